Background: an optimization exercise with open tools, aiming at small area. Do not read the settings as production practice. RTL that was checked went through simulation tests only; none was proved equivalent to the original. Runs are listed by start time; runs that overlapped did not see each other's results, and the first one shown may already differ from the original design. The series may have gaps, and a smaller design here may also do less where the tests do not look. Function not checked in runs 7 to 9: the RTL went through the layout flow alone. No driver is modelled on the clock port, so clocking that relies on it looks cheaper here than on a real chip. Power figures rest on the tool's default switching activity, not on a simulated workload.

$ cat flow/design.v
module axi_shifter
#(
	parameter DATA_WIDTH = 16,
	parameter SHIFTER = 0,
	parameter SHIFT_VALUE_LEN = 4
)
(
	input logic [DATA_WIDTH*8 -1 : 0] data_in,
        input logic [SHIFT_VALUE_LEN-1:0] shift_value,
	output logic [DATA_WIDTH*8 -1 : 0] data_out
);
always_comb data_out = (SHIFTER ==0) ?  data_in >> (8 * shift_value* 16 ) : data_in >> (8 * shift_value ) ; 
endmodule
module axi_keep_shifter
#(
	parameter DATA_WIDTH = 16,
	parameter SHIFTER = 0,
	parameter SHIFT_VALUE_LEN = 4
)
(
	input logic [DATA_WIDTH*8 -1 : 0] data_in,
        input logic [SHIFT_VALUE_LEN-1:0] shift_value,
	output logic [DATA_WIDTH*8 -1 : 0] data_out
);
always_comb data_out = (SHIFTER ==0) ?  data_in >> ( shift_value* 16 ) : data_in >> ( shift_value ) ; 
endmodule
module axi_trim
#(
	parameter DATA_WIDTH = 8,
	parameter TRIM_LEN = 7
)
(
	input logic         clk,
	input logic         rst_n,
	input logic [DATA_WIDTH*8-1:0] trim_in_tdata,
	input logic [DATA_WIDTH-1:0]   trim_in_tkeep,
	input logic                    trim_in_tlast,
	input logic                    trim_in_tvalid,
	output logic                   trim_in_tready,
	output logic [DATA_WIDTH*8-1:0] trim_out_tdata,
	output logic [DATA_WIDTH-1:0]   trim_out_tkeep,
	output logic                    trim_out_tlast,
	output logic                    trim_out_tvalid,
	input logic                   trim_out_tready,
	input logic [TRIM_LEN-1:0]     trim_len
);
logic [DATA_WIDTH*8*2-1:0] trim_in_tdata_d1;
logic [DATA_WIDTH*8*2-1:0] trim_in_tdata_d1_masked;
logic [DATA_WIDTH*8*2-1:0] trim_in_tdata_d2_in;
logic [DATA_WIDTH*8*2-1:0] trim_in_tdata_d2;
logic [DATA_WIDTH*8*2-1:0] trim_in_tdata_d3_in;
logic [DATA_WIDTH*8*2-1:0] trim_in_tdata_d3;
logic [1:0] d1_valid;
logic d2_valid;
logic d3_valid;
logic d1_out_valid;
logic [1:0] d1_last;
logic d2_last;
logic d3_last;
logic d1_out_last;
logic [7:0] trim_len_d1_in;
logic [7:0] trim_len_d1_0;
logic [7:0] trim_len_d1_1;
logic [7:0] trim_len_d2;
logic [DATA_WIDTH-1:0] keep_in_d1_in;
logic [DATA_WIDTH-1:0] keep_in_d1_0;
logic [DATA_WIDTH-1:0] keep_in_d1_1;
logic [DATA_WIDTH*2-1:0] keep_in_d1_masked;
logic [DATA_WIDTH*2-1:0] keep_in_d2_in;
logic [DATA_WIDTH*2-1:0] keep_in_d2;
logic [DATA_WIDTH*2-1:0] keep_in_d3_in;
logic [DATA_WIDTH*2-1:0] keep_in_d3;
logic d1_push;
always_comb d1_push = (trim_in_tvalid | |d1_last ) & trim_out_tready;
always_ff @(posedge clk or negedge rst_n) begin 
  if (!rst_n)
    trim_in_tdata_d1 <= 'b0;
  else
    if (d1_push)
    begin
	trim_in_tdata_d1[DATA_WIDTH*8-1:0] <= trim_in_tdata_d1[DATA_WIDTH*8+:8*DATA_WIDTH];
	trim_in_tdata_d1[DATA_WIDTH*8+:8*DATA_WIDTH] <= trim_in_tdata;
    end
end
always_ff @(posedge clk or negedge rst_n) begin 
  if (!rst_n)
    d1_valid <= 'b0;
  else
    if (d1_push)
    begin
	d1_valid <= {d1_valid[0],trim_in_tvalid} ;
    end
end
always_ff @(posedge clk or negedge rst_n) begin 
  if (!rst_n)
    d1_last <= 'b0;
  else
    if (d1_push)
    begin
	d1_last <= {d1_last[0],trim_in_tlast} ;
    end
end
always_comb trim_len_d1_in = 8'b0+ trim_len;
always_ff @(posedge clk or negedge rst_n) begin 
  if (!rst_n)
  begin
    trim_len_d1_0 <= 'b0;
    trim_len_d1_1 <= 'b0;
    end
  else
    if (d1_push)
    begin
	trim_len_d1_0 <= trim_len_d1_in ;
	trim_len_d1_1 <= trim_len_d1_0;
    end
end
always_ff @(posedge clk or negedge rst_n) begin 
  if (!rst_n)
  begin
    keep_in_d1_0 <= 'b0;
    keep_in_d1_1 <= 'b0;
    end
  else
    if (d1_push)
    begin
	keep_in_d1_0 <= trim_in_tkeep ;
	keep_in_d1_1 <= keep_in_d1_0;
    end
end
always_comb trim_in_tdata_d1_masked = ( d1_last[1] ) ?  trim_in_tdata_d1 & {DATA_WIDTH*8{1'b1}} : trim_in_tdata_d1 ;
always_comb keep_in_d1_masked = ( d1_last[1] ) ?  {keep_in_d1_0,keep_in_d1_1} & {DATA_WIDTH{1'b1}} : {keep_in_d1_0,keep_in_d1_1} ;
axi_shifter
#( .DATA_WIDTH (8* DATA_WIDTH*2),
  .SHIFTER (0)
  ) u_axi_shifter_0
(
	.data_in ( trim_in_tdata_d1_masked ),
	.data_out ( trim_in_tdata_d2_in ),
	.shift_value (trim_len_d1_1[7:4])
);
axi_keep_shifter
#( .DATA_WIDTH (DATA_WIDTH*2),
   .SHIFTER (0)
  ) u_axi_shifter_keep_0
(
	.data_in ( keep_in_d1_masked),
	.data_out ( keep_in_d2_in ),
	.shift_value (trim_len_d1_1[7:4])
);
always_comb d1_out_valid = d1_valid[1] ;
always_ff @(posedge clk or negedge rst_n) begin 
  if (!rst_n)
    trim_in_tdata_d2 <= 'b0;
  else
    if ( trim_out_tready)
    begin
	trim_in_tdata_d2 <=  d1_out_valid ? trim_in_tdata_d2_in : '0 ;
    end
end
always_ff @(posedge clk or negedge rst_n) begin 
  if (!rst_n)
    keep_in_d2 <= 'b0;
  else
    if ( trim_out_tready)
    begin
	keep_in_d2 <=  d1_out_valid ? keep_in_d2_in : '0 ;
    end
end
always_ff @(posedge clk or negedge rst_n) begin 
  if (!rst_n)
    d2_valid <= 'b0;
  else
    if ( trim_out_tready)
    begin
	d2_valid <= d1_out_valid;
    end
end
always_ff @(posedge clk or negedge rst_n) begin 
  if (!rst_n)
    d2_last <= 'b0;
  else
    if ( trim_out_tready)
    begin
	d2_last <= d1_last[1];
    end
end
always_ff @(posedge clk or negedge rst_n) begin 
  if (!rst_n)
    trim_len_d2 <= 'b0;
  else
    if ( trim_out_tready)
    begin
	trim_len_d2 <= trim_len_d1_1 ;
    end
end
axi_shifter
#( .DATA_WIDTH (8*DATA_WIDTH*2),
  .SHIFTER (1)
  ) u_axi_shifter_1
(
	.data_in ( trim_in_tdata_d2 ),
	.data_out ( trim_in_tdata_d3_in ),
	.shift_value (trim_len_d2[3:0])
);
axi_keep_shifter
#( .DATA_WIDTH (DATA_WIDTH*2),
  .SHIFTER (1)
  ) u_axi_shifter_keep_1
(
	.data_in ( keep_in_d2 ),
	.data_out ( keep_in_d3_in ),
	.shift_value (trim_len_d2[3:0])
);
always_ff @(posedge clk or negedge rst_n) begin 
  if (!rst_n)
    trim_in_tdata_d3 <= 'b1;
  else
    if ( trim_out_tready)
    begin
	trim_in_tdata_d3 <= trim_in_tdata_d3_in;
    end
end
always_ff @(posedge clk or negedge rst_n) begin 
  if (!rst_n)
    keep_in_d3 <= 'b1;
  else
    if ( trim_out_tready)
    begin
	keep_in_d3 <= keep_in_d3_in;
    end
end
always_ff @(posedge clk or negedge rst_n) begin 
  if (!rst_n)
    d3_valid <= 'b0;
  else
    if (trim_out_tready)
    begin
	d3_valid <= d2_valid ;
    end
end
always_ff @(posedge clk or negedge rst_n) begin 
  if (!rst_n)
    d3_last <= 'b0;
  else
    if (trim_out_tready)
    begin
	d3_last <= d2_last ;
    end
end
always_comb trim_out_tdata = trim_in_tdata_d3[DATA_WIDTH*8-1:0];
always_comb trim_out_tkeep = keep_in_d3[DATA_WIDTH-1:0];
always_comb trim_out_tvalid = d3_valid & |(keep_in_d3[DATA_WIDTH-1:0]) ;
always_comb trim_out_tlast = trim_out_tvalid & ((d2_valid & ( |(keep_in_d3_in[DATA_WIDTH-1:0]) == 0)) ? d2_last : d3_last );
always_comb trim_in_tready = trim_out_tready; 
endmodule
$ cat flow/run.sh
#!/bin/bash
# synth_recipe.tcl (not shown) runs the flow's synth.tcl, then flattens the netlist and writes it again
# the make line also repeats each setting of config.mk as NAME=value (left out here)
make -C /OpenROAD-flow-scripts/flow DESIGN_CONFIG=/design/flow/config.mk WORK_HOME=/design/flow/orfs CLKGATE_MAP_FILE= SYNTH_SCRIPT=/design/flow/synth_recipe.tcl finish
$ cat flow/config.mk
export PLATFORM = sky130hd
export DESIGN_NAME = axi_trim
export DESIGN_NICKNAME = axi_trim
export VERILOG_FILES = /design/flow/design.v
export SDC_FILE = /design/flow/constraint.sdc
export NUM_CORES = 4
export LEC_CHECK = 0
export CAP_MARGIN = 20
export CORE_MARGIN = 2
export CORE_UTILIZATION = 40
export SLEW_MARGIN = 20
$ cat flow/constraint.sdc
create_clock -name core_clock -period 4.0 [get_ports {clk}]
set_input_delay 0.8000 -clock core_clock [delete_from_list [all_inputs] [get_ports {clk}]]
set_output_delay 0.8000 -clock core_clock [all_outputs]
set_load 0.01 [all_outputs]
==> reports/metrics.yaml, run 1 <==
run_status:
  outcome: "no timing/DRC/antenna violations"
synth:
  netlist_area_sq_mm: 0.0188
  seq_area_frac_synth_pct: 51.3
  ys_ff_latch: 386
  ys_types: 42
  postSynth.asyncResetShare_pct: 100
  yosys_warnings: 13
  syn-num-nets: 1772
  syn_avg_cell_area_sq_um: 11.2
  dominantRegCellSynth: "dfrtp_1"
  synth_edf_count: 0
  syn_inst: 1688
critical_path:
  critPathMaxFanout: 12
  startpoint_type: "register"
  required_ps: 3200
  criticalPathCategory: "register to primary output"
  r2r_slack_ps: 920
  arrival_ps: 2790
  cp-end-kind: "primary output"
timing:
  rsz0062_at_grt: "no"
  hold_viol: 0
  period_needed_ps: 3590
  worst_pin_slew_ps: 1070
  slew_headroom_pct: 28.7
  setup_viol: 0
  fin_crit_sh_pct: 89.8
  fmax_ghz: 0.278
  slew_violations: 0
  fin_setup_tns_ps: 0
  fin_skew_ps: 13.9
detailed_routing:
  drc: 0
  drt_wl_total_mm: 53.0
  antenna_left: 0
  top_layer_used: "met4"
  wl_met3_mm: 4.43
  wl_per_cell_microns: 21.8
  drt_pass1_iterations: 5
  wl_met1_mm: 24.7
  routed-via-count: 13500
  dr_wl_met2_mm: 22.3
  drtIter0Drc: 1423
  viasPerCell: 5.56
power:
  clockPowerShare_pct: 32.8
  p_leak_nw: 9.10
  powerDensity_mw_per_mm2: 504
  p_int_mw: 7.90
  combinationalPowerShare_pct: 23.0
  ir_drop_mv: 0.351
  sw_frac_of_total_pct: 29.9
  report.power.total_mw: 11.3
  seqPwrFrac_pct: 44.3
  switching_power_mw: 3.36
cts:
  cts_max_level: 2
  cts_tree: "done"
  cts_made_buffers: 41
  clkTransAtPathRegs_ps: 60
  clock_tree.root_cell: "clkbuf_16"
  cts.sinks: 386
  insertion_delay_ps: 560
  clock_path_buffers: 3
floorplan:
  core_area_sq_mm: 0.0466
  die_w_microns: 221
  die_area_sq_mm: 0.0489
  rows: 79
  pin_count: 159
  initial_utilization_pct: 40.5
  fp.dieH_microns: 221
placed_design:
  dp_hpwl_mm: 37.0
  place_inst: 2357
  gp_congestion: 0.883
  port_buffers: 158
grt:
  antenna_found_initial: 1
  grt_usage_pct: 21.6
  grt_pass1_wl_mm: 81.8
  grt_max_degree: 142
  overflow: 0
  grt_pass1_vias: 13100
cells_and_area:
  area_delta_synth_final_pct: 18.6
  drive_gt1_share_pct: 22.5
  nNetsFinal: 1881
  fill_cells: 4278
  final-instance-count-excl-fill: 2433
  num_antenna_cells: 0
job:
  cap_violations: 0
worst_hold_path:
  hold_path_class: "input port to async pin"
[through the flow]
step | util [%] | setup WS (ps) | area [sq um] | hold WS (ps)
after global placement | 45.1 | 332 | 21000 | 453
after floorplan | - | 1160 | 18800 | 442
after global routing | 48.0 | 215 | 22400 | 351
final | 48.0 | 409 | 22400 | 276
after detailed placement | 45.1 | 361 | 21000 | 461
after CTS | 48.0 | 1.51 | 22400 | 313
[final timing paths]
path / to / start / depth (start not counted)
worst min-delay path: trim_in_tdata_d1[88] / rst_n / 1
worst max register to register: trim_in_tdata_d3[33] / trim_len_d2[0] / 8
max in group asynchronous: trim_in_tdata_d1[64] / rst_n / 2
worst max-delay path: trim_out_tlast / trim_len_d2[0] / 9
worst min register to register: trim_in_tdata_d2[17] / trim_in_tdata_d1[17] / 2
min in group core_clock: trim_in_tdata_d2[17] / trim_in_tdata_d1[17] / 2
[critical path, cell delays in order (launching register included)]
cell and delay [ps]:
dfrtp_4 450, buf_4 160, buf_6 180, mux2_2 340, a221oi_1 300, a21oi_2 100
nor4_2 210, nand3b_1 150, mux2i_1 170, dlymetal6s2s_1 170
[timing repair]
item / CTS / global route
setup buffers: 4 / 0
gates resized for setup: 2 / 1
pin swaps: 0 / 0
hold buffers: 0 / 0
setup endpoints to repair: 1 / 1
[cell usage after synthesis, types with 3 or more instances]
cell type | number | area (sq um)
buf_2 | 36 | 180
o211a_1 | 8 | 80.1
nand2_1 | 209 | 785
and2_1 | 3 | 18.8
buf_4 | 6 | 45.0
mux2_2 | 206 | 2320
buf_1 | 11 | 41.3
a21oi_1 | 106 | 531
nor2_1 | 94 | 353
nand3_1 | 4 | 20.0
and3_1 | 17 | 106
nor3_1 | 4 | 20.0
mux4_2 | 88 | 1980
a22oi_1 | 16 | 120
a31oi_1 | 3 | 18.8
nor4_1 | 3 | 18.8
nor2b_1 | 5 | 31.3
clkbuf_1 | 68 | 255
dfrtp_1 | 384 | 9610
mux2i_1 | 43 | 430
a211oi_1 | 9 | 67.6
o21ai_0 | 176 | 881
or3_1 | 7 | 43.8
a211o_1 | 7 | 61.3
o211ai_1 | 3 | 22.5
inv_1 | 150 | 563
[cells by family after synthesis]
logic type	share of synthesized area [%]
muxes	25.2
AOI/OAI and AO/OA	9.86
DFF	51.3
buffers and inverters	6.01
and+or+nand+nor	7.68
[sequential cells by signal, summed over array words and instances, names as in the netlist]
register and cells:
d1_last 2, d1_valid 2, d2_last 1, d2_valid 1, d3_last 1, d3_valid 1
keep_in_d1_0 8, keep_in_d1_1 8, keep_in_d2 16, keep_in_d3 8, trim_in_tdata_d1 128, trim_in_tdata_d2 128
trim_in_tdata_d3 64, trim_len_d1_0 7, trim_len_d1_1 7, trim_len_d2 4
[metal layers]
metal	up-vias	GRT usage [%]
li1	6080	-
met1	6858	33.5
met2	510	30.2
met3	73	4.90
met4	0	6.19
met5	-	0
[placed cells by master (no fill, tap or decap), drive strengths merged, types with 2 or more instances in the layout]
cell type / synthesis / final
o211ai: 3 / 3
and2: 3 / 3
dfrtp: 384 / 384
o21ai: 176 / 176
mux2i: 44 / 44
a31oi: 3 / 3
and3: 17 / 17
nor2: 94 / 94
o31ai: 2 / 2
dfstp: 2 / 2
nor4: 5 / 5
inv: 152 / 152
a211o: 7 / 7
nor2b: 5 / 5
a221oi: 2 / 2
clkinvlp: 0 / 2
nor3: 4 / 4
clkdlybuf4s50: 0 / 155
o211a: 8 / 8
mux4: 88 / 88
a22oi: 16 / 16
or3: 7 / 7
clkinv: 0 / 7
buf: 56 / 34
a211oi: 9 / 9
nand2: 209 / 209
clkbuf: 68 / 63
nand3: 4 / 4
mux2: 206 / 206
a21oi: 106 / 106
[final cells by class]
type,instances,area (sq um),area share [%]
sequential,386,9670,43.3
multi-input combinational,1026,8100,36.2
clock buffer,63,1240,5.54
timing repair buffer,190,1960,8.76
inverter,152,571,2.55
tap,607,759,3.40
clock inverter,9,61.3,0.274
[power groups by stage]
| stage | registers (mW) | logic (mW) | clock network, mW |
|---|---|---|---|
| CTS | 4.98 | 2.59 | 3.77 |
| global route | 5.05 | 2.80 | 3.93 |
| detailed placement | 5.07 | 2.53 | 0 |
| floorplan | 4.85 | 1.68 | 0 |
| global placement | 5.05 | 2.49 | 0 |
| finish | 4.98 | 2.58 | 3.69 |
==> inputs of run 2 (changes only) <==
==> flow/design.v (replaced) <==
module axi_trim
#(
	parameter DATA_WIDTH = 8,
	parameter TRIM_LEN = 7
)
(
	input logic         clk,
	input logic         rst_n,
	input logic [DATA_WIDTH*8-1:0] trim_in_tdata,
	input logic [DATA_WIDTH-1:0]   trim_in_tkeep,
	input logic                    trim_in_tlast,
	input logic                    trim_in_tvalid,
	output logic                   trim_in_tready,
	output logic [DATA_WIDTH*8-1:0] trim_out_tdata,
	output logic [DATA_WIDTH-1:0]   trim_out_tkeep,
	output logic                    trim_out_tlast,
	output logic                    trim_out_tvalid,
	input logic                   trim_out_tready,
	input logic [TRIM_LEN-1:0]     trim_len
);
logic [63:0] prev_data;    
logic [7:0]  prev_keep;    
logic [3:0]  t_q;          
logic        in_pkt;       
logic        flush;        
logic [7:0]  sel_prev;     
logic [2:0]  rot;
logic [63:0] merged;
logic [7:0]  merged_keep;
logic        tail;
always_comb begin
	rot = t_q[2:0] & {3{~t_q[3]}};
	for (int i = 0; i < 8; i++)
		sel_prev[i] = (i >= t_q);
	for (int i = 0; i < 8; i++) begin
		merged[8*i +: 8] = sel_prev[i] ? prev_data[8*i +: 8] : trim_in_tdata[8*i +: 8];
		merged_keep[i]   = sel_prev[i] ? prev_keep[i] : (trim_in_tkeep[i] & ~flush);
	end
	trim_out_tdata = 64'({merged, merged} >> (8*rot));
	trim_out_tkeep = 8'({merged_keep, merged_keep} >> rot);
	tail = (trim_len[3] == 1'b0) && trim_in_tkeep[trim_len[2:0]];
end
always_comb trim_out_tvalid = flush | (trim_in_tvalid & in_pkt);
always_comb trim_out_tlast  = flush | (trim_in_tlast & ~tail);
always_comb trim_in_tready  = trim_out_tready;
always_ff @(posedge clk) begin
	if (trim_out_tready) begin
		prev_data <= trim_in_tdata;
		prev_keep <= trim_in_tkeep;
		t_q       <= trim_len[3:0];
	end
end
always_ff @(posedge clk or negedge rst_n) begin
	if (!rst_n) begin
		in_pkt <= 1'b0;
		flush  <= 1'b0;
	end else if (trim_out_tready) begin
		flush <= trim_in_tvalid & trim_in_tlast & tail;
		if (trim_in_tvalid)
			in_pkt <= ~trim_in_tlast;
	end
end
endmodule
==> run 2 against run 1 <==
Net effect:
- routed wire length decreased by 53%
- clock-buffer cell count decreased by 54
- register-to-register slack improved by 2200 ps
- critical path depth decreased by 1
- non-clock buffer count increased by 5
- hold slack improved by 220 ps
- largest cell class is now multi-input gates
- utilization increased by 5.8 points
- highest routed layer unchanged
==> reports/metrics.yaml, run 2 <==
detailed_routing:
  drt_pass1_iterations: 7  # +2
  routed-via-count: 6820  # -50%
  drt_wl_total_mm: 24.8  # -53%
  drc: 0  # unchanged
  wl_per_cell_microns: 22.8  # +4.6%
  viasPerCell: 6.26  # +13%
  antenna_left: 0  # unchanged
  drtIter0Drc: 877  # -38%
job:
  cap_violations: 0  # unchanged
timing:
  worst_pin_slew_ps: 901  # -169 ps
  slew_violations: 0  # unchanged
  fin_setup_tns_ps: 0  # unchanged
  fin_crit_sh_pct: 96.9  # +7.2 points
  slew_headroom_pct: 39.7  # +11 points
  period_needed_ps: 3880  # +286 ps
  hold_ws_ps: 494  # +218 ps
  fin_ws_ps: 123  # -286 ps
  rsz0062_at_grt: "no"
  hold_viol: 0  # unchanged
  fin_skew_ps: 0  # -13.9 ps
  fmax_ghz: 0.258  # -7.4%
  setup_viol: 0  # unchanged
floorplan:
  core_area_sq_mm: 0.0165  # -65%
  initial_utilization_pct: 40.6  # +0.077 points
  die_w_microns: 133  # -40%
  die_area_sq_mm: 0.0177  # -64%
  pin_count: 159  # unchanged
  rows: 47  # -41%
  fp.dieH_microns: 133  # -40%
cts:
  clock_tree.root_cell: "clkbuf_16"
  clock_path_buffers: 2  # -1
  cts_tree: "done"
  clkTransAtPathRegs_ps: 60  # about the same
  cts_max_level: 3  # +1
  insertion_delay_ps: 350  # -210 ps
  cts_made_buffers: 9  # -78%
  cts.sinks: 78  # -80%
synth:
  synth_area_leader_cell: "edfxtp_1"
  ys_ff_latch: 78  # -80%
  synth_top_area_share_pct: 34.2  # -17 points
  syn_avg_cell_area_sq_um: 9.19  # -18%
  synthMuxAreaShare_pct: 21.8  # -3.4 points
  ys_types: 60  # +43%
  netlist_area_sq_mm: 0.00668  # -65%
  yosys-top-cells-count: "mux2i_1 (106), edfxtp_1 (76), nand2_1 (70)"
  syn-num-nets: 811  # -54%
  synth_compound_area_share_pct: 24.0  # +14 points
  yosys-top-cells-area: "edfxtp_1 (34%), mux2i_1 (16%), a21oi_1 (4.6%)"
  yosys.area_share.simple_pct: 12.6  # +5.0 points
  synth_xor_xnor_area_share_pct: 0  # unchanged
  dominantRegCellSynth: "edfxtp_1"
  postSynth.asyncResetShare_pct: 2.56  # -97 points
  synth_adder_area_share_pct: 0  # unchanged
  synth_edf_count: 76  # +76
  syn_inst: 727  # -57%
  yosys_warnings: 1  # -12
  synth_top_family_by_area: "compound AO/OA/AOI/OAI gates"
  seq_area_frac_synth_pct: 34.9  # -16 points
  yosys.cell_count.top_type: "mux2i_1"
cells_and_area:
  final_cell_mix: "clkdlybuf4s50_1 (153), mux2i_1 (106), edfxtp_1 (76)"
  top_register: "prev_data"
  fill_cells: 1501  # -65%
  area_delta_synth_final_pct: 32.6
  num_antenna_cells: 0  # unchanged
  reg_top3: "prev_data (64), prev_keep (8), t_q (4)"
  largest_reg_flops: 64
  nNetsFinal: 948  # -50%
  final_common_cell: "clkdlybuf4s50_1"
  drive_gt1_share_pct: 11.6  # -11 points
critical_path:
  reg2reg_from: "flush"
  critPathTopFamily: "buffers and inverters"
  path_cells: "buf_4 > or2_4 > buf_12 > mux2_2 > o21ai_0 > o21a_1 > o2bb2ai_1 > clkdlybuf4s50_1"
  cp-end-kind: "primary output"
  critPathMaxStageDelay_ps: 490  # +40 ps
  arrival_ps: 3080  # +290 ps
  crit_path_start: "t_q[2]"
  critPathMaxFanout: 24  # +12
  path_buf_inv: 3  # unchanged
  required_ps: 3200  # about the same
  crit_slowest_cell: "clkdlybuf4s50_1"
  criticalPathCategory: "register to primary output"
  startpoint_type: "register"
worst_hold_path:
  hold_path_class: "register to register"
  min_from: "in_pkt"
placed_design:
  dp_slack_ps: 154  # -207 ps
  gp_congestion: 0.931  # +5.5%
  dp_hpwl_mm: 17.0  # -54%
  port_buffers: 155  # -1.9%
grt:
  overflow: 0  # unchanged
  grt_pass1_wl_mm: 38.8  # -53%
  antenna_found_initial: 0  # -1
  grt_max_degree: 80  # -44%
  grt_pass1_vias: 6847  # -48%
  grt_usage_pct: 27.8  # +6.2 points
power:
  ir_drop_mv: 0.244  # -31%
  p_leak_nw: 3.41  # -63%
  powerDensity_mw_per_mm2: 361  # -28%
run_status:
  outcome: "no timing/DRC/antenna violations"
## run 2: changes by cell type after synthesis, sizes merged, moves of 16 or more
cell / delta
dfrtp: -382
mux2: -191
nand2: -139
inv: -134
o21ai: -126
mux4: -78
edfxtp: +76
mux2i: +62
clkbuf: -47
a21oi: -43
nor2: -37
o22ai: +35
a221oi: +16
and3: -16
## run 2: worst reg2reg max path, stage by stage, from the launching register on
cell	delay (ps)
dfrtp_1	510
inv_1	160
o22ai_1	190
## run 2: power breakdown
| part | switching [mW] | leakage (nW) | internal (mW) |
|---|---|---|---|
| clock | 0.362 | 0.149 | 0.543 |
| combinational | 0.667 | 2.49 | 0.607 |
| sequential | 0.0451 | 0.770 | 0.971 |
## run 2: final cells by class
cell class / count / area (sq um) / share of cell area (%)
timing repair buffer: 195 / 1910 / 21.6
clock buffer: 9 / 225 / 2.54
clock inverter: 7 / 88.8 / 1.00
inverter: 18 / 71.3 / 0.805
sequential: 78 / 2330 / 26.3
tap: 220 / 275 / 3.11
multi-input combinational: 562 / 3950 / 44.6
## run 2: per-stage QoR
step                area (sq um)  std cells  util (%)  power (mW)
detailed placement          8420       1066      51.2        2.27
CTS                         8770       1086      53.2        3.18
global route                8860       1089      53.8        3.33
global placement            8420       1066      51.2        2.26
floorplan                   6680        727         -        1.69
finish                      8860       1089      53.8        3.20
## run 2: routing by layer
layer	routed length [microns]	track usage, %	part of all wire, %
met5	0	0	0
met3	2070	4.87	8.3
met1	10400	37.1	42
met4	418	9.34	1.7
met2	11900	46.0	48
## run 2: final timing paths
kind	cells after the start	end	slack (ps)
max	8	trim_out_tdata[29]	120
min	2	in_pkt	490
max reg2reg	2	flush	3070
min reg2reg	2	in_pkt	490
max in group asynchronous	1	in_pkt	3280
min in group asynchronous	1	flush	610
## run 2: cell families (layout without fill, tap and decap cells)
| kind of cell | Yosys count | after routing |
|---|---|---|
| multiplexers | 131 | 131 |
| buffers and inverters | 87 | 229 |
| flip-flops | 78 | 78 |
| AND/OR/NAND/NOR | 186 | 186 |
| AO/OA/AOI/OAI | 245 | 245 |
## run 2: timing repair
action / 4_1_cts / 5_1_grt
buffers inserted: 4 / 2
hold buffers: 0 / 0
cloned: 0 / 0
pin swaps: 0 / 1
resized for setup: 0 / 10
hold endpoints to repair: 0 / 0
setup endpoints to repair: 2 / 9
==> inputs of run 3 (changes only) <==
--- a/flow/design.v
+++ b/flow/design.v
@@ -28,4 +28,6 @@
 logic [63:0] merged;
 logic [7:0]  merged_keep;
+logic [63:0] r1, r2;
+logic [7:0]  k1, k2;
 logic        tail;
 always_comb begin
@@ -37,6 +39,10 @@
 		merged_keep[i]   = sel_prev[i] ? prev_keep[i] : (trim_in_tkeep[i] & ~flush);
 	end
-	trim_out_tdata = 64'({merged, merged} >> (8*rot));
-	trim_out_tkeep = 8'({merged_keep, merged_keep} >> rot);
+	r1 = rot[2] ? {merged[31:0], merged[63:32]} : merged;
+	r2 = rot[1] ? {r1[15:0], r1[63:16]} : r1;
+	trim_out_tdata = rot[0] ? {r2[7:0], r2[63:8]} : r2;
+	k1 = rot[2] ? {merged_keep[3:0], merged_keep[7:4]} : merged_keep;
+	k2 = rot[1] ? {k1[1:0], k1[7:2]} : k1;
+	trim_out_tkeep = rot[0] ? {k2[0], k2[7:1]} : k2;
 	tail = (trim_len[3] == 1'b0) && trim_in_tkeep[trim_len[2:0]];
 end
==> run 3 against run 2 <==
Net effect:
- fmax rose by 1.5%
- total power fell by 4.8%
- sequential cell count did not move
- die area fell by 9.5%
- worst setup slack improved by 59 ps
- utilization rose by 2.0 points
- synthesized cell count fell by 15%
- non-clock buffer count fell by 7
- sequential share of layout area rose by 2.2 points
- via count fell by 15%
- highest routed layer unchanged
==> reports/metrics.yaml, run 3 <==
run_status:
  outcome: "no timing/DRC/antenna violations"
cts:
  clock_tree.root_cell: "clkbuf_16"
  clock_path_buffers: 2  # unchanged
  cts_tree: "done"
  cts.sinks: 78  # unchanged
  clkTransAtPathRegs_ps: 60  # about the same
  cts_made_buffers: 9  # unchanged
  cts_max_level: 3  # unchanged
  insertion_delay_ps: 350  # about the same
floorplan:
  pin_count: 159  # unchanged
  rows: 44  # -6.4%
  fp.dieH_microns: 127  # -4.9%
  die_area_sq_mm: 0.0161  # -9.5%
  initial_utilization_pct: 41.1  # +0.58 points
  core_area_sq_mm: 0.0146  # -11%
  die_w_microns: 127  # -4.9%
critical_path:
  startpoint_type: "register"
  critPathMostFrequentCell: "mux2i_1"
  crit_slowest_cell: "clkdlybuf4s50_1"
  r2r_slack_ps: 3050  # -20 ps
  ff2ff_path_depth: 2  # unchanged
  reg2reg_from: "flush"
  critPathMaxFanout: 15  # -38%
  criticalPathCategory: "register to primary output"
  arrival_ps: 3020  # -60 ps
  critPathMaxStageDelay_ps: 600  # +110 ps
  cp-end-kind: "primary output"
  rr_endpoint: "flush"
  crit_path_start: "t_q[3]"
  path_cells: "buf_4 > a211oi_1 > mux2i_1 > mux2i_1 > mux2i_1 > a22oi_1 > clkdlybuf4s50_1"
  required_ps: 3200  # about the same
placed_design:
  dp_slack_ps: 243  # +88.9 ps
  gp_congestion: 0.881  # -5.4%
  port_buffers: 155  # unchanged
  dp_hpwl_mm: 15.0  # -12%
synth:
  seq_area_frac_synth_pct: 38.7  # +3.8 points
  yosys-top-cells-area: "edfxtp_1 (38%), mux2i_1 (15%), mux2_2 (7.5%)"
  synth_area_leader_cell: "edfxtp_1"
  netlist_area_sq_mm: 0.00602  # -9.8%
  postSynth.asyncResetShare_pct: 2.56  # unchanged
  ys_types: 45  # -25%
  syn_inst: 620  # -15%
  yosys_warnings: 1  # unchanged
  dominantRegCellSynth: "edfxtp_1"
  syn-num-nets: 704  # -13%
  syn_avg_cell_area_sq_um: 9.72  # +5.8%
  yosys-top-cells-count: "mux2i_1 (92), edfxtp_1 (76), nand2_1 (67)"
  ys_ff_latch: 78  # unchanged
  synth_edf_count: 76  # unchanged
  synth_top_area_share_pct: 37.9  # +3.7 points
  yosys.cell_count.top_type: "mux2i_1"
worst_hold_path:
  hold_path_class: "register to register"
  min_path_cells: 2  # unchanged
  min_from: "in_pkt"
  holdPathEnd: "in_pkt"
cells_and_area:
  drive_gt1_share_pct: 14.3  # +2.7 points
  final_common_cell: "clkdlybuf4s50_1"
  nNetsFinal: 849  # -10%
  top_register: "prev_data"
  largest_reg_flops: 64  # unchanged
  area_delta_synth_final_pct: 35.7
  fin_util_pct: 55.8  # +2.0 points
  num_antenna_cells: 0  # unchanged
  reg_top3: "prev_data (64), prev_keep (8), t_q (4)"
  final_cell_mix: "clkdlybuf4s50_1 (154), mux2i_1 (92), edfxtp_1 (76)"
grt:
  overflow: 0  # unchanged
  grt_usage_pct: 26.0  # -1.9 points
  grt_max_degree: 80  # unchanged
  antenna_found_initial: 0  # unchanged
  grt_pass1_wl_mm: 32.2  # -17%
  grt_pass1_vias: 5770  # -16%
timing:
  hold_viol: 0  # unchanged
  slew_headroom_pct: 28.1  # -12 points
  fin_crit_sh_pct: 95.4  # -1.5 points
  setup_viol: 0  # unchanged
  fin_skew_ps: 0  # unchanged
  rsz0062_at_grt: "no"
  worst_pin_slew_ps: 1080  # +178 ps
  fin_setup_tns_ps: 0  # unchanged
  fmax_ghz: 0.262  # +1.5%
  fin_ws_ps: 182  # +58.8 ps
  period_needed_ps: 3820  # -58.8 ps
  hold_ws_ps: 491  # -3.82 ps
  slew_violations: 0  # unchanged
power:
  ir_drop_mv: 0.212  # -13%
  powerDensity_mw_per_mm2: 372  # +3.2%
  p_leak_nw: 3.12  # -8.5%
detailed_routing:
  wl_per_cell_microns: 21.8  # -4.3%
  drc: 0  # unchanged
  drtIter0Drc: 626  # -29%
  drt_pass1_iterations: 5  # -2
  routed-via-count: 5774  # -15%
  viasPerCell: 6.05  # -3.4%
  drt_wl_total_mm: 20.8  # -16%
  antenna_left: 0  # unchanged
job:
  cap_violations: 0  # unchanged
[run 3: cell count changes after synthesis, sizes merged, moves of 6 or more]
cell,delta
a221o,+8
mux2i,-14
nand2b,-11
buf,-17
nor2,-9
a221oi,-17
mux2,+27
inv,-12
o22ai,-31
a21oi,-7
o21ai,-18
mux4,-6
[run 3: stage by stage]
stage | cell area [sq um] | cells | power (mW)
5_1_grt | 8170 | 954 | 3.18
3_3_place_gp | 7870 | 938 | 2.19
2_1_floorplan | 6020 | 620 | 1.62
6_report | 8170 | 954 | 3.04
3_5_place_dp | 7870 | 938 | 2.20
4_1_cts | 8170 | 954 | 3.05
[run 3: how the worst max path moves through the flow]
stage	endpoint	depth (start not counted)	slack (ps)
after floorplan	trim_out_tdata[53]	7	1320
after global placement	trim_out_tdata[12]	7	250
after detailed placement	trim_out_tdata[24]	6	240
after CTS	trim_out_tdata[7]	7	90
after global routing	trim_out_tkeep[0]	7	20
final	trim_out_tkeep[0]	7	180
[run 3: cell families (layout without fill, tap and decap cells)]
group,after synthesis,count (layout),synth area share [%]
AO/OA/AOI/OAI,177,177,19.8
buffers and inverters,61,211,4.53
flip-flops,78,78,38.7
multiplexers,138,138,24.7
AND/OR/NAND/NOR,166,166,12.3
[run 3: layout make-up]
cell class	instances	area [sq um]
Fill cell	1318	6470
Multi-Input combinational cell	481	3440
Sequential cell	78	2330
Timing Repair Buffer	188	1850
Clock buffer	11	243
Tap cell	184	230
Clock inverter	5	58.8
Inverter	7	26.3
[run 3: power breakdown]
| group | switching (mW) | internal, mW | total, mW | leakage [nW] |
|---|---|---|---|---|
| Clock | 0.348 | 0.502 | 0.849 | 0.142 |
| Sequential | 0.0296 | 0.971 | 1.00 | 0.770 |
| Combinational | 0.603 | 0.590 | 1.19 | 2.20 |
[run 3: worst max-delay path, delay by kind of cell, from the launching register on]
kind / cells / cell delay, ps
buffers and inverters: 2 / 850
AO/OA/AOI/OAI: 2 / 710
multiplexers: 3 / 600
flip-flops: 1 / 510
[run 3: layer usage]
layer  vias to the layer above  track usage (%)  routed length, microns
met1                      2793             31.1                    8310
li1                       2666                -                       -
met5                         -                0                       0
met4                         0             12.9                     793
met3                        45             4.05                    1260
met2                       270             45.4                   10400
[run 3: timing repair]
action / 4_1_cts / 5_1_grt
endpoints found under the setup margin: 0 / 8
setup buffers: 0 / 0
endpoints found under the hold margin: 0 / 0
resized for setup: 0 / 2
hold buffers: 0 / 0
==> inputs of run 4 (changes only) <==
--- a/flow/config.mk
+++ b/flow/config.mk
@@ -8,4 +8,5 @@
 export CAP_MARGIN = 20
 export CORE_MARGIN = 2
-export CORE_UTILIZATION = 40
+export CORE_UTILIZATION = 70
+export CTS_BUF_LIST = sky130_fd_sc_hd__clkbuf_2 sky130_fd_sc_hd__clkbuf_4
 export SLEW_MARGIN = 20
==> run 4 against run 3 <==
Net effect:
- the flow now stops in 5_1_grt
- area after synthesis unchanged
- synthesized cell count stayed put
==> reports/metrics.yaml, run 4 <==
floorplan:
  fp.dieH_microns: 96.8  # -24%
  rows: 33  # -25%
  die_w_microns: 96.8  # -24%
  initial_utilization_pct: 72.6  # +31 points
  pin_count: 159  # unchanged
synth:
  yosys.cell_count.top_type: "mux2i_1"
  postSynth.asyncResetShare_pct: 2.56  # unchanged
  yosys-top-cells-count: "mux2i_1 (92), edfxtp_1 (76), nand2_1 (67)"
  yosys_warnings: 1  # unchanged
  seq_area_frac_synth_pct: 38.7  # unchanged
  dominantRegCellSynth: "edfxtp_1"
  syn_inst: 620  # unchanged
  netlist_area_sq_mm: 0.00602  # unchanged
  synth_top_area_share_pct: 37.9  # unchanged
  ys_ff_latch: 78  # unchanged
  syn_avg_cell_area_sq_um: 9.72  # unchanged
  synth_area_leader_cell: "edfxtp_1"
  synth_edf_count: 76  # unchanged
  syn-num-nets: 704  # unchanged
  ys_types: 45  # unchanged
  yosys-top-cells-area: "edfxtp_1 (38%), mux2i_1 (15%), mux2_2 (7.5%)"
grt:
  grt_usage_pct: 94.7
  grt_max_degree: 80
  overflow: 533
cts:
  cts_max_level: 3  # unchanged
  cts.sinks: 78  # unchanged
  clock_path_buffers: 2  # unchanged
  hold_buffers: 0  # unchanged
  clock_tree.root_cell: "clkbuf_4"
  cts_made_buffers: 9  # unchanged
run_status:
  outcome: "did not finish"
  haltStage: "5_1_grt"
  first-error: "[ERROR GRT-0232] Routing congestion too high. Check the congestion heatmap in the GUI."
placed_design:
  dp_hpwl_mm: 15.3  # +2.0%
  port_buffers: 155  # unchanged
  gp_congestion: 1.01  # +14%
timing:
  endpoint_type: "primary output"
  postGrtWorstEndpoint: "trim_out_tdata[6]"
==> run 4: cell counts after synthesis <==
No cell type changed its count.
==> run 4: what timing repair did <==
| action | in CTS |
|---|---|
| setup buffers | 4 |
| hold endpoints to repair | 0 |
| endpoints found under the setup margin | 31 |
| pin swaps | 1 |
| resized for setup | 9 |
==> run 4: power by group through the flow <==
| stage | clock (mW) | sequential [mW] | combinational (mW) |
|---|---|---|---|
| after CTS | 0.528 | 1.01 | 1.22 |
| after detailed placement | 0 | 1.02 | 1.16 |
| after global placement | 0 | 1.02 | 1.12 |
| after floorplan | 0 | 1.01 | 0.613 |
==> run 4: stage by stage <==
step                instances  setup WS, ps  instance area (sq um)
global placement          854           298                   7720
detailed placement        854           148                   7720
floorplan                 620          1320                   6020
CTS                       874          31.7                   7930
==> run 4: cell families after synthesis <==
kind of cell,after synthesis,share of synthesized area (%)
buffers and inverters,61,4.53
muxes,138,24.7
DFF,78,38.7
AOI/OAI and AO/OA,177,19.8
and+or+nand+nor,166,12.3
==> run 4: layer usage <==
layer,overflow,global-route usage [%]
met2,350,116
met1,3,89.3
met5,1,26.9
met3,9,75.3
met4,170,107
==> run 4: how the worst max path moves through the flow <==
stage / slack [ps] / endpoint / cells after the start / from
4_1_cts: 30 / trim_out_tdata[0] / 8 / t_q[2]
3_3_place_gp: 300 / trim_out_tdata[12] / 7 / trim_in_tdata[20]
2_1_floorplan: 1320 / trim_out_tdata[53] / 7 / t_q[1]
3_5_place_dp: 150 / trim_out_tdata[12] / 7 / trim_in_tdata[20]
==> inputs of run 5 (changes only) <==
==> flow/flow/run.sh (new file) <==
#!/bin/bash
# Standard ORFS layout with three changes: an area-oriented ABC mapping script
# (abc_area.script here), the smallest buffer on the ports, and clock tree
# synthesis without dummy loads. Each tool's output goes to a log of its own.
set -euo pipefail
here=$(pwd)
rm -rf "$here/scripts"
cp -r "$FLOW_HOME/scripts" "$here/scripts"
cp "$here/flow/abc_area.script" "$here/scripts/abc_area.script"
export SCRIPTS_DIR="$here/scripts"
export BUFFER_PORTS_ARGS="-buffer_cell sky130_fd_sc_hd__buf_1"
export CTS_ARGS="-sink_clustering_enable -repair_clock_nets -dont_use_dummy_load"
bash standard.sh > "$here/standard_flow.log" 2>&1
==> flow/flow/abc_area.script (new file) <==
strash
dch
amap
topo
==> flow/standard.sh (new file) <==
#!/bin/bash
# synth_recipe.tcl (not shown) runs the flow's synth.tcl, then flattens the netlist and writes it again
# the make line also repeats each setting of config.mk as NAME=value (left out here)
make -C /OpenROAD-flow-scripts/flow DESIGN_CONFIG=/design/flow/config.mk WORK_HOME=/design/flow/orfs CLKGATE_MAP_FILE= SYNTH_SCRIPT=/design/flow/synth_recipe.tcl "${@:-finish}"
--- a/flow/config.mk
+++ b/flow/config.mk
@@ -6,7 +6,7 @@
 export NUM_CORES = 4
 export LEC_CHECK = 0
+export ABC_AREA = 1
 export CAP_MARGIN = 20
 export CORE_MARGIN = 2
-export CORE_UTILIZATION = 70
-export CTS_BUF_LIST = sky130_fd_sc_hd__clkbuf_2 sky130_fd_sc_hd__clkbuf_4
+export CORE_UTILIZATION = 40
 export SLEW_MARGIN = 20
removed: flow/run.sh
==> run 5 against run 4 <==
Net effect:
- the run now finishes clean
- synthesized cell count down 33%
- area after synthesis down 22%
==> reports/metrics.yaml, run 5 <==
detailed_routing:
  drt_wl_total_mm: 16.5
  antenna_left: 0
  drt_pass1_iterations: 5
  routed-via-count: 4921
  drc: 0
  drtIter0Drc: 347
  wl_per_cell_microns: 22.2
  viasPerCell: 6.64
cells_and_area:
  top_register: "prev_data"
  area_delta_synth_final_pct: 25.7
  fill_cells: 1116
  final_cell_mix: "buf_1 (154), o22ai_1 (131), o22a_1 (120)"
  final_common_cell: "buf_1"
  nNetsFinal: 683
  reg_top3: "prev_data (64), prev_keep (8), t_q (4)"
  drive_gt1_share_pct: 7.54
  fin_util_pct: 51.5
  largest_reg_flops: 64
critical_path:
  cp_num_cells: 10
  critPathMaxStageDelay_ps: 540
  required_ps: 3200
  crit_slowest_cell: "edfxtp_1"
  r2r_slack_ps: 3100
  arrival_ps: 3030
  ff2ff_path_depth: 2
  path_cells: "nor2_2 > clkinvlp_4 > nor2_1 > buf_4 > clkinvlp_4 > a32oi_1 > o22a_1 > o22a_1 > o22ai_1 > buf_1"
  startpoint_type: "register"
  cp-end-kind: "primary output"
  path_buf_inv: 4
  critPathTopFamily: "buffers and inverters"
  criticalPathCategory: "register to primary output"
  critPathMaxFanout: 11
synth:
  yosys.cell_count.top_type: "o22ai_1"
  syn_avg_cell_area_sq_um: 11.3  # +16%
  syn_inst: 415  # -33%
  synth_edf_count: 76  # unchanged
  netlist_area_sq_mm: 0.00468  # -22%
  ys_types: 19  # -58%
  yosys-top-cells-area: "edfxtp_1 (49%), o22a_1 (22%), o22ai_1 (18%)"
  synth_area_leader_cell: "edfxtp_1"
  seq_area_frac_synth_pct: 49.8  # +11 points
  yosys_warnings: 1  # unchanged
  syn-num-nets: 499  # -29%
  dominantRegCellSynth: "edfxtp_1"
  synth_top_area_share_pct: 48.8  # +11 points
  ys_ff_latch: 78  # unchanged
  postSynth.asyncResetShare_pct: 2.56  # unchanged
  yosys-top-cells-count: "o22ai_1 (131), o22a_1 (120), edfxtp_1 (76)"
cts:
  insertion_delay_ps: 330
  cts_made_buffers: 9  # unchanged
  clock_path_buffers: 2  # unchanged
  cts_max_level: 3  # unchanged
  hold_buffers: 0  # unchanged
  clkTransAtPathRegs_ps: 60
  clock_tree.root_cell: "clkbuf_16"
  cts.sinks: 78  # unchanged
  cts_tree: "done"
floorplan:
  initial_utilization_pct: 41.0  # -32 points
  die_w_microns: 112  # +16%
  core_area_sq_mm: 0.0114
  die_area_sq_mm: 0.0126
  pin_count: 159  # unchanged
  rows: 39  # +18%
  fp.dieH_microns: 112  # +16%
power:
  ir_drop_mv: 0.184
  switching_power_uw: 884
  seqPwrFrac_pct: 38.2
  p_int_mw: 1.72
  sw_frac_of_total_pct: 34.0
  combinationalPowerShare_pct: 35.3
  clockPowerShare_pct: 26.4
  powerDensity_mw_per_mm2: 442
  p_leak_nw: 1.82
job:
  cap_violations: 0
grt:
  grt_usage_pct: 24.7
  grt_pass1_wl_mm: 24.2
  grt_pass1_vias: 4401
  grt_max_degree: 73
  overflow: 0
  antenna_found_initial: 0
timing:
  slew_violations: 0
  period_needed_ps: 3830
  slew_headroom_pct: 41.1
  worst_pin_slew_ps: 882
  fmax_ghz: 0.261
  fin_crit_sh_pct: 95.7
  setup_viol: 0
  hold_viol: 0
  fin_skew_ps: 0
  fin_ws_ps: 173
placed_design:
  dp_hpwl_mm: 11.2  # -27%
  dp_slack_ps: 361  # +213 ps
  port_buffers: 155  # unchanged
  gp_congestion: 0.842  # -16%
run_status:
  outcome: "no timing/DRC/antenna violations"
worst_hold_path:
  hold_path_class: "input port to async pin"
## run 5: changes by cell type after synthesis, moves of 22 or more
cell,delta
o22a_1,+120
mux2_2,-40
a211oi_1,-24
o21ai_0,-22
clkbuf_1,-23
mux2i_1,-92
nand2_1,-54
o22ai_1,+127
a21oi_1,-52
nor2_1,-34
## run 5: final timing paths
path | startpoint | endpoint
worst max-delay path | t_q[3] | trim_out_tkeep[7]
worst min-delay path | rst_n | in_pkt
worst max register to register | flush | flush
worst min register to register | in_pkt | in_pkt
max in group asynchronous | rst_n | flush
min in group core_clock | in_pkt | in_pkt
## run 5: power by group through the flow
stage                     logic (mW)  registers (mW)  clock network, mW
after floorplan                0.586            1.00                  0
after global placement         0.883            1.01                  0
after detailed placement       0.899            1.01                  0
after CTS                      0.904           0.995              0.692
after global routing           0.993            1.00              0.725
final                          0.919           0.996              0.688
## run 5: layer usage
| metal | GRT usage [%] | routed length, microns | up-vias |
|---|---|---|---|
| li1 | - | - | 2289 |
| met5 | 0 | 0 | - |
| met3 | 5.13 | 1130 | 23 |
| met2 | 39.5 | 7630 | 203 |
| met1 | 34.1 | 7420 | 2406 |
| met4 | 7.15 | 299 | 0 |
## run 5: cell families after synthesis
family	count (synthesis)	synth area share (%)
compound gates	292	46.5
buf+inv	18	1.52
flops	78	49.8
simple gates	27	2.17
## run 5: metrics by stage
step                cell area [sq um]  total power [mW]  std cells  hold slack [ps]  TNS, ps
floorplan                        4720              1.59        415              450        0
global placement                 5600              1.89        728              474        0
detailed placement               5600              1.91        728              487        0
CTS                              5830              2.59        737              236        0
global route                     5880              2.72        740              235    -11.7
finish                           5880              2.60        741              240        0
## run 5: final cells by class
type	count	area [sq um]	share of cell area, %
inverters	17	90.1	1.53
repair buffers	174	741	12.6
multi-input cells	319	2310	39.3
well taps	143	179	3.04
diodes	1	2.50	0.0425
clock buffers	9	225	3.83
flip-flops and latches	78	2330	39.6
## run 5: what timing repair did
action,in CTS,in global routing
gates resized for setup,0,6
setup buffers,0,3
endpoints found under the setup margin,0,72
## run 5: worst reg2reg max path, delay by kind of cell, from the launching register on
kind            cells  cell delay (ps)
compound gates      1              200
buf+inv             1              280
flops               1              320
==> inputs of run 6 (changes only) <==
--- a/flow/design.v
+++ b/flow/design.v
@@ -19,30 +19,27 @@
 	input logic [TRIM_LEN-1:0]     trim_len
 );
-logic [63:0] prev_data;    
+logic [63:0] prev_data_n;  
 logic [7:0]  prev_keep;    
-logic [3:0]  t_q;          
 logic        in_pkt;       
 logic        flush;        
-logic [7:0]  sel_prev;     
-logic [2:0]  rot;
-logic [63:0] merged;
-logic [7:0]  merged_keep;
-logic [63:0] r1, r2;
-logic [7:0]  k1, k2;
+logic [2:0]  rot;          
+logic [7:0]  low;          
+logic [63:0] d1, d2, in_rot;
+logic [7:0]  k1, k2, keep_rot;
 logic        tail;
 always_comb begin
-	rot = t_q[2:0] & {3{~t_q[3]}};
-	for (int i = 0; i < 8; i++)
-		sel_prev[i] = (i >= t_q);
-	for (int i = 0; i < 8; i++) begin
-		merged[8*i +: 8] = sel_prev[i] ? prev_data[8*i +: 8] : trim_in_tdata[8*i +: 8];
-		merged_keep[i]   = sel_prev[i] ? prev_keep[i] : (trim_in_tkeep[i] & ~flush);
+	rot = trim_len[2:0];
+	for (int j = 0; j < 8; j++)
+		low[j] = (j + trim_len[3:0] < 8);
+	d1 = rot[2] ? {trim_in_tdata[31:0], trim_in_tdata[63:32]} : trim_in_tdata;
+	d2 = rot[1] ? {d1[15:0], d1[63:16]} : d1;
+	in_rot = rot[0] ? {d2[7:0], d2[63:8]} : d2;
+	k1 = rot[2] ? {trim_in_tkeep[3:0], trim_in_tkeep[7:4]} : trim_in_tkeep;
+	k2 = rot[1] ? {k1[1:0], k1[7:2]} : k1;
+	keep_rot = rot[0] ? {k2[0], k2[7:1]} : k2;
+	for (int j = 0; j < 8; j++) begin
+		trim_out_tdata[8*j +: 8] = (flush | low[j]) ? ~prev_data_n[8*j +: 8] : in_rot[8*j +: 8];
+		trim_out_tkeep[j]        = (flush | low[j]) ? prev_keep[j] : keep_rot[j];
 	end
-	r1 = rot[2] ? {merged[31:0], merged[63:32]} : merged;
-	r2 = rot[1] ? {r1[15:0], r1[63:16]} : r1;
-	trim_out_tdata = rot[0] ? {r2[7:0], r2[63:8]} : r2;
-	k1 = rot[2] ? {merged_keep[3:0], merged_keep[7:4]} : merged_keep;
-	k2 = rot[1] ? {k1[1:0], k1[7:2]} : k1;
-	trim_out_tkeep = rot[0] ? {k2[0], k2[7:1]} : k2;
 	tail = (trim_len[3] == 1'b0) && trim_in_tkeep[trim_len[2:0]];
 end
@@ -52,7 +49,6 @@
 always_ff @(posedge clk) begin
 	if (trim_out_tready) begin
-		prev_data <= trim_in_tdata;
-		prev_keep <= trim_in_tkeep;
-		t_q       <= trim_len[3:0];
+		prev_data_n <= ~in_rot;
+		prev_keep <= keep_rot & low;
 	end
 end
==> flow/flow/run.sh (replaced) <==
#!/bin/bash
# Standard ORFS layout with these changes: an area-oriented ABC mapping
# (abc_area.script here) that maps 2:1 muxes to inverting o22ai cells (the
# non-inverting mux-like cells are withheld from ABC only), the smallest
# buffer on the ports, and clock tree synthesis with small clock buffers and
# without dummy loads. Each tool's output goes to a log of its own under
# orfs/logs; standard_flow.log has the make output.
set -euo pipefail
here=$(pwd)
rm -rf "$here/scripts"
cp -r "$FLOW_HOME/scripts" "$here/scripts"
cp "$here/flow/abc_area.script" "$here/scripts/abc_area.script"
du=""
for c in o22a_1 o22a_2 o22a_4 a22o_1 a22o_2 a22o_4 mux2_1 mux2_2 mux2_4 mux2_8; do
  du="$du -dont_use sky130_fd_sc_hd__$c"
done
sed -i "s|log_cmd abc {\*}\$abc_args|log_cmd abc {*}\$abc_args$du|" "$here/scripts/synth.tcl"
grep -q "sky130_fd_sc_hd__mux2_8" "$here/scripts/synth.tcl"
export SCRIPTS_DIR="$here/scripts"
export BUFFER_PORTS_ARGS="-buffer_cell sky130_fd_sc_hd__buf_1"
export CTS_ARGS="-sink_clustering_enable -repair_clock_nets -dont_use_dummy_load -buf_list {sky130_fd_sc_hd__clkbuf_2 sky130_fd_sc_hd__clkbuf_4}"
bash standard.sh > "$here/standard_flow.log" 2>&1
==> flow/flow/abc_area.script (replaced) <==
strash
dch
amap -m -F 4 -A 20
topo
==> run 6 against run 5 <==
Net effect:
- largest cell class unchanged
- clock skew unchanged
- total power down 23%
- critical path type is now input port to primary output
- still clean
- die area decreased by 9.2%
==> reports/metrics.yaml, run 6 <==
job:
  cap_violations: 0  # unchanged
cells_and_area:
  fill_cells: 1013  # -9.2%
  seqCellArea_sq_mm: 0.00221  # -5.2%
  nNetsFinal: 685  # +0.29%
  area_delta_synth_final_pct: 23.1
  final-instance-count-excl-fill: 735  # -0.81%
  finish.instance_area_sq_mm: 0.00521  # -11%
  drive_gt1_share_pct: 5.84  # -1.7 points
  num_antenna_cells: 0  # -1
  final_cell_mix: "o22ai_1 (279), buf_1 (151), edfxtp_1 (72)"
  fin_util_pct: 50.5  # -1.0 points
  largest_reg_flops: 64  # unchanged
  multi_input_area_sq_mm: 0.00195  # -16%
  reg_top3: "prev_data_n (64), prev_keep (8)"
  final_common_cell: "o22ai_1"
  top_register: "prev_data_n"
synth:
  synthMuxAreaShare_pct: 0  # unchanged
  synth_edf_count: 72  # -5.3%
  syn-num-nets: 502  # +0.60%
  yosys-top-cells-area: "edfxtp_1 (51%), o22ai_1 (41%), o21ai_0 (1.7%)"
  yosys_warnings: 1  # unchanged
  synth_compound_area_share_pct: 43.4  # -3.1 points
  yosys.cell_count.top_type: "o22ai_1"
  ys_ff_latch: 74  # -5.1%
  ys_types: 12  # -7
  synth_xor_xnor_area_share_pct: 0  # unchanged
  synth_top_area_share_pct: 51.0  # +2.3 points
  postSynth.asyncResetShare_pct: 2.70  # +0.14 points
  syn_inst: 418  # +0.72%
  syn_avg_cell_area_sq_um: 10.1  # -10%
  yosys.area_share.simple_pct: 2.60  # +0.43 points
  seq_area_frac_synth_pct: 52.2  # +2.4 points
  synth_adder_area_share_pct: 0  # unchanged
  dominantRegCellSynth: "edfxtp_1"
  yosys-top-cells-count: "o22ai_1 (279), edfxtp_1 (72), clkinv_1 (18)"
  synth_area_leader_cell: "edfxtp_1"
  synth_top_family_by_area: "compound AO/OA/AOI/OAI gates"
  netlist_area_sq_mm: 0.00424  # -9.5%
timing:
  period_needed_ps: 3710  # -120 ps
  setup_viol: 0  # unchanged
  fin_crit_sh_pct: 92.7  # -3.0 points
  rsz0062_at_grt: "no"
  fin_skew_ps: 0  # unchanged
  hold_ws_ps: 131  # -109 ps
  fmax_ghz: 0.270  # +3.2%
  hold_viol: 0  # unchanged
  slew_violations: 0  # unchanged
  fin_setup_tns_ps: 0  # unchanged
  worst_pin_slew_ps: 985  # +103 ps
  slew_headroom_pct: 34.3  # -6.8 points
cts:
  hold_buffers: 0  # unchanged
  clkTransAtPathRegs_ps: 110  # +50 ps
  post_cts_buffers: 0  # unchanged
  cts.sinks: 74  # -5.1%
  cts_max_level: 3  # unchanged
  clock_path_buffers: 2  # unchanged
  cts_tree: "done"
  insertion_delay_ps: 420  # +90 ps
  clock_tree.root_cell: "clkbuf_4"
  cts_resized: 0  # unchanged
  cts_made_buffers: 9  # unchanged
placed_design:
  placed_cell_area_sq_mm: 0.00515  # -8.1%
  dp_hpwl_mm: 11.1  # -0.96%
  place_inst: 726  # -0.27%
  port_buffers: 155  # unchanged
  gp_congestion: 0.928  # +10%
detailed_routing:
  drtIter0Drc: 418  # +20%
  drc: 0  # unchanged
  antenna_left: 0  # unchanged
  drt_pass1_iterations: 5  # unchanged
  routed-via-count: 4876  # -0.91%
  drt_wl_total_mm: 15.5  # -5.9%
  viasPerCell: 6.63  # -0.11%
  wl_per_cell_microns: 21.1  # -5.2%
critical_path:
  criticalPathCategory: "input port to primary output"
  critPathMaxStageDelay_ps: 460  # -80 ps
  required_ps: 3200  # about the same
  critPathMaxFanout: 53  # +42
  r2r_slack_ps: 3010  # -90 ps
  path_cells: "clkbuf_2 > clkinv_4 > buf_4 > o21ai_0 > nand2_1 > clkinv_1 > o22ai_1 > buf_1"
  cp-end-kind: "primary output"
  startpoint_type: "input port"
  crit_slowest_cell: "buf_4"
  arrival_ps: 2910  # -120 ps
floorplan:
  fp.dieH_microns: 107  # -4.7%
  die_w_microns: 107  # -4.7%
  die_area_sq_mm: 0.0114  # -9.2%
  initial_utilization_pct: 41.0  # +0.045 points
  rows: 37  # -5.1%
  core_area_sq_mm: 0.0103  # -9.6%
  pin_count: 159  # unchanged
power:
  combinationalPowerShare_pct: 33.5  # -1.8 points
  ir_drop_mv: 0.196  # +6.6%
  p_int_mw: 1.28  # -25%
  powerDensity_mw_per_mm2: 382  # -14%
  p_leak_nw: 1.53  # -16%
  seqPwrFrac_pct: 48.9  # +11 points
  clockPowerShare_pct: 17.5  # -8.9 points
  switching_power_uw: 708  # -20%
  sw_frac_of_total_pct: 35.5  # +1.5 points
grt:
  grt_pass1_wl_mm: 23.9  # -1.6%
  grt_usage_pct: 27.3  # +2.6 points
  grt_pass1_vias: 4457  # +1.3%
  overflow: 0  # unchanged
  grt_max_degree: 75  # +2.7%
  antenna_found_initial: 0  # unchanged
run_status:
  outcome: "no timing/DRC/antenna violations"
worst_hold_path:
  hold_path_class: "input port to async pin"
run 6: cell types whose count changed after synthesis, moves of 4 or more:
| cell | previous run | this run |
|---|---|---|
| a21oi_1 | 4 | 0 |
| o22ai_1 | 131 | 279 |
| a222oi_1 | 6 | 0 |
| o21bai_1 | 6 | 0 |
| a32oi_1 | 6 | 0 |
| a22oi_1 | 5 | 1 |
| edfxtp_1 | 76 | 72 |
| o22a_1 | 120 | 0 |
| o21ai_0 | 9 | 14 |
run 6: metrics by stage:
stage               setup WS [ps]  total power [mW]
finish                        292              1.99
global route                 51.8              2.10
CTS                           321              2.00
detailed placement            331              1.65
global placement              420              1.64
floorplan                     119              1.36
run 6: path summary, 6_finish.rpt:
path,from,endpoint,cells after the start
hold / removal,rst_n,flush,1
setup / recovery,trim_len[2],trim_out_tdata[24],8
min in group core_clock,in_pkt,in_pkt,2
max in group asynchronous,rst_n,in_pkt,1
hold reg to reg,in_pkt,in_pkt,2
setup reg to reg,flush,flush,2
run 6: cells by family (layout without fill, tap and decap cells):
family | count (synthesis) | count (layout)
AO/OA/AOI/OAI | 296 | 296
flip-flops | 74 | 74
AND/OR/NAND/NOR | 29 | 29
buffers and inverters | 19 | 200
run 6: power groups by stage:
stage,clock (mW),combinational [mW],sequential (mW)
after floorplan,0,0.371,0.984
after global placement,0,0.651,0.990
after detailed placement,0,0.659,0.991
after CTS,0.359,0.662,0.975
after global routing,0.386,0.734,0.983
final,0.349,0.668,0.975
run 6: critical path, delay by kind of cell:
kind	cells	cell delay, ps
buffers and inverters	5	1290
AOI/OAI and AO/OA	2	450
and+or+nand+nor	1	350
run 6: final cells by class:
type | instances | area share (%)
Clock buffer | 9 | 1.30
Inverter | 18 | 1.49
Multi-Input combinational cell | 325 | 37.4
Sequential cell | 74 | 42.4
Tap cell | 136 | 3.26
Timing Repair Buffer | 173 | 14.1
run 6: per-layer routing:
layer / global-route usage, % / up-vias / part of all wire, %
met2: 41.1 / 259 / 44
met3: 6.02 / 46 / 7.9
li1: - / 2289 / -
met1: 36.8 / 2282 / 43
met4: 14.4 / 0 / 4.7
met5: 0 / - / 0
==> inputs of run 7 (changes only) <==
--- a/flow/design.v
+++ b/flow/design.v
@@ -20,5 +20,5 @@
 );
 logic [63:0] prev_data_n;  
-logic [7:0]  prev_keep;    
+logic [7:1]  tail_keep;    
 logic        in_pkt;       
 logic        flush;        
@@ -40,6 +40,6 @@
 	for (int j = 0; j < 8; j++) begin
 		trim_out_tdata[8*j +: 8] = (flush | low[j]) ? ~prev_data_n[8*j +: 8] : in_rot[8*j +: 8];
-		trim_out_tkeep[j]        = (flush | low[j]) ? prev_keep[j] : keep_rot[j];
 	end
+	trim_out_tkeep = flush ? {tail_keep, 1'b1} : (low | keep_rot);
 	tail = (trim_len[3] == 1'b0) && trim_in_tkeep[trim_len[2:0]];
 end
@@ -50,5 +50,5 @@
 	if (trim_out_tready) begin
 		prev_data_n <= ~in_rot;
-		prev_keep <= keep_rot & low;
+		tail_keep <= keep_rot[7:1] & low[7:1];
 	end
 end
--- a/flow/flow/run.sh
+++ b/flow/flow/run.sh
@@ -19,4 +19,4 @@
 export SCRIPTS_DIR="$here/scripts"
 export BUFFER_PORTS_ARGS="-buffer_cell sky130_fd_sc_hd__buf_1"
-export CTS_ARGS="-sink_clustering_enable -repair_clock_nets -dont_use_dummy_load -buf_list {sky130_fd_sc_hd__clkbuf_2 sky130_fd_sc_hd__clkbuf_4}"
+export CTS_ARGS="-sink_clustering_enable -repair_clock_nets -dont_use_dummy_load -buf_list {sky130_fd_sc_hd__clkbuf_8 sky130_fd_sc_hd__clkbuf_16} -sink_clustering_size 40 -sink_clustering_max_diameter 300"
 bash standard.sh > "$here/standard_flow.log" 2>&1
==> run 7 against run 6 <==
Net effect:
- first-iteration DRC count rose by 3.6%
- utilization up 0.45 points
- total power up 3.8%
- fmax down 1.3%
- critical path depth rose by 2
- critical endpoint is now trim_out_tdata[12]
==> reports/metrics.yaml, run 7 <==
detailed_routing:
  drc: 0  # unchanged
  antenna_left: 0  # unchanged
  wl_per_cell_microns: 20.5  # -2.7%
  routed-via-count: 4882  # +0.12%
  drt_pass1_iterations: 5  # unchanged
  viasPerCell: 6.63  # about the same
  drtIter0Drc: 433  # +3.6%
  drt_wl_total_mm: 15.1  # -2.5%
timing:
  rsz0062_at_grt: "no"
  slew_headroom_pct: 36.0  # +1.7 points
  fin_setup_tns_ps: 0  # unchanged
  fin_skew_ps: 0  # unchanged
  hold_viol: 0  # unchanged
  fmax_ghz: 0.266  # -1.3%
  fin_crit_sh_pct: 93.9  # +1.2 points
  fin_ws_ps: 244  # -48.1 ps
  slew_violations: 0  # unchanged
  period_needed_ps: 3760  # +48.1 ps
  worst_pin_slew_ps: 960  # -25.4 ps
  setup_viol: 0  # unchanged
critical_path:
  critPathMaxStageDelay_ps: 310  # -150 ps
  arrival_ps: 2960  # +50 ps
  critPathTopFamily: "buffers and inverters"
  criticalPathCategory: "input port to primary output"
  path_cells: "clkbuf_2 > clkinv_4 > o21ai_0 > clkinv_1 > nor2_1 > clkinv_1 > nor2_1 > clkinv_1 > o22ai_1 > buf_1"
  critPathMostFrequentCell: "clkinv_1"
  required_ps: 3200  # about the same
  cp-end-kind: "primary output"
  path_buf_inv: 6  # +1
  startpoint_type: "input port"
  critPathMaxFanout: 35  # -34%
  crit_slowest_cell: "o21ai_0"
job:
  cap_violations: 0  # unchanged
cells_and_area:
  num_antenna_cells: 0  # unchanged
  top_register: "prev_data_n"
  fill_cells: 993  # -2.0%
  final-instance-count-excl-fill: 736  # +0.14%
  drive_gt1_share_pct: 5.50  # -0.34 points
  final_common_cell: "o22ai_1"
  nNetsFinal: 686  # +0.15%
  final_cell_mix: "o22ai_1 (279), buf_1 (151), edfxtp_1 (71)"
  reg_top3: "prev_data_n (64), tail_keep (7)"
  seqCellArea_sq_mm: 0.00218  # -1.4%
  multi_input_area_sq_mm: 0.00195  # -0.19%
  largest_reg_flops: 64  # unchanged
  fin_util_pct: 50.9  # +0.45 points
  area_delta_synth_final_pct: 24.3
synth:
  yosys-top-cells-count: "o22ai_1 (279), edfxtp_1 (71), nor2_1 (25)"
  ys_ff_latch: 73  # -1.4%
  syn_avg_cell_area_sq_um: 10.0  # -1.0%
  postSynth.asyncResetShare_pct: 2.74  # +0.037 points
  syn_inst: 420  # +0.48%
  ys_types: 12  # unchanged
  netlist_area_sq_mm: 0.00421  # -0.56%
  yosys-top-cells-area: "edfxtp_1 (51%), o22ai_1 (41%), nor2_1 (2.2%)"
  synth_edf_count: 71  # -1.4%
  yosys.cell_count.top_type: "o22ai_1"
  seq_area_frac_synth_pct: 51.8  # -0.42 points
  dominantRegCellSynth: "edfxtp_1"
  synth_area_leader_cell: "edfxtp_1"
  syn-num-nets: 504  # +0.40%
  synth_top_area_share_pct: 50.6  # -0.42 points
  yosys_warnings: 1  # unchanged
cts:
  cts_made_buffers: 9  # unchanged
  cts_max_level: 3  # unchanged
  clock_tree.root_cell: "clkbuf_8"
  hold_buffers: 0  # unchanged
  clock_path_buffers: 2  # unchanged
  insertion_delay_ps: 360  # -60 ps
  cts_resized: 0  # unchanged
  cts_tree: "done"
  clkTransAtPathRegs_ps: 80  # -30 ps
  cts.sinks: 73  # -1.4%
  post_cts_buffers: 0  # unchanged
run_status:
  outcome: "no timing/DRC/antenna violations"
floorplan:
  fp.dieH_microns: 107  # -0.27%
  initial_utilization_pct: 41.0  # -0.046 points
  die_area_sq_mm: 0.0114  # -0.54%
  die_w_microns: 107  # -0.27%
  pin_count: 159  # unchanged
  rows: 37  # unchanged
  core_area_sq_mm: 0.0103  # -0.45%
placed_design:
  port_buffers: 155  # unchanged
  gp_congestion: 0.924  # -0.43%
  place_inst: 727  # +0.14%
  dp_slack_ps: 286  # -44.9 ps
  dp_hpwl_mm: 11.1  # -0.14%
grt:
  grt_pass1_wl_mm: 22.6  # -5.2%
  grt_pass1_vias: 4320  # -3.1%
  antenna_found_initial: 0  # unchanged
  overflow: 0  # unchanged
  grt_usage_pct: 26.0  # -1.3 points
  grt_max_degree: 74  # -1.3%
power:
  powerDensity_mw_per_mm2: 395  # +3.4%
  ir_drop_mv: 0.213  # +8.7%
  p_leak_nw: 1.54  # +1.1%
worst_hold_path:
  hold_path_class: "input port to async pin"
run 7: cell families after synthesis:
logic type / after synthesis / synth area share [%]
flip-flops: 73 / 51.8
AND/OR/NAND/NOR: 33 / 3.00
buffers and inverters: 21 / 1.96
AO/OA/AOI/OAI: 293 / 43.2
run 7: per-layer routing:
metal	wire length [microns]	vias to the layer above	share of wire (%)	GRT usage [%]
met3	1280	40	8.5	4.92
met5	0	-	0	0
met1	6400	2286	42	35.1
met2	6830	273	45	40.4
met4	597	0	4.0	12.3
li1	-	2283	-	-
run 7: worst paths after layout:
check | from | endpoint | slack, ps | cells past startpoint
setup / recovery | trim_len[1] | trim_out_tdata[12] | 240 | 10
max in group asynchronous | rst_n | flush | 3650 | 1
min in group core_clock | in_pkt | in_pkt | 490 | 2
hold / removal | rst_n | in_pkt | 220 | 1
setup reg to reg | flush | flush | 2800 | 2
hold reg to reg | in_pkt | in_pkt | 490 | 2
run 7: worst register-to-register path, cell delays in order, from the launching register on:
cell and delay [ps]:
dfrtp_1 500, clkinv_1 380, o32ai_1 230
run 7: area by class of cell:
type / count / area share (%)
Clock buffer: 9 / 2.37
Sequential cell: 73 / 41.7
Tap cell: 136 / 3.25
Multi-Input combinational cell: 326 / 37.2
Timing Repair Buffer: 172 / 13.9
Inverter: 20 / 1.62
run 7: metrics by stage:
| step | total power [mW] | area (sq um) | hold WS (ps) |
|---|---|---|---|
| 2_1_floorplan | 1.34 | 4220 | 450 |
| 3_3_place_gp | 1.61 | 5110 | 463 |
| 3_5_place_dp | 1.62 | 5110 | 483 |
| 4_1_cts | 2.07 | 5240 | 199 |
| 5_1_grt | 2.17 | 5240 | 201 |
| 6_report | 2.07 | 5240 | 216 |
run 7: report_power, final:
group | total (mW) | switching [mW] | internal, mW
registers | 0.963 | 0.0229 | 0.940
clock network | 0.452 | 0.251 | 0.201
logic | 0.654 | 0.430 | 0.225
==> inputs of run 8 (changes only) <==
--- a/flow/flow/run.sh
+++ b/flow/flow/run.sh
@@ -19,4 +19,4 @@
 export SCRIPTS_DIR="$here/scripts"
 export BUFFER_PORTS_ARGS="-buffer_cell sky130_fd_sc_hd__buf_1"
-export CTS_ARGS="-sink_clustering_enable -repair_clock_nets -dont_use_dummy_load -buf_list {sky130_fd_sc_hd__clkbuf_8 sky130_fd_sc_hd__clkbuf_16} -sink_clustering_size 40 -sink_clustering_max_diameter 300"
+export CTS_ARGS="-sink_clustering_enable -repair_clock_nets -dont_use_dummy_load -buf_list {sky130_fd_sc_hd__clkbuf_4 sky130_fd_sc_hd__clkbuf_8}"
 bash standard.sh > "$here/standard_flow.log" 2>&1
--- a/flow/config.mk
+++ b/flow/config.mk
@@ -7,6 +7,6 @@
 export LEC_CHECK = 0
 export ABC_AREA = 1
-export CAP_MARGIN = 20
+export CAP_MARGIN = 0
 export CORE_MARGIN = 2
 export CORE_UTILIZATION = 40
-export SLEW_MARGIN = 20
+export SLEW_MARGIN = 0
==> run 8 against run 7 <==
Net effect:
- still clean on timing, DRC and antenna
- clock power about the same
- die area unchanged
- sequential cell count unchanged
- worst setup slack unchanged
- via count did not move
- register-to-register slack hardly changed
- final area unchanged
==> reports/metrics.yaml, run 8 <==
run_status:
  outcome: "no timing/DRC/antenna violations"
power:
  combinationalPowerShare_pct: 31.6  # about the same
  sw_frac_of_total_pct: 34.0  # unchanged
  p_int_mw: 1.37  # unchanged
  report.power.total_mw: 2.07  # unchanged
  p_leak_nw: 1.54  # unchanged
  seqPwrFrac_pct: 46.5  # about the same
  powerDensity_mw_per_mm2: 395  # unchanged
  switching_power_uw: 704  # unchanged
  ir_drop_mv: 0.213  # unchanged
  clockPowerShare_pct: 21.8  # about the same
floorplan:
  core_area_sq_mm: 0.0103  # unchanged
  rows: 37  # unchanged
  die_area_sq_mm: 0.0114  # unchanged
  pin_count: 159  # unchanged
  die_w_microns: 107  # unchanged
  initial_utilization_pct: 41.0  # unchanged
  fp.dieH_microns: 107  # unchanged
synth:
  syn_inst: 420  # unchanged
  postSynth.asyncResetShare_pct: 2.74  # unchanged
  synth_edf_count: 71  # unchanged
  dominantRegCellSynth: "edfxtp_1"
  syn-num-nets: 504  # unchanged
  synth_area_leader_cell: "edfxtp_1"
  yosys-top-cells-area: "edfxtp_1 (51%), o22ai_1 (41%), nor2_1 (2.2%)"
  netlist_area_sq_mm: 0.00421  # unchanged
  yosys_warnings: 1  # unchanged
  ys_ff_latch: 73  # unchanged
  yosys.cell_count.top_type: "o22ai_1"
  ys_types: 12  # unchanged
  syn_avg_cell_area_sq_um: 10.0  # unchanged
  seq_area_frac_synth_pct: 51.8  # unchanged
  yosys-top-cells-count: "o22ai_1 (279), edfxtp_1 (71), nor2_1 (25)"
  synth_top_area_share_pct: 50.6  # unchanged
cts:
  cts.sinks: 73  # unchanged
  clock_path_buffers: 2  # unchanged
  clock_tree.root_cell: "clkbuf_8"
  cts_max_level: 3  # unchanged
  cts_tree: "done"
  clkTransAtPathRegs_ps: 80  # about the same
  cts_made_buffers: 9  # unchanged
  post_cts_buffers: 0  # unchanged
  cts_resized: 0  # unchanged
  insertion_delay_ps: 360  # about the same
  hold_buffers: 0  # unchanged
cells_and_area:
  top_register: "prev_data_n"
  num_antenna_cells: 0  # unchanged
  drive_gt1_share_pct: 5.50  # unchanged
  final-instance-count-excl-fill: 736  # unchanged
  largest_reg_flops: 64  # unchanged
  final_cell_mix: "o22ai_1 (279), buf_1 (151), edfxtp_1 (71)"
  fill_cells: 993  # unchanged
  fin_util_pct: 50.9  # unchanged
  nNetsFinal: 686  # unchanged
  final_common_cell: "o22ai_1"
  reg_top3: "prev_data_n (64), tail_keep (7)"
  area_delta_synth_final_pct: 24.3  # unchanged
critical_path:
  arrival_ps: 2960  # about the same
  r2r_slack_ps: 2800  # about the same
  required_ps: 3200  # about the same
  critPathMaxFanout: 35  # unchanged
  rr_endpoint: "flush"
  startpoint_type: "input port"
  criticalPathCategory: "input port to primary output"
  ff2ff_path_depth: 2  # unchanged
  cp-end-kind: "primary output"
  reg2reg_from: "flush"
timing:
  slew_violations: 0  # unchanged
  rsz0062_at_grt: "no"
  fin_setup_tns_ps: 0  # unchanged
  worst_pin_slew_ps: 960  # unchanged
  fin_ws_ps: 244  # unchanged
  setup_viol: 0  # unchanged
  fin_crit_sh_pct: 93.9  # unchanged
  hold_viol: 0  # unchanged
  slew_headroom_pct: 36.0  # unchanged
  fin_skew_ps: 0  # unchanged
  fmax_ghz: 0.266  # unchanged
  period_needed_ps: 3760  # unchanged
placed_design:
  dp_hpwl_mm: 11.1  # unchanged
  port_buffers: 155  # unchanged
  dp_slack_ps: 286  # unchanged
  place_inst: 727  # unchanged
  gp_congestion: 0.924  # unchanged
grt:
  overflow: 0  # unchanged
  grt_usage_pct: 26.0  # unchanged
  grtUsageMet3_pct: 4.92  # unchanged
  grt_pass1_vias: 4320  # unchanged
  busiest_layer: "met2"
  grt_max_degree: 74  # unchanged
  antenna_found_initial: 0  # unchanged
  grtUsageMet1_pct: 35.1  # unchanged
  grt_pass1_wl_mm: 22.6  # unchanged
  grtUsageMet2_pct: 40.4  # unchanged
worst_hold_path:
  hold_path_class: "input port to async pin"
detailed_routing:
  viasPerCell: 6.63  # unchanged
  wl_per_cell_microns: 20.5  # unchanged
  drc: 0  # unchanged
  drt_wl_total_mm: 15.1  # unchanged
  routed-via-count: 4882  # unchanged
  drtIter0Drc: 433  # unchanged
  drt_pass1_iterations: 5  # unchanged
  antenna_left: 0  # unchanged
job:
  cap_violations: 0  # unchanged
-- run 8: cell counts after synthesis --
Identical to the previous run, type by type.
-- run 8: critical path: stages --
cell and delay (ps):
clkbuf_2 160, clkinv_4 230, o21ai_0 310, clkinv_1 130
nor2_1 150, clkinv_1 270, nor2_1 230, clkinv_1 250
o22ai_1 240, buf_1 170
-- run 8: power groups by stage --
stage	combinational [mW]	clock [mW]	sequential (mW)
final	0.654	0.452	0.963
after global routing	0.710	0.491	0.970
after CTS	0.648	0.460	0.963
after detailed placement	0.645	0	0.977
after global placement	0.637	0	0.977
after floorplan	0.365	0	0.971
-- run 8: routing by layer --
metal  part of all wire [%]  wire (microns)  up-vias
met1                     42            6400     2286
li1                       -               -     2283
met3                    8.5            1280       40
met4                    4.0             597        0
met5                      0               0        -
met2                     45            6830      273
-- run 8: per-stage QoR --
step | area (sq um) | hold slack (ps)
floorplan | 4220 | 450
global placement | 5110 | 463
detailed placement | 5110 | 483
CTS | 5240 | 199
global route | 5240 | 201
finish | 5240 | 216
-- run 8: how the worst max path moves through the flow --
stage	start	endpoint	slack (ps)	cells past startpoint
5_1_grt	trim_len[1]	trim_out_tdata[12]	20	10
2_1_floorplan	trim_len[1]	trim_out_tdata[10]	50	8
3_5_place_dp	trim_len[1]	trim_out_tdata[14]	290	10
6_report	trim_len[1]	trim_out_tdata[12]	240	10
4_1_cts	trim_len[1]	trim_out_tdata[14]	290	10
3_3_place_gp	trim_len[1]	trim_out_tdata[12]	390	10
-- run 8: layout make-up --
cell class                      instances  area, sq um  share of cell area (%)
Clock buffer                            9          124                    2.37
Inverter                               20         85.1                    1.62
Tap cell                              136          170                    3.25
Timing Repair Buffer                  172          727                    13.9
Sequential cell                        73         2180                    41.7
Multi-Input combinational cell        326         1950                    37.2
-- run 8: cells by family after synthesis --
| logic type | after synthesis | synth area share (%) |
|---|---|---|
| compound gates | 293 | 43.2 |
| flops | 73 | 51.8 |
| simple gates | 33 | 3.00 |
| buf+inv | 21 | 1.96 |
==> inputs of run 9 (changes only) <==
--- a/flow/config.mk
+++ b/flow/config.mk
@@ -7,6 +7,7 @@
 export LEC_CHECK = 0
 export ABC_AREA = 1
-export CAP_MARGIN = 0
+export CAP_MARGIN = 20
 export CORE_MARGIN = 2
 export CORE_UTILIZATION = 40
-export SLEW_MARGIN = 0
+export GPL_TIMING_DRIVEN = 0
+export SLEW_MARGIN = 20
==> run 9 against run 8 <==
Net effect:
- still clean
- global-route usage down 0.27 points
- sequential power about the same
- area after synthesis stayed put
- largest cell class unchanged
==> reports/metrics.yaml, run 9 <==
run_status:
  outcome: "no timing/DRC/antenna violations"
critical_path:
  reg2reg_from: "flush"
  path_cells: "buf_6 > buf_16 > inv_12 > o21ai_1 > clkinv_1 > nor2_4 > clkinv_2 > nor2_4 > clkinv_2 > o22ai_1 > buf_1"
  cp-end-kind: "primary output"
  required_ps: 3200  # about the same
  crit_slowest_cell: "buf_6"
  critPathMaxStageDelay_ps: 260  # -50 ps
  critPathMaxFanout: 74  # +110%
  arrival_ps: 3010  # +50 ps
  crit_path_start: "trim_len[1]"
  criticalPathCategory: "input port to primary output"
  path_buf_inv: 7  # +1
  startpoint_type: "input port"
  critPathTopFamily: "buffers and inverters"
cts:
  insertion_delay_ps: 340  # -20 ps
  cts_made_buffers: 9  # unchanged
  cts_tree: "done"
  cts_max_level: 3  # unchanged
  clkTransAtPathRegs_ps: 70  # about the same
  clock_path_buffers: 2  # unchanged
  cts.sinks: 73  # unchanged
  clock_tree.root_cell: "clkbuf_8"
synth:
  seq_area_frac_synth_pct: 51.8  # unchanged
  yosys.area_share.simple_pct: 3.00  # unchanged
  netlist_area_sq_mm: 0.00421  # unchanged
  synth_compound_area_share_pct: 43.2  # unchanged
  ys_ff_latch: 73  # unchanged
  postSynth.asyncResetShare_pct: 2.74  # unchanged
  synth_xor_xnor_area_share_pct: 0  # unchanged
  synth_top_area_share_pct: 50.6  # unchanged
  yosys_warnings: 1  # unchanged
  ys_types: 12  # unchanged
  synth_area_leader_cell: "edfxtp_1"
  yosys.cell_count.top_type: "o22ai_1"
  synth_edf_count: 71  # unchanged
  yosys-top-cells-area: "edfxtp_1 (51%), o22ai_1 (41%), nor2_1 (2.2%)"
  yosys-top-cells-count: "o22ai_1 (279), edfxtp_1 (71), nor2_1 (25)"
  syn-num-nets: 504  # unchanged
  synthMuxAreaShare_pct: 0  # unchanged
  dominantRegCellSynth: "edfxtp_1"
  syn_inst: 420  # unchanged
  synth_adder_area_share_pct: 0  # unchanged
  synth_top_family_by_area: "compound AO/OA/AOI/OAI gates"
  syn_avg_cell_area_sq_um: 10.0  # unchanged
timing:
  fin_crit_sh_pct: 95.2  # +1.3 points
  worst_pin_slew_ps: 758  # -202 ps
  slew_violations: 0  # unchanged
  hold_viol: 0  # unchanged
  rsz0062_at_grt: "no"
  fin_skew_ps: 0  # unchanged
  period_needed_ps: 3810  # +53.8 ps
  slew_headroom_pct: 49.3  # +13 points
  fin_ws_ps: 190  # -53.8 ps
  setup_viol: 0  # unchanged
  fin_setup_tns_ps: 0  # unchanged
  fmax_ghz: 0.263  # -1.4%
grt:
  grt_pass1_wl_mm: 22.4  # -0.95%
  grt_usage_pct: 25.7  # -0.27 points
  overflow: 0  # unchanged
  antenna_found_initial: 0  # unchanged
  grt_max_degree: 75  # +1.4%
  grt_pass1_vias: 4327  # +0.16%
detailed_routing:
  dr_wl_met2_mm: 7.15  # +4.7%
  top_layer_used: "met4"
  drtIter0Drc: 302  # -30%
  routed-via-count: 4865  # -0.35%
  drt_pass1_iterations: 5  # unchanged
  viasPerCell: 6.66  # +0.47%
  antenna_left: 0  # unchanged
  wl_met1_mm: 6.42  # +0.25%
  drt_wl_total_mm: 15.1  # about the same
  wl_met3_mm: 1.24  # -2.8%
  drc: 0  # unchanged
  wl_per_cell_microns: 20.7  # +0.87%
cells_and_area:
  reg_top3: "prev_data_n (64), tail_keep (7)"
  fill_cells: 1008  # +1.5%
  top_register: "prev_data_n"
  final_common_cell: "o22ai_1"
  drive_gt1_share_pct: 6.23  # +0.73 points
  final_cell_mix: "o22ai_1 (279), buf_1 (151), edfxtp_1 (71)"
  nNetsFinal: 680  # -0.87%
  area_delta_synth_final_pct: 26.9
  largest_reg_flops: 64  # unchanged
  num_antenna_cells: 0  # unchanged
  fin_util_pct: 52.0  # +1.1 points
  finish.instance_area_sq_mm: 0.00535  # +2.1%
placed_design:
  port_buffers: 155  # unchanged
  placed_cell_area_sq_mm: 0.00511  # about the same
  dp_hpwl_mm: 11.1  # about the same
  gp_congestion: 0.890  # -3.7%
  dp_slack_ps: -1870  # -2150 ps
floorplan:
  core_area_sq_mm: 0.0103  # unchanged
  fp.dieH_microns: 107  # unchanged
  initial_utilization_pct: 41.0  # unchanged
  die_area_sq_mm: 0.0114  # unchanged
  rows: 37  # unchanged
  pin_count: 159  # unchanged
  die_w_microns: 107  # unchanged
power:
  powerDensity_mw_per_mm2: 390  # -1.2%
  ir_drop_mv: 0.192  # -10%
  p_leak_nw: 1.56  # +1.3%
  report.power.total_mw: 2.09  # +0.91%
job:
  cap_violations: 0  # unchanged
worst_hold_path:
  hold_path_class: "input port to async pin"
-- run 9: per-layer routing --
| layer | track usage [%] | vias to the layer above |
|---|---|---|
| met5 | 0 | - |
| met2 | 41.9 | 256 |
| met1 | 34.7 | 2300 |
| met3 | 4.80 | 30 |
| met4 | 8.53 | 0 |
| li1 | - | 2279 |
-- run 9: where the power goes --
group          switching, mW  leakage (nW)  internal [mW]
clock                  0.258        0.0647          0.201
sequential            0.0237         0.718          0.939
combinational          0.433         0.782          0.233
total                  0.714          1.56           1.37
-- run 9: worst paths after layout --
path                                           end  slack (ps)  cells past startpoint
worst min register to register              in_pkt         520                      2
worst max-delay path            trim_out_tdata[12]         190                     11
worst min-delay path                         flush         230                      1
max in group asynchronous                   in_pkt        3640                      1
min in group core_clock                     in_pkt         520                      2
worst max register to register               flush        2630                      2
-- run 9: logic make-up (layout without fill, tap and decap cells) --
group                  Yosys count  after routing
AND/OR/NAND/NOR                 33             33
AO/OA/AOI/OAI                  293            293
buffers and inverters           21            195
flip-flops                      73             73
-- run 9: layout make-up --
class	count	area [sq um]	share of cell area (%)
Timing Repair Buffer	165	759	14.2
Buffer	1	7.51	0.140
Sequential cell	73	2180	40.8
Inverter	20	113	2.11
Clock buffer	9	124	2.32
Multi-Input combinational cell	326	1990	37.2
Tap cell	136	170	3.18
-- run 9: stage by stage --
| stage | std cells | hold WS (ps) |
|---|---|---|
| after global placement | 711 | 471 |
| after CTS | 727 | 216 |
| after global routing | 730 | 222 |
| after floorplan | 420 | 450 |
| final | 730 | 231 |
| after detailed placement | 717 | 497 |
-- run 9: what timing repair did --
action / 4_1_cts / 5_1_grt
pin swaps: 1 / 1
hold buffers: 0 / 0
gates resized for setup: 18 / 8
hold endpoints to repair: 0 / 0
setup endpoints to repair: 44 / 26
setup buffers: 1 / 3
==> inputs of run 10 (changes only) <==
--- a/flow/design.v
+++ b/flow/design.v
@@ -20,5 +20,5 @@
 );
 logic [63:0] prev_data_n;  
-logic [7:1]  tail_keep;    
+logic [2:0]  tail_cnt;     
 logic        in_pkt;       
 logic        flush;        
@@ -28,4 +28,6 @@
 logic [7:0]  k1, k2, keep_rot;
 logic        tail;
+logic [7:0]  tk;           
+logic [7:0]  tail_keep;
 always_comb begin
 	rot = trim_len[2:0];
@@ -41,5 +43,8 @@
 		trim_out_tdata[8*j +: 8] = (flush | low[j]) ? ~prev_data_n[8*j +: 8] : in_rot[8*j +: 8];
 	end
-	trim_out_tkeep = flush ? {tail_keep, 1'b1} : (low | keep_rot);
+	for (int j = 0; j < 8; j++)
+		tail_keep[j] = (tail_cnt >= j);
+	trim_out_tkeep = flush ? tail_keep : (low | keep_rot);
+	tk = keep_rot & low;
 	tail = (trim_len[3] == 1'b0) && trim_in_tkeep[trim_len[2:0]];
 end
@@ -50,5 +55,6 @@
 	if (trim_out_tready) begin
 		prev_data_n <= ~in_rot;
-		tail_keep <= keep_rot[7:1] & low[7:1];
+		tail_cnt  <= {tk[4], tk[6] | (tk[2] & ~tk[4]),
+		              tk[7] | (tk[5] & ~tk[6]) | (tk[3] & ~tk[4]) | (tk[1] & ~tk[2])};
 	end
 end
--- a/flow/flow/run.sh
+++ b/flow/flow/run.sh
@@ -19,4 +19,4 @@
 export SCRIPTS_DIR="$here/scripts"
 export BUFFER_PORTS_ARGS="-buffer_cell sky130_fd_sc_hd__buf_1"
-export CTS_ARGS="-sink_clustering_enable -repair_clock_nets -dont_use_dummy_load -buf_list {sky130_fd_sc_hd__clkbuf_4 sky130_fd_sc_hd__clkbuf_8}"
+export CTS_ARGS="-sink_clustering_enable -repair_clock_nets -dont_use_dummy_load -buf_list {sky130_fd_sc_hd__clkbuf_8}"
 bash standard.sh > "$here/standard_flow.log" 2>&1
--- a/flow/config.mk
+++ b/flow/config.mk
@@ -10,4 +10,3 @@
 export CORE_MARGIN = 2
 export CORE_UTILIZATION = 40
-export GPL_TIMING_DRIVEN = 0
 export SLEW_MARGIN = 20
==> run 10 against run 9 <==
Net effect:
- die area decreased by 1.9%
- sequential share of layout area decreased by 0.76 points
- worst setup slack improved by 220 ps
- final cell count up 0.68%
- total power shrank 3.3%
- area after synthesis fell by 2.0%
- critical path depth down 2
- non-clock buffer count increased by 8
- largest cell class unchanged
- largest power group unchanged
==> reports/metrics.yaml, run 10 <==
run_status:
  outcome: "no timing/DRC/antenna violations"
cts:
  clock_path_buffers: 2  # unchanged
  hold_buffers: 0  # unchanged
  cts_resized: 0  # -18
  cts_made_buffers: 9  # unchanged
  insertion_delay_ps: 330  # about the same
  clock_tree.root_cell: "clkbuf_8"
  post_cts_buffers: 0  # -1
  cts_tree: "done"
  clkTransAtPathRegs_ps: 70  # about the same
  cts.sinks: 69  # -5.5%
  cts_max_level: 3  # unchanged
critical_path:
  startpoint_type: "input port"
  r2r_slack_ps: 2830  # +200 ps
  critPathMaxStageDelay_ps: 510  # +250 ps
  path_buf_inv: 4  # -3
  required_ps: 3200  # about the same
  criticalPathCategory: "input port to primary output"
  critPathMaxFanout: 12  # -84%
  cp-end-kind: "primary output"
  critPathTopFamily: "buffers and inverters"
  arrival_ps: 2790  # -220 ps
  path_cells: "clkbuf_2 > nor2_1 > clkinv_1 > nor3_1 > nor2_1 > clkinv_1 > a221oi_1 > a21oi_1 > buf_1"
  crit_slowest_cell: "nor2_1"
grt:
  grtUsageMet2_pct: 39.8  # -2.1 points
  grtUsageMet3_pct: 4.33  # -0.47 points
  overflow: 0  # unchanged
  antenna_found_initial: 0  # unchanged
  grt_usage_pct: 26.7  # +0.93 points
  grt_pass1_vias: 4391  # +1.5%
  grt_max_degree: 69  # -8.0%
  grtUsageMet1_pct: 37.9  # +3.2 points
  grt_pass1_wl_mm: 23.0  # +2.7%
  busiest_layer: "met2"
job:
  cap_violations: 0  # unchanged
synth:
  seq_area_frac_synth_pct: 49.9  # -1.9 points
  ys_ff_latch: 69  # -5.5%
  syn_inst: 417  # -0.71%
  yosys.cell_count.top_type: "o22ai_1"
  yosys-top-cells-count: "o22ai_1 (277), edfxtp_1 (67), clkinv_1 (18)"
  dominantRegCellSynth: "edfxtp_1"
  synth_area_leader_cell: "edfxtp_1"
  syn_avg_cell_area_sq_um: 9.90  # -1.3%
  postSynth.asyncResetShare_pct: 2.90  # +0.16 points
  syn-num-nets: 501  # -0.60%
  yosys-top-cells-area: "edfxtp_1 (49%), o22ai_1 (42%), clkinv_1 (1.6%)"
  synth_top_area_share_pct: 48.7  # -1.9 points
  yosys_warnings: 1  # unchanged
  ys_types: 20  # +8
  netlist_area_sq_mm: 0.00413  # -2.0%
  synth_edf_count: 67  # -5.6%
power:
  powerDensity_mw_per_mm2: 392  # +0.46%
  ir_drop_mv: 0.182  # -5.2%
  p_leak_nw: 1.52  # -2.7%
detailed_routing:
  routed-via-count: 4940  # +1.5%
  drt_wl_total_mm: 15.4  # +1.6%
  drc: 0  # unchanged
  drtIter0Drc: 446  # +48%
  antenna_left: 0  # unchanged
  viasPerCell: 6.72  # +0.85%
  drt_pass1_iterations: 5  # unchanged
  wl_per_cell_microns: 20.9  # +0.86%
timing:
  fin_setup_tns_ps: 0  # unchanged
  hold_viol: 0  # unchanged
  worst_pin_slew_ps: 885  # +127 ps
  fmax_ghz: 0.279  # +6.2%
  rsz0062_at_grt: "no"
  slew_headroom_pct: 41.0  # -8.3 points
  setup_viol: 0  # unchanged
  fin_skew_ps: 0  # unchanged
  period_needed_ps: 3590  # -223 ps
  fin_crit_sh_pct: 89.7  # -5.6 points
  slew_violations: 0  # unchanged
placed_design:
  port_buffers: 155  # unchanged
  dp_hpwl_mm: 10.9  # -1.8%
  gp_congestion: 0.932  # +4.7%
  placed_cell_area_sq_mm: 0.00502  # -1.6%
floorplan:
  initial_utilization_pct: 40.6  # -0.44 points
  pin_count: 159  # unchanged
  die_w_microns: 106  # -0.95%
  die_area_sq_mm: 0.0112  # -1.9%
  core_area_sq_mm: 0.0102  # -0.90%
  rows: 37  # unchanged
  fp.dieH_microns: 106  # -0.95%
cells_and_area:
  num_antenna_cells: 0  # unchanged
  fill_cells: 997  # -1.1%
  finish.instance_area_sq_mm: 0.00515  # -3.7%
  nNetsFinal: 685  # +0.74%
  drive_gt1_share_pct: 5.84  # -0.39 points
  final_cell_mix: "o22ai_1 (277), buf_1 (151), edfxtp_1 (67)"
  area_delta_synth_final_pct: 24.7
  largest_reg_flops: 64  # unchanged
  final_common_cell: "o22ai_1"
  reg_top3: "prev_data_n (64), tail_cnt (3)"
  top_register: "prev_data_n"
worst_hold_path:
  hold_path_class: "input port to async pin"
## run 10: changes by cell type in the layout (fill, tap and decap cells not counted), moves of 3 or more
cell / before / now
buf_4: 6 / 19
nand2_1: 5 / 12
nor2_1: 21 / 14
buf_12: 5 / 0
a21oi_1: 7 / 3
edfxtp_1: 71 / 67
nor2_4: 4 / 0
o21ai_0: 3 / 7
clkbuf_2: 0 / 3
## run 10: worst paths after layout
| check | to | start | depth (start not counted) |
|---|---|---|---|
| max | trim_out_tkeep[7] | trim_len[2] | 9 |
| min | in_pkt | rst_n | 1 |
| max reg2reg | flush | flush | 2 |
| min reg2reg | in_pkt | in_pkt | 2 |
| max in group asynchronous | flush | rst_n | 1 |
| min in group core_clock | in_pkt | in_pkt | 2 |
## run 10: area by class of cell
class | instances | area [sq um] | share of cell area (%)
flip-flops and latches | 69 | 2060 | 40.0
multi-input cells | 329 | 1990 | 38.7
repair buffers | 174 | 729 | 14.2
well taps | 136 | 170 | 3.30
clock buffers | 9 | 124 | 2.41
inverters | 18 | 70.1 | 1.36
## run 10: per-layer routing
layer | wire length (microns) | vias to the layer above
met5 | 0 | -
met4 | 547 | 0
met3 | 1570 | 41
met2 | 6680 | 327
met1 | 6550 | 2288
li1 | - | 2284
## run 10: cell families after synthesis
family	share of synthesized area, %
compound gates	45.1
simple gates	3.18
flops	49.9
buf+inv	1.82
## run 10: per-stage QoR
step                setup slack, ps  util (%)  power, mW  cells  hold slack [ps]
CTS                             467      50.6       2.01    735              237
floorplan                       337         -       1.29    417              450
global route                    180      50.6       2.11    735              246
detailed placement              468      49.3       1.58    726              493
finish                          414      50.6       2.02    735              237
global placement                504      49.3       1.57    726              464
## run 10: power by group
group / switching, mW / internal, mW / total, mW
combinational: 0.437 / 0.226 / 0.663
sequential: 0.0235 / 0.891 / 0.914
clock: 0.241 / 0.201 / 0.442
==> inputs of run 11 (changes only) <==
--- a/flow/flow/run.sh
+++ b/flow/flow/run.sh
@@ -4,5 +4,6 @@
 # non-inverting mux-like cells are withheld from ABC only), the smallest
 # buffer on the ports, and clock tree synthesis with small clock buffers and
-# without dummy loads. Each tool's output goes to a log of its own under
+# without dummy loads, then smaller clock buffers where the clock slew allows
+# (post_cts.tcl). Each tool's output goes to a log of its own under
 # orfs/logs; standard_flow.log has the make output.
 set -euo pipefail
@@ -19,4 +20,5 @@
 export SCRIPTS_DIR="$here/scripts"
 export BUFFER_PORTS_ARGS="-buffer_cell sky130_fd_sc_hd__buf_1"
+export POST_CTS_TCL="$here/flow/post_cts.tcl"
 export CTS_ARGS="-sink_clustering_enable -repair_clock_nets -dont_use_dummy_load -buf_list {sky130_fd_sc_hd__clkbuf_8}"
 bash standard.sh > "$here/standard_flow.log" 2>&1
==> flow/flow/post_cts.tcl (new file) <==
# After clock tree synthesis: swap each clock buffer for the smaller
# clkbuf_4 where every flip-flop clock pin keeps a slew of at most 100 ps.
proc worst_clk_slew {} {
  set w 0
  foreach p [get_pins -hier */CLK] {
    set s [get_property $p slew_max]
    if {$s > $w} { set w $s }
  }
  return $w
}
estimate_parasitics -placement
puts "post_cts: worst flip-flop clock slew before [worst_clk_slew]"
foreach inst [get_cells clkbuf_*_clk] {
  set old [get_property $inst ref_name]
  if {$old ne "sky130_fd_sc_hd__clkbuf_8"} { continue }
  replace_cell $inst sky130_fd_sc_hd__clkbuf_4
  estimate_parasitics -placement
  set w [worst_clk_slew]
  if {$w > 0.100} {
    replace_cell $inst $old
    estimate_parasitics -placement
    puts "post_cts: kept [get_full_name $inst] as $old ($w)"
  } else {
    puts "post_cts: [get_full_name $inst] now clkbuf_4 ($w)"
  }
}
puts "post_cts: worst flip-flop clock slew after [worst_clk_slew]"
--- a/flow/config.mk
+++ b/flow/config.mk
@@ -9,4 +9,4 @@
 export CAP_MARGIN = 20
 export CORE_MARGIN = 2
-export CORE_UTILIZATION = 40
+export CORE_UTILIZATION = 55
 export SLEW_MARGIN = 20
==> run 11 against run 10 <==
Net effect:
- final area fell by 1.5%
- worst setup slack got worse by 110 ps
- die area fell by 26%
- sequential share of layout area rose by 0.62 points
- final cell count fell by 5.2%
- global-route usage rose by 8.3 points
- largest power group unchanged
- sequential power barely moved
- sequential cell count did not move
- first-iteration DRC count rose by 55%
- clock skew did not move
- hold slack got worse by 66 ps
==> reports/metrics.yaml, run 11 <==
synth:
  yosys.cell_count.top_type: "o22ai_1"
  syn-num-nets: 501  # unchanged
  syn_avg_cell_area_sq_um: 9.90  # unchanged
  yosys_warnings: 1  # unchanged
  synth_top_area_share_pct: 48.7  # unchanged
  yosys-top-cells-count: "o22ai_1 (277), edfxtp_1 (67), clkinv_1 (18)"
  dominantRegCellSynth: "edfxtp_1"
  netlist_area_sq_mm: 0.00413  # unchanged
  synth_edf_count: 67  # unchanged
  ys_ff_latch: 69  # unchanged
  postSynth.asyncResetShare_pct: 2.90  # unchanged
  synth_area_leader_cell: "edfxtp_1"
  syn_inst: 417  # unchanged
  yosys-top-cells-area: "edfxtp_1 (49%), o22ai_1 (42%), clkinv_1 (1.6%)"
  seq_area_frac_synth_pct: 49.9  # unchanged
  ys_types: 20  # unchanged
power:
  ir_drop_mv: 0.223  # +23%
  report.power.total_mw: 1.94  # -4.1%
  combinationalPowerShare_pct: 34.0  # +1.2 points
  sw_frac_of_total_pct: 35.3  # +0.54 points
  clockPowerShare_pct: 18.7  # -3.2 points
  powerDensity_mw_per_mm2: 382  # -2.6%
  seqPwrFrac_pct: 47.2  # +1.9 points
  switching_power_uw: 683  # -2.6%
  p_int_mw: 1.25  # -4.9%
  p_leak_nw: 1.51  # -1.1%
floorplan:
  rows: 31  # -16%
  core_area_sq_mm: 0.00725  # -29%
  die_area_sq_mm: 0.00822  # -26%
  initial_utilization_pct: 56.9  # +16 points
  fp.dieH_microns: 90.7  # -14%
  die_w_microns: 90.7  # -14%
  pin_count: 159  # unchanged
placed_design:
  dp_hpwl_mm: 9.89  # -9.1%
  port_buffers: 155  # unchanged
  gp_congestion: 0.942  # +1.0%
  place_inst: 688  # -5.2%
worst_hold_path:
  hold_path_class: "input port to async pin"
cells_and_area:
  final_common_cell: "o22ai_1"
  final-instance-count-excl-fill: 697  # -5.2%
  fin_util_pct: 69.9  # +19 points
  drive_gt1_share_pct: 5.69  # -0.16 points
  top_register: "prev_data_n"
  reg_top3: "prev_data_n (64), tail_cnt (3)"
  largest_reg_flops: 64  # unchanged
  num_antenna_cells: 0  # unchanged
  final_cell_mix: "o22ai_1 (277), buf_1 (151), edfxtp_1 (67)"
  nNetsFinal: 684  # -0.15%
  fill_cells: 625  # -37%
  area_delta_synth_final_pct: 22.8
detailed_routing:
  viasPerCell: 7.25  # +7.8%
  antenna_left: 0  # unchanged
  drt_wl_total_mm: 14.7  # -4.1%
  routed-via-count: 5052  # +2.3%
  drt_pass1_iterations: 5  # unchanged
  drc: 0  # unchanged
  drtIter0Drc: 692  # +55%
  wl_per_cell_microns: 21.1  # +1.2%
grt:
  grt_pass1_wl_mm: 22.5  # -2.3%
  overflow: 0  # unchanged
  antenna_found_initial: 0  # unchanged
  grt_pass1_vias: 4444  # +1.2%
  grt_usage_pct: 35.0  # +8.3 points
  grt_max_degree: 76  # +10%
timing:
  slew_headroom_pct: 46.7  # +5.7 points
  fin_setup_tns_ps: 0  # unchanged
  worst_pin_slew_ps: 799  # -85.7 ps
  slew_violations: 0  # unchanged
  fmax_ghz: 0.270  # -3.1%
  fin_skew_ps: 0  # unchanged
  period_needed_ps: 3700  # +113 ps
  fin_crit_sh_pct: 92.5  # +2.8 points
  rsz0062_at_grt: "no"
  hold_viol: 0  # unchanged
  setup_viol: 0  # unchanged
critical_path:
  cp-end-kind: "primary output"
  reg2reg_from: "flush"
  ff2ff_path_depth: 2  # unchanged
  required_ps: 3200  # about the same
  crit_path_start: "trim_len[2]"
  rr_endpoint: "flush"
  critPathMaxFanout: 12  # unchanged
  r2r_slack_ps: 2820  # about the same
  arrival_ps: 2900  # +110 ps
  startpoint_type: "input port"
  criticalPathCategory: "input port to primary output"
job:
  cap_violations: 0  # unchanged
cts:
  clkTransAtPathRegs_ps: 80  # about the same
  cts.sinks: 69  # unchanged
  insertion_delay_ps: 390  # +60 ps
  cts_tree: "done"
run_status:
  outcome: "no timing/DRC/antenna violations"
==> run 11: worst max-delay path by stage <==
stage                                    end  slack (ps)  cells past startpoint
after floorplan            trim_out_tkeep[5]         340                      5
after global placement    trim_out_tdata[13]         400                      9
after detailed placement   trim_out_tdata[8]         340                      9
after global routing       trim_out_tdata[8]         150                      9
final                      trim_out_tdata[8]         300                      9
==> run 11: area by class of cell <==
cell class	instances	area, sq um	area share, %
clock buffer	9	86.3	1.70
inverter	18	70.1	1.38
multi-input combinational	329	1990	39.3
sequential	69	2060	40.7
tap	99	124	2.44
timing repair buffer	173	734	14.5
==> run 11: power groups by stage <==
stage | clock network (mW) | registers (mW) | logic (mW)
floorplan | 0 | 0.922 | 0.367
global placement | 0 | 0.927 | 0.631
detailed placement | 0 | 0.928 | 0.643
global route | 0.387 | 0.922 | 0.710
finish | 0.363 | 0.915 | 0.659
==> run 11: logic make-up (layout without fill, tap and decap cells) <==
family | count (synthesis) | after routing | share of synthesized area [%]
flip-flops | 69 | 69 | 49.9
buffers and inverters | 19 | 200 | 1.82
AND/OR/NAND/NOR | 32 | 32 | 3.18
AO/OA/AOI/OAI | 297 | 297 | 45.1
==> run 11: metal layers <==
layer  wire (microns)  global-route usage [%]
met1             5590                    47.9
met2             6610                    54.4
met3             2020                    7.43
met4              516                    14.5
met5                0                       0
==> run 11: per-stage QoR <==
stage	setup slack [ps]	hold WS (ps)	area, sq um
final	300	172	5070
after global routing	151	159	5070
after detailed placement	342	499	4980
after global placement	403	464	4980
after floorplan	337	450	4130
==> run 11: critical path, cell delays in order <==
cell and delay (ps):
clkbuf_2 290, clkinv_2 260, nor2_1 210, a21oi_1 120, nor2_1 100, buf_4 210
clkinv_1 370, o22ai_1 320, buf_1 210
==> inputs of run 12 (changes only) <==
--- a/flow/config.mk
+++ b/flow/config.mk
@@ -9,4 +9,4 @@
 export CAP_MARGIN = 20
 export CORE_MARGIN = 2
-export CORE_UTILIZATION = 55
+export CORE_UTILIZATION = 40
 export SLEW_MARGIN = 20
==> run 12 against run 11 <==
Net effect:
- non-clock buffer count grew 1
- still clean
- final cell count grew 5.5%
- hold slack lost 24 ps
- critical endpoint is now trim_out_tkeep[7]
- clock skew is the same
- critical path type unchanged
- final area grew 0.81%
- critical path depth is the same
- die area grew 36%
- combinational power is essentially flat
- area after synthesis is the same
==> reports/metrics.yaml, run 12 <==
power:
  p_leak_nw: 1.51  # about the same
  ir_drop_mv: 0.158  # -29%
  report.power.total_mw: 1.94  # +0.27%
  powerDensity_mw_per_mm2: 380  # -0.54%
placed_design:
  dp_slack_ps: 468  # +126 ps
  dp_hpwl_mm: 10.9  # +10%
  placed_cell_area_sq_mm: 0.00502  # +0.83%
  port_buffers: 155  # unchanged
  gp_congestion: 0.932  # -1.0%
  place_inst: 726  # +5.5%
floorplan:
  initial_utilization_pct: 40.6  # -16 points
  die_area_sq_mm: 0.0112  # +36%
  die_w_microns: 106  # +17%
  core_area_sq_mm: 0.0102  # +40%
  pin_count: 159  # unchanged
  rows: 37  # +19%
  fp.dieH_microns: 106  # +17%
detailed_routing:
  routed-via-count: 4898  # -3.0%
  drc: 0  # unchanged
  drtIter0Drc: 432  # -38%
  antenna_left: 0  # unchanged
  drt_pass1_iterations: 5  # unchanged
  drt_wl_total_mm: 15.3  # +3.9%
  wl_per_cell_microns: 20.8  # -1.5%
  viasPerCell: 6.66  # -8.1%
cells_and_area:
  top_register: "prev_data_n"
  drive_gt1_share_pct: 5.84  # +0.16 points
  final_cell_mix: "o22ai_1 (277), buf_1 (151), edfxtp_1 (67)"
  fill_cells: 1004  # +61%
  fin_util_pct: 50.2  # -20 points
  num_antenna_cells: 0  # unchanged
  reg_top3: "prev_data_n (64), tail_cnt (3)"
  area_delta_synth_final_pct: 23.8
  finish.instance_area_sq_mm: 0.00511  # +0.81%
  final_common_cell: "o22ai_1"
  seqCellArea_sq_mm: 0.00206  # unchanged
  final-instance-count-excl-fill: 735  # +5.5%
  multi_input_area_sq_mm: 0.00199  # unchanged
  nNetsFinal: 685  # +0.15%
  largest_reg_flops: 64  # unchanged
critical_path:
  critPathMaxFanout: 12  # unchanged
  required_ps: 3200  # about the same
  r2r_slack_ps: 2820  # about the same
  crit_slowest_cell: "nor2_1"
  ff2ff_path_depth: 2  # unchanged
  critPathMaxStageDelay_ps: 510  # +140 ps
  criticalPathCategory: "input port to primary output"
  path_cells: "clkbuf_2 > nor2_1 > clkinv_1 > nor3_1 > nor2_1 > clkinv_1 > a221oi_1 > a21oi_1 > buf_1"
  arrival_ps: 2790  # -110 ps
  rr_endpoint: "flush"
  reg2reg_from: "flush"
  startpoint_type: "input port"
  cp-end-kind: "primary output"
synth:
  seq_area_frac_synth_pct: 49.9  # unchanged
  ys_types: 20  # unchanged
  yosys-top-cells-area: "edfxtp_1 (49%), o22ai_1 (42%), clkinv_1 (1.6%)"
  dominantRegCellSynth: "edfxtp_1"
  yosys-top-cells-count: "o22ai_1 (277), edfxtp_1 (67), clkinv_1 (18)"
  ys_ff_latch: 69  # unchanged
  synth_edf_count: 67  # unchanged
  netlist_area_sq_mm: 0.00413  # unchanged
  synth_area_leader_cell: "edfxtp_1"
  syn-num-nets: 501  # unchanged
  yosys.cell_count.top_type: "o22ai_1"
  syn_avg_cell_area_sq_um: 9.90  # unchanged
  yosys_warnings: 1  # unchanged
  syn_inst: 417  # unchanged
  postSynth.asyncResetShare_pct: 2.90  # unchanged
  synth_top_area_share_pct: 48.7  # unchanged
grt:
  grtUsageMet2_pct: 39.8  # -15 points
  grt_usage_pct: 26.7  # -8.3 points
  grtUsageMet1_pct: 37.9  # -10 points
  grt_pass1_vias: 4389  # -1.2%
  busiest_layer: "met2"
  grt_pass1_wl_mm: 23.0  # +2.4%
  antenna_found_initial: 0  # unchanged
  overflow: 0  # unchanged
  grtUsageMet3_pct: 4.33  # -3.1 points
  grt_max_degree: 69  # -9.2%
timing:
  fin_crit_sh_pct: 89.8  # -2.7 points
  hold_viol: 0  # unchanged
  fin_setup_tns_ps: 0  # unchanged
  fmax_ghz: 0.278  # +3.0%
  rsz0062_at_grt: "no"
  period_needed_ps: 3590  # -108 ps
  hold_ws_ps: 148  # -23.9 ps
  slew_violations: 0  # unchanged
  slew_headroom_pct: 40.6  # -6.1 points
  fin_skew_ps: 0  # unchanged
  fin_ws_ps: 409  # +108 ps
  worst_pin_slew_ps: 890  # +91.5 ps
  setup_viol: 0  # unchanged
worst_hold_path:
  hold_path_class: "input port to async pin"
cts:
  clkTransAtPathRegs_ps: 100  # +20 ps
  cts.sinks: 69  # unchanged
  insertion_delay_ps: 410  # +20 ps
  cts_tree: "done"
job:
  cap_violations: 0  # unchanged
run_status:
  outcome: "no timing/DRC/antenna violations"
run 12: power by group:
group / internal (mW) / total (mW) / switching [mW]
Combinational: 0.226 / 0.661 / 0.435
Clock: 0.136 / 0.367 / 0.230
Sequential: 0.890 / 0.913 / 0.0234
run 12: cell families (layout without fill, tap and decap cells):
logic type / Yosys count / in the layout / synth area share (%)
flip-flops: 69 / 69 / 49.9
AND/OR/NAND/NOR: 32 / 32 / 3.18
buffers and inverters: 19 / 201 / 1.82
AO/OA/AOI/OAI: 297 / 297 / 45.1
run 12: final cells by class:
cell class                 count  area share (%)
tap                          136            3.33
inverter                      18            1.37
sequential                    69            40.3
multi-input combinational    329            39.0
timing repair buffer         174            14.3
clock buffer                   9            1.69
run 12: critical path: cells and delay by family:
kind | cells | cell delay [ps]
AND/OR/NAND/NOR | 3 | 700
buffers and inverters | 4 | 910
AO/OA/AOI/OAI | 2 | 360
run 12: worst max path at each step:
stage	start	endpoint	slack, ps	depth (start not counted)
after floorplan	trim_len[0]	trim_out_tkeep[5]	340	5
after global placement	trim_len[2]	trim_out_tkeep[7]	500	9
after detailed placement	trim_len[2]	trim_out_tkeep[7]	470	9
after global routing	trim_len[2]	trim_out_tkeep[7]	180	9
final	trim_len[2]	trim_out_tkeep[7]	410	9
run 12: routing by layer:
layer  wire, microns  share of wire (%)
met5               0                  0
met4             540                3.5
met3            1510                9.9
met2            6630                 43
met1            6620                 43
==> inputs of run 13 (changes only) <==
==> flow/run.sh (new file) <==
#!/bin/bash
# synth_recipe.tcl (not shown) runs the flow's synth.tcl, then flattens the netlist and writes it again
# the make line also repeats each setting of config.mk as NAME=value (left out here)
make -C /OpenROAD-flow-scripts/flow DESIGN_CONFIG=/design/flow/config.mk WORK_HOME=/design/flow/orfs CLKGATE_MAP_FILE= SYNTH_SCRIPT=/design/flow/synth_recipe.tcl finish
--- a/flow/config.mk
+++ b/flow/config.mk
@@ -10,3 +10,4 @@
 export CORE_MARGIN = 2
 export CORE_UTILIZATION = 40
+export CTS_BUF_LIST = sky130_fd_sc_hd__clkbuf_8
 export SLEW_MARGIN = 20
removed: flow/flow/run.sh
removed: flow/flow/abc_area.script
removed: flow/flow/post_cts.tcl
removed: flow/standard.sh
==> run 13 against run 12 <==
Net effect:
- still clean
- clock skew unchanged
- area after synthesis increased by 41%
- clock power increased by 44%
- utilization increased by 2.5 points
- die area increased by 40%
- hold slack improved by 350 ps
- global-route usage decreased by 1.5 points
- highest routed layer unchanged
==> reports/metrics.yaml, run 13 <==
run_status:
  outcome: "no timing/DRC/antenna violations"
floorplan:
  core_area_sq_mm: 0.0144  # +42%
  die_area_sq_mm: 0.0156  # +40%
  pin_count: 159  # unchanged
  initial_utilization_pct: 40.5  # -0.069 points
  die_w_microns: 125  # +18%
  fp.dieH_microns: 125  # +18%
  rows: 44  # +19%
detailed_routing:
  wl_per_cell_microns: 17.2  # -18%
  drc: 0  # unchanged
  drt_pass1_iterations: 6  # +1
  drt_wl_total_mm: 19.8  # +29%
  viasPerCell: 5.20  # -22%
  routed-via-count: 5990  # +22%
  drtIter0Drc: 533  # +23%
  antenna_left: 0  # unchanged
synth:
  synth_edf_count: 67  # unchanged
  yosys_warnings: 1  # unchanged
  dominantRegCellSynth: "edfxtp_1"
  ys_ff_latch: 69  # unchanged
  yosys.cell_count.top_type: "nand2_1"
  synth_area_leader_cell: "edfxtp_1"
  synth_top_area_share_pct: 34.5  # -14 points
  yosys-top-cells-area: "edfxtp_1 (34%), nand2_1 (20%), mux2i_1 (9.1%)"
  ys_types: 26  # +30%
  yosys-top-cells-count: "nand2_1 (307), o21ai_0 (94), nand3_1 (92)"
  seq_area_frac_synth_pct: 35.3  # -15 points
  netlist_area_sq_mm: 0.00584  # +41%
  syn_inst: 834  # +100%
  syn_avg_cell_area_sq_um: 7.00  # -29%
  postSynth.asyncResetShare_pct: 2.90  # unchanged
  syn-num-nets: 918  # +83%
critical_path:
  critPathMaxStageDelay_ps: 650  # +140 ps
  path_buf_inv: 2  # -2
  criticalPathCategory: "input port to primary output"
  crit_slowest_cell: "clkdlybuf4s50_1"
  critPathTopFamily: "buffers and inverters"
  critPathMaxFanout: 17  # +5
  path_cells: "clkdlybuf4s50_1 > nor2_4 > nand2_2 > nand2_2 > o21ai_2 > nand3_1 > o21ai_1 > clkdlybuf4s50_1"
  arrival_ps: 2960  # +170 ps
  startpoint_type: "input port"
  required_ps: 3200  # about the same
  r2r_slack_ps: 2850  # +30 ps
  cp-end-kind: "primary output"
timing:
  fmax_ghz: 0.266  # -4.6%
  rsz0062_at_grt: "no"
  hold_viol: 0  # unchanged
  slew_headroom_pct: 41.6  # +0.91 points
  fin_setup_tns_ps: 0  # unchanged
  hold_ws_ps: 497  # +349 ps
  fin_ws_ps: 235  # -174 ps
  fin_skew_ps: 0  # unchanged
  slew_violations: 0  # unchanged
  worst_pin_slew_ps: 877  # -13.6 ps
  period_needed_ps: 3760  # +174 ps
  setup_viol: 0  # unchanged
  fin_crit_sh_pct: 94.1  # +4.3 points
cts:
  cts_tree: "done"
  clock_path_buffers: 2
  cts_max_level: 3
  clock_tree.root_cell: "clkbuf_8"
  cts.sinks: 69  # unchanged
  clkTransAtPathRegs_ps: 70  # -30 ps
  cts_resized: 0
  insertion_delay_ps: 360  # -50 ps
  post_cts_buffers: 0
  hold_buffers: 0
  cts_made_buffers: 9
worst_hold_path:
  hold_path_class: "register to register"
placed_design:
  dp_hpwl_mm: 15.0  # +38%
  gp_congestion: 0.881  # -5.5%
  port_buffers: 155  # unchanged
  dp_slack_ps: 253  # -215 ps
grt:
  antenna_found_initial: 0  # unchanged
  overflow: 0  # unchanged
  grt_max_degree: 72  # +4.3%
  grt_usage_pct: 25.2  # -1.5 points
  grt_pass1_vias: 5528  # +26%
  grt_pass1_wl_mm: 30.4  # +32%
cells_and_area:
  final_common_cell: "nand2_1"
  area_delta_synth_final_pct: 30.1
  fin_util_pct: 52.7  # +2.5 points
  fill_cells: 1444  # +44%
  seqCellArea_sq_mm: 0.00206  # unchanged
  largest_reg_flops: 64  # unchanged
  nNetsFinal: 1047  # +53%
  num_antenna_cells: 0  # unchanged
  final_cell_mix: "nand2_1 (307), clkdlybuf4s50_1 (151), o21ai_0 (94)"
  top_register: "prev_data_n"
  multi_input_area_sq_mm: 0.00315  # +58%
  drive_gt1_share_pct: 5.89  # +0.045 points
  reg_top3: "prev_data_n (64), tail_cnt (3)"
power:
  powerDensity_mw_per_mm2: 316  # -17%
  report.power.total_mw: 2.40  # +24%
  p_leak_nw: 3.54  # +140%
  ir_drop_mv: 0.138  # -13%
job:
  cap_violations: 0  # unchanged
run 13: area by class of cell:
cell class / instances / share of cell area (%)
Multi-Input combinational cell: 636 / 41.4
Tap cell: 184 / 3.03
Clock inverter: 7 / 0.560
Timing Repair Buffer: 169 / 22.4
Clock buffer: 9 / 1.63
Inverter: 78 / 3.85
Sequential cell: 69 / 27.1
run 13: through the flow:
stage | area [sq um] | cells
final | 7600 | 1152
after global routing | 7600 | 1152
after CTS | 7600 | 1152
after detailed placement | 7430 | 1136
after global placement | 7430 | 1136
after floorplan | 5840 | 834
run 13: metal layers:
layer	vias to the layer above	GRT usage, %	wire length [microns]
met5	-	0	0
met4	0	7.65	371
met3	20	4.68	1550
met2	252	37.0	8470
met1	2682	37.6	9400
li1	3036	-	-
run 13: tightest hold or removal path, stage by stage (launching register included):
cell	delay (ps)
dfrtp_1	340
nand2_1	50
o21ai_0	70
run 13: cells by family (layout without fill, tap and decap cells):
group                  after synthesis  in the layout  synth area share [%]
AO/OA/AOI/OAI                      161            161                  14.7
buffers and inverters              129            263                  10.8
flip-flops                          69             69                  35.3
multiplexers                        53             53                  9.09
AND/OR/NAND/NOR                    422            422                  30.0
run 13: worst paths after layout:
| check | startpoint | end | cells after the start |
|---|---|---|---|
| setup / recovery | trim_len[3] | trim_out_tdata[63] | 8 |
| hold / removal | in_pkt | in_pkt | 2 |
| setup reg to reg | flush | flush | 2 |
| hold reg to reg | in_pkt | in_pkt | 2 |
| max in group asynchronous | rst_n | flush | 1 |
| min in group asynchronous | rst_n | in_pkt | 1 |
run 13: where the power goes:
part	switching (mW)	internal (mW)
Sequential	0.0228	0.891
Combinational	0.530	0.429
Clock	0.308	0.222
==> inputs of run 14 (changes only) <==
==> flow/flow/run.sh (new file) <==
#!/bin/bash
# Standard ORFS layout with these changes: an area-oriented ABC mapping
# (abc_area.script here) that maps 2:1 muxes to inverting o22ai cells (the
# non-inverting mux-like cells are withheld from ABC only), the smallest
# buffer on the ports, and clock tree synthesis with small clock buffers and
# without dummy loads, then smaller clock buffers where the clock slew allows
# (post_cts.tcl). Each tool's output goes to a log of its own under
# orfs/logs; standard_flow.log has the make output.
set -euo pipefail
here=$(pwd)
rm -rf "$here/scripts"
cp -r "$FLOW_HOME/scripts" "$here/scripts"
cp "$here/flow/abc_area.script" "$here/scripts/abc_area.script"
du=""
for c in o22a_1 o22a_2 o22a_4 a22o_1 a22o_2 a22o_4 mux2_1 mux2_2 mux2_4 mux2_8; do
  du="$du -dont_use sky130_fd_sc_hd__$c"
done
sed -i "s|log_cmd abc {\*}\$abc_args|log_cmd abc {*}\$abc_args$du|" "$here/scripts/synth.tcl"
grep -q "sky130_fd_sc_hd__mux2_8" "$here/scripts/synth.tcl"
export SCRIPTS_DIR="$here/scripts"
export BUFFER_PORTS_ARGS="-buffer_cell sky130_fd_sc_hd__buf_1"
export POST_CTS_TCL="$here/flow/post_cts.tcl"
export CTS_ARGS="-sink_clustering_enable -repair_clock_nets -dont_use_dummy_load -buf_list {sky130_fd_sc_hd__clkbuf_8}"
bash standard.sh > "$here/standard_flow.log" 2>&1
==> flow/flow/abc_area.script (new file) <==
strash
dch
amap
topo
==> flow/flow/post_cts.tcl (new file) <==
# After clock tree synthesis: swap each clock buffer for the smaller
# clkbuf_4 where every flip-flop clock pin keeps a slew of at most 100 ps.
proc worst_clk_slew {} {
  set w 0
  foreach p [get_pins -hier */CLK] {
    set s [get_property $p slew_max]
    if {$s > $w} { set w $s }
  }
  return $w
}
estimate_parasitics -placement
puts "post_cts: worst flip-flop clock slew before [worst_clk_slew]"
foreach inst [get_cells clkbuf_*_clk] {
  set old [get_property $inst ref_name]
  if {$old ne "sky130_fd_sc_hd__clkbuf_8"} { continue }
  replace_cell $inst sky130_fd_sc_hd__clkbuf_4
  estimate_parasitics -placement
  set w [worst_clk_slew]
  if {$w > 0.100} {
    replace_cell $inst $old
    estimate_parasitics -placement
    puts "post_cts: kept [get_full_name $inst] as $old ($w)"
  } else {
    puts "post_cts: [get_full_name $inst] now clkbuf_4 ($w)"
  }
}
puts "post_cts: worst flip-flop clock slew after [worst_clk_slew]"
==> flow/standard.sh (new file) <==
#!/bin/bash
# synth_recipe.tcl (not shown) runs the flow's synth.tcl, then flattens the netlist and writes it again
# the make line also repeats each setting of config.mk as NAME=value (left out here)
make -C /OpenROAD-flow-scripts/flow DESIGN_CONFIG=/design/flow/config.mk WORK_HOME=/design/flow/orfs CLKGATE_MAP_FILE= SYNTH_SCRIPT=/design/flow/synth_recipe.tcl "${@:-finish}"
--- a/flow/config.mk
+++ b/flow/config.mk
@@ -10,4 +10,3 @@
 export CORE_MARGIN = 2
 export CORE_UTILIZATION = 40
-export CTS_BUF_LIST = sky130_fd_sc_hd__clkbuf_8
 export SLEW_MARGIN = 20
removed: flow/run.sh
==> run 14 against run 13 <==
Net effect:
- still clean
- global-route usage grew 1.5 points
- hold slack lost 340 ps
- synthesized cell count shrank 50%
- largest power group is now sequential cells
==> reports/metrics.yaml, run 14 <==
run_status:
  outcome: "no timing/DRC/antenna violations"
timing:
  fin_setup_tns_ps: 0  # unchanged
  fin_skew_ps: 0  # unchanged
  setup_viol: 0  # unchanged
  slew_violations: 0  # unchanged
  fin_crit_sh_pct: 89.5  # -4.6 points
  fin_ws_ps: 421  # +185 ps
  period_needed_ps: 3580  # -185 ps
  fmax_ghz: 0.279  # +5.2%
  slew_headroom_pct: 36.7  # -4.9 points
  worst_pin_slew_ps: 949  # +72.8 ps
  rsz0062_at_grt: "no"
  hold_viol: 0  # unchanged
cells_and_area:
  final_cell_mix: "o22ai_1 (279), buf_1 (151), edfxtp_1 (67)"
  top_register: "prev_data_n"
  final-instance-count-excl-fill: 729  # -37%
  finish.instance_area_sq_mm: 0.00509  # -33%
  drive_gt1_share_pct: 5.73  # -0.15 points
  area_delta_synth_final_pct: 23.7
  reg_top3: "prev_data_n (64), tail_cnt (3)"
  final_common_cell: "o22ai_1"
  num_antenna_cells: 0  # unchanged
  fill_cells: 999  # -31%
  largest_reg_flops: 64  # unchanged
  nNetsFinal: 679  # -35%
floorplan:
  die_w_microns: 105  # -16%
  core_area_sq_mm: 0.0101  # -30%
  initial_utilization_pct: 40.6  # +0.13 points
  die_area_sq_mm: 0.0111  # -29%
  fp.dieH_microns: 105  # -16%
  pin_count: 159  # unchanged
  rows: 37  # -16%
power:
  p_leak_nw: 1.49  # -58%
  report.power.total_mw: 1.96  # -19%
  powerDensity_mw_per_mm2: 384  # +21%
  ir_drop_mv: 0.177  # +28%
synth:
  ys_types: 18  # -31%
  postSynth.asyncResetShare_pct: 2.90  # unchanged
  syn_inst: 413  # -50%
  yosys-top-cells-count: "o22ai_1 (279), edfxtp_1 (67), clkinv_1 (17)"
  seq_area_frac_synth_pct: 50.1  # +15 points
  yosys_warnings: 1  # unchanged
  synth_area_leader_cell: "edfxtp_1"
  syn_avg_cell_area_sq_um: 9.97  # +42%
  dominantRegCellSynth: "edfxtp_1"
  yosys-top-cells-area: "edfxtp_1 (49%), o22ai_1 (42%), clkinv_1 (1.5%)"
  ys_ff_latch: 69  # unchanged
  syn-num-nets: 497  # -46%
  netlist_area_sq_mm: 0.00412  # -29%
  synth_top_area_share_pct: 48.9  # +14 points
  synth_edf_count: 67  # unchanged
  yosys.cell_count.top_type: "o22ai_1"
detailed_routing:
  drtIter0Drc: 429  # -20%
  routed-via-count: 4864  # -19%
  wl_per_cell_microns: 21.2  # +23%
  drt_wl_total_mm: 15.4  # -22%
  viasPerCell: 6.67  # +28%
  drc: 0  # unchanged
  antenna_left: 0  # unchanged
  drt_pass1_iterations: 5  # -1
grt:
  grt_usage_pct: 26.7  # +1.5 points
  grt_pass1_wl_mm: 23.1  # -24%
  grt_pass1_vias: 4495  # -19%
  grt_max_degree: 74  # +2.8%
  overflow: 0  # unchanged
  antenna_found_initial: 0  # unchanged
critical_path:
  criticalPathCategory: "register to primary output"
  reg2reg_from: "flush"
  critPathMostFrequentCell: "clkinv_1"
  critPathMaxFanout: 11  # -6
  cp-end-kind: "primary output"
  arrival_ps: 2780  # -180 ps
  required_ps: 3200  # about the same
  path_cells: "clkinv_1 > nand2_1 > clkinv_1 > a22oi_1 > buf_1"
  cp_num_cells: 5  # -3
  path_buf_inv: 3  # +1
  critPathMaxStageDelay_ps: 620  # -30 ps
  ff2ff_path_depth: 2  # unchanged
  startpoint_type: "register"
  crit_path_start: "flush"
  crit_path_end: "trim_out_tkeep[5]"
  crit_slowest_cell: "dfrtp_1"
  rr_endpoint: "flush"
  r2r_slack_ps: 2710  # -140 ps
  critPathTopFamily: "buffers and inverters"
worst_hold_path:
  hold_path_class: "input port to async pin"
placed_design:
  port_buffers: 155  # unchanged
  placed_cell_area_sq_mm: 0.00500  # -33%
  dp_slack_ps: 282  # +28.5 ps
  place_inst: 720  # -37%
  dp_hpwl_mm: 11.0  # -27%
  gp_congestion: 0.992  # +13%
job:
  cap_violations: 0  # unchanged
cts:
  cts.sinks: 69  # unchanged
  insertion_delay_ps: 410  # +50 ps
  clkTransAtPathRegs_ps: 70  # about the same
  cts_tree: "done"
## run 14: changes by cell type in the layout (fill, tap and decap cells not counted), sizes merged, moves of 4 or more
| cell | change |
|---|---|
| a22oi | +4 |
| mux2i | -53 |
| nand3 | -91 |
| o21ai | -145 |
| buf | +151 |
| clkdlybuf4s50 | -151 |
| inv | -80 |
| or2 | -9 |
| o22ai | +279 |
| clkinv | +14 |
| nand2 | -301 |
## run 14: worst min path at each step
stage               endpoint  slack, ps  depth (start not counted)
floorplan             in_pkt        460                          1
global placement      in_pkt        470                          1
detailed placement    in_pkt        480                          1
global route           flush        130                          1
finish                in_pkt        160                          1
## run 14: cell families (layout without fill, tap and decap cells)
kind of cell	count (synthesis)	after routing	share of synthesized area (%)
simple gates	27	27	2.67
flops	69	69	50.1
buf+inv	18	198	1.73
compound gates	299	299	45.5
## run 14: routing by layer
layer	wire length (microns)	vias to the layer above	global-route usage, %
met3	1260	26	5.94
met4	342	0	9.43
li1	-	2264	-
met2	7310	281	43.9
met5	0	-	0
met1	6520	2293	34.7
## run 14: area by class of cell
cell class              instances  area, sq um  share of cell area [%]
clock buffers                   9         92.6                    1.82
flip-flops and latches         69         2060                    40.5
well taps                     136          170                    3.34
multi-input cells             326         1990                    39.0
inverters                      17         67.6                    1.33
repair buffers                172          714                    14.0
## run 14: power breakdown
part           leakage, nW  internal, mW  total [mW]  switching (mW)
sequential           0.678         0.891       0.917          0.0269
clock               0.0518         0.147       0.386           0.240
combinational        0.760         0.224       0.653           0.429
total                 1.49          1.26        1.96           0.696
## run 14: per-stage QoR
step	utilization (%)	hold WS, ps
2_1_floorplan	-	464
3_3_place_gp	49.3	475
5_1_grt	50.2	131
6_report	50.2	156
3_5_place_dp	49.3	481
==> inputs of run 15 (changes only) <==
--- a/flow/flow/run.sh
+++ b/flow/flow/run.sh
@@ -5,5 +5,5 @@
 # buffer on the ports, and clock tree synthesis with small clock buffers and
 # without dummy loads, then smaller clock buffers where the clock slew allows
-# (post_cts.tcl). Each tool's output goes to a log of its own under
+# and other buffers smaller where timing and slew allow (post_cts.tcl). Each tool's output goes to a log of its own under
 # orfs/logs; standard_flow.log has the make output.
 set -euo pipefail
--- a/flow/flow/post_cts.tcl
+++ b/flow/flow/post_cts.tcl
@@ -26,2 +26,35 @@
 }
 puts "post_cts: worst flip-flop clock slew after [worst_clk_slew]"
+
+# Then swap each buffer outside the clock tree for the smallest buffer that
+# keeps setup slack of at least 150 ps, hold slack of at least 50 ps and no
+# slew or capacitance violation.
+proc shrink_ok {} {
+  estimate_parasitics -placement
+  if {[sta::worst_slack_cmd max] < 0.15e-9} { return 0 }
+  if {[sta::worst_slack_cmd min] < 0.05e-9} { return 0 }
+  if {[sta::max_slew_violation_count] > 0} { return 0 }
+  if {[sta::max_capacitance_violation_count] > 0} { return 0 }
+  return 1
+}
+set saved 0
+foreach inst [get_cells *] {
+  set m [get_property $inst ref_name]
+  if {![regexp {^sky130_fd_sc_hd__(buf|clkbuf)_(2|4|6|8|12|16)$} $m]} { continue }
+  set n [get_full_name $inst]
+  if {[string match clkbuf_*_clk $n]} { continue }
+  set a0 [get_property [get_lib_cells */$m] area]
+  foreach c {sky130_fd_sc_hd__buf_1 sky130_fd_sc_hd__buf_2 sky130_fd_sc_hd__buf_4} {
+    set a1 [get_property [get_lib_cells */$c] area]
+    if {$a1 >= $a0} { break }
+    replace_cell $inst $c
+    if {[shrink_ok]} {
+      set saved [expr {$saved + $a0 - $a1}]
+      puts "post_cts: $n $m -> $c"
+      break
+    }
+    replace_cell $inst $m
+  }
+}
+estimate_parasitics -placement
+puts "post_cts: buffers shrunk by $saved um2, setup slack [sta::worst_slack_cmd max], hold slack [sta::worst_slack_cmd min]"
==> run 15 against run 14 <==
Net effect:
- still clean
- global-route usage unchanged
- area after synthesis is the same
- utilization fell by 0.47 points
- sequential power about the same
- total power is 0.43% lower
- critical endpoint is now trim_out_tdata[27]
- largest cell class unchanged
==> reports/metrics.yaml, run 15 <==
timing:
  slew_headroom_pct: 35.2  # -1.5 points
  rsz0062_at_grt: "no"
  fmax_ghz: 0.270  # -3.3%
  fin_skew_ps: 0  # unchanged
  fin_crit_sh_pct: 92.6  # +3.1 points
  slew_violations: 0  # unchanged
  fin_setup_tns_ps: 0  # unchanged
  worst_pin_slew_ps: 972  # +22.7 ps
  period_needed_ps: 3700  # +123 ps
  setup_viol: 0  # unchanged
  hold_viol: 0  # unchanged
detailed_routing:
  antenna_left: 0  # unchanged
  routed-via-count: 4878  # +0.29%
  drc: 0  # unchanged
  drt_pass1_iterations: 5  # unchanged
  drt_wl_total_mm: 15.3  # -0.76%
  viasPerCell: 6.69  # +0.29%
  wl_per_cell_microns: 21.0  # -0.76%
  drtIter0Drc: 468  # +9.1%
cts:
  cts.sinks: 69  # unchanged
  cts_tree: "done"
  clkTransAtPathRegs_ps: 70  # about the same
  insertion_delay_ps: 400  # about the same
run_status:
  outcome: "no timing/DRC/antenna violations"
cells_and_area:
  area_delta_synth_final_pct: 22.5
  drive_gt1_share_pct: 3.71  # -2.0 points
  num_antenna_cells: 0  # unchanged
  final_common_cell: "o22ai_1"
  nNetsFinal: 679  # unchanged
  final_cell_mix: "o22ai_1 (279), buf_1 (163), edfxtp_1 (67)"
  reg_top3: "prev_data_n (64), tail_cnt (3)"
  largest_reg_flops: 64  # unchanged
  top_register: "prev_data_n"
critical_path:
  path_cells: "buf_1 > clkinv_2 > buf_2 > o21ai_0 > nand2_1 > clkinv_1 > o22ai_1 > buf_1"
  critPathMaxStageDelay_ps: 550  # -70 ps
  crit_slowest_cell: "buf_2"
  cp-end-kind: "primary output"
  criticalPathCategory: "input port to primary output"
  critPathMostFrequentCell: "buf_1"
  arrival_ps: 2900  # +120 ps
  startpoint_type: "input port"
  critPathMaxFanout: 41  # +30
  required_ps: 3200  # about the same
synth:
  synth_compound_area_share_pct: 45.5  # unchanged
  synth_top_area_share_pct: 48.9  # unchanged
  yosys.area_share.simple_pct: 2.67  # unchanged
  synth_xor_xnor_area_share_pct: 0  # unchanged
  yosys_warnings: 1  # unchanged
  synth_top_family_by_area: "compound AO/OA/AOI/OAI gates"
  dominantRegCellSynth: "edfxtp_1"
  netlist_area_sq_mm: 0.00412  # unchanged
  yosys-top-cells-count: "o22ai_1 (279), edfxtp_1 (67), clkinv_1 (17)"
  postSynth.asyncResetShare_pct: 2.90  # unchanged
  synth_area_leader_cell: "edfxtp_1"
  yosys-top-cells-area: "edfxtp_1 (49%), o22ai_1 (42%), clkinv_1 (1.5%)"
  syn_avg_cell_area_sq_um: 9.97  # unchanged
  syn_inst: 413  # unchanged
  syn-num-nets: 497  # unchanged
  synthMuxAreaShare_pct: 0  # unchanged
  synth_edf_count: 67  # unchanged
  yosys.cell_count.top_type: "o22ai_1"
  ys_types: 18  # unchanged
  seq_area_frac_synth_pct: 50.1  # unchanged
  ys_ff_latch: 69  # unchanged
  synth_adder_area_share_pct: 0  # unchanged
floorplan:
  fp.dieH_microns: 105  # unchanged
  initial_utilization_pct: 40.6  # unchanged
  core_area_sq_mm: 0.0101  # unchanged
  rows: 37  # unchanged
  pin_count: 159  # unchanged
  die_w_microns: 105  # unchanged
  die_area_sq_mm: 0.0111  # unchanged
power:
  p_leak_nw: 1.45  # -2.9%
  ir_drop_mv: 0.176  # -0.57%
  report.power.total_mw: 1.95  # -0.43%
  powerDensity_mw_per_mm2: 386  # +0.51%
grt:
  grt_pass1_wl_mm: 23.1  # about the same
  grt_pass1_vias: 4494  # -0.022%
  overflow: 0  # unchanged
  grt_usage_pct: 26.7  # unchanged
  antenna_found_initial: 0  # unchanged
  grt_max_degree: 74  # unchanged
placed_design:
  gp_congestion: 0.992  # unchanged
  dp_hpwl_mm: 11.0  # unchanged
  port_buffers: 155  # unchanged
job:
  cap_violations: 0  # unchanged
worst_hold_path:
  hold_path_class: "input port to async pin"
==> run 15: cell count changes in the layout (fill, tap and decap cells not counted) <==
cell,before,now
buf_1,151,163
buf_2,1,2
buf_4,17,4
==> run 15: path summary, 6_finish.rpt <==
path,depth (start not counted),endpoint,from,slack [ps]
worst max-delay path,8,trim_out_tdata[27],trim_len[2],300
worst min-delay path,1,flush,rst_n,160
worst max register to register,2,flush,flush,2690
worst min register to register,1,in_pkt,in_pkt,490
max in group asynchronous,1,flush,rst_n,3720
min in group core_clock,1,in_pkt,in_pkt,490
==> run 15: area by class of cell <==
class / instances / area [sq um]
sequential: 69 / 2060
clock buffer: 9 / 92.6
timing repair buffer: 172 / 667
fill: 1005 / 5090
inverter: 17 / 67.6
tap: 136 / 170
multi-input combinational: 326 / 1990
==> run 15: logic make-up after synthesis <==
group | after synthesis
AO/OA/AOI/OAI | 299
AND/OR/NAND/NOR | 27
buffers and inverters | 18
flip-flops | 69
==> run 15: critical path, delay by kind of cell <==
family | cells | cell delay (ps)
buffers and inverters | 5 | 1280
AO/OA/AOI/OAI | 2 | 480
AND/OR/NAND/NOR | 1 | 330
==> run 15: per-layer routing <==
metal	track usage [%]	wire (microns)
met5	0	0
met2	43.9	7330
met1	34.7	6360
met3	5.94	1310
met4	9.43	322
==> run 15: report_power, final <==
group	total, mW	leakage (nW)	switching [mW]	internal [mW]
Sequential	0.917	0.678	0.0269	0.891
Clock	0.386	0.0518	0.239	0.147
Combinational	0.645	0.716	0.428	0.217
Total	1.95	1.45	0.694	1.25
==> run 15: through the flow <==
stage	cells	setup slack (ps)	util, %	hold slack, ps	area (sq um)
floorplan	413	453	-	464	4120
global placement	720	314	49.3	475	5000
detailed placement	720	282	49.3	481	5000
global route	729	20.6	49.8	131	5050
finish	729	298	49.8	160	5050
==> inputs of run 16 (changes only) <==
--- a/flow/flow/run.sh
+++ b/flow/flow/run.sh
@@ -5,5 +5,5 @@
 # buffer on the ports, and clock tree synthesis with small clock buffers and
 # without dummy loads, then smaller clock buffers where the clock slew allows
-# and other buffers smaller where timing and slew allow (post_cts.tcl). Each tool's output goes to a log of its own under
+# and other gates smaller where timing and slew allow (post_cts.tcl). Each tool's output goes to a log of its own under
 # orfs/logs; standard_flow.log has the make output.
 set -euo pipefail
--- a/flow/flow/post_cts.tcl
+++ b/flow/flow/post_cts.tcl
@@ -14,18 +14,18 @@
   set old [get_property $inst ref_name]
   if {$old ne "sky130_fd_sc_hd__clkbuf_8"} { continue }
-  replace_cell $inst sky130_fd_sc_hd__clkbuf_4
+  foreach c {sky130_fd_sc_hd__clkbuf_4} {
+    replace_cell $inst $c
+    estimate_parasitics -placement
+    set w [worst_clk_slew]
+    if {$w <= 0.100} { break }
+    replace_cell $inst $old
+    set c $old
+  }
   estimate_parasitics -placement
-  set w [worst_clk_slew]
-  if {$w > 0.100} {
-    replace_cell $inst $old
-    estimate_parasitics -placement
-    puts "post_cts: kept [get_full_name $inst] as $old ($w)"
-  } else {
-    puts "post_cts: [get_full_name $inst] now clkbuf_4 ($w)"
-  }
+  puts "post_cts: [get_full_name $inst] is $c ([worst_clk_slew])"
 }
 puts "post_cts: worst flip-flop clock slew after [worst_clk_slew]"
 
-# Then swap each buffer outside the clock tree for the smallest buffer that
+# Then swap each other gate for the smallest drive of the same function that
 # keeps setup slack of at least 150 ps, hold slack of at least 50 ps and no
 # slew or capacitance violation.
@@ -41,11 +41,20 @@
 foreach inst [get_cells *] {
   set m [get_property $inst ref_name]
-  if {![regexp {^sky130_fd_sc_hd__(buf|clkbuf)_(2|4|6|8|12|16)$} $m]} { continue }
+  if {![regexp {^(sky130_fd_sc_hd__[a-z0-9]+)_([0-9]+)$} $m -> base drive]} { continue }
+  if {$drive <= 1 || [string match "*df*" $base] || [string match "*dl*" $base]} { continue }
   set n [get_full_name $inst]
   if {[string match clkbuf_*_clk $n]} { continue }
+  set cands {}
+  if {$base eq "sky130_fd_sc_hd__buf" || $base eq "sky130_fd_sc_hd__clkbuf"} {
+    set cands {sky130_fd_sc_hd__buf_1 sky130_fd_sc_hd__buf_2 sky130_fd_sc_hd__buf_4}
+  } else {
+    foreach d {0 1 2 4} {
+      if {$d < $drive && [llength [get_lib_cells -quiet */${base}_$d]]} { lappend cands ${base}_$d }
+    }
+  }
   set a0 [get_property [get_lib_cells */$m] area]
-  foreach c {sky130_fd_sc_hd__buf_1 sky130_fd_sc_hd__buf_2 sky130_fd_sc_hd__buf_4} {
+  foreach c $cands {
     set a1 [get_property [get_lib_cells */$c] area]
-    if {$a1 >= $a0} { break }
+    if {$a1 >= $a0} { continue }
     replace_cell $inst $c
     if {[shrink_ok]} {
@@ -58,3 +67,3 @@
 }
 estimate_parasitics -placement
-puts "post_cts: buffers shrunk by $saved um2, setup slack [sta::worst_slack_cmd max], hold slack [sta::worst_slack_cmd min]"
+puts "post_cts: gates shrunk by $saved um2, setup slack [sta::worst_slack_cmd max], hold slack [sta::worst_slack_cmd min]"
==> run 16 against run 15 <==
Net effect:
- still clean
- clock skew stayed put
- combinational power is 0.6% higher
- first-iteration DRC count is 4.9% lower
- utilization is 0.086 points higher
- clock power hardly changed
- routed wire length is 1.3% higher
==> reports/metrics.yaml, run 16 <==
run_status:
  outcome: "no timing/DRC/antenna violations"
detailed_routing:
  drtIter0Drc: 445  # -4.9%
  drc: 0  # unchanged
  routed-via-count: 4920  # +0.86%
  drt_pass1_iterations: 5  # unchanged
  antenna_left: 0  # unchanged
  viasPerCell: 6.74  # +0.72%
  wl_per_cell_microns: 21.2  # +1.1%
  drt_wl_total_mm: 15.5  # +1.3%
critical_path:
  r2r_slack_ps: 2700  # about the same
  critPathMaxFanout: 21  # -49%
  required_ps: 3200  # about the same
  criticalPathCategory: "input port to primary output"
  cp-end-kind: "primary output"
  startpoint_type: "input port"
  reg2reg_from: "flush"
  arrival_ps: 2930  # +30 ps
  ff2ff_path_depth: 2  # unchanged
  rr_endpoint: "flush"
placed_design:
  dp_hpwl_mm: 11.0  # unchanged
  port_buffers: 155  # unchanged
  gp_congestion: 0.992  # unchanged
timing:
  hold_viol: 0  # unchanged
  slew_headroom_pct: 35.4  # +0.21 points
  fin_crit_sh_pct: 93.2  # +0.62 points
  slew_violations: 0  # unchanged
  rsz0062_at_grt: "no"
  hold_ws_ps: 153  # -7.10 ps
  fmax_ghz: 0.268  # -0.67%
  period_needed_ps: 3730  # +24.9 ps
  fin_skew_ps: 0  # unchanged
  fin_setup_tns_ps: 0  # unchanged
  worst_pin_slew_ps: 969  # -3.15 ps
  setup_viol: 0  # unchanged
cells_and_area:
  num_antenna_cells: 0  # unchanged
  reg_top3: "prev_data_n (64), tail_cnt (3)"
  nNetsFinal: 680  # +0.15%
  top_register: "prev_data_n"
  seqCellArea_sq_mm: 0.00206  # unchanged
  final_common_cell: "o22ai_1"
  area_delta_synth_final_pct: 22.8
  multi_input_area_sq_mm: 0.00199  # unchanged
  final_cell_mix: "o22ai_1 (279), buf_1 (164), edfxtp_1 (67)"
  fill_cells: 1004  # -0.10%
  largest_reg_flops: 64  # unchanged
  drive_gt1_share_pct: 3.20  # -0.51 points
cts:
  insertion_delay_ps: 410  # about the same
  cts.sinks: 69  # unchanged
  cts_tree: "done"
  clkTransAtPathRegs_ps: 70  # about the same
synth:
  synth_edf_count: 67  # unchanged
  postSynth.asyncResetShare_pct: 2.90  # unchanged
  syn_avg_cell_area_sq_um: 9.97  # unchanged
  yosys.cell_count.top_type: "o22ai_1"
  syn-num-nets: 497  # unchanged
  ys_types: 18  # unchanged
  synth_top_area_share_pct: 48.9  # unchanged
  yosys-top-cells-count: "o22ai_1 (279), edfxtp_1 (67), clkinv_1 (17)"
  yosys_warnings: 1  # unchanged
  syn_inst: 413  # unchanged
  netlist_area_sq_mm: 0.00412  # unchanged
  yosys-top-cells-area: "edfxtp_1 (49%), o22ai_1 (42%), clkinv_1 (1.5%)"
  seq_area_frac_synth_pct: 50.1  # unchanged
  synth_area_leader_cell: "edfxtp_1"
  ys_ff_latch: 69  # unchanged
  dominantRegCellSynth: "edfxtp_1"
floorplan:
  fp.dieH_microns: 105  # unchanged
  die_w_microns: 105  # unchanged
  core_area_sq_mm: 0.0101  # unchanged
  pin_count: 159  # unchanged
  initial_utilization_pct: 40.6  # unchanged
  die_area_sq_mm: 0.0111  # unchanged
  rows: 37  # unchanged
power:
  p_leak_nw: 1.44  # -0.23%
  seqPwrFrac_pct: 47.0  # about the same
  sw_frac_of_total_pct: 35.7  # +0.077 points
  switching_power_uw: 697  # +0.40%
  p_int_mw: 1.25  # about the same
  clockPowerShare_pct: 19.8  # about the same
  combinationalPowerShare_pct: 33.2  # about the same
  powerDensity_mw_per_mm2: 386  # about the same
  ir_drop_mv: 0.173  # -1.5%
grt:
  overflow: 0  # unchanged
  grt_max_degree: 74  # unchanged
  grt_usage_pct: 26.7  # unchanged
  grt_pass1_wl_mm: 23.1  # unchanged
  grt_pass1_vias: 4494  # unchanged
  antenna_found_initial: 0  # unchanged
worst_hold_path:
  hold_path_class: "input port to async pin"
job:
  cap_violations: 0  # unchanged
==> run 16: cell count changes in the layout (fill, tap and decap cells not counted), sizes merged <==
cell	delta
buf	+1
==> run 16: layout make-up <==
class,count,area share [%]
repair buffers,173,13.4
well taps,136,3.37
multi-input cells,326,39.3
clock buffers,9,1.83
flip-flops and latches,69,40.8
inverters,17,1.26
==> run 16: worst max-delay path by stage <==
stage                                    end         from
final                      trim_out_tkeep[5]  trim_len[0]
after global routing       trim_out_tkeep[5]  trim_len[0]
after detailed placement   trim_out_tkeep[7]  trim_len[3]
after global placement     trim_out_tkeep[7]  trim_len[3]
after floorplan           trim_out_tdata[56]  trim_len[0]
==> run 16: routing by layer <==
layer	vias up	wire (microns)	global-route usage, %
li1	2275	-	-
met1	2336	6530	34.7
met2	283	7350	43.9
met3	26	1270	5.94
met4	0	363	9.43
met5	-	0	0
==> run 16: cell families after synthesis <==
group,synth area share (%)
simple gates,2.67
buf+inv,1.73
flops,50.1
compound gates,45.5
==> run 16: critical path, stage by stage <==
cell      delay [ps]
buf_1            120
clkinv_1         520
o21ai_0          470
nand2_1          340
clkinv_1         340
a22oi_1          160
buf_1            170
==> run 16: power by group through the flow <==
stage / registers [mW] / clock network [mW] / logic (mW)
floorplan: 0.923 / 0 / 0.366
global placement: 0.930 / 0 / 0.634
detailed placement: 0.931 / 0 / 0.645
global route: 0.925 / 0.416 / 0.702
finish: 0.917 / 0.386 / 0.649
==> run 16: through the flow <==
| step | area (sq um) | total power [mW] | setup slack, ps | util, % | cells |
|---|---|---|---|---|---|
| floorplan | 4120 | 1.29 | 453 | - | 413 |
| global placement | 5000 | 1.56 | 314 | 49.3 | 720 |
| detailed placement | 5000 | 1.58 | 282 | 49.3 | 720 |
| global route | 5050 | 2.04 | 135 | 49.9 | 730 |
| finish | 5050 | 1.95 | 273 | 49.9 | 730 |

[port drivers added, routing unchanged]
In the flow no input, the clock included, has a driving cell. The finished layouts below were timed again as built, in two steps. Step 1 sets driving cells, clkbuf_16 on the clock port and buf_2 on the other inputs (assumed; they add their load-dependent delay and slew). Step 2 times the ports against the registers' clock, not the clock port: input delays grow and output delays shrink by t, the midpoint of the rising clock arrivals with the driver on. Slacks: ideal ports / drivers / drivers and shift; pairs: ideal ports / drivers.
run | t (ns) | setup WS [ns] | hold slack, ns | latest minus earliest clock arrival (ns) | slew at the worst register clock pin (ns)
run 1 | 0.604 | 0.409 / 0.356 / 0.924 | 0.276 / 0.272 / 0.470 | 0.014 / 0.014 | 0.06 / 0.06
run 2 | 0.393 | 0.123 / 0.079 / 0.124 | 0.494 / 0.494 / 0.494 | 0.008 / 0.008 | 0.07 / 0.07
run 3 | 0.391 | 0.182 / 0.138 / 0.185 | 0.491 / 0.491 / 0.491 | 0.012 / 0.012 | 0.06 / 0.06
run 5 | 0.364 | 0.173 / 0.133 / 0.498 | 0.240 / 0.225 / 0.494 | 0.018 / 0.017 | 0.06 / 0.06
run 6 | 0.449 | 0.292 / 0.242 / 0.242 | 0.131 / 0.128 / 0.507 | 0.017 / 0.017 | 0.12 / 0.12
run 7 | 0.383 | 0.244 / 0.207 / 0.207 | 0.216 / 0.208 / 0.493 | 0.015 / 0.015 | 0.08 / 0.08
run 8 | 0.383 | 0.244 / 0.207 / 0.207 | 0.216 / 0.208 / 0.493 | 0.015 / 0.015 | 0.08 / 0.08
run 9 | 0.372 | 0.190 / 0.152 / 0.152 | 0.231 / 0.229 / 0.515 | 0.017 / 0.017 | 0.08 / 0.08
run 10 | 0.373 | 0.414 / 0.385 / 0.385 | 0.237 / 0.223 / 0.510 | 0.038 / 0.039 | 0.09 / 0.09
run 11 | 0.416 | 0.300 / 0.277 / 0.277 | 0.172 / 0.165 / 0.515 | 0.028 / 0.028 | 0.10 / 0.10
run 12 | 0.432 | 0.409 / 0.380 / 0.380 | 0.148 / 0.136 / 0.517 | 0.032 / 0.031 | 0.10 / 0.10
run 13 | 0.402 | 0.235 / 0.212 / 0.212 | 0.497 / 0.497 / 0.497 | 0.013 / 0.014 | 0.09 / 0.09
run 14 | 0.452 | 0.421 / 0.389 / 0.416 | 0.156 / 0.156 / 0.494 | 0.025 / 0.025 | 0.10 / 0.10
run 15 | 0.450 | 0.298 / 0.276 / 0.276 | 0.160 / 0.159 / 0.493 | 0.027 / 0.027 | 0.10 / 0.10
run 16 | 0.453 | 0.273 / 0.248 / 0.248 | 0.153 / 0.152 / 0.493 | 0.026 / 0.026 | 0.10 / 0.10
After both steps setup and hold are still met in every run listed. For run 6, which loses most, drivers alone change the setup slack by -0.050 ns; drivers and shift together by -0.050 ns.
